What follows belongs to an exercise in optimizing a design on an open flow for small area; a production flow would make more cautious choices. The RTL was checked by simulation tests, not by an equivalence proof against the original design. Runs are listed by start time; runs that overlapped did not see each other's results, and the first one shown may already differ from the original design. Not every run is shown, and edits may drop behaviour that the tests do not exercise. Power and IR drop assume default switching activity.

## design/flow/design.v

```verilog
module blend_sum (
	input  wire [7:0] d00, d01, d10, d11,
	input  wire [7:0] c00, c01, c10, c11,
	output wire [7:0] s
);
	wire p_d00_0_0 = d00[0] & c00[0];
	wire p_d00_0_1 = d00[0] & c00[1];
	wire p_d00_0_2 = d00[0] & c00[2];
	wire p_d00_0_3 = d00[0] & c00[3];
	wire p_d00_0_4 = d00[0] & c00[4];
	wire p_d00_0_5 = d00[0] & c00[5];
	wire p_d00_0_6 = d00[0] & c00[6];
	wire p_d00_0_7 = d00[0] & c00[7];
	wire p_d00_1_0 = d00[1] & c00[0];
	wire p_d00_1_1 = d00[1] & c00[1];
	wire p_d00_1_2 = d00[1] & c00[2];
	wire p_d00_1_3 = d00[1] & c00[3];
	wire p_d00_1_4 = d00[1] & c00[4];
	wire p_d00_1_5 = d00[1] & c00[5];
	wire p_d00_1_6 = d00[1] & c00[6];
	wire p_d00_1_7 = d00[1] & c00[7];
	wire p_d00_2_0 = d00[2] & c00[0];
	wire p_d00_2_1 = d00[2] & c00[1];
	wire p_d00_2_2 = d00[2] & c00[2];
	wire p_d00_2_3 = d00[2] & c00[3];
	wire p_d00_2_4 = d00[2] & c00[4];
	wire p_d00_2_5 = d00[2] & c00[5];
	wire p_d00_2_6 = d00[2] & c00[6];
	wire p_d00_2_7 = d00[2] & c00[7];
	wire p_d00_3_0 = d00[3] & c00[0];
	wire p_d00_3_1 = d00[3] & c00[1];
	wire p_d00_3_2 = d00[3] & c00[2];
	wire p_d00_3_3 = d00[3] & c00[3];
	wire p_d00_3_4 = d00[3] & c00[4];
	wire p_d00_3_5 = d00[3] & c00[5];
	wire p_d00_3_6 = d00[3] & c00[6];
	wire p_d00_3_7 = d00[3] & c00[7];
	wire p_d00_4_0 = d00[4] & c00[0];
	wire p_d00_4_1 = d00[4] & c00[1];
	wire p_d00_4_2 = d00[4] & c00[2];
	wire p_d00_4_3 = d00[4] & c00[3];
	wire p_d00_4_4 = d00[4] & c00[4];
	wire p_d00_4_5 = d00[4] & c00[5];
	wire p_d00_4_6 = d00[4] & c00[6];
	wire p_d00_4_7 = d00[4] & c00[7];
	wire p_d00_5_0 = d00[5] & c00[0];
	wire p_d00_5_1 = d00[5] & c00[1];
	wire p_d00_5_2 = d00[5] & c00[2];
	wire p_d00_5_3 = d00[5] & c00[3];
	wire p_d00_5_4 = d00[5] & c00[4];
	wire p_d00_5_5 = d00[5] & c00[5];
	wire p_d00_5_6 = d00[5] & c00[6];
	wire p_d00_5_7 = d00[5] & c00[7];
	wire p_d00_6_0 = d00[6] & c00[0];
	wire p_d00_6_1 = d00[6] & c00[1];
	wire p_d00_6_2 = d00[6] & c00[2];
	wire p_d00_6_3 = d00[6] & c00[3];
	wire p_d00_6_4 = d00[6] & c00[4];
	wire p_d00_6_5 = d00[6] & c00[5];
	wire p_d00_6_6 = d00[6] & c00[6];
	wire p_d00_6_7 = d00[6] & c00[7];
	wire p_d00_7_0 = d00[7] & c00[0];
	wire p_d00_7_1 = d00[7] & c00[1];
	wire p_d00_7_2 = d00[7] & c00[2];
	wire p_d00_7_3 = d00[7] & c00[3];
	wire p_d00_7_4 = d00[7] & c00[4];
	wire p_d00_7_5 = d00[7] & c00[5];
	wire p_d00_7_6 = d00[7] & c00[6];
	wire p_d00_7_7 = d00[7] & c00[7];
	wire p_d01_0_0 = d01[0] & c01[0];
	wire p_d01_0_1 = d01[0] & c01[1];
	wire p_d01_0_2 = d01[0] & c01[2];
	wire p_d01_0_3 = d01[0] & c01[3];
	wire p_d01_0_4 = d01[0] & c01[4];
	wire p_d01_0_5 = d01[0] & c01[5];
	wire p_d01_0_6 = d01[0] & c01[6];
	wire p_d01_0_7 = d01[0] & c01[7];
	wire p_d01_1_0 = d01[1] & c01[0];
	wire p_d01_1_1 = d01[1] & c01[1];
	wire p_d01_1_2 = d01[1] & c01[2];
	wire p_d01_1_3 = d01[1] & c01[3];
	wire p_d01_1_4 = d01[1] & c01[4];
	wire p_d01_1_5 = d01[1] & c01[5];
	wire p_d01_1_6 = d01[1] & c01[6];
	wire p_d01_1_7 = d01[1] & c01[7];
	wire p_d01_2_0 = d01[2] & c01[0];
	wire p_d01_2_1 = d01[2] & c01[1];
	wire p_d01_2_2 = d01[2] & c01[2];
	wire p_d01_2_3 = d01[2] & c01[3];
	wire p_d01_2_4 = d01[2] & c01[4];
	wire p_d01_2_5 = d01[2] & c01[5];
	wire p_d01_2_6 = d01[2] & c01[6];
	wire p_d01_2_7 = d01[2] & c01[7];
	wire p_d01_3_0 = d01[3] & c01[0];
	wire p_d01_3_1 = d01[3] & c01[1];
	wire p_d01_3_2 = d01[3] & c01[2];
	wire p_d01_3_3 = d01[3] & c01[3];
	wire p_d01_3_4 = d01[3] & c01[4];
	wire p_d01_3_5 = d01[3] & c01[5];
	wire p_d01_3_6 = d01[3] & c01[6];
	wire p_d01_3_7 = d01[3] & c01[7];
	wire p_d01_4_0 = d01[4] & c01[0];
	wire p_d01_4_1 = d01[4] & c01[1];
	wire p_d01_4_2 = d01[4] & c01[2];
	wire p_d01_4_3 = d01[4] & c01[3];
	wire p_d01_4_4 = d01[4] & c01[4];
	wire p_d01_4_5 = d01[4] & c01[5];
	wire p_d01_4_6 = d01[4] & c01[6];
	wire p_d01_4_7 = d01[4] & c01[7];
	wire p_d01_5_0 = d01[5] & c01[0];
	wire p_d01_5_1 = d01[5] & c01[1];
	wire p_d01_5_2 = d01[5] & c01[2];
	wire p_d01_5_3 = d01[5] & c01[3];
	wire p_d01_5_4 = d01[5] & c01[4];
	wire p_d01_5_5 = d01[5] & c01[5];
	wire p_d01_5_6 = d01[5] & c01[6];
	wire p_d01_5_7 = d01[5] & c01[7];
	wire p_d01_6_0 = d01[6] & c01[0];
	wire p_d01_6_1 = d01[6] & c01[1];
	wire p_d01_6_2 = d01[6] & c01[2];
	wire p_d01_6_3 = d01[6] & c01[3];
	wire p_d01_6_4 = d01[6] & c01[4];
	wire p_d01_6_5 = d01[6] & c01[5];
	wire p_d01_6_6 = d01[6] & c01[6];
	wire p_d01_6_7 = d01[6] & c01[7];
	wire p_d01_7_0 = d01[7] & c01[0];
	wire p_d01_7_1 = d01[7] & c01[1];
	wire p_d01_7_2 = d01[7] & c01[2];
	wire p_d01_7_3 = d01[7] & c01[3];
	wire p_d01_7_4 = d01[7] & c01[4];
	wire p_d01_7_5 = d01[7] & c01[5];
	wire p_d01_7_6 = d01[7] & c01[6];
	wire p_d01_7_7 = d01[7] & c01[7];
	wire p_d10_0_0 = d10[0] & c10[0];
	wire p_d10_0_1 = d10[0] & c10[1];
	wire p_d10_0_2 = d10[0] & c10[2];
	wire p_d10_0_3 = d10[0] & c10[3];
	wire p_d10_0_4 = d10[0] & c10[4];
	wire p_d10_0_5 = d10[0] & c10[5];
	wire p_d10_0_6 = d10[0] & c10[6];
	wire p_d10_0_7 = d10[0] & c10[7];
	wire p_d10_1_0 = d10[1] & c10[0];
	wire p_d10_1_1 = d10[1] & c10[1];
	wire p_d10_1_2 = d10[1] & c10[2];
	wire p_d10_1_3 = d10[1] & c10[3];
	wire p_d10_1_4 = d10[1] & c10[4];
	wire p_d10_1_5 = d10[1] & c10[5];
	wire p_d10_1_6 = d10[1] & c10[6];
	wire p_d10_1_7 = d10[1] & c10[7];
	wire p_d10_2_0 = d10[2] & c10[0];
	wire p_d10_2_1 = d10[2] & c10[1];
	wire p_d10_2_2 = d10[2] & c10[2];
	wire p_d10_2_3 = d10[2] & c10[3];
	wire p_d10_2_4 = d10[2] & c10[4];
	wire p_d10_2_5 = d10[2] & c10[5];
	wire p_d10_2_6 = d10[2] & c10[6];
	wire p_d10_2_7 = d10[2] & c10[7];
	wire p_d10_3_0 = d10[3] & c10[0];
	wire p_d10_3_1 = d10[3] & c10[1];
	wire p_d10_3_2 = d10[3] & c10[2];
	wire p_d10_3_3 = d10[3] & c10[3];
	wire p_d10_3_4 = d10[3] & c10[4];
	wire p_d10_3_5 = d10[3] & c10[5];
	wire p_d10_3_6 = d10[3] & c10[6];
	wire p_d10_3_7 = d10[3] & c10[7];
	wire p_d10_4_0 = d10[4] & c10[0];
	wire p_d10_4_1 = d10[4] & c10[1];
	wire p_d10_4_2 = d10[4] & c10[2];
	wire p_d10_4_3 = d10[4] & c10[3];
	wire p_d10_4_4 = d10[4] & c10[4];
	wire p_d10_4_5 = d10[4] & c10[5];
	wire p_d10_4_6 = d10[4] & c10[6];
	wire p_d10_4_7 = d10[4] & c10[7];
	wire p_d10_5_0 = d10[5] & c10[0];
	wire p_d10_5_1 = d10[5] & c10[1];
	wire p_d10_5_2 = d10[5] & c10[2];
	wire p_d10_5_3 = d10[5] & c10[3];
	wire p_d10_5_4 = d10[5] & c10[4];
	wire p_d10_5_5 = d10[5] & c10[5];
	wire p_d10_5_6 = d10[5] & c10[6];
	wire p_d10_5_7 = d10[5] & c10[7];
	wire p_d10_6_0 = d10[6] & c10[0];
	wire p_d10_6_1 = d10[6] & c10[1];
	wire p_d10_6_2 = d10[6] & c10[2];
	wire p_d10_6_3 = d10[6] & c10[3];
	wire p_d10_6_4 = d10[6] & c10[4];
	wire p_d10_6_5 = d10[6] & c10[5];
	wire p_d10_6_6 = d10[6] & c10[6];
	wire p_d10_6_7 = d10[6] & c10[7];
	wire p_d10_7_0 = d10[7] & c10[0];
	wire p_d10_7_1 = d10[7] & c10[1];
	wire p_d10_7_2 = d10[7] & c10[2];
	wire p_d10_7_3 = d10[7] & c10[3];
	wire p_d10_7_4 = d10[7] & c10[4];
	wire p_d10_7_5 = d10[7] & c10[5];
	wire p_d10_7_6 = d10[7] & c10[6];
	wire p_d10_7_7 = d10[7] & c10[7];
	wire p_d11_0_0 = d11[0] & c11[0];
	wire p_d11_0_1 = d11[0] & c11[1];
	wire p_d11_0_2 = d11[0] & c11[2];
	wire p_d11_0_3 = d11[0] & c11[3];
	wire p_d11_0_4 = d11[0] & c11[4];
	wire p_d11_0_5 = d11[0] & c11[5];
	wire p_d11_0_6 = d11[0] & c11[6];
	wire p_d11_0_7 = d11[0] & c11[7];
	wire p_d11_1_0 = d11[1] & c11[0];
	wire p_d11_1_1 = d11[1] & c11[1];
	wire p_d11_1_2 = d11[1] & c11[2];
	wire p_d11_1_3 = d11[1] & c11[3];
	wire p_d11_1_4 = d11[1] & c11[4];
	wire p_d11_1_5 = d11[1] & c11[5];
	wire p_d11_1_6 = d11[1] & c11[6];
	wire p_d11_1_7 = d11[1] & c11[7];
	wire p_d11_2_0 = d11[2] & c11[0];
	wire p_d11_2_1 = d11[2] & c11[1];
	wire p_d11_2_2 = d11[2] & c11[2];
	wire p_d11_2_3 = d11[2] & c11[3];
	wire p_d11_2_4 = d11[2] & c11[4];
	wire p_d11_2_5 = d11[2] & c11[5];
	wire p_d11_2_6 = d11[2] & c11[6];
	wire p_d11_2_7 = d11[2] & c11[7];
	wire p_d11_3_0 = d11[3] & c11[0];
	wire p_d11_3_1 = d11[3] & c11[1];
	wire p_d11_3_2 = d11[3] & c11[2];
	wire p_d11_3_3 = d11[3] & c11[3];
	wire p_d11_3_4 = d11[3] & c11[4];
	wire p_d11_3_5 = d11[3] & c11[5];
	wire p_d11_3_6 = d11[3] & c11[6];
	wire p_d11_3_7 = d11[3] & c11[7];
	wire p_d11_4_0 = d11[4] & c11[0];
	wire p_d11_4_1 = d11[4] & c11[1];
	wire p_d11_4_2 = d11[4] & c11[2];
	wire p_d11_4_3 = d11[4] & c11[3];
	wire p_d11_4_4 = d11[4] & c11[4];
	wire p_d11_4_5 = d11[4] & c11[5];
	wire p_d11_4_6 = d11[4] & c11[6];
	wire p_d11_4_7 = d11[4] & c11[7];
	wire p_d11_5_0 = d11[5] & c11[0];
	wire p_d11_5_1 = d11[5] & c11[1];
	wire p_d11_5_2 = d11[5] & c11[2];
	wire p_d11_5_3 = d11[5] & c11[3];
	wire p_d11_5_4 = d11[5] & c11[4];
	wire p_d11_5_5 = d11[5] & c11[5];
	wire p_d11_5_6 = d11[5] & c11[6];
	wire p_d11_5_7 = d11[5] & c11[7];
	wire p_d11_6_0 = d11[6] & c11[0];
	wire p_d11_6_1 = d11[6] & c11[1];
	wire p_d11_6_2 = d11[6] & c11[2];
	wire p_d11_6_3 = d11[6] & c11[3];
	wire p_d11_6_4 = d11[6] & c11[4];
	wire p_d11_6_5 = d11[6] & c11[5];
	wire p_d11_6_6 = d11[6] & c11[6];
	wire p_d11_6_7 = d11[6] & c11[7];
	wire p_d11_7_0 = d11[7] & c11[0];
	wire p_d11_7_1 = d11[7] & c11[1];
	wire p_d11_7_2 = d11[7] & c11[2];
	wire p_d11_7_3 = d11[7] & c11[3];
	wire p_d11_7_4 = d11[7] & c11[4];
	wire p_d11_7_5 = d11[7] & c11[5];
	wire p_d11_7_6 = d11[7] & c11[6];
	wire p_d11_7_7 = d11[7] & c11[7];
	wire t1 = p_d00_0_7 ^ p_d00_1_6 ^ p_d00_2_5;
	wire t2 = (p_d00_0_7 & p_d00_1_6) | (p_d00_2_5 & (p_d00_0_7 ^ p_d00_1_6));
	wire t3 = p_d00_3_4 ^ p_d00_4_3 ^ p_d00_5_2;
	wire t4 = (p_d00_3_4 & p_d00_4_3) | (p_d00_5_2 & (p_d00_3_4 ^ p_d00_4_3));
	wire t5 = p_d00_1_7 ^ p_d00_2_6 ^ p_d00_3_5;
	wire t6 = (p_d00_1_7 & p_d00_2_6) | (p_d00_3_5 & (p_d00_1_7 ^ p_d00_2_6));
	wire t7 = p_d00_0_4 ^ p_d00_1_3;
	wire t8 = p_d00_0_4 & p_d00_1_3;
	wire t9 = p_d00_0_5 ^ p_d00_1_4 ^ p_d00_2_3;
	wire t10 = (p_d00_0_5 & p_d00_1_4) | (p_d00_2_3 & (p_d00_0_5 ^ p_d00_1_4));
	wire t11 = p_d00_3_2 ^ p_d00_4_1 ^ p_d00_5_0;
	wire t12 = (p_d00_3_2 & p_d00_4_1) | (p_d00_5_0 & (p_d00_3_2 ^ p_d00_4_1));
	wire t13 = p_d01_0_5 ^ p_d01_1_4 ^ p_d01_2_3;
	wire t14 = (p_d01_0_5 & p_d01_1_4) | (p_d01_2_3 & (p_d01_0_5 ^ p_d01_1_4));
	wire t15 = p_d00_0_6 ^ p_d00_1_5 ^ p_d00_2_4;
	wire t16 = (p_d00_0_6 & p_d00_1_5) | (p_d00_2_4 & (p_d00_0_6 ^ p_d00_1_5));
	wire t17 = p_d00_3_3 ^ p_d00_4_2 ^ p_d00_5_1;
	wire t18 = (p_d00_3_3 & p_d00_4_2) | (p_d00_5_1 & (p_d00_3_3 ^ p_d00_4_2));
	wire t19 = p_d00_6_0 ^ p_d01_0_6 ^ p_d01_1_5;
	wire t20 = (p_d00_6_0 & p_d01_0_6) | (p_d01_1_5 & (p_d00_6_0 ^ p_d01_0_6));
	wire t21 = p_d01_2_4 ^ p_d01_3_3 ^ p_d01_4_2;
	wire t22 = (p_d01_2_4 & p_d01_3_3) | (p_d01_4_2 & (p_d01_2_4 ^ p_d01_3_3));
	wire t23 = p_d01_5_1 ^ p_d01_6_0 ^ p_d10_0_6;
	wire t24 = (p_d01_5_1 & p_d01_6_0) | (p_d10_0_6 & (p_d01_5_1 ^ p_d01_6_0));
	wire t25 = p_d10_1_5 ^ p_d10_2_4 ^ p_d10_3_3;
	wire t26 = (p_d10_1_5 & p_d10_2_4) | (p_d10_3_3 & (p_d10_1_5 ^ p_d10_2_4));
	wire t27 = t1 ^ t3 ^ p_d00_6_1;
	wire t28 = (t1 & t3) | (p_d00_6_1 & (t1 ^ t3));
	wire t29 = p_d00_7_0 ^ p_d01_0_7 ^ p_d01_1_6;
	wire t30 = (p_d00_7_0 & p_d01_0_7) | (p_d01_1_6 & (p_d00_7_0 ^ p_d01_0_7));
	wire t31 = p_d01_2_5 ^ p_d01_3_4 ^ p_d01_4_3;
	wire t32 = (p_d01_2_5 & p_d01_3_4) | (p_d01_4_3 & (p_d01_2_5 ^ p_d01_3_4));
	wire t33 = p_d01_5_2 ^ p_d01_6_1 ^ p_d01_7_0;
	wire t34 = (p_d01_5_2 & p_d01_6_1) | (p_d01_7_0 & (p_d01_5_2 ^ p_d01_6_1));
	wire t35 = p_d10_0_7 ^ p_d10_1_6 ^ p_d10_2_5;
	wire t36 = (p_d10_0_7 & p_d10_1_6) | (p_d10_2_5 & (p_d10_0_7 ^ p_d10_1_6));
	wire t37 = p_d10_3_4 ^ p_d10_4_3 ^ p_d10_5_2;
	wire t38 = (p_d10_3_4 & p_d10_4_3) | (p_d10_5_2 & (p_d10_3_4 ^ p_d10_4_3));
	wire t39 = p_d10_6_1 ^ p_d10_7_0 ^ p_d11_0_7;
	wire t40 = (p_d10_6_1 & p_d10_7_0) | (p_d11_0_7 & (p_d10_6_1 ^ p_d10_7_0));
	wire t41 = p_d11_1_6 ^ p_d11_2_5;
	wire t42 = p_d11_1_6 & p_d11_2_5;
	wire t43 = t2 ^ t4 ^ t5;
	wire t44 = (t2 & t4) | (t5 & (t2 ^ t4));
	wire t45 = p_d00_4_4 ^ p_d00_5_3 ^ p_d00_6_2;
	wire t46 = (p_d00_4_4 & p_d00_5_3) | (p_d00_6_2 & (p_d00_4_4 ^ p_d00_5_3));
	wire t47 = p_d00_7_1 ^ p_d01_1_7 ^ p_d01_2_6;
	wire t48 = (p_d00_7_1 & p_d01_1_7) | (p_d01_2_6 & (p_d00_7_1 ^ p_d01_1_7));
	wire t49 = p_d01_3_5 ^ p_d01_4_4 ^ p_d01_5_3;
	wire t50 = (p_d01_3_5 & p_d01_4_4) | (p_d01_5_3 & (p_d01_3_5 ^ p_d01_4_4));
	wire t51 = p_d01_6_2 ^ p_d01_7_1 ^ p_d10_1_7;
	wire t52 = (p_d01_6_2 & p_d01_7_1) | (p_d10_1_7 & (p_d01_6_2 ^ p_d01_7_1));
	wire t53 = p_d10_2_6 ^ p_d10_3_5 ^ p_d10_4_4;
	wire t54 = (p_d10_2_6 & p_d10_3_5) | (p_d10_4_4 & (p_d10_2_6 ^ p_d10_3_5));
	wire t55 = p_d10_5_3 ^ p_d10_6_2 ^ p_d10_7_1;
	wire t56 = (p_d10_5_3 & p_d10_6_2) | (p_d10_7_1 & (p_d10_5_3 ^ p_d10_6_2));
	wire t57 = p_d11_1_7 ^ p_d11_2_6 ^ p_d11_3_5;
	wire t58 = (p_d11_1_7 & p_d11_2_6) | (p_d11_3_5 & (p_d11_1_7 ^ p_d11_2_6));
	wire t59 = p_d11_4_4 ^ p_d11_5_3;
	wire t60 = p_d11_4_4 & p_d11_5_3;
	wire t61 = t6 ^ p_d00_2_7 ^ p_d00_3_6;
	wire t62 = (t6 & p_d00_2_7) | (p_d00_3_6 & (t6 ^ p_d00_2_7));
	wire t63 = p_d00_4_5 ^ p_d00_5_4 ^ p_d00_6_3;
	wire t64 = (p_d00_4_5 & p_d00_5_4) | (p_d00_6_3 & (p_d00_4_5 ^ p_d00_5_4));
	wire t65 = p_d00_7_2 ^ p_d01_2_7 ^ p_d01_3_6;
	wire t66 = (p_d00_7_2 & p_d01_2_7) | (p_d01_3_6 & (p_d00_7_2 ^ p_d01_2_7));
	wire t67 = p_d01_4_5 ^ p_d01_5_4 ^ p_d01_6_3;
	wire t68 = (p_d01_4_5 & p_d01_5_4) | (p_d01_6_3 & (p_d01_4_5 ^ p_d01_5_4));
	wire t69 = p_d01_7_2 ^ p_d10_2_7 ^ p_d10_3_6;
	wire t70 = (p_d01_7_2 & p_d10_2_7) | (p_d10_3_6 & (p_d01_7_2 ^ p_d10_2_7));
	wire t71 = p_d10_4_5 ^ p_d10_5_4 ^ p_d10_6_3;
	wire t72 = (p_d10_4_5 & p_d10_5_4) | (p_d10_6_3 & (p_d10_4_5 ^ p_d10_5_4));
	wire t73 = p_d10_7_2 ^ p_d11_2_7 ^ p_d11_3_6;
	wire t74 = (p_d10_7_2 & p_d11_2_7) | (p_d11_3_6 & (p_d10_7_2 ^ p_d11_2_7));
	wire t75 = p_d11_4_5 ^ p_d11_5_4;
	wire t76 = p_d11_4_5 & p_d11_5_4;
	wire t77 = p_d00_3_7 ^ p_d00_4_6 ^ p_d00_5_5;
	wire t78 = (p_d00_3_7 & p_d00_4_6) | (p_d00_5_5 & (p_d00_3_7 ^ p_d00_4_6));
	wire t79 = p_d00_6_4 ^ p_d00_7_3 ^ p_d01_3_7;
	wire t80 = (p_d00_6_4 & p_d00_7_3) | (p_d01_3_7 & (p_d00_6_4 ^ p_d00_7_3));
	wire t81 = p_d01_4_6 ^ p_d01_5_5 ^ p_d01_6_4;
	wire t82 = (p_d01_4_6 & p_d01_5_5) | (p_d01_6_4 & (p_d01_4_6 ^ p_d01_5_5));
	wire t83 = p_d01_7_3 ^ p_d10_3_7 ^ p_d10_4_6;
	wire t84 = (p_d01_7_3 & p_d10_3_7) | (p_d10_4_6 & (p_d01_7_3 ^ p_d10_3_7));
	wire t85 = p_d10_5_5 ^ p_d10_6_4;
	wire t86 = p_d10_5_5 & p_d10_6_4;
	wire t87 = p_d00_4_7 ^ p_d00_5_6 ^ p_d00_6_5;
	wire t88 = (p_d00_4_7 & p_d00_5_6) | (p_d00_6_5 & (p_d00_4_7 ^ p_d00_5_6));
	wire t89 = p_d00_0_3 ^ p_d00_1_2 ^ p_d00_2_1;
	wire t90 = (p_d00_0_3 & p_d00_1_2) | (p_d00_2_1 & (p_d00_0_3 ^ p_d00_1_2));
	wire t91 = p_d00_3_0 ^ p_d01_0_3;
	wire t92 = p_d00_3_0 & p_d01_0_3;
	wire t93 = t7 ^ p_d00_2_2 ^ p_d00_3_1;
	wire t94 = (t7 & p_d00_2_2) | (p_d00_3_1 & (t7 ^ p_d00_2_2));
	wire t95 = p_d00_4_0 ^ p_d01_0_4 ^ p_d01_1_3;
	wire t96 = (p_d00_4_0 & p_d01_0_4) | (p_d01_1_3 & (p_d00_4_0 ^ p_d01_0_4));
	wire t97 = p_d01_2_2 ^ p_d01_3_1 ^ p_d01_4_0;
	wire t98 = (p_d01_2_2 & p_d01_3_1) | (p_d01_4_0 & (p_d01_2_2 ^ p_d01_3_1));
	wire t99 = p_d10_0_4 ^ p_d10_1_3 ^ p_d10_2_2;
	wire t100 = (p_d10_0_4 & p_d10_1_3) | (p_d10_2_2 & (p_d10_0_4 ^ p_d10_1_3));
	wire t101 = t8 ^ t9 ^ t11;
	wire t102 = (t8 & t9) | (t11 & (t8 ^ t9));
	wire t103 = t13 ^ p_d01_3_2 ^ p_d01_4_1;
	wire t104 = (t13 & p_d01_3_2) | (p_d01_4_1 & (t13 ^ p_d01_3_2));
	wire t105 = p_d01_5_0 ^ p_d10_0_5 ^ p_d10_1_4;
	wire t106 = (p_d01_5_0 & p_d10_0_5) | (p_d10_1_4 & (p_d01_5_0 ^ p_d10_0_5));
	wire t107 = p_d10_2_3 ^ p_d10_3_2 ^ p_d10_4_1;
	wire t108 = (p_d10_2_3 & p_d10_3_2) | (p_d10_4_1 & (p_d10_2_3 ^ p_d10_3_2));
	wire t109 = p_d10_5_0 ^ p_d11_0_5 ^ p_d11_1_4;
	wire t110 = (p_d10_5_0 & p_d11_0_5) | (p_d11_1_4 & (p_d10_5_0 ^ p_d11_0_5));
	wire t111 = t10 ^ t12 ^ t14;
	wire t112 = (t10 & t12) | (t14 & (t10 ^ t12));
	wire t113 = t15 ^ t17 ^ t19;
	wire t114 = (t15 & t17) | (t19 & (t15 ^ t17));
	wire t115 = t21 ^ t23 ^ t25;
	wire t116 = (t21 & t23) | (t25 & (t21 ^ t23));
	wire t117 = p_d10_4_2 ^ p_d10_5_1 ^ p_d10_6_0;
	wire t118 = (p_d10_4_2 & p_d10_5_1) | (p_d10_6_0 & (p_d10_4_2 ^ p_d10_5_1));
	wire t119 = p_d11_0_6 ^ p_d11_1_5 ^ p_d11_2_4;
	wire t120 = (p_d11_0_6 & p_d11_1_5) | (p_d11_2_4 & (p_d11_0_6 ^ p_d11_1_5));
	wire t121 = p_d11_3_3 ^ p_d11_4_2;
	wire t122 = p_d11_3_3 & p_d11_4_2;
	wire t123 = t16 ^ t18 ^ t20;
	wire t124 = (t16 & t18) | (t20 & (t16 ^ t18));
	wire t125 = t22 ^ t24 ^ t26;
	wire t126 = (t22 & t24) | (t26 & (t22 ^ t24));
	wire t127 = t27 ^ t29 ^ t31;
	wire t128 = (t27 & t29) | (t31 & (t27 ^ t29));
	wire t129 = t33 ^ t35 ^ t37;
	wire t130 = (t33 & t35) | (t37 & (t33 ^ t35));
	wire t131 = t39 ^ t41 ^ p_d11_3_4;
	wire t132 = (t39 & t41) | (p_d11_3_4 & (t39 ^ t41));
	wire t133 = p_d11_4_3 ^ p_d11_5_2 ^ p_d11_6_1;
	wire t134 = (p_d11_4_3 & p_d11_5_2) | (p_d11_6_1 & (p_d11_4_3 ^ p_d11_5_2));
	wire t135 = t28 ^ t30 ^ t32;
	wire t136 = (t28 & t30) | (t32 & (t28 ^ t30));
	wire t137 = t34 ^ t36 ^ t38;
	wire t138 = (t34 & t36) | (t38 & (t34 ^ t36));
	wire t139 = t40 ^ t42 ^ t43;
	wire t140 = (t40 & t42) | (t43 & (t40 ^ t42));
	wire t141 = t45 ^ t47 ^ t49;
	wire t142 = (t45 & t47) | (t49 & (t45 ^ t47));
	wire t143 = t51 ^ t53 ^ t55;
	wire t144 = (t51 & t53) | (t55 & (t51 ^ t53));
	wire t145 = t57 ^ t59 ^ p_d11_6_2;
	wire t146 = (t57 & t59) | (p_d11_6_2 & (t57 ^ t59));
	wire t147 = t44 ^ t46 ^ t48;
	wire t148 = (t44 & t46) | (t48 & (t44 ^ t46));
	wire t149 = t50 ^ t52 ^ t54;
	wire t150 = (t50 & t52) | (t54 & (t50 ^ t52));
	wire t151 = t56 ^ t58 ^ t60;
	wire t152 = (t56 & t58) | (t60 & (t56 ^ t58));
	wire t153 = t61 ^ t63 ^ t65;
	wire t154 = (t61 & t63) | (t65 & (t61 ^ t63));
	wire t155 = t67 ^ t69 ^ t71;
	wire t156 = (t67 & t69) | (t71 & (t67 ^ t69));
	wire t157 = t73 ^ t75 ^ p_d11_6_3;
	wire t158 = (t73 & t75) | (p_d11_6_3 & (t73 ^ t75));
	wire t159 = t62 ^ t64 ^ t66;
	wire t160 = (t62 & t64) | (t66 & (t62 ^ t64));
	wire t161 = t68 ^ t70 ^ t72;
	wire t162 = (t68 & t70) | (t72 & (t68 ^ t70));
	wire t163 = t74 ^ t76 ^ t77;
	wire t164 = (t74 & t76) | (t77 & (t74 ^ t76));
	wire t165 = t79 ^ t81 ^ t83;
	wire t166 = (t79 & t81) | (t83 & (t79 ^ t81));
	wire t167 = t85 ^ p_d10_7_3 ^ p_d11_3_7;
	wire t168 = (t85 & p_d10_7_3) | (p_d11_3_7 & (t85 ^ p_d10_7_3));
	wire t169 = p_d11_4_6 ^ p_d11_5_5 ^ p_d11_6_4;
	wire t170 = (p_d11_4_6 & p_d11_5_5) | (p_d11_6_4 & (p_d11_4_6 ^ p_d11_5_5));
	wire t171 = t78 ^ t80 ^ t82;
	wire t172 = (t78 & t80) | (t82 & (t78 ^ t80));
	wire t173 = t84 ^ t86 ^ t87;
	wire t174 = (t84 & t86) | (t87 & (t84 ^ t86));
	wire t175 = p_d00_7_4 ^ p_d01_4_7 ^ p_d01_5_6;
	wire t176 = (p_d00_7_4 & p_d01_4_7) | (p_d01_5_6 & (p_d00_7_4 ^ p_d01_4_7));
	wire t177 = p_d01_6_5 ^ p_d01_7_4 ^ p_d10_4_7;
	wire t178 = (p_d01_6_5 & p_d01_7_4) | (p_d10_4_7 & (p_d01_6_5 ^ p_d01_7_4));
	wire t179 = p_d10_5_6 ^ p_d10_6_5 ^ p_d10_7_4;
	wire t180 = (p_d10_5_6 & p_d10_6_5) | (p_d10_7_4 & (p_d10_5_6 ^ p_d10_6_5));
	wire t181 = p_d11_4_7 ^ p_d11_5_6 ^ p_d11_6_5;
	wire t182 = (p_d11_4_7 & p_d11_5_6) | (p_d11_6_5 & (p_d11_4_7 ^ p_d11_5_6));
	wire t183 = t88 ^ p_d00_5_7 ^ p_d00_6_6;
	wire t184 = (t88 & p_d00_5_7) | (p_d00_6_6 & (t88 ^ p_d00_5_7));
	wire t185 = p_d00_7_5 ^ p_d01_5_7 ^ p_d01_6_6;
	wire t186 = (p_d00_7_5 & p_d01_5_7) | (p_d01_6_6 & (p_d00_7_5 ^ p_d01_5_7));
	wire t187 = p_d01_7_5 ^ p_d10_5_7 ^ p_d10_6_6;
	wire t188 = (p_d01_7_5 & p_d10_5_7) | (p_d10_6_6 & (p_d01_7_5 ^ p_d10_5_7));
	wire t189 = p_d00_0_2 ^ p_d00_1_1 ^ p_d00_2_0;
	wire t190 = (p_d00_0_2 & p_d00_1_1) | (p_d00_2_0 & (p_d00_0_2 ^ p_d00_1_1));
	wire t191 = p_d01_0_2 ^ p_d01_1_1;
	wire t192 = p_d01_0_2 & p_d01_1_1;
	wire t193 = t89 ^ t91 ^ p_d01_1_2;
	wire t194 = (t89 & t91) | (p_d01_1_2 & (t89 ^ t91));
	wire t195 = p_d01_2_1 ^ p_d01_3_0 ^ p_d10_0_3;
	wire t196 = (p_d01_2_1 & p_d01_3_0) | (p_d10_0_3 & (p_d01_2_1 ^ p_d01_3_0));
	wire t197 = p_d10_1_2 ^ p_d10_2_1 ^ p_d10_3_0;
	wire t198 = (p_d10_1_2 & p_d10_2_1) | (p_d10_3_0 & (p_d10_1_2 ^ p_d10_2_1));
	wire t199 = t90 ^ t92 ^ t93;
	wire t200 = (t90 & t92) | (t93 & (t90 ^ t92));
	wire t201 = t95 ^ t97 ^ t99;
	wire t202 = (t95 & t97) | (t99 & (t95 ^ t97));
	wire t203 = p_d10_3_1 ^ p_d10_4_0 ^ p_d11_0_4;
	wire t204 = (p_d10_3_1 & p_d10_4_0) | (p_d11_0_4 & (p_d10_3_1 ^ p_d10_4_0));
	wire t205 = p_d11_1_3 ^ p_d11_2_2;
	wire t206 = p_d11_1_3 & p_d11_2_2;
	wire t207 = t94 ^ t96 ^ t98;
	wire t208 = (t94 & t96) | (t98 & (t94 ^ t96));
	wire t209 = t100 ^ t101 ^ t103;
	wire t210 = (t100 & t101) | (t103 & (t100 ^ t101));
	wire t211 = t105 ^ t107 ^ t109;
	wire t212 = (t105 & t107) | (t109 & (t105 ^ t107));
	wire t213 = p_d11_2_3 ^ p_d11_3_2 ^ p_d11_4_1;
	wire t214 = (p_d11_2_3 & p_d11_3_2) | (p_d11_4_1 & (p_d11_2_3 ^ p_d11_3_2));
	wire t215 = t102 ^ t104 ^ t106;
	wire t216 = (t102 & t104) | (t106 & (t102 ^ t104));
	wire t217 = t108 ^ t110 ^ t111;
	wire t218 = (t108 & t110) | (t111 & (t108 ^ t110));
	wire t219 = t113 ^ t115 ^ t117;
	wire t220 = (t113 & t115) | (t117 & (t113 ^ t115));
	wire t221 = t119 ^ t121 ^ p_d11_5_1;
	wire t222 = (t119 & t121) | (p_d11_5_1 & (t119 ^ t121));
	wire t223 = t112 ^ t114 ^ t116;
	wire t224 = (t112 & t114) | (t116 & (t112 ^ t114));
	wire t225 = t118 ^ t120 ^ t122;
	wire t226 = (t118 & t120) | (t122 & (t118 ^ t120));
	wire t227 = t123 ^ t125 ^ t127;
	wire t228 = (t123 & t125) | (t127 & (t123 ^ t125));
	wire t229 = t129 ^ t131 ^ t133;
	wire t230 = (t129 & t131) | (t133 & (t129 ^ t131));
	wire t231 = t124 ^ t126 ^ t128;
	wire t232 = (t124 & t126) | (t128 & (t124 ^ t126));
	wire t233 = t130 ^ t132 ^ t134;
	wire t234 = (t130 & t132) | (t134 & (t130 ^ t132));
	wire t235 = t135 ^ t137 ^ t139;
	wire t236 = (t135 & t137) | (t139 & (t135 ^ t137));
	wire t237 = t141 ^ t143 ^ t145;
	wire t238 = (t141 & t143) | (t145 & (t141 ^ t143));
	wire t239 = t136 ^ t138 ^ t140;
	wire t240 = (t136 & t138) | (t140 & (t136 ^ t138));
	wire t241 = t142 ^ t144 ^ t146;
	wire t242 = (t142 & t144) | (t146 & (t142 ^ t144));
	wire t243 = t147 ^ t149 ^ t151;
	wire t244 = (t147 & t149) | (t151 & (t147 ^ t149));
	wire t245 = t153 ^ t155 ^ t157;
	wire t246 = (t153 & t155) | (t157 & (t153 ^ t155));
	wire t247 = t148 ^ t150 ^ t152;
	wire t248 = (t148 & t150) | (t152 & (t148 ^ t150));
	wire t249 = t154 ^ t156 ^ t158;
	wire t250 = (t154 & t156) | (t158 & (t154 ^ t156));
	wire t251 = t159 ^ t161 ^ t163;
	wire t252 = (t159 & t161) | (t163 & (t159 ^ t161));
	wire t253 = t165 ^ t167 ^ t169;
	wire t254 = (t165 & t167) | (t169 & (t165 ^ t167));
	wire t255 = t160 ^ t162 ^ t164;
	wire t256 = (t160 & t162) | (t164 & (t160 ^ t162));
	wire t257 = t166 ^ t168 ^ t170;
	wire t258 = (t166 & t168) | (t170 & (t166 ^ t168));
	wire t259 = t171 ^ t173 ^ t175;
	wire t260 = (t171 & t173) | (t175 & (t171 ^ t173));
	wire t261 = t177 ^ t179 ^ t181;
	wire t262 = (t177 & t179) | (t181 & (t177 ^ t179));
	wire t263 = t172 ^ t174 ^ t176;
	wire t264 = (t172 & t174) | (t176 & (t172 ^ t174));
	wire t265 = t178 ^ t180 ^ t182;
	wire t266 = (t178 & t180) | (t182 & (t178 ^ t180));
	wire t267 = t183 ^ t185 ^ t187;
	wire t268 = (t183 & t185) | (t187 & (t183 ^ t185));
	wire t269 = p_d10_7_5 ^ p_d11_5_7 ^ p_d11_6_6;
	wire t270 = (p_d10_7_5 & p_d11_5_7) | (p_d11_6_6 & (p_d10_7_5 ^ p_d11_5_7));
	wire t271 = t184 ^ t186 ^ t188;
	wire t272 = (t184 & t186) | (t188 & (t184 ^ t186));
	wire t273 = p_d00_6_7 ^ p_d00_7_6 ^ p_d01_6_7;
	wire t274 = (p_d00_6_7 & p_d00_7_6) | (p_d01_6_7 & (p_d00_6_7 ^ p_d00_7_6));
	wire t275 = p_d01_7_6 ^ p_d10_6_7 ^ p_d10_7_6;
	wire t276 = (p_d01_7_6 & p_d10_6_7) | (p_d10_7_6 & (p_d01_7_6 ^ p_d10_6_7));
	wire t277 = p_d00_0_1 ^ p_d00_1_0 ^ p_d01_0_1;
	wire t278 = (p_d00_0_1 & p_d00_1_0) | (p_d01_0_1 & (p_d00_0_1 ^ p_d00_1_0));
	wire t279 = t189 ^ t191 ^ p_d01_2_0;
	wire t280 = (t189 & t191) | (p_d01_2_0 & (t189 ^ t191));
	wire t281 = p_d10_0_2 ^ p_d10_1_1 ^ p_d10_2_0;
	wire t282 = (p_d10_0_2 & p_d10_1_1) | (p_d10_2_0 & (p_d10_0_2 ^ p_d10_1_1));
	wire t283 = t190 ^ t192 ^ t193;
	wire t284 = (t190 & t192) | (t193 & (t190 ^ t192));
	wire t285 = t195 ^ t197 ^ p_d11_0_3;
	wire t286 = (t195 & t197) | (p_d11_0_3 & (t195 ^ t197));
	wire t287 = p_d11_1_2 ^ p_d11_2_1;
	wire t288 = p_d11_1_2 & p_d11_2_1;
	wire t289 = t194 ^ t196 ^ t198;
	wire t290 = (t194 & t196) | (t198 & (t194 ^ t196));
	wire t291 = t199 ^ t201 ^ t203;
	wire t292 = (t199 & t201) | (t203 & (t199 ^ t201));
	wire t293 = t205 ^ p_d11_3_1 ^ p_d11_4_0;
	wire t294 = (t205 & p_d11_3_1) | (p_d11_4_0 & (t205 ^ p_d11_3_1));
	wire t295 = t200 ^ t202 ^ t204;
	wire t296 = (t200 & t202) | (t204 & (t200 ^ t202));
	wire t297 = t206 ^ t207 ^ t209;
	wire t298 = (t206 & t207) | (t209 & (t206 ^ t207));
	wire t299 = t211 ^ t213 ^ p_d11_5_0;
	wire t300 = (t211 & t213) | (p_d11_5_0 & (t211 ^ t213));
	wire t301 = t208 ^ t210 ^ t212;
	wire t302 = (t208 & t210) | (t212 & (t208 ^ t210));
	wire t303 = t214 ^ t215 ^ t217;
	wire t304 = (t214 & t215) | (t217 & (t214 ^ t215));
	wire t305 = t219 ^ t221 ^ p_d11_6_0;
	wire t306 = (t219 & t221) | (p_d11_6_0 & (t219 ^ t221));
	wire t307 = t216 ^ t218 ^ t220;
	wire t308 = (t216 & t218) | (t220 & (t216 ^ t218));
	wire t309 = t222 ^ t223 ^ t225;
	wire t310 = (t222 & t223) | (t225 & (t222 ^ t223));
	wire t311 = t227 ^ t229 ^ p_d11_7_0;
	wire t312 = (t227 & t229) | (p_d11_7_0 & (t227 ^ t229));
	wire t313 = t224 ^ t226 ^ t228;
	wire t314 = (t224 & t226) | (t228 & (t224 ^ t226));
	wire t315 = t230 ^ t231 ^ t233;
	wire t316 = (t230 & t231) | (t233 & (t230 ^ t231));
	wire t317 = t235 ^ t237 ^ p_d11_7_1;
	wire t318 = (t235 & t237) | (p_d11_7_1 & (t235 ^ t237));
	wire t319 = t232 ^ t234 ^ t236;
	wire t320 = (t232 & t234) | (t236 & (t232 ^ t234));
	wire t321 = t238 ^ t239 ^ t241;
	wire t322 = (t238 & t239) | (t241 & (t238 ^ t239));
	wire t323 = t243 ^ t245 ^ p_d11_7_2;
	wire t324 = (t243 & t245) | (p_d11_7_2 & (t243 ^ t245));
	wire t325 = t240 ^ t242 ^ t244;
	wire t326 = (t240 & t242) | (t244 & (t240 ^ t242));
	wire t327 = t246 ^ t247 ^ t249;
	wire t328 = (t246 & t247) | (t249 & (t246 ^ t247));
	wire t329 = t251 ^ t253 ^ p_d11_7_3;
	wire t330 = (t251 & t253) | (p_d11_7_3 & (t251 ^ t253));
	wire t331 = t248 ^ t250 ^ t252;
	wire t332 = (t248 & t250) | (t252 & (t248 ^ t250));
	wire t333 = t254 ^ t255 ^ t257;
	wire t334 = (t254 & t255) | (t257 & (t254 ^ t255));
	wire t335 = t259 ^ t261 ^ p_d11_7_4;
	wire t336 = (t259 & t261) | (p_d11_7_4 & (t259 ^ t261));
	wire t337 = t256 ^ t258 ^ t260;
	wire t338 = (t256 & t258) | (t260 & (t256 ^ t258));
	wire t339 = t262 ^ t263 ^ t265;
	wire t340 = (t262 & t263) | (t265 & (t262 ^ t263));
	wire t341 = t267 ^ t269 ^ p_d11_7_5;
	wire t342 = (t267 & t269) | (p_d11_7_5 & (t267 ^ t269));
	wire t343 = t264 ^ t266 ^ t268;
	wire t344 = (t264 & t266) | (t268 & (t264 ^ t266));
	wire t345 = t270 ^ t271 ^ t273;
	wire t346 = (t270 & t271) | (t273 & (t270 ^ t271));
	wire t347 = t275 ^ p_d11_6_7 ^ p_d11_7_6;
	wire t348 = (t275 & p_d11_6_7) | (p_d11_7_6 & (t275 ^ p_d11_6_7));
	wire t349 = t272 ^ t274 ^ t276;
	wire t350 = (t272 & t274) | (t276 & (t272 ^ t274));
	wire t351 = p_d00_7_7 ^ p_d01_7_7 ^ p_d10_7_7;
	wire t352 = (p_d00_7_7 & p_d01_7_7) | (p_d10_7_7 & (p_d00_7_7 ^ p_d01_7_7));
	wire t353 = t277 ^ p_d01_1_0 ^ p_d10_0_1;
	wire t354 = (t277 & p_d01_1_0) | (p_d10_0_1 & (t277 ^ p_d01_1_0));
	wire t355 = t278 ^ t279 ^ t281;
	wire t356 = (t278 & t279) | (t281 & (t278 ^ t279));
	wire t357 = p_d11_0_2 ^ p_d11_1_1;
	wire t358 = p_d11_0_2 & p_d11_1_1;
	wire t359 = t280 ^ t282 ^ t283;
	wire t360 = (t280 & t282) | (t283 & (t280 ^ t282));
	wire t361 = t285 ^ t287 ^ p_d11_3_0;
	wire t362 = (t285 & t287) | (p_d11_3_0 & (t285 ^ t287));
	wire t363 = t284 ^ t286 ^ t288;
	wire t364 = (t284 & t286) | (t288 & (t284 ^ t286));
	wire t365 = t289 ^ t291 ^ t293;
	wire t366 = (t289 & t291) | (t293 & (t289 ^ t291));
	wire t367 = t290 ^ t292 ^ t294;
	wire t368 = (t290 & t292) | (t294 & (t290 ^ t292));
	wire t369 = t295 ^ t297 ^ t299;
	wire t370 = (t295 & t297) | (t299 & (t295 ^ t297));
	wire t371 = t296 ^ t298 ^ t300;
	wire t372 = (t296 & t298) | (t300 & (t296 ^ t298));
	wire t373 = t301 ^ t303 ^ t305;
	wire t374 = (t301 & t303) | (t305 & (t301 ^ t303));
	wire t375 = t302 ^ t304 ^ t306;
	wire t376 = (t302 & t304) | (t306 & (t302 ^ t304));
	wire t377 = t307 ^ t309 ^ t311;
	wire t378 = (t307 & t309) | (t311 & (t307 ^ t309));
	wire t379 = t308 ^ t310 ^ t312;
	wire t380 = (t308 & t310) | (t312 & (t308 ^ t310));
	wire t381 = t313 ^ t315 ^ t317;
	wire t382 = (t313 & t315) | (t317 & (t313 ^ t315));
	wire t383 = t314 ^ t316 ^ t318;
	wire t384 = (t314 & t316) | (t318 & (t314 ^ t316));
	wire t385 = t319 ^ t321 ^ t323;
	wire t386 = (t319 & t321) | (t323 & (t319 ^ t321));
	wire t387 = t320 ^ t322 ^ t324;
	wire t388 = (t320 & t322) | (t324 & (t320 ^ t322));
	wire t389 = t325 ^ t327 ^ t329;
	wire t390 = (t325 & t327) | (t329 & (t325 ^ t327));
	wire t391 = t326 ^ t328 ^ t330;
	wire t392 = (t326 & t328) | (t330 & (t326 ^ t328));
	wire t393 = t331 ^ t333 ^ t335;
	wire t394 = (t331 & t333) | (t335 & (t331 ^ t333));
	wire t395 = t332 ^ t334 ^ t336;
	wire t396 = (t332 & t334) | (t336 & (t332 ^ t334));
	wire t397 = t337 ^ t339 ^ t341;
	wire t398 = (t337 & t339) | (t341 & (t337 ^ t339));
	wire t399 = t338 ^ t340 ^ t342;
	wire t400 = (t338 & t340) | (t342 & (t338 ^ t340));
	wire t401 = t343 ^ t345 ^ t347;
	wire t402 = (t343 & t345) | (t347 & (t343 ^ t345));
	wire t403 = t344 ^ t346 ^ t348;
	wire t404 = (t344 & t346) | (t348 & (t344 ^ t346));
	wire t405 = t349 ^ t351 ^ p_d11_7_7;
	wire t406 = (t349 & t351) | (p_d11_7_7 & (t349 ^ t351));
	wire t407 = p_d00_0_0 ^ p_d01_0_0;
	wire t408 = p_d00_0_0 & p_d01_0_0;
	wire t409 = t353 ^ p_d10_1_0 ^ p_d11_0_1;
	wire t410 = (t353 & p_d10_1_0) | (p_d11_0_1 & (t353 ^ p_d10_1_0));
	wire t411 = t354 ^ t355 ^ t357;
	wire t412 = (t354 & t355) | (t357 & (t354 ^ t355));
	wire t413 = t356 ^ t358 ^ t359;
	wire t414 = (t356 & t358) | (t359 & (t356 ^ t358));
	wire t415 = t360 ^ t362 ^ t363;
	wire t416 = (t360 & t362) | (t363 & (t360 ^ t362));
	wire t417 = t364 ^ t366 ^ t367;
	wire t418 = (t364 & t366) | (t367 & (t364 ^ t366));
	wire t419 = t368 ^ t370 ^ t371;
	wire t420 = (t368 & t370) | (t371 & (t368 ^ t370));
	wire t421 = t372 ^ t374 ^ t375;
	wire t422 = (t372 & t374) | (t375 & (t372 ^ t374));
	wire t423 = t376 ^ t378 ^ t379;
	wire t424 = (t376 & t378) | (t379 & (t376 ^ t378));
	wire t425 = t380 ^ t382 ^ t383;
	wire t426 = (t380 & t382) | (t383 & (t380 ^ t382));
	wire t427 = t384 ^ t386 ^ t387;
	wire t428 = (t384 & t386) | (t387 & (t384 ^ t386));
	wire t429 = t388 ^ t390 ^ t391;
	wire t430 = (t388 & t390) | (t391 & (t388 ^ t390));
	wire t431 = t392 ^ t394 ^ t395;
	wire t432 = (t392 & t394) | (t395 & (t392 ^ t394));
	wire t433 = t396 ^ t398 ^ t399;
	wire t434 = (t396 & t398) | (t399 & (t396 ^ t398));
	wire t435 = t400 ^ t402 ^ t403;
	wire t436 = (t400 & t402) | (t403 & (t400 ^ t402));
	wire t437 = t404 ^ t406 ^ t350;
	wire t438 = (t404 & t406) | (t350 & (t404 ^ t406));
	wire t439 = t407 ^ p_d10_0_0;
	wire t440 = t407 & p_d10_0_0;
	wire t441 = t408 ^ t409 ^ p_d11_1_0;
	wire t442 = (t408 & t409) | (p_d11_1_0 & (t408 ^ t409));
	wire t443 = t410 ^ t411 ^ p_d11_2_0;
	wire t444 = (t410 & t411) | (p_d11_2_0 & (t410 ^ t411));
	wire t445 = t412 ^ t413 ^ t361;
	wire t446 = (t412 & t413) | (t361 & (t412 ^ t413));
	wire t447 = t414 ^ t415 ^ t365;
	wire t448 = (t414 & t415) | (t365 & (t414 ^ t415));
	wire t449 = t416 ^ t417 ^ t369;
	wire t450 = (t416 & t417) | (t369 & (t416 ^ t417));
	wire t451 = t418 ^ t419 ^ t373;
	wire t452 = (t418 & t419) | (t373 & (t418 ^ t419));
	wire t453 = t420 ^ t421 ^ t377;
	wire t454 = (t420 & t421) | (t377 & (t420 ^ t421));
	wire t455 = t422 ^ t423 ^ t381;
	wire t456 = (t422 & t423) | (t381 & (t422 ^ t423));
	wire t457 = t424 ^ t425 ^ t385;
	wire t458 = (t424 & t425) | (t385 & (t424 ^ t425));
	wire t459 = t426 ^ t427 ^ t389;
	wire t460 = (t426 & t427) | (t389 & (t426 ^ t427));
	wire t461 = t428 ^ t429 ^ t393;
	wire t462 = (t428 & t429) | (t393 & (t428 ^ t429));
	wire t463 = t430 ^ t431 ^ t397;
	wire t464 = (t430 & t431) | (t397 & (t430 ^ t431));
	wire t465 = t432 ^ t433 ^ t401;
	wire t466 = (t432 & t433) | (t401 & (t432 ^ t433));
	wire t467 = t434 ^ t435 ^ t405;
	wire t468 = (t434 & t435) | (t405 & (t434 ^ t435));
	wire t469 = t436 ^ t437 ^ t352;
	wire t470 = (t436 & t437) | (t352 & (t436 ^ t437));
	wire [15:0] row0 = {t468, t466, t464, t462, t460, t458, t456, t454, t452, t450, t448, t446, t444, t442, t440, t439};
	wire [15:0] row1 = {t469, t467, t465, t463, t461, t459, t457, t455, t453, t451, t449, t447, t445, t443, t441, p_d11_0_0};
	wire [15:0] sum = row0 + row1;
	assign s = sum[15:8];
endmodule
module ramFifo (
	input  wire        clk   ,
	input  wire        we    ,
	input  wire [1:0]  wline ,
	input  wire [4:0]  waddr ,
	input  wire [23:0] wdata ,
	input  wire [4:0]  raddr ,
	input  wire [1:0]  rline ,		 
	output reg  [23:0] readData00,	 
	output reg  [23:0] readData01,	 
	output reg  [23:0] readData10,	 
	output reg  [23:0] readData11	 
);
reg [3071:0] mem;
genvar l, b, k;
generate
	for (l = 0; l < 4; l = l + 1) begin : g_wl
		for (b = 0; b < 2; b = b + 1) begin : g_wb
			for (k = 0; k < 16; k = k + 1) begin : g_wk
				always @(posedge clk)
					if (we && wline == l && waddr == (2*k + b)) mem[(l*32 + b*16 + k)*24 +: 24] <= wdata;
			end
		end
	end
endgenerate
wire [3:0] eIdx = raddr[4:1] + raddr[0];
wire [3:0] oIdx = raddr[4:1];
reg [23:0] evenQ [0:3];
reg [23:0] oddQ  [0:3];
integer li;
always @(*) begin
	for (li = 0; li < 4; li = li + 1) begin
		evenQ[li] = mem[(li*32 + eIdx)*24 +: 24];
		oddQ[li]  = mem[(li*32 + 16 + oIdx)*24 +: 24];
	end
end
wire [1:0]  rline1 = rline + 2'd1;
wire [23:0] e0 = evenQ[rline],  o0 = oddQ[rline];
wire [23:0] e1 = evenQ[rline1], o1 = oddQ[rline1];
always @(posedge clk) begin
	readData00 <= raddr[0] ? o0 : e0;
	readData01 <= raddr[0] ? e0 : o0;
	readData10 <= raddr[0] ? o1 : e1;
	readData11 <= raddr[0] ? e1 : o1;
end
endmodule  
module helai_video_scale #(
parameter	DATA_WIDTH         =	8 ,
parameter	CHANNELS           =	3 ,
parameter 	DISCARD_CNT_WIDTH  =	8 ,
parameter	INPUT_X_RES_WIDTH  =	5 ,
parameter	INPUT_Y_RES_WIDTH  =	11,
parameter	OUTPUT_X_RES_WIDTH =	11,
parameter	OUTPUT_Y_RES_WIDTH =	11,
parameter	FRACTION_BITS      =	8 ,
parameter	SCALE_INT_BITS     =	8 ,
parameter	SCALE_FRAC_BITS    =	14,
parameter	BUFFER_SIZE        =	4 ,
parameter	SCALE_BITS         =	SCALE_INT_BITS + SCALE_FRAC_BITS
)(
input  wire							                 clk             ,
input  wire							                 rst             ,
input  wire [23:0]                                   i_vid_data      ,
input  wire							                 i_vid_de        ,
output wire							                 o_vid_fifo_read ,
input  wire							                 i_vid_vs        ,
output reg  [23:0]                                   o_vout_data     ,
output reg							                 o_vout_de       ,
output wire                                          o_vout_vs       ,
input  wire							                 i_vout_read     ,
input  wire [DISCARD_CNT_WIDTH-1:0]	                 i_discard_cnt   ,	 
input  wire [4:0]	                                 i_src_image_x   ,
input  wire [10:0]	                                 i_src_image_y   ,
input  wire [10:0]	                                 i_des_image_x   ,
input  wire [10:0]	                                 i_des_image_y   ,	 
input  wire [21:0]			                         i_scaler_x_ratio,
input  wire [21:0]			                         i_scaler_y_ratio,
input  wire [OUTPUT_X_RES_WIDTH-1+SCALE_FRAC_BITS:0] i_left_offset   ,	 
input  wire [SCALE_FRAC_BITS-1:0]	                 i_top_offset    ,	 
input  wire							                 i_scaler_type
);
assign o_vout_vs = i_vid_vs;
wire clr = rst | i_vid_vs;
reg        advanceRead1;
reg        advanceRead2;
reg [2:0]  fillCount;
reg [1:0]  readSel;			 
reg [1:0]  writeSel;		 
reg        readyForRead;
reg [10:0] outputColumn;
reg [18:0] xScaleAmount;	 
reg [13:0] yScaleFrac;		 
wire [14:0] yFracNext = {1'b0, yScaleFrac} + {1'b0, i_scaler_y_ratio[13:0]};
wire [8:0]  yStep = i_scaler_y_ratio[21:14] + yFracNext[14];
reg        lineSwitchOutputDisable;
reg        dOutValidInt;
reg        readState;
wire [4:0]  xPixLow     = xScaleAmount[18:14];
wire allDataWritten;
always @(posedge clk) begin
	if (clr) begin
		outputColumn <= 0;
		xScaleAmount <= 0;
		yScaleFrac <= 0;
		readState <= 0;
		dOutValidInt <= 0;
		lineSwitchOutputDisable <= 0;
		advanceRead1 <= 0;
		advanceRead2 <= 0;
	end
	else begin
		if (!readState) begin
			xScaleAmount <= 0;
			yScaleFrac <= 0;
			if (readyForRead) begin
				readState <= 1;
				dOutValidInt <= 1;
			end
		end
		else begin
			if (i_vout_read && dOutValidInt) begin
				if (outputColumn == i_des_image_x) begin
					if (yStep == 9'd1) begin
						advanceRead1 <= 1;
						if (fillCount < 3) dOutValidInt <= 0;
					end
					else if (yStep > 9'd1) begin
						advanceRead2 <= 1;
						if (fillCount < 4) dOutValidInt <= 0;
					end
					outputColumn <= 0;
					xScaleAmount <= 0;
					yScaleFrac <= yFracNext[13:0];
					lineSwitchOutputDisable <= 1;
				end
				else begin
					if (lineSwitchOutputDisable == 0) begin
						outputColumn <= outputColumn + 1;
						xScaleAmount <= xScaleAmount + i_scaler_x_ratio[18:0];
					end
					advanceRead1 <= 0;
					advanceRead2 <= 0;
					lineSwitchOutputDisable <= 0;
				end
			end
			else begin
				advanceRead1 <= 0;
				advanceRead2 <= 0;
				lineSwitchOutputDisable <= 0;
			end
			if (fillCount >= 2 && dOutValidInt == 0 || allDataWritten) begin
				if (!advanceRead1 && !advanceRead2) begin
					dOutValidInt <= 1;
					lineSwitchOutputDisable <= 0;
				end
			end
		end
	end
end
reg dOutValid_1, dOutValid_2, dOutValid_3;
always @(posedge clk) begin
	if (rst) begin
		dOutValid_1 <= 0;
		dOutValid_2 <= 0;
		dOutValid_3 <= 0;
		o_vout_de <= 0;
	end
	else begin
		dOutValid_1 <= i_vout_read && dOutValidInt && !lineSwitchOutputDisable;
		dOutValid_2 <= dOutValid_1;
		dOutValid_3 <= dOutValid_2;
		o_vout_de <= dOutValid_3;
	end
end
reg [4:0] raddr1, raddr2;
reg [1:0] rsel1;
reg [7:0] xBlend, xBlend2, yBlend1;
always @(posedge clk) begin
	raddr1 <= xPixLow; raddr2 <= raddr1;
	rsel1 <= readSel;
	xBlend  <= xScaleAmount[13:6];
	xBlend2 <= xBlend;
	yBlend1 <= yScaleFrac[13:6];
end
wire [15:0] P    = xBlend2 * yBlend1;
wire        rUp  = P[7:0] >= 8'd129;
wire        rDn  = P[7:0] >= 8'd128;
wire [8:0]  bc11 = P[15:8] + rUp;
wire [8:0]  bc01 = xBlend2 - P[15:8] - rDn;
wire [8:0]  bc10 = yBlend1 - P[15:8] - rDn;
wire [8:0]  bc00 = 9'd256 - xBlend2 - yBlend1 + P[15:8] + rUp;
reg [8:0] coeff00, coeff01, coeff10, coeff11;
always @(posedge clk) begin
	if (i_scaler_type == 1'b0) begin
		coeff00 <= bc00;
		coeff01 <= bc01;
		coeff10 <= bc10;
		coeff11 <= bc11;
	end
	else begin
		coeff00 <= {~xBlend2[7] & ~yBlend1[7], 8'd0};
		coeff01 <= { xBlend2[7] & ~yBlend1[7], 8'd0};
		coeff10 <= {~xBlend2[7] &  yBlend1[7], 8'd0};
		coeff11 <= { xBlend2[7] &  yBlend1[7], 8'd0};
	end
end
wire [23:0] readData00, readData01, readData10, readData11;
genvar ch;
generate
	for (ch = 0; ch < 3; ch = ch + 1) begin : g_blend
		wire [7:0] d00 = readData00[8*ch +: 8];
		wire [7:0] d01 = readData01[8*ch +: 8];
		wire [7:0] d10 = readData10[8*ch +: 8];
		wire [7:0] d11 = readData11[8*ch +: 8];
		wire [7:0] sum;
		blend_sum u_sum (
			.d00(d00), .d01(d01), .d10(d10), .d11(d11),
			.c00(coeff00[7:0]), .c01(coeff01[7:0]), .c10(coeff10[7:0]), .c11(coeff11[7:0]),
			.s(sum)
		);
		wire [7:0] pass = (d00 & {8{coeff00[8]}}) | (d01 & {8{coeff01[8]}}) |
		                  (d10 & {8{coeff10[8]}}) | (d11 & {8{coeff11[8]}});
		always @(posedge clk) o_vout_data[8*ch +: 8] <= sum | pass;
	end
endgenerate
reg [8:0]  writeNextValidLine;
reg [9:0]  writeNextPlusOne;
reg [8:0]  writeRowCount;
reg [22:0] writeLineAcc;	 
reg        getNextPlusOne;
always @(posedge clk) begin
	if (clr) begin
		writeLineAcc <= 0;
		writeNextValidLine <= 0;
		writeNextPlusOne <= 1;
		getNextPlusOne <= 1;
	end
	else begin
		if (writeRowCount >= writeNextValidLine) begin
			if (getNextPlusOne) writeNextPlusOne <= writeNextValidLine + 1;
			getNextPlusOne <= 0;
			writeLineAcc <= writeLineAcc + {1'b0, i_scaler_y_ratio};
			writeNextValidLine <= writeLineAcc[22:14];
		end
		else getNextPlusOne <= 1;
	end
end
reg       discardInput;
reg [1:0] writeState;		 
reg [4:0] writeColCount;
reg       enableNextDin;
reg       forceRead;
wire xfer = i_vid_de & o_vid_fifo_read;
always @(posedge clk) begin
	if (clr) begin
		writeState <= 0;
		enableNextDin <= 0;
		discardInput <= 0;
		readyForRead <= 0;
		writeRowCount <= 0;
		writeColCount <= 0;
		forceRead <= 0;
	end
	else begin
		case (writeState)
			2'd0: begin
				discardInput <= 0;
				enableNextDin <= 1;
				writeState <= 1;
			end
			2'd1: begin
				if (xfer) begin
					if (writeColCount == i_src_image_x) begin
						if ((writeNextValidLine == writeRowCount + 1) || (writeNextPlusOne == writeRowCount + 1)) discardInput <= 0;
						else discardInput <= 1;
						if (writeRowCount[1]) readyForRead <= 1;
						if (writeRowCount == i_src_image_y[8:0]) begin
							writeState <= 2;
							enableNextDin <= 0;
							forceRead <= 1;
						end
						writeColCount <= 0;
						writeRowCount <= writeRowCount + 1;
					end
					else writeColCount <= writeColCount + 1;
				end
			end
			default: ;
		endcase
	end
end
wire advanceWrite = (writeColCount == i_src_image_x) & (discardInput == 0) & xfer;
assign allDataWritten = writeState == 2;
assign o_vid_fifo_read = (fillCount < BUFFER_SIZE) & enableNextDin;
wire writeEnable = xfer & ~discardInput & ~forceRead;
always @(posedge clk) begin
	if (clr) begin
		readSel <= 0;
		writeSel <= 0;
		fillCount <= 0;
	end
	else begin
		if (advanceRead1) readSel <= readSel + 2'd1;
		else if (advanceRead2) readSel <= readSel + 2'd2;
		if (advanceWrite) writeSel <= writeSel + 2'd1;
		if (advanceWrite) begin
			if (advanceRead1) fillCount <= fillCount;
			else if (advanceRead2) fillCount <= fillCount - 1;
			else fillCount <= fillCount + 1;
		end
		else begin
			if (advanceRead1) fillCount <= fillCount - 1;
			else if (advanceRead2) fillCount <= fillCount - 2;
		end
	end
end
ramFifo ramRB (
	.clk       (clk          ),
	.we        (writeEnable  ),
	.wline     (writeSel     ),
	.waddr     (writeColCount),
	.wdata     (i_vid_data   ),
	.raddr     (raddr2       ),
	.rline     (rsel1        ),
	.readData00(readData00   ),
	.readData01(readData01   ),
	.readData10(readData10   ),
	.readData11(readData11   )
);
endmodule	 
module scaler_top (
	input  wire        clk             ,
	input  wire        rst             ,
	input  wire [23:0] i_vid_data      ,
	input  wire        i_vid_de        ,
	output wire        o_vid_fifo_read ,
	input  wire        i_vid_vs        ,
	output wire [23:0] o_vout_data     ,
	output wire        o_vout_de       ,
	output wire        o_vout_vs       ,
	input  wire        i_vout_read     ,
	input  wire [4:0]  i_src_image_x   ,
	input  wire [10:0] i_src_image_y   ,
	input  wire [10:0] i_des_image_x   ,
	input  wire [10:0] i_des_image_y   ,
	input  wire [21:0] i_scaler_x_ratio,
	input  wire [21:0] i_scaler_y_ratio,
	input  wire        i_scaler_type
);
helai_video_scale #(
	.DATA_WIDTH         (8 ),
	.CHANNELS           (3 ),
	.DISCARD_CNT_WIDTH  (8 ),
	.INPUT_X_RES_WIDTH  (5 ),
	.INPUT_Y_RES_WIDTH  (11),
	.OUTPUT_X_RES_WIDTH (11),
	.OUTPUT_Y_RES_WIDTH (11),
	.FRACTION_BITS      (8 ),
	.SCALE_INT_BITS     (8 ),
	.SCALE_FRAC_BITS    (14),
	.BUFFER_SIZE        (4 )
) u_scale (
	.clk             (clk             ),
	.rst             (rst             ),
	.i_vid_data      (i_vid_data      ),
	.i_vid_de        (i_vid_de        ),
	.o_vid_fifo_read (o_vid_fifo_read ),
	.i_vid_vs        (i_vid_vs        ),
	.o_vout_data     (o_vout_data     ),
	.o_vout_de       (o_vout_de       ),
	.o_vout_vs       (o_vout_vs       ),
	.i_vout_read     (i_vout_read     ),
	.i_discard_cnt   (8'd0            ),
	.i_src_image_x   (i_src_image_x   ),
	.i_src_image_y   (i_src_image_y   ),
	.i_des_image_x   (i_des_image_x   ),
	.i_des_image_y   (i_des_image_y   ),
	.i_scaler_x_ratio(i_scaler_x_ratio),
	.i_scaler_y_ratio(i_scaler_y_ratio),
	.i_left_offset   (25'd0           ),
	.i_top_offset    (14'd0           ),
	.i_scaler_type   (i_scaler_type   )
);
endmodule
```

## design/flow/run.sh

```bash
#!/bin/bash
# synth_recipe.tcl (not shown) runs the flow's synth.tcl, then flattens the netlist and writes it again
# the make line also repeats each setting of config.mk as NAME=value (left out here)
make -C /OpenROAD-flow-scripts/flow DESIGN_CONFIG=/design/flow/config.mk WORK_HOME=/design/flow/orfs CLKGATE_MAP_FILE= SYNTH_SCRIPT=/design/flow/synth_recipe.tcl finish
```

## design/flow/config.mk

```make
export PLATFORM = sky130hd
export DESIGN_NAME = scaler_top
export DESIGN_NICKNAME = scaler_top
export VERILOG_FILES = /design/flow/design.v
export SDC_FILE = /design/flow/constraint.sdc
export NUM_CORES = 4
export LEC_CHECK = 0
export CAP_MARGIN = 20
export CORE_MARGIN = 2
export CORE_UTILIZATION = 40
export SLEW_MARGIN = 20
```

## design/flow/constraint.sdc

```tcl
create_clock -name core_clock -period 10.0 [get_ports {clk}]
set_input_delay 2.0000 -clock core_clock [delete_from_list [all_inputs] [get_ports {clk}]]
set_output_delay 2.0000 -clock core_clock [all_outputs]
set_load 0.01 [all_outputs]
```

==> results.txt, run 1 <==
- Worst-case headroom to the max-slew limit: 0.211
- Category of the most critical setup path: reg2reg
- Routability-driven placement finished with a final weighted congestion of 0.848.
- The final hold violation count was 0.
- Logic depth of the worst register-to-register path: 27
- Overall fraction of global-route tracks in use: 0.208
- Area Overhead vs Synth: 12.2%
* CP arrival: 8.23 ns
- The pre-antenna-repair detailed-routing pass consisted of 6 iterations.
- Between clock sinks in the finished design, the worst skew comes to 0.0932 ns.
- Post-cts hold buffer count: 0
* Commonest non-fill, non-tap cell in the layout: sky130_fd_sc_hd__edfxtp_1
- Critical register-to-register path endpoint: u_scale.coeff00[8]
- Broken down by cell family, the worst path's largest delay share belongs to adder cells.
* Vias in the first global route: 86400
- At the worst endpoint, the required time is 10.82 ns.
- Number of synthesized register bits: 3386
- After routing the design area is 177000 um2.
- Of the synthesized area, sequential elements account for 0.624.
- In this run the mean area of a mapped cell was 17.3 um2.
- Layout cells sized above 1: 0.195
- Final ANT Viol Nets: 0
- Count of boundary I/O pins: 139
- In this run the core area contains 230 standard-cell rows.
- The slowest stage of the critical path belongs to the cell sky130_fd_sc_hd__xor2_1.
- Setup violations remaining at the end of the flow were counted as 0.
- Hold is met by 0.326 ns.
- Counting along the longest clock path gives a buffer depth of 4.
- Setup repair after global routing left no endpoint under its margin.
- Post-CTS repair changed the size of 0 cells.
- Pin slew with the least headroom to its limit: 1.18 ns
* Overall die width: 632 um
- The share of synthesized area in the top cell type comes to 0.585.
- Setup TNS Final: 0 ns
- The number of setup buffers added after CTS is 0.
* Worst vdd rail ir drop: 0.000133 V
- Yosys attributes the largest share of cell area to sky130_fd_sc_hd__edfxtp_1, sky130_fd_sc_hd__mux4_2, sky130_fd_sc_hd__fa_1.
- The flow ran to the end and the layout has no timing, DRC or antenna violations.
- Largest incremental delay on the critical path: 0.64 ns
- Height of the chip: 632 um
- The H-tree was split into 5 levels.
- The final route contains 82600 vias.
- Buf+Inv Stages, Crit Path: 5
* Most area-hungry cell type in the Yosys netlist: sky130_fd_sc_hd__edfxtp_1
* Minimum clock period after layout: 7.40 ns
* Critical register-to-register path startpoint: u_scale.xBlend2[2]
- Average detailed-routed wire length per instance: 28.0 um
- The finished layout holds 14900 standard cells, fillers aside.
* Final period util: 0.740
* Number of distinct library cells after synthesis: 67
- The analysis attributes to cell leakage a power of 59.4 nW.
* TritonCTS clock tree: done
* Cell area after synthesis: 158000 um2
- Maximum fanout encountered on the critical timing path: 9
- Final setup slack of the worst path: 2.60 ns
- Syn. warnings: 4
- The tightest min-delay check is of the reg2reg type.
- Nature of the critical path startpoint: flip-flop
* Post-placement setup slack: 2.66 ns
* Max Cap Violations: 0
- The path with the worst hold slack has its endpoint at u_scale.xBlend2[5].
- Count of flip-flops with a built-in enable after synthesis: 3072
* Clock transition time at the flip-flop clock pins of the worst setup and hold paths: 0.06 ns
- Based on the critical path, the design can be clocked at up to 135 MHz.
- Maximum number of pins on one net before global-route repair: 193
- The worst register-to-register path has a setup slack of 2.60 ns.
* Hold path startpoint: u_scale.xBlend[5]
* Final HPWL from detailed placement: 256000 um
* Total length of routed wires: 418000 um
- Cells on Worst Hold Path: 0
- Net count after synthesis: 10200
- CORE AREA: 393000 um2
- Fraction of registers with async set or reset after synthesis: 0
* Critical path endpoint category: flip-flop
- Synthesis handed over a netlist of 9143 instances.
- The top cell types in the final layout, fill and taps aside, are sky130_fd_sc_hd__edfxtp_1, sky130_fd_sc_hd__mux4_2, sky130_fd_sc_hd__inv_1.
* Total placed cells including tap cells: 14300
- The number of max-slew violations in the final report is 0.
* Power per standard cell area: 162 nW/um2
- Number of DRC markers after the initial detailed-route iteration: 9185
* Via/cell ratio: 5.54
- Number of sinks driven by the clock tree: 3386
- The clock reaches the later pin of the worst-skew pair after 0.99 ns.
- In the synthesized netlist the dominant register cell turns out to be sky130_fd_sc_hd__edfxtp_1.
* Placed cell areas: 166000 um2
- In the routed design, unresolved DRC markers number 0.
- The first global-routing pass estimated 605000 um of wire.
- For this configuration, the core starts out at a cell density of 0.402.
- CTS Root Cell: sky130_fd_sc_hd__clkbuf_16
- CTS Buf Count: 351
* # port buffers: 122
- Final layout net count: 10500
* Die ar.: 400000 um2
- GRT Residual Overflow: 0
- The initial antenna violation count was 19.
[metrics by stage]
step	util	power, W
floorplan	-	0.0160
global placement	0.423	0.0163
detailed placement	0.423	0.0163
CTS	0.451	0.0289
global route	0.451	0.0295
finish	0.451	0.0287
[cell usage after synthesis (all sizes together), types with 5 or more instances]
cell,count
mux2,55
o21ai,107
o41ai,5
nand2,504
or3,14
fa,712
edfxtp,3072
or2,10
or4,6
a211oi,29
a22oi,58
clkbuf,282
nor2,325
mux2i,173
nand4,25
a21oi,177
and3,28
a21o,38
nor2b,28
a211o,5
buf,146
nor3b,5
o21a,19
o31a,6
nor3,32
ha,255
xor2,67
o31ai,9
mux4,960
inv,837
o21bai,16
dfxtp,314
nand3,105
a31oi,16
xnor2,99
nand2b,40
nand3b,7
and2,510
[power breakdown]
part,leakage (nW),switching (W),internal [W]
Sequential,30.2,0.0000353,0.0154
Clock,5.35,0.00543,0.00721
Combinational,23.8,0.000398,0.000141
Total,59.4,0.00587,0.0228
[worst reg2reg max path, delay by kind of cell (launching register included)]
| family | cells | cell delay [ns] |
|---|---|---|
| buf+inv | 5 | 0.53 |
| fa+ha+maj | 8 | 3.22 |
| flops | 1 | 0.41 |
| mux | 1 | 0.26 |
| xor+xnor | 2 | 0.74 |
| compound gates | 9 | 1.87 |
| simple gates | 2 | 0.24 |
[logic make-up (layout without fill, tap and decap cells)]
family / after synthesis / count (layout) / share of synthesized area
and+or+nand+nor: 1651 / 1651 / 0.0515
adders and majority gates: 967 / 967 / 0.111
buffers and inverters: 1265 / 1794 / 0.0318
xor gates and xnor gates: 166 / 166 / 0.00921
AOI/OAI and AO/OA: 520 / 520 / 0.0207
DFF: 3386 / 3386 / 0.624
muxes: 1188 / 1188 / 0.152
other: 0 / 14 / 0
[worst max-delay path by stage]
stage | startpoint | end | cells after the start
after floorplan | u_scale.coeff00[3] | u_scale.o_vout_data[22] | 21
after global placement | u_scale.coeff00[6] | u_scale.o_vout_data[23] | 23
after detailed placement | u_scale.coeff00[6] | u_scale.o_vout_data[23] | 23
after CTS | u_scale.coeff00[6] | u_scale.o_vout_data[23] | 23
after global routing | u_scale.yBlend1[2] | u_scale.coeff00[8] | 27
final | u_scale.xBlend2[2] | u_scale.coeff00[8] | 27
[state kept, by name (all words and copies together) (netlist names), 9 cells and up]
name and count:
u_scale.writeRowCount 9, u_scale.writeNextValidLine 9, u_scale.coeff10 9, u_scale.yScaleFrac 14
u_scale.ramRB.readData00 24, u_scale.coeff01 9, u_scale.ramRB.readData10 24, u_scale.outputColumn 11
u_scale.o_vout_data 24, u_scale.ramRB.mem 3072, u_scale.ramRB.readData01 24, u_scale.xScaleAmount 19
u_scale.ramRB.readData11 24, u_scale.writeLineAcc 23, u_scale.coeff11 9, u_scale.writeNextPlusOne 10
u_scale.coeff00 9
[final cells by class]
cell class | count | area [um2]
flip-flops and latches | 3386 | 98600
diodes | 14 | 35.0
multi-input cells | 4492 | 54800
well taps | 5220 | 6530
clock buffers | 439 | 9420
repair buffers | 338 | 3060
clock inverters | 180 | 1530
inverters | 837 | 3140
fillers | 33600 | 215000
[per-layer routing]
metal / up-vias / global-route usage / wire [um]
met5: - / 0 / 20
met4: 4 / 0.0557 / 11300
met3: 539 / 0.0301 / 29400
met2: 3170 / 0.336 / 199000
met1: 44200 / 0.298 / 178000
li1: 34600 / - / -
==> run 2: changes to the inputs <==
--- a/design/flow/design.v
+++ b/design/flow/design.v
@@ -759,17 +759,18 @@
 		end
 	end
 endgenerate
-wire [3:0] eIdx = raddr[4:1] + raddr[0];
-wire [3:0] oIdx = raddr[4:1];
-reg [23:0] evenQ [0:3];
-reg [23:0] oddQ  [0:3];
-integer li;
-always @(*) begin
-	for (li = 0; li < 4; li = li + 1) begin
-		evenQ[li] = mem[(li*32 + eIdx)*24 +: 24];
-		oddQ[li]  = mem[(li*32 + 16 + oIdx)*24 +: 24];
+wire [3:0]  eIdx = raddr[4:1] + raddr[0];
+wire [3:0]  oIdx = raddr[4:1];
+wire [15:0] eSel = 16'd1 << eIdx;
+wire [15:0] oSel = 16'd1 << oIdx;
+wire [23:0] evenQ [0:3];
+wire [23:0] oddQ  [0:3];
+generate
+	for (l = 0; l < 4; l = l + 1) begin : g_rd
+		sel16 u_even (.sel(eSel), .d(mem[l*768       +: 384]), .q(evenQ[l]));
+		sel16 u_odd  (.sel(oSel), .d(mem[l*768 + 384 +: 384]), .q(oddQ[l]));
 	end
-end
+endgenerate
 wire [1:0]  rline1 = rline + 2'd1;
 wire [23:0] e0 = evenQ[rline],  o0 = oddQ[rline];
 wire [23:0] e1 = evenQ[rline1], o1 = oddQ[rline1];
@@ -780,6 +781,17 @@
 	readData11 <= raddr[0] ? e1 : o1;
 end
 endmodule  
+module sel16 (
+	input  wire [15:0]  sel,
+	input  wire [383:0] d,
+	output reg  [23:0]  q
+);
+integer k;
+always @(*) begin
+	q = 24'd0;
+	for (k = 0; k < 16; k = k + 1) q = q | (d[k*24 +: 24] & {24{sel[k]}});
+end
+endmodule
 module helai_video_scale #(
 parameter	DATA_WIDTH         =	8 ,
 parameter	CHANNELS           =	3 ,
==> design/flow/config.mk (replaced) <==
export PLATFORM = sky130hd
export DESIGN_NAME = scaler_top
export DESIGN_NICKNAME = scaler_top
export VERILOG_FILES = /design/flow/design.v
export SDC_FILE = /design/flow/constraint.sdc
export NUM_CORES = 4
export LEC_CHECK = 0
export CAP_MARGIN = 0
export CORE_MARGIN = 2
export CORE_UTILIZATION = 60
export CTS_BUF_LIST = sky130_fd_sc_hd__clkbuf_8
export CTS_CLUSTER_SIZE = 30
export GPL_TIMING_DRIVEN = 0
export SLEW_MARGIN = 0
export SYNTH_HIERARCHICAL = 1
==> results.txt, run 2 <==
* Final hold viol count: 0
- Run status: complete, but fails checks
- Critical path endpoint category: flip-flop
- Mean instance size in the synthesized netlist: 15.4 um2
- Final Slew Violations: 50
- Logic depth of the worst register-to-register path: 24
- After detailed placement, the total cell area comes to 162000 um2.
- Buffers inserted by post-CTS timing repair: 0
* Unrepaired setup endpoints after global routing: no
* Net count after synthesis: 11000
* Number of sinks driven by the clock tree: 3386
- The routed layout has 95200 vias.
- STA puts the critical path data required time at 10.98 ns.
- Count of boundary I/O pins: 139
* Worst-case headroom to the max-slew limit: -0.0110
- In the final layout, the share of cells above drive strength 1 is 0.132.
- Post-placement setup slack: 2.27 ns
- Insertion delay of the later-clocked pin in the worst-skew pair: 1.19 ns
* Layer with the highest usage after global routing: met2
* Number of DRC markers after the initial detailed-route iteration: 10800
- Detailed placement finished with a half-perimeter wire length of 319000 um.
- In the routed layout, each cell is associated on average with a via count of 6.55.
- Hold path startpoint: u_scale.xBlend[4]
- Synthesis produced 9953 cells.
- Max-cap violations in this run came to 2.
* Average detailed-routed wire length per instance: 31.3 um
- In this run, CTS created clock tree buffers numbering 547.
- At the worst endpoint, the arrival time is 8.61 ns.
* Height of the chip: 509 um
- Total placed cells including tap cells: 13600
- The die covers 260000 um2.
* Maximum fanout encountered on the critical timing path: 24
- Summed over all cells, the static leakage comes to 59.9 nW.
* CORE AREA: 254000 um2
- Clock transition time at the flip-flop clock pins of the worst setup and hold paths: 0.06 ns
- # port buffers: 121
* Worst vdd rail ir drop: 0.000177 V
- The initial antenna violation count came to 36.
* Met1 capacity usage during global routing: 0.497
- GRT Residual Overflow: 0
- Number of standard-cell rows in the floorplan: 185
- For the pin with the worst max-slew slack, the measured transition is 1.52 ns.
* Maximum number of pins on one net before global-route repair: 109
* Final Instance Area: 172000 um2
* Smallest hold slack: 0.325 ns
- Register with the most flip-flops: u_scale.ramRB.mem
- In the post-route analysis, the smallest setup slack over all paths is 2.38 ns.
* Category of the most critical setup path: reg2reg
* Max reg flops: 3072
* Syn. warnings: 9
- Commonest non-fill, non-tap cell in the layout: sky130_fd_sc_hd__edfxtp_1
- The worst path in the final design needs a cycle of 7.62 ns, including I/O delays and setup.
* Post-CTS sizing: 0
- In the global route stage, met3 resource usage came out at 0.0716.
- Across the routed clock network, the largest skew measured is 0.0776 ns.
- Cell area after synthesis: 153000 um2
- The worst hold path was traced through 0 stages.
- The tree is rooted in a sky130_fd_sc_hd__clkbuf_8.
* Max H-tree Level: 6
- After detailed routing, the number of remaining DRC violations is 0.
- Initial standard-cell utilization of the core: 0.603
* Commonest cells after routing, fill and taps aside: sky130_fd_sc_hd__edfxtp_1, sky130_fd_sc_hd__inv_1, sky130_fd_sc_hd__a221oi_1
* Highest clock rate: 131 MHz
- Overall die width: 509 um
* Final Wtd Congestion: 0.967
- Layout check failures: capacitance limit, slew limit
* Final layout net count: 11800
- TritonCTS clock tree: done
* First-pass GRT wire length: 652000 um
- Critical register-to-register path endpoint: u_scale.o_vout_data[23]
- Min-Delay Endpoint: u_scale.xBlend2[4]
- Met2 global-route usage: 0.541
- The area growth from synthesis to layout is 12.3%.
* Reg-to-reg setup timing slack: 2.38 ns
- Power per standard cell area: 156 nW/um2
- Post-cts hold buffer count: 0
- Critical register-to-register path startpoint: u_scale.coeff00[4]
- Final ANT Viol Nets: 0
- Non-filler instance count after layout: 14500
* Vias in the first global route: 94500
- Overall fraction of global-route tracks in use: 0.350
- Router iterations before antenna repair: 10
- The path class of the tightest hold or removal check is reg2reg.
* Clock buffer depth: 4
- The worst setup path is launched from a flip-flop.
- Summed over all layers, the routed wires come to 455000 um.
- Final period util: 0.762
- Final-report setup violation count: 0
## run 2: changes by cell type in the layout (fill, tap and decap cells not counted), sizes merged, moves of 97 or more
cell,change
o221ai,+97
a22o,+769
clkbuf,+311
a221oi,+768
inv,+221
mux4,-960
buf,+146
nand4,+190
## run 2: critical path, cell delays in order (launching register included)
cell and delay (ns):
sky130_fd_sc_hd__dfxtp_1 1.32, sky130_fd_sc_hd__nand2_1 0.16, sky130_fd_sc_hd__fa_1 0.52, sky130_fd_sc_hd__fa_1 0.52, sky130_fd_sc_hd__inv_1 0.06, sky130_fd_sc_hd__fa_1 0.53, sky130_fd_sc_hd__inv_1 0.05, sky130_fd_sc_hd__fa_1 0.48
sky130_fd_sc_hd__inv_1 0.07, sky130_fd_sc_hd__fa_1 0.53, sky130_fd_sc_hd__inv_1 0.05, sky130_fd_sc_hd__fa_1 0.35, sky130_fd_sc_hd__inv_1 0.09, sky130_fd_sc_hd__fa_1 0.41, sky130_fd_sc_hd__inv_1 0.09, sky130_fd_sc_hd__fa_1 0.41
sky130_fd_sc_hd__inv_1 0.06, sky130_fd_sc_hd__ha_1 0.30, sky130_fd_sc_hd__a21oi_1 0.25, sky130_fd_sc_hd__o211ai_1 0.14, sky130_fd_sc_hd__a221o_1 0.33, sky130_fd_sc_hd__a31oi_1 0.38, sky130_fd_sc_hd__xnor2_1 0.12, sky130_fd_sc_hd__a21oi_1 0.13
sky130_fd_sc_hd__nand2_1 0.12
## run 2: power breakdown
part           switching, W  internal (W)
registers         0.0000322        0.0154
clock network       0.00543       0.00542
logic              0.000413      0.000167
## run 2: area by class of cell
class / count / area (um2)
inverters: 848 / 3180
plain buffers: 392 / 2520
flip-flops and latches: 3386 / 98600
fillers: 17500 / 81900
well taps: 3366 / 4210
clock buffers: 566 / 7790
multi-input cells: 5327 / 50100
diodes: 17 / 42.5
clock inverters: 367 / 1880
repair buffers: 275 / 3950
## run 2: per-layer routing
metal  wire [um]  vias to the layer above
met5         237                        -
li1            -                    40100
met4       18200                       30
met1      182000                    49200
met2      210000                     4929
met3       44400                      942
## run 2: worst max-delay path by stage
stage | end | slack [ns] | depth (start not counted) | from
after floorplan | u_scale.coeff00[8] | 3.66 | 25 | u_scale.yBlend1[7]
after global placement | u_scale.ramRB.readData00[1] | -0.77 | 9 | u_scale.raddr2[0]
after detailed placement | u_scale.o_vout_data[23] | 2.27 | 24 | u_scale.coeff00[2]
after CTS | u_scale.o_vout_data[23] | 2.24 | 24 | u_scale.coeff00[2]
after global routing | u_scale.o_vout_data[23] | 2.02 | 24 | u_scale.coeff00[4]
final | u_scale.o_vout_data[23] | 2.38 | 24 | u_scale.coeff00[4]
## run 2: per-stage QoR
step	utilization	power [W]	setup TNS [ns]
6_report	0.678	0.0269	0
5_1_grt	0.678	0.0277	0
4_1_cts	0.677	0.0270	0
3_5_place_dp	0.639	0.0163	0
3_3_place_gp	0.624	0.0164	-9.45
2_1_floorplan	-	0.0160	0
==> run 3: changes to the inputs <==
==> design/flow/flow/run.sh (new file) <==
#!/bin/bash
# Standard layout (standard.sh: synthesis, floorplan, placement,
# routing) with one change at clock tree synthesis: clusters of up to 24
# flip-flops per clkbuf_16 leaf buffer and no dummy loads, instead of the
# default clusters of about 11 and balancing dummy loads. The make output
# goes to flow_make.log; each ORFS step keeps its own log under orfs/logs.
set -euo pipefail
cd "$(dirname "$0")/.."
B=sky130_fd_sc_hd__clkbuf_16
bash standard.sh \
  CTS_ARGS="-sink_clustering_enable -repair_clock_nets -dont_use_dummy_load -buf_list $B -sink_clustering_size 24 -sink_clustering_max_diameter 60 -sink_buffer_max_cap_derate 1.0" \
  finish > flow_make.log 2>&1
==> design/flow/standard.sh (new file) <==
#!/bin/bash
# synth_recipe.tcl (not shown) runs the flow's synth.tcl, then flattens the netlist and writes it again
# the make line also repeats each setting of config.mk as NAME=value (left out here)
make -C /OpenROAD-flow-scripts/flow DESIGN_CONFIG=/design/flow/config.mk WORK_HOME=/design/flow/orfs CLKGATE_MAP_FILE= SYNTH_SCRIPT=/design/flow/synth_recipe.tcl "${@:-finish}"
==> design/flow/config.mk (replaced) <==
export PLATFORM = sky130hd
export DESIGN_NAME = scaler_top
export DESIGN_NICKNAME = scaler_top
export VERILOG_FILES = /design/flow/design.v
export SDC_FILE = /design/flow/constraint.sdc
export NUM_CORES = 4
export LEC_CHECK = 0
export CAP_MARGIN = 20
export CORE_MARGIN = 2
export CORE_UTILIZATION = 60
export SLEW_MARGIN = 20
export SYNTH_HIERARCHICAL = 1
removed: design/flow/run.sh
==> results.txt, run 3 <==
* CORE AREA: 254000 um2
- Via/cell ratio: 6.85
- The die covers 260000 um2.
- Maximum number of pins on one net before global-route repair: 100
* Setup TNS Final: 0 ns
- Measured against its own limit, the worst slew margin works out to 0.201.
- Routability-driven placement finished with a final weighted congestion of 0.924.
* TritonCTS clock tree: done
- Final Slew Violations: 0
- Together, buffers and inverters on the worst path number 5.
* CTS Buf Count: 199
- Max reg flops: 3072
- Across every metal layer, demand over resource in global routing totals 0.355.
* Number of standard-cell rows in the floorplan: 185
- Clock transition time at the flip-flop clock pins of the worst setup and hold paths: 0.09 ns
- Net switching power figure: 0.00468 W
* Hold path startpoint: u_scale.xBlend[6]
- Total area of multi-input combinational cells: 49900 um2
* Worst vdd rail ir drop: 0.000180 V
- GRT Residual Overflow: 0
* Final hold viol count: 0
- Register with the most flip-flops: u_scale.ramRB.mem
- After clock tree synthesis, the repair step resized 0 gates.
- Layout cells sized above 1: 0.0905
* Hold crit path type: reg2reg
- Of the total power, the clock network draws 0.327.
- The detail route stage leaves a number of antenna-violating nets equal to 0.
- The sequential cells in the finished layout cover a total of 98500 um2.
- CTS Root Cell: sky130_fd_sc_hd__clkbuf_16
- Filler Cells Inserted: 18300
- Counting along the longest clock path gives a buffer depth of 3.
- The share of total power dissipated in combinational logic is 0.022.
* Final Instance Area: 164000 um2
- Setup violations remaining at the end of the flow were counted as 0.
* Nature of the critical path startpoint: flip-flop
* Net count after synthesis: 11000
- Once placement finished, the instance area stood at 159000 um2.
- Post-cts hold buffer count: 0
- Initial standard-cell utilization of the core: 0.603
- For the worst-skew pair, the clock arrives at the later sink with an insertion delay of 0.92 ns.
- Final HPWL from detailed placement: 280000 um
* Pin slew with the least headroom to its limit: 1.20 ns
* Average detailed-routed wire length per instance: 34.2 um
- The cell area that synthesis handed to floorplanning was 153000 um2.
* Overall die width: 509 um
- First-pass GRT wire length: 654000 um
* Commonest non-fill, non-tap cell in the layout: sky130_fd_sc_hd__edfxtp_1
- STA classifies the critical path endpoint as a flip-flop.
* Category of the most critical setup path: reg2reg
- Summed over all cells, the static leakage comes to 55.5 nW.
- Of all nets on the critical path, the largest fanout is 8.
- # port buffers: 122
- The worst register-to-register path ends at u_scale.coeff00[8].
- Across the routed clock network, the largest skew measured is 0.156 ns.
- Dividing total power by cell area gives a power density of 145 nW/um2.
- Number of sinks driven by the clock tree: 3386
* Vias in the first global route: 91800
- Dividing the final minimum period by the clock period gives 0.746.
- The slowest stage of the critical path is the sky130_fd_sc_hd__dfxtp_1 cell.
- Max-cap violations in this run came to 0.
- The worst register-to-register path has a depth of 25.
* Seq pwr share: 0.651
- Area Overhead vs Synth: 7.14%
* Required time of the worst setup path: 10.70 ns
* Count of vias placed by the detailed router: 92700
- Number of DRC violations after detailed routing: 0
- Yosys printed 9 warnings.
- Buffers inserted by post-CTS timing repair: 0
- Cell-internal power: 0.0191 W
- Critical register-to-register path startpoint: u_scale.yBlend1[7]
- At the end of the flow, the number of nets in the layout was 11200.
* Reg-to-reg setup timing slack: 2.54 ns
* Commonest cells after routing, fill and taps aside: sky130_fd_sc_hd__edfxtp_1, sky130_fd_sc_hd__inv_1, sky130_fd_sc_hd__a221oi_1
* Run status: timing/DRC/antenna clean
- Initial antenna violation count: 16
- Router iterations before antenna repair: 7
- After the first detailed-routing iteration, the DRC count stood at 11700.
* Mean instance size in the synthesized netlist: 15.4 um2
- In this design, the largest share of critical-path delay is due to adder cells.
- The path with the worst hold slack has its endpoint at u_scale.xBlend2[6].
- For this run, the slowest stage of the critical path takes 0.63 ns.
- CP arrival: 8.16 ns
* Unrepaired setup endpoints after global routing: no
- 139 I/O pins were placed.
- The worst hold path was traced through 0 stages.
* Total length of routed wires: 462000 um
* Height of the chip: 509 um
* Highest clock rate: 134 MHz
- The cell count after synthesis came out at 9953.
- In this run the number of H-tree levels came out at 4.
* Minimum clock period after layout: 7.46 ns
- Of the total power, the share spent switching nets is 0.197.
==> run 3: routing by layer <==
layer	wire length (um)	vias up	share of wire	global-route usage
li1	-	38400	-	-
met2	210000	4891	0.45	0.547
met5	71	-	0.00015	0
met3	48400	750	0.10	0.0751
met4	18200	10	0.039	0.122
met1	185000	48600	0.40	0.509
==> run 3: area by class of cell <==
type,count,area share
inverter,848,0.0194
timing repair buffer,387,0.0204
antenna,16,0.000244
clock buffer,199,0.0303
tap,3366,0.0256
sequential,3386,0.600
multi-input combinational,5327,0.304
==> run 3: metrics by stage <==
step            util  instances  hold slack (ns)  power, W  setup WS [ns]
5_1_grt        0.646      13500            0.336    0.0243           2.11
6_report       0.646      13500            0.328    0.0237           2.54
3_5_place_dp   0.626      13300            0.312    0.0163           2.54
3_3_place_gp   0.626      13300            0.313    0.0163           2.73
2_1_floorplan      -       9953            0.310    0.0160           3.66
4_1_cts        0.645      13500            0.330    0.0238           2.47
==> run 3: worst max path at each step <==
stage	cells after the start	endpoint	startpoint	slack, ns
floorplan	25	u_scale.coeff00[8]	u_scale.yBlend1[7]	3.66
CTS	25	u_scale.coeff00[8]	u_scale.yBlend1[7]	2.47
finish	25	u_scale.coeff00[8]	u_scale.yBlend1[7]	2.54
detailed placement	25	u_scale.coeff00[8]	u_scale.yBlend1[7]	2.54
global placement	25	u_scale.coeff00[8]	u_scale.yBlend1[7]	2.73
global route	25	u_scale.coeff00[8]	u_scale.yBlend1[7]	2.11
==> run 3: power by group through the flow <==
stage          registers, W  logic, W  clock network, W
6_report             0.0155  0.000532           0.00776
3_5_place_dp         0.0158  0.000525                 0
3_3_place_gp         0.0158  0.000502                 0
2_1_floorplan        0.0158  0.000197                 0
5_1_grt              0.0155  0.000572           0.00828
4_1_cts              0.0155  0.000525           0.00782
==> run 4: changes to the inputs <==
==> design/flow/design.v (replaced) <==
module blend_sum (
	input  wire [7:0] d00, d01, d10, d11,
	input  wire [7:0] c00, c01, c10, c11,
	output wire [7:0] s
);
	wire p_d00_c00_0_0 = d00[0] & c00[0];
	wire p_d00_c00_0_1 = d00[0] & c00[1];
	wire p_d00_c00_0_2 = d00[0] & c00[2];
	wire p_d00_c00_0_3 = d00[0] & c00[3];
	wire p_d00_c00_0_4 = d00[0] & c00[4];
	wire p_d00_c00_0_5 = d00[0] & c00[5];
	wire p_d00_c00_0_6 = d00[0] & c00[6];
	wire p_d00_c00_0_7 = d00[0] & c00[7];
	wire p_d00_c00_1_0 = d00[1] & c00[0];
	wire p_d00_c00_1_1 = d00[1] & c00[1];
	wire p_d00_c00_1_2 = d00[1] & c00[2];
	wire p_d00_c00_1_3 = d00[1] & c00[3];
	wire p_d00_c00_1_4 = d00[1] & c00[4];
	wire p_d00_c00_1_5 = d00[1] & c00[5];
	wire p_d00_c00_1_6 = d00[1] & c00[6];
	wire p_d00_c00_1_7 = d00[1] & c00[7];
	wire p_d00_c00_2_0 = d00[2] & c00[0];
	wire p_d00_c00_2_1 = d00[2] & c00[1];
	wire p_d00_c00_2_2 = d00[2] & c00[2];
	wire p_d00_c00_2_3 = d00[2] & c00[3];
	wire p_d00_c00_2_4 = d00[2] & c00[4];
	wire p_d00_c00_2_5 = d00[2] & c00[5];
	wire p_d00_c00_2_6 = d00[2] & c00[6];
	wire p_d00_c00_2_7 = d00[2] & c00[7];
	wire p_d00_c00_3_0 = d00[3] & c00[0];
	wire p_d00_c00_3_1 = d00[3] & c00[1];
	wire p_d00_c00_3_2 = d00[3] & c00[2];
	wire p_d00_c00_3_3 = d00[3] & c00[3];
	wire p_d00_c00_3_4 = d00[3] & c00[4];
	wire p_d00_c00_3_5 = d00[3] & c00[5];
	wire p_d00_c00_3_6 = d00[3] & c00[6];
	wire p_d00_c00_3_7 = d00[3] & c00[7];
	wire p_d00_c00_4_0 = d00[4] & c00[0];
	wire p_d00_c00_4_1 = d00[4] & c00[1];
	wire p_d00_c00_4_2 = d00[4] & c00[2];
	wire p_d00_c00_4_3 = d00[4] & c00[3];
	wire p_d00_c00_4_4 = d00[4] & c00[4];
	wire p_d00_c00_4_5 = d00[4] & c00[5];
	wire p_d00_c00_4_6 = d00[4] & c00[6];
	wire p_d00_c00_4_7 = d00[4] & c00[7];
	wire p_d00_c00_5_0 = d00[5] & c00[0];
	wire p_d00_c00_5_1 = d00[5] & c00[1];
	wire p_d00_c00_5_2 = d00[5] & c00[2];
	wire p_d00_c00_5_3 = d00[5] & c00[3];
	wire p_d00_c00_5_4 = d00[5] & c00[4];
	wire p_d00_c00_5_5 = d00[5] & c00[5];
	wire p_d00_c00_5_6 = d00[5] & c00[6];
	wire p_d00_c00_5_7 = d00[5] & c00[7];
	wire p_d00_c00_6_0 = d00[6] & c00[0];
	wire p_d00_c00_6_1 = d00[6] & c00[1];
	wire p_d00_c00_6_2 = d00[6] & c00[2];
	wire p_d00_c00_6_3 = d00[6] & c00[3];
	wire p_d00_c00_6_4 = d00[6] & c00[4];
	wire p_d00_c00_6_5 = d00[6] & c00[5];
	wire p_d00_c00_6_6 = d00[6] & c00[6];
	wire p_d00_c00_6_7 = d00[6] & c00[7];
	wire p_d00_c00_7_0 = d00[7] & c00[0];
	wire p_d00_c00_7_1 = d00[7] & c00[1];
	wire p_d00_c00_7_2 = d00[7] & c00[2];
	wire p_d00_c00_7_3 = d00[7] & c00[3];
	wire p_d00_c00_7_4 = d00[7] & c00[4];
	wire p_d00_c00_7_5 = d00[7] & c00[5];
	wire p_d00_c00_7_6 = d00[7] & c00[6];
	wire p_d00_c00_7_7 = d00[7] & c00[7];
	wire p_d01_c01_0_0 = d01[0] & c01[0];
	wire p_d01_c01_0_1 = d01[0] & c01[1];
	wire p_d01_c01_0_2 = d01[0] & c01[2];
	wire p_d01_c01_0_3 = d01[0] & c01[3];
	wire p_d01_c01_0_4 = d01[0] & c01[4];
	wire p_d01_c01_0_5 = d01[0] & c01[5];
	wire p_d01_c01_0_6 = d01[0] & c01[6];
	wire p_d01_c01_0_7 = d01[0] & c01[7];
	wire p_d01_c01_1_0 = d01[1] & c01[0];
	wire p_d01_c01_1_1 = d01[1] & c01[1];
	wire p_d01_c01_1_2 = d01[1] & c01[2];
	wire p_d01_c01_1_3 = d01[1] & c01[3];
	wire p_d01_c01_1_4 = d01[1] & c01[4];
	wire p_d01_c01_1_5 = d01[1] & c01[5];
	wire p_d01_c01_1_6 = d01[1] & c01[6];
	wire p_d01_c01_1_7 = d01[1] & c01[7];
	wire p_d01_c01_2_0 = d01[2] & c01[0];
	wire p_d01_c01_2_1 = d01[2] & c01[1];
	wire p_d01_c01_2_2 = d01[2] & c01[2];
	wire p_d01_c01_2_3 = d01[2] & c01[3];
	wire p_d01_c01_2_4 = d01[2] & c01[4];
	wire p_d01_c01_2_5 = d01[2] & c01[5];
	wire p_d01_c01_2_6 = d01[2] & c01[6];
	wire p_d01_c01_2_7 = d01[2] & c01[7];
	wire p_d01_c01_3_0 = d01[3] & c01[0];
	wire p_d01_c01_3_1 = d01[3] & c01[1];
	wire p_d01_c01_3_2 = d01[3] & c01[2];
	wire p_d01_c01_3_3 = d01[3] & c01[3];
	wire p_d01_c01_3_4 = d01[3] & c01[4];
	wire p_d01_c01_3_5 = d01[3] & c01[5];
	wire p_d01_c01_3_6 = d01[3] & c01[6];
	wire p_d01_c01_3_7 = d01[3] & c01[7];
	wire p_d01_c01_4_0 = d01[4] & c01[0];
	wire p_d01_c01_4_1 = d01[4] & c01[1];
	wire p_d01_c01_4_2 = d01[4] & c01[2];
	wire p_d01_c01_4_3 = d01[4] & c01[3];
	wire p_d01_c01_4_4 = d01[4] & c01[4];
	wire p_d01_c01_4_5 = d01[4] & c01[5];
	wire p_d01_c01_4_6 = d01[4] & c01[6];
	wire p_d01_c01_4_7 = d01[4] & c01[7];
	wire p_d01_c01_5_0 = d01[5] & c01[0];
	wire p_d01_c01_5_1 = d01[5] & c01[1];
	wire p_d01_c01_5_2 = d01[5] & c01[2];
	wire p_d01_c01_5_3 = d01[5] & c01[3];
	wire p_d01_c01_5_4 = d01[5] & c01[4];
	wire p_d01_c01_5_5 = d01[5] & c01[5];
	wire p_d01_c01_5_6 = d01[5] & c01[6];
	wire p_d01_c01_5_7 = d01[5] & c01[7];
	wire p_d01_c01_6_0 = d01[6] & c01[0];
	wire p_d01_c01_6_1 = d01[6] & c01[1];
	wire p_d01_c01_6_2 = d01[6] & c01[2];
	wire p_d01_c01_6_3 = d01[6] & c01[3];
	wire p_d01_c01_6_4 = d01[6] & c01[4];
	wire p_d01_c01_6_5 = d01[6] & c01[5];
	wire p_d01_c01_6_6 = d01[6] & c01[6];
	wire p_d01_c01_6_7 = d01[6] & c01[7];
	wire p_d01_c01_7_0 = d01[7] & c01[0];
	wire p_d01_c01_7_1 = d01[7] & c01[1];
	wire p_d01_c01_7_2 = d01[7] & c01[2];
	wire p_d01_c01_7_3 = d01[7] & c01[3];
	wire p_d01_c01_7_4 = d01[7] & c01[4];
	wire p_d01_c01_7_5 = d01[7] & c01[5];
	wire p_d01_c01_7_6 = d01[7] & c01[6];
	wire p_d01_c01_7_7 = d01[7] & c01[7];
	wire p_d10_c10_0_0 = d10[0] & c10[0];
	wire p_d10_c10_0_1 = d10[0] & c10[1];
	wire p_d10_c10_0_2 = d10[0] & c10[2];
	wire p_d10_c10_0_3 = d10[0] & c10[3];
	wire p_d10_c10_0_4 = d10[0] & c10[4];
	wire p_d10_c10_0_5 = d10[0] & c10[5];
	wire p_d10_c10_0_6 = d10[0] & c10[6];
	wire p_d10_c10_0_7 = d10[0] & c10[7];
	wire p_d10_c10_1_0 = d10[1] & c10[0];
	wire p_d10_c10_1_1 = d10[1] & c10[1];
	wire p_d10_c10_1_2 = d10[1] & c10[2];
	wire p_d10_c10_1_3 = d10[1] & c10[3];
	wire p_d10_c10_1_4 = d10[1] & c10[4];
	wire p_d10_c10_1_5 = d10[1] & c10[5];
	wire p_d10_c10_1_6 = d10[1] & c10[6];
	wire p_d10_c10_1_7 = d10[1] & c10[7];
	wire p_d10_c10_2_0 = d10[2] & c10[0];
	wire p_d10_c10_2_1 = d10[2] & c10[1];
	wire p_d10_c10_2_2 = d10[2] & c10[2];
	wire p_d10_c10_2_3 = d10[2] & c10[3];
	wire p_d10_c10_2_4 = d10[2] & c10[4];
	wire p_d10_c10_2_5 = d10[2] & c10[5];
	wire p_d10_c10_2_6 = d10[2] & c10[6];
	wire p_d10_c10_2_7 = d10[2] & c10[7];
	wire p_d10_c10_3_0 = d10[3] & c10[0];
	wire p_d10_c10_3_1 = d10[3] & c10[1];
	wire p_d10_c10_3_2 = d10[3] & c10[2];
	wire p_d10_c10_3_3 = d10[3] & c10[3];
	wire p_d10_c10_3_4 = d10[3] & c10[4];
	wire p_d10_c10_3_5 = d10[3] & c10[5];
	wire p_d10_c10_3_6 = d10[3] & c10[6];
	wire p_d10_c10_3_7 = d10[3] & c10[7];
	wire p_d10_c10_4_0 = d10[4] & c10[0];
	wire p_d10_c10_4_1 = d10[4] & c10[1];
	wire p_d10_c10_4_2 = d10[4] & c10[2];
	wire p_d10_c10_4_3 = d10[4] & c10[3];
	wire p_d10_c10_4_4 = d10[4] & c10[4];
	wire p_d10_c10_4_5 = d10[4] & c10[5];
	wire p_d10_c10_4_6 = d10[4] & c10[6];
	wire p_d10_c10_4_7 = d10[4] & c10[7];
	wire p_d10_c10_5_0 = d10[5] & c10[0];
	wire p_d10_c10_5_1 = d10[5] & c10[1];
	wire p_d10_c10_5_2 = d10[5] & c10[2];
	wire p_d10_c10_5_3 = d10[5] & c10[3];
	wire p_d10_c10_5_4 = d10[5] & c10[4];
	wire p_d10_c10_5_5 = d10[5] & c10[5];
	wire p_d10_c10_5_6 = d10[5] & c10[6];
	wire p_d10_c10_5_7 = d10[5] & c10[7];
	wire p_d10_c10_6_0 = d10[6] & c10[0];
	wire p_d10_c10_6_1 = d10[6] & c10[1];
	wire p_d10_c10_6_2 = d10[6] & c10[2];
	wire p_d10_c10_6_3 = d10[6] & c10[3];
	wire p_d10_c10_6_4 = d10[6] & c10[4];
	wire p_d10_c10_6_5 = d10[6] & c10[5];
	wire p_d10_c10_6_6 = d10[6] & c10[6];
	wire p_d10_c10_6_7 = d10[6] & c10[7];
	wire p_d10_c10_7_0 = d10[7] & c10[0];
	wire p_d10_c10_7_1 = d10[7] & c10[1];
	wire p_d10_c10_7_2 = d10[7] & c10[2];
	wire p_d10_c10_7_3 = d10[7] & c10[3];
	wire p_d10_c10_7_4 = d10[7] & c10[4];
	wire p_d10_c10_7_5 = d10[7] & c10[5];
	wire p_d10_c10_7_6 = d10[7] & c10[6];
	wire p_d10_c10_7_7 = d10[7] & c10[7];
	wire p_d11_c11_0_0 = d11[0] & c11[0];
	wire p_d11_c11_0_1 = d11[0] & c11[1];
	wire p_d11_c11_0_2 = d11[0] & c11[2];
	wire p_d11_c11_0_3 = d11[0] & c11[3];
	wire p_d11_c11_0_4 = d11[0] & c11[4];
	wire p_d11_c11_0_5 = d11[0] & c11[5];
	wire p_d11_c11_0_6 = d11[0] & c11[6];
	wire p_d11_c11_0_7 = d11[0] & c11[7];
	wire p_d11_c11_1_0 = d11[1] & c11[0];
	wire p_d11_c11_1_1 = d11[1] & c11[1];
	wire p_d11_c11_1_2 = d11[1] & c11[2];
	wire p_d11_c11_1_3 = d11[1] & c11[3];
	wire p_d11_c11_1_4 = d11[1] & c11[4];
	wire p_d11_c11_1_5 = d11[1] & c11[5];
	wire p_d11_c11_1_6 = d11[1] & c11[6];
	wire p_d11_c11_1_7 = d11[1] & c11[7];
	wire p_d11_c11_2_0 = d11[2] & c11[0];
	wire p_d11_c11_2_1 = d11[2] & c11[1];
	wire p_d11_c11_2_2 = d11[2] & c11[2];
	wire p_d11_c11_2_3 = d11[2] & c11[3];
	wire p_d11_c11_2_4 = d11[2] & c11[4];
	wire p_d11_c11_2_5 = d11[2] & c11[5];
	wire p_d11_c11_2_6 = d11[2] & c11[6];
	wire p_d11_c11_2_7 = d11[2] & c11[7];
	wire p_d11_c11_3_0 = d11[3] & c11[0];
	wire p_d11_c11_3_1 = d11[3] & c11[1];
	wire p_d11_c11_3_2 = d11[3] & c11[2];
	wire p_d11_c11_3_3 = d11[3] & c11[3];
	wire p_d11_c11_3_4 = d11[3] & c11[4];
	wire p_d11_c11_3_5 = d11[3] & c11[5];
	wire p_d11_c11_3_6 = d11[3] & c11[6];
	wire p_d11_c11_3_7 = d11[3] & c11[7];
	wire p_d11_c11_4_0 = d11[4] & c11[0];
	wire p_d11_c11_4_1 = d11[4] & c11[1];
	wire p_d11_c11_4_2 = d11[4] & c11[2];
	wire p_d11_c11_4_3 = d11[4] & c11[3];
	wire p_d11_c11_4_4 = d11[4] & c11[4];
	wire p_d11_c11_4_5 = d11[4] & c11[5];
	wire p_d11_c11_4_6 = d11[4] & c11[6];
	wire p_d11_c11_4_7 = d11[4] & c11[7];
	wire p_d11_c11_5_0 = d11[5] & c11[0];
	wire p_d11_c11_5_1 = d11[5] & c11[1];
	wire p_d11_c11_5_2 = d11[5] & c11[2];
	wire p_d11_c11_5_3 = d11[5] & c11[3];
	wire p_d11_c11_5_4 = d11[5] & c11[4];
	wire p_d11_c11_5_5 = d11[5] & c11[5];
	wire p_d11_c11_5_6 = d11[5] & c11[6];
	wire p_d11_c11_5_7 = d11[5] & c11[7];
	wire p_d11_c11_6_0 = d11[6] & c11[0];
	wire p_d11_c11_6_1 = d11[6] & c11[1];
	wire p_d11_c11_6_2 = d11[6] & c11[2];
	wire p_d11_c11_6_3 = d11[6] & c11[3];
	wire p_d11_c11_6_4 = d11[6] & c11[4];
	wire p_d11_c11_6_5 = d11[6] & c11[5];
	wire p_d11_c11_6_6 = d11[6] & c11[6];
	wire p_d11_c11_6_7 = d11[6] & c11[7];
	wire p_d11_c11_7_0 = d11[7] & c11[0];
	wire p_d11_c11_7_1 = d11[7] & c11[1];
	wire p_d11_c11_7_2 = d11[7] & c11[2];
	wire p_d11_c11_7_3 = d11[7] & c11[3];
	wire p_d11_c11_7_4 = d11[7] & c11[4];
	wire p_d11_c11_7_5 = d11[7] & c11[5];
	wire p_d11_c11_7_6 = d11[7] & c11[6];
	wire p_d11_c11_7_7 = d11[7] & c11[7];
	wire t1 = p_d00_c00_0_7 ^ p_d00_c00_1_6 ^ p_d00_c00_2_5;
	wire t2 = (p_d00_c00_0_7 & p_d00_c00_1_6) | (p_d00_c00_2_5 & (p_d00_c00_0_7 ^ p_d00_c00_1_6));
	wire t3 = p_d00_c00_3_4 ^ p_d00_c00_4_3 ^ p_d00_c00_5_2;
	wire t4 = (p_d00_c00_3_4 & p_d00_c00_4_3) | (p_d00_c00_5_2 & (p_d00_c00_3_4 ^ p_d00_c00_4_3));
	wire t5 = p_d00_c00_1_7 ^ p_d00_c00_2_6 ^ p_d00_c00_3_5;
	wire t6 = (p_d00_c00_1_7 & p_d00_c00_2_6) | (p_d00_c00_3_5 & (p_d00_c00_1_7 ^ p_d00_c00_2_6));
	wire t7 = p_d00_c00_0_4 ^ p_d00_c00_1_3;
	wire t8 = p_d00_c00_0_4 & p_d00_c00_1_3;
	wire t9 = p_d00_c00_0_5 ^ p_d00_c00_1_4 ^ p_d00_c00_2_3;
	wire t10 = (p_d00_c00_0_5 & p_d00_c00_1_4) | (p_d00_c00_2_3 & (p_d00_c00_0_5 ^ p_d00_c00_1_4));
	wire t11 = p_d00_c00_3_2 ^ p_d00_c00_4_1 ^ p_d00_c00_5_0;
	wire t12 = (p_d00_c00_3_2 & p_d00_c00_4_1) | (p_d00_c00_5_0 & (p_d00_c00_3_2 ^ p_d00_c00_4_1));
	wire t13 = p_d01_c01_0_5 ^ p_d01_c01_1_4 ^ p_d01_c01_2_3;
	wire t14 = (p_d01_c01_0_5 & p_d01_c01_1_4) | (p_d01_c01_2_3 & (p_d01_c01_0_5 ^ p_d01_c01_1_4));
	wire t15 = p_d00_c00_0_6 ^ p_d00_c00_1_5 ^ p_d00_c00_2_4;
	wire t16 = (p_d00_c00_0_6 & p_d00_c00_1_5) | (p_d00_c00_2_4 & (p_d00_c00_0_6 ^ p_d00_c00_1_5));
	wire t17 = p_d00_c00_3_3 ^ p_d00_c00_4_2 ^ p_d00_c00_5_1;
	wire t18 = (p_d00_c00_3_3 & p_d00_c00_4_2) | (p_d00_c00_5_1 & (p_d00_c00_3_3 ^ p_d00_c00_4_2));
	wire t19 = p_d00_c00_6_0 ^ p_d01_c01_0_6 ^ p_d01_c01_1_5;
	wire t20 = (p_d00_c00_6_0 & p_d01_c01_0_6) | (p_d01_c01_1_5 & (p_d00_c00_6_0 ^ p_d01_c01_0_6));
	wire t21 = p_d01_c01_2_4 ^ p_d01_c01_3_3 ^ p_d01_c01_4_2;
	wire t22 = (p_d01_c01_2_4 & p_d01_c01_3_3) | (p_d01_c01_4_2 & (p_d01_c01_2_4 ^ p_d01_c01_3_3));
	wire t23 = p_d01_c01_5_1 ^ p_d01_c01_6_0 ^ p_d10_c10_0_6;
	wire t24 = (p_d01_c01_5_1 & p_d01_c01_6_0) | (p_d10_c10_0_6 & (p_d01_c01_5_1 ^ p_d01_c01_6_0));
	wire t25 = p_d10_c10_1_5 ^ p_d10_c10_2_4 ^ p_d10_c10_3_3;
	wire t26 = (p_d10_c10_1_5 & p_d10_c10_2_4) | (p_d10_c10_3_3 & (p_d10_c10_1_5 ^ p_d10_c10_2_4));
	wire t27 = t1 ^ t3 ^ p_d00_c00_6_1;
	wire t28 = (t1 & t3) | (p_d00_c00_6_1 & (t1 ^ t3));
	wire t29 = p_d00_c00_7_0 ^ p_d01_c01_0_7 ^ p_d01_c01_1_6;
	wire t30 = (p_d00_c00_7_0 & p_d01_c01_0_7) | (p_d01_c01_1_6 & (p_d00_c00_7_0 ^ p_d01_c01_0_7));
	wire t31 = p_d01_c01_2_5 ^ p_d01_c01_3_4 ^ p_d01_c01_4_3;
	wire t32 = (p_d01_c01_2_5 & p_d01_c01_3_4) | (p_d01_c01_4_3 & (p_d01_c01_2_5 ^ p_d01_c01_3_4));
	wire t33 = p_d01_c01_5_2 ^ p_d01_c01_6_1 ^ p_d01_c01_7_0;
	wire t34 = (p_d01_c01_5_2 & p_d01_c01_6_1) | (p_d01_c01_7_0 & (p_d01_c01_5_2 ^ p_d01_c01_6_1));
	wire t35 = p_d10_c10_0_7 ^ p_d10_c10_1_6 ^ p_d10_c10_2_5;
	wire t36 = (p_d10_c10_0_7 & p_d10_c10_1_6) | (p_d10_c10_2_5 & (p_d10_c10_0_7 ^ p_d10_c10_1_6));
	wire t37 = p_d10_c10_3_4 ^ p_d10_c10_4_3 ^ p_d10_c10_5_2;
	wire t38 = (p_d10_c10_3_4 & p_d10_c10_4_3) | (p_d10_c10_5_2 & (p_d10_c10_3_4 ^ p_d10_c10_4_3));
	wire t39 = p_d10_c10_6_1 ^ p_d10_c10_7_0 ^ p_d11_c11_0_7;
	wire t40 = (p_d10_c10_6_1 & p_d10_c10_7_0) | (p_d11_c11_0_7 & (p_d10_c10_6_1 ^ p_d10_c10_7_0));
	wire t41 = p_d11_c11_1_6 ^ p_d11_c11_2_5;
	wire t42 = p_d11_c11_1_6 & p_d11_c11_2_5;
	wire t43 = t2 ^ t4 ^ t5;
	wire t44 = (t2 & t4) | (t5 & (t2 ^ t4));
	wire t45 = p_d00_c00_4_4 ^ p_d00_c00_5_3 ^ p_d00_c00_6_2;
	wire t46 = (p_d00_c00_4_4 & p_d00_c00_5_3) | (p_d00_c00_6_2 & (p_d00_c00_4_4 ^ p_d00_c00_5_3));
	wire t47 = p_d00_c00_7_1 ^ p_d01_c01_1_7 ^ p_d01_c01_2_6;
	wire t48 = (p_d00_c00_7_1 & p_d01_c01_1_7) | (p_d01_c01_2_6 & (p_d00_c00_7_1 ^ p_d01_c01_1_7));
	wire t49 = p_d01_c01_3_5 ^ p_d01_c01_4_4 ^ p_d01_c01_5_3;
	wire t50 = (p_d01_c01_3_5 & p_d01_c01_4_4) | (p_d01_c01_5_3 & (p_d01_c01_3_5 ^ p_d01_c01_4_4));
	wire t51 = p_d01_c01_6_2 ^ p_d01_c01_7_1 ^ p_d10_c10_1_7;
	wire t52 = (p_d01_c01_6_2 & p_d01_c01_7_1) | (p_d10_c10_1_7 & (p_d01_c01_6_2 ^ p_d01_c01_7_1));
	wire t53 = p_d10_c10_2_6 ^ p_d10_c10_3_5 ^ p_d10_c10_4_4;
	wire t54 = (p_d10_c10_2_6 & p_d10_c10_3_5) | (p_d10_c10_4_4 & (p_d10_c10_2_6 ^ p_d10_c10_3_5));
	wire t55 = p_d10_c10_5_3 ^ p_d10_c10_6_2 ^ p_d10_c10_7_1;
	wire t56 = (p_d10_c10_5_3 & p_d10_c10_6_2) | (p_d10_c10_7_1 & (p_d10_c10_5_3 ^ p_d10_c10_6_2));
	wire t57 = p_d11_c11_1_7 ^ p_d11_c11_2_6 ^ p_d11_c11_3_5;
	wire t58 = (p_d11_c11_1_7 & p_d11_c11_2_6) | (p_d11_c11_3_5 & (p_d11_c11_1_7 ^ p_d11_c11_2_6));
	wire t59 = p_d11_c11_4_4 ^ p_d11_c11_5_3;
	wire t60 = p_d11_c11_4_4 & p_d11_c11_5_3;
	wire t61 = t6 ^ p_d00_c00_2_7 ^ p_d00_c00_3_6;
	wire t62 = (t6 & p_d00_c00_2_7) | (p_d00_c00_3_6 & (t6 ^ p_d00_c00_2_7));
	wire t63 = p_d00_c00_4_5 ^ p_d00_c00_5_4 ^ p_d00_c00_6_3;
	wire t64 = (p_d00_c00_4_5 & p_d00_c00_5_4) | (p_d00_c00_6_3 & (p_d00_c00_4_5 ^ p_d00_c00_5_4));
	wire t65 = p_d00_c00_7_2 ^ p_d01_c01_2_7 ^ p_d01_c01_3_6;
	wire t66 = (p_d00_c00_7_2 & p_d01_c01_2_7) | (p_d01_c01_3_6 & (p_d00_c00_7_2 ^ p_d01_c01_2_7));
	wire t67 = p_d01_c01_4_5 ^ p_d01_c01_5_4 ^ p_d01_c01_6_3;
	wire t68 = (p_d01_c01_4_5 & p_d01_c01_5_4) | (p_d01_c01_6_3 & (p_d01_c01_4_5 ^ p_d01_c01_5_4));
	wire t69 = p_d01_c01_7_2 ^ p_d10_c10_2_7 ^ p_d10_c10_3_6;
	wire t70 = (p_d01_c01_7_2 & p_d10_c10_2_7) | (p_d10_c10_3_6 & (p_d01_c01_7_2 ^ p_d10_c10_2_7));
	wire t71 = p_d10_c10_4_5 ^ p_d10_c10_5_4 ^ p_d10_c10_6_3;
	wire t72 = (p_d10_c10_4_5 & p_d10_c10_5_4) | (p_d10_c10_6_3 & (p_d10_c10_4_5 ^ p_d10_c10_5_4));
	wire t73 = p_d10_c10_7_2 ^ p_d11_c11_2_7 ^ p_d11_c11_3_6;
	wire t74 = (p_d10_c10_7_2 & p_d11_c11_2_7) | (p_d11_c11_3_6 & (p_d10_c10_7_2 ^ p_d11_c11_2_7));
	wire t75 = p_d11_c11_4_5 ^ p_d11_c11_5_4;
	wire t76 = p_d11_c11_4_5 & p_d11_c11_5_4;
	wire t77 = p_d00_c00_3_7 ^ p_d00_c00_4_6 ^ p_d00_c00_5_5;
	wire t78 = (p_d00_c00_3_7 & p_d00_c00_4_6) | (p_d00_c00_5_5 & (p_d00_c00_3_7 ^ p_d00_c00_4_6));
	wire t79 = p_d00_c00_6_4 ^ p_d00_c00_7_3 ^ p_d01_c01_3_7;
	wire t80 = (p_d00_c00_6_4 & p_d00_c00_7_3) | (p_d01_c01_3_7 & (p_d00_c00_6_4 ^ p_d00_c00_7_3));
	wire t81 = p_d01_c01_4_6 ^ p_d01_c01_5_5 ^ p_d01_c01_6_4;
	wire t82 = (p_d01_c01_4_6 & p_d01_c01_5_5) | (p_d01_c01_6_4 & (p_d01_c01_4_6 ^ p_d01_c01_5_5));
	wire t83 = p_d01_c01_7_3 ^ p_d10_c10_3_7 ^ p_d10_c10_4_6;
	wire t84 = (p_d01_c01_7_3 & p_d10_c10_3_7) | (p_d10_c10_4_6 & (p_d01_c01_7_3 ^ p_d10_c10_3_7));
	wire t85 = p_d10_c10_5_5 ^ p_d10_c10_6_4;
	wire t86 = p_d10_c10_5_5 & p_d10_c10_6_4;
	wire t87 = p_d00_c00_4_7 ^ p_d00_c00_5_6 ^ p_d00_c00_6_5;
	wire t88 = (p_d00_c00_4_7 & p_d00_c00_5_6) | (p_d00_c00_6_5 & (p_d00_c00_4_7 ^ p_d00_c00_5_6));
	wire t89 = p_d00_c00_0_3 ^ p_d00_c00_1_2 ^ p_d00_c00_2_1;
	wire t90 = (p_d00_c00_0_3 & p_d00_c00_1_2) | (p_d00_c00_2_1 & (p_d00_c00_0_3 ^ p_d00_c00_1_2));
	wire t91 = p_d00_c00_3_0 ^ p_d01_c01_0_3;
	wire t92 = p_d00_c00_3_0 & p_d01_c01_0_3;
	wire t93 = t7 ^ p_d00_c00_2_2 ^ p_d00_c00_3_1;
	wire t94 = (t7 & p_d00_c00_2_2) | (p_d00_c00_3_1 & (t7 ^ p_d00_c00_2_2));
	wire t95 = p_d00_c00_4_0 ^ p_d01_c01_0_4 ^ p_d01_c01_1_3;
	wire t96 = (p_d00_c00_4_0 & p_d01_c01_0_4) | (p_d01_c01_1_3 & (p_d00_c00_4_0 ^ p_d01_c01_0_4));
	wire t97 = p_d01_c01_2_2 ^ p_d01_c01_3_1 ^ p_d01_c01_4_0;
	wire t98 = (p_d01_c01_2_2 & p_d01_c01_3_1) | (p_d01_c01_4_0 & (p_d01_c01_2_2 ^ p_d01_c01_3_1));
	wire t99 = p_d10_c10_0_4 ^ p_d10_c10_1_3 ^ p_d10_c10_2_2;
	wire t100 = (p_d10_c10_0_4 & p_d10_c10_1_3) | (p_d10_c10_2_2 & (p_d10_c10_0_4 ^ p_d10_c10_1_3));
	wire t101 = t8 ^ t9 ^ t11;
	wire t102 = (t8 & t9) | (t11 & (t8 ^ t9));
	wire t103 = t13 ^ p_d01_c01_3_2 ^ p_d01_c01_4_1;
	wire t104 = (t13 & p_d01_c01_3_2) | (p_d01_c01_4_1 & (t13 ^ p_d01_c01_3_2));
	wire t105 = p_d01_c01_5_0 ^ p_d10_c10_0_5 ^ p_d10_c10_1_4;
	wire t106 = (p_d01_c01_5_0 & p_d10_c10_0_5) | (p_d10_c10_1_4 & (p_d01_c01_5_0 ^ p_d10_c10_0_5));
	wire t107 = p_d10_c10_2_3 ^ p_d10_c10_3_2 ^ p_d10_c10_4_1;
	wire t108 = (p_d10_c10_2_3 & p_d10_c10_3_2) | (p_d10_c10_4_1 & (p_d10_c10_2_3 ^ p_d10_c10_3_2));
	wire t109 = p_d10_c10_5_0 ^ p_d11_c11_0_5 ^ p_d11_c11_1_4;
	wire t110 = (p_d10_c10_5_0 & p_d11_c11_0_5) | (p_d11_c11_1_4 & (p_d10_c10_5_0 ^ p_d11_c11_0_5));
	wire t111 = t10 ^ t12 ^ t14;
	wire t112 = (t10 & t12) | (t14 & (t10 ^ t12));
	wire t113 = t15 ^ t17 ^ t19;
	wire t114 = (t15 & t17) | (t19 & (t15 ^ t17));
	wire t115 = t21 ^ t23 ^ t25;
	wire t116 = (t21 & t23) | (t25 & (t21 ^ t23));
	wire t117 = p_d10_c10_4_2 ^ p_d10_c10_5_1 ^ p_d10_c10_6_0;
	wire t118 = (p_d10_c10_4_2 & p_d10_c10_5_1) | (p_d10_c10_6_0 & (p_d10_c10_4_2 ^ p_d10_c10_5_1));
	wire t119 = p_d11_c11_0_6 ^ p_d11_c11_1_5 ^ p_d11_c11_2_4;
	wire t120 = (p_d11_c11_0_6 & p_d11_c11_1_5) | (p_d11_c11_2_4 & (p_d11_c11_0_6 ^ p_d11_c11_1_5));
	wire t121 = p_d11_c11_3_3 ^ p_d11_c11_4_2;
	wire t122 = p_d11_c11_3_3 & p_d11_c11_4_2;
	wire t123 = t16 ^ t18 ^ t20;
	wire t124 = (t16 & t18) | (t20 & (t16 ^ t18));
	wire t125 = t22 ^ t24 ^ t26;
	wire t126 = (t22 & t24) | (t26 & (t22 ^ t24));
	wire t127 = t27 ^ t29 ^ t31;
	wire t128 = (t27 & t29) | (t31 & (t27 ^ t29));
	wire t129 = t33 ^ t35 ^ t37;
	wire t130 = (t33 & t35) | (t37 & (t33 ^ t35));
	wire t131 = t39 ^ t41 ^ p_d11_c11_3_4;
	wire t132 = (t39 & t41) | (p_d11_c11_3_4 & (t39 ^ t41));
	wire t133 = p_d11_c11_4_3 ^ p_d11_c11_5_2 ^ p_d11_c11_6_1;
	wire t134 = (p_d11_c11_4_3 & p_d11_c11_5_2) | (p_d11_c11_6_1 & (p_d11_c11_4_3 ^ p_d11_c11_5_2));
	wire t135 = t28 ^ t30 ^ t32;
	wire t136 = (t28 & t30) | (t32 & (t28 ^ t30));
	wire t137 = t34 ^ t36 ^ t38;
	wire t138 = (t34 & t36) | (t38 & (t34 ^ t36));
	wire t139 = t40 ^ t42 ^ t43;
	wire t140 = (t40 & t42) | (t43 & (t40 ^ t42));
	wire t141 = t45 ^ t47 ^ t49;
	wire t142 = (t45 & t47) | (t49 & (t45 ^ t47));
	wire t143 = t51 ^ t53 ^ t55;
	wire t144 = (t51 & t53) | (t55 & (t51 ^ t53));
	wire t145 = t57 ^ t59 ^ p_d11_c11_6_2;
	wire t146 = (t57 & t59) | (p_d11_c11_6_2 & (t57 ^ t59));
	wire t147 = t44 ^ t46 ^ t48;
	wire t148 = (t44 & t46) | (t48 & (t44 ^ t46));
	wire t149 = t50 ^ t52 ^ t54;
	wire t150 = (t50 & t52) | (t54 & (t50 ^ t52));
	wire t151 = t56 ^ t58 ^ t60;
	wire t152 = (t56 & t58) | (t60 & (t56 ^ t58));
	wire t153 = t61 ^ t63 ^ t65;
	wire t154 = (t61 & t63) | (t65 & (t61 ^ t63));
	wire t155 = t67 ^ t69 ^ t71;
	wire t156 = (t67 & t69) | (t71 & (t67 ^ t69));
	wire t157 = t73 ^ t75 ^ p_d11_c11_6_3;
	wire t158 = (t73 & t75) | (p_d11_c11_6_3 & (t73 ^ t75));
	wire t159 = t62 ^ t64 ^ t66;
	wire t160 = (t62 & t64) | (t66 & (t62 ^ t64));
	wire t161 = t68 ^ t70 ^ t72;
	wire t162 = (t68 & t70) | (t72 & (t68 ^ t70));
	wire t163 = t74 ^ t76 ^ t77;
	wire t164 = (t74 & t76) | (t77 & (t74 ^ t76));
	wire t165 = t79 ^ t81 ^ t83;
	wire t166 = (t79 & t81) | (t83 & (t79 ^ t81));
	wire t167 = t85 ^ p_d10_c10_7_3 ^ p_d11_c11_3_7;
	wire t168 = (t85 & p_d10_c10_7_3) | (p_d11_c11_3_7 & (t85 ^ p_d10_c10_7_3));
	wire t169 = p_d11_c11_4_6 ^ p_d11_c11_5_5 ^ p_d11_c11_6_4;
	wire t170 = (p_d11_c11_4_6 & p_d11_c11_5_5) | (p_d11_c11_6_4 & (p_d11_c11_4_6 ^ p_d11_c11_5_5));
	wire t171 = t78 ^ t80 ^ t82;
	wire t172 = (t78 & t80) | (t82 & (t78 ^ t80));
	wire t173 = t84 ^ t86 ^ t87;
	wire t174 = (t84 & t86) | (t87 & (t84 ^ t86));
	wire t175 = p_d00_c00_7_4 ^ p_d01_c01_4_7 ^ p_d01_c01_5_6;
	wire t176 = (p_d00_c00_7_4 & p_d01_c01_4_7) | (p_d01_c01_5_6 & (p_d00_c00_7_4 ^ p_d01_c01_4_7));
	wire t177 = p_d01_c01_6_5 ^ p_d01_c01_7_4 ^ p_d10_c10_4_7;
	wire t178 = (p_d01_c01_6_5 & p_d01_c01_7_4) | (p_d10_c10_4_7 & (p_d01_c01_6_5 ^ p_d01_c01_7_4));
	wire t179 = p_d10_c10_5_6 ^ p_d10_c10_6_5 ^ p_d10_c10_7_4;
	wire t180 = (p_d10_c10_5_6 & p_d10_c10_6_5) | (p_d10_c10_7_4 & (p_d10_c10_5_6 ^ p_d10_c10_6_5));
	wire t181 = p_d11_c11_4_7 ^ p_d11_c11_5_6 ^ p_d11_c11_6_5;
	wire t182 = (p_d11_c11_4_7 & p_d11_c11_5_6) | (p_d11_c11_6_5 & (p_d11_c11_4_7 ^ p_d11_c11_5_6));
	wire t183 = t88 ^ p_d00_c00_5_7 ^ p_d00_c00_6_6;
	wire t184 = (t88 & p_d00_c00_5_7) | (p_d00_c00_6_6 & (t88 ^ p_d00_c00_5_7));
	wire t185 = p_d00_c00_7_5 ^ p_d01_c01_5_7 ^ p_d01_c01_6_6;
	wire t186 = (p_d00_c00_7_5 & p_d01_c01_5_7) | (p_d01_c01_6_6 & (p_d00_c00_7_5 ^ p_d01_c01_5_7));
	wire t187 = p_d01_c01_7_5 ^ p_d10_c10_5_7 ^ p_d10_c10_6_6;
	wire t188 = (p_d01_c01_7_5 & p_d10_c10_5_7) | (p_d10_c10_6_6 & (p_d01_c01_7_5 ^ p_d10_c10_5_7));
	wire t189 = p_d00_c00_0_2 ^ p_d00_c00_1_1 ^ p_d00_c00_2_0;
	wire t190 = (p_d00_c00_0_2 & p_d00_c00_1_1) | (p_d00_c00_2_0 & (p_d00_c00_0_2 ^ p_d00_c00_1_1));
	wire t191 = p_d01_c01_0_2 ^ p_d01_c01_1_1;
	wire t192 = p_d01_c01_0_2 & p_d01_c01_1_1;
	wire t193 = t89 ^ t91 ^ p_d01_c01_1_2;
	wire t194 = (t89 & t91) | (p_d01_c01_1_2 & (t89 ^ t91));
	wire t195 = p_d01_c01_2_1 ^ p_d01_c01_3_0 ^ p_d10_c10_0_3;
	wire t196 = (p_d01_c01_2_1 & p_d01_c01_3_0) | (p_d10_c10_0_3 & (p_d01_c01_2_1 ^ p_d01_c01_3_0));
	wire t197 = p_d10_c10_1_2 ^ p_d10_c10_2_1 ^ p_d10_c10_3_0;
	wire t198 = (p_d10_c10_1_2 & p_d10_c10_2_1) | (p_d10_c10_3_0 & (p_d10_c10_1_2 ^ p_d10_c10_2_1));
	wire t199 = t90 ^ t92 ^ t93;
	wire t200 = (t90 & t92) | (t93 & (t90 ^ t92));
	wire t201 = t95 ^ t97 ^ t99;
	wire t202 = (t95 & t97) | (t99 & (t95 ^ t97));
	wire t203 = p_d10_c10_3_1 ^ p_d10_c10_4_0 ^ p_d11_c11_0_4;
	wire t204 = (p_d10_c10_3_1 & p_d10_c10_4_0) | (p_d11_c11_0_4 & (p_d10_c10_3_1 ^ p_d10_c10_4_0));
	wire t205 = p_d11_c11_1_3 ^ p_d11_c11_2_2;
	wire t206 = p_d11_c11_1_3 & p_d11_c11_2_2;
	wire t207 = t94 ^ t96 ^ t98;
	wire t208 = (t94 & t96) | (t98 & (t94 ^ t96));
	wire t209 = t100 ^ t101 ^ t103;
	wire t210 = (t100 & t101) | (t103 & (t100 ^ t101));
	wire t211 = t105 ^ t107 ^ t109;
	wire t212 = (t105 & t107) | (t109 & (t105 ^ t107));
	wire t213 = p_d11_c11_2_3 ^ p_d11_c11_3_2 ^ p_d11_c11_4_1;
	wire t214 = (p_d11_c11_2_3 & p_d11_c11_3_2) | (p_d11_c11_4_1 & (p_d11_c11_2_3 ^ p_d11_c11_3_2));
	wire t215 = t102 ^ t104 ^ t106;
	wire t216 = (t102 & t104) | (t106 & (t102 ^ t104));
	wire t217 = t108 ^ t110 ^ t111;
	wire t218 = (t108 & t110) | (t111 & (t108 ^ t110));
	wire t219 = t113 ^ t115 ^ t117;
	wire t220 = (t113 & t115) | (t117 & (t113 ^ t115));
	wire t221 = t119 ^ t121 ^ p_d11_c11_5_1;
	wire t222 = (t119 & t121) | (p_d11_c11_5_1 & (t119 ^ t121));
	wire t223 = t112 ^ t114 ^ t116;
	wire t224 = (t112 & t114) | (t116 & (t112 ^ t114));
	wire t225 = t118 ^ t120 ^ t122;
	wire t226 = (t118 & t120) | (t122 & (t118 ^ t120));
	wire t227 = t123 ^ t125 ^ t127;
	wire t228 = (t123 & t125) | (t127 & (t123 ^ t125));
	wire t229 = t129 ^ t131 ^ t133;
	wire t230 = (t129 & t131) | (t133 & (t129 ^ t131));
	wire t231 = t124 ^ t126 ^ t128;
	wire t232 = (t124 & t126) | (t128 & (t124 ^ t126));
	wire t233 = t130 ^ t132 ^ t134;
	wire t234 = (t130 & t132) | (t134 & (t130 ^ t132));
	wire t235 = t135 ^ t137 ^ t139;
	wire t236 = (t135 & t137) | (t139 & (t135 ^ t137));
	wire t237 = t141 ^ t143 ^ t145;
	wire t238 = (t141 & t143) | (t145 & (t141 ^ t143));
	wire t239 = t136 ^ t138 ^ t140;
	wire t240 = (t136 & t138) | (t140 & (t136 ^ t138));
	wire t241 = t142 ^ t144 ^ t146;
	wire t242 = (t142 & t144) | (t146 & (t142 ^ t144));
	wire t243 = t147 ^ t149 ^ t151;
	wire t244 = (t147 & t149) | (t151 & (t147 ^ t149));
	wire t245 = t153 ^ t155 ^ t157;
	wire t246 = (t153 & t155) | (t157 & (t153 ^ t155));
	wire t247 = t148 ^ t150 ^ t152;
	wire t248 = (t148 & t150) | (t152 & (t148 ^ t150));
	wire t249 = t154 ^ t156 ^ t158;
	wire t250 = (t154 & t156) | (t158 & (t154 ^ t156));
	wire t251 = t159 ^ t161 ^ t163;
	wire t252 = (t159 & t161) | (t163 & (t159 ^ t161));
	wire t253 = t165 ^ t167 ^ t169;
	wire t254 = (t165 & t167) | (t169 & (t165 ^ t167));
	wire t255 = t160 ^ t162 ^ t164;
	wire t256 = (t160 & t162) | (t164 & (t160 ^ t162));
	wire t257 = t166 ^ t168 ^ t170;
	wire t258 = (t166 & t168) | (t170 & (t166 ^ t168));
	wire t259 = t171 ^ t173 ^ t175;
	wire t260 = (t171 & t173) | (t175 & (t171 ^ t173));
	wire t261 = t177 ^ t179 ^ t181;
	wire t262 = (t177 & t179) | (t181 & (t177 ^ t179));
	wire t263 = t172 ^ t174 ^ t176;
	wire t264 = (t172 & t174) | (t176 & (t172 ^ t174));
	wire t265 = t178 ^ t180 ^ t182;
	wire t266 = (t178 & t180) | (t182 & (t178 ^ t180));
	wire t267 = t183 ^ t185 ^ t187;
	wire t268 = (t183 & t185) | (t187 & (t183 ^ t185));
	wire t269 = p_d10_c10_7_5 ^ p_d11_c11_5_7 ^ p_d11_c11_6_6;
	wire t270 = (p_d10_c10_7_5 & p_d11_c11_5_7) | (p_d11_c11_6_6 & (p_d10_c10_7_5 ^ p_d11_c11_5_7));
	wire t271 = t184 ^ t186 ^ t188;
	wire t272 = (t184 & t186) | (t188 & (t184 ^ t186));
	wire t273 = p_d00_c00_6_7 ^ p_d00_c00_7_6 ^ p_d01_c01_6_7;
	wire t274 = (p_d00_c00_6_7 & p_d00_c00_7_6) | (p_d01_c01_6_7 & (p_d00_c00_6_7 ^ p_d00_c00_7_6));
	wire t275 = p_d01_c01_7_6 ^ p_d10_c10_6_7 ^ p_d10_c10_7_6;
	wire t276 = (p_d01_c01_7_6 & p_d10_c10_6_7) | (p_d10_c10_7_6 & (p_d01_c01_7_6 ^ p_d10_c10_6_7));
	wire t277 = p_d00_c00_0_1 ^ p_d00_c00_1_0 ^ p_d01_c01_0_1;
	wire t278 = (p_d00_c00_0_1 & p_d00_c00_1_0) | (p_d01_c01_0_1 & (p_d00_c00_0_1 ^ p_d00_c00_1_0));
	wire t279 = t189 ^ t191 ^ p_d01_c01_2_0;
	wire t280 = (t189 & t191) | (p_d01_c01_2_0 & (t189 ^ t191));
	wire t281 = p_d10_c10_0_2 ^ p_d10_c10_1_1 ^ p_d10_c10_2_0;
	wire t282 = (p_d10_c10_0_2 & p_d10_c10_1_1) | (p_d10_c10_2_0 & (p_d10_c10_0_2 ^ p_d10_c10_1_1));
	wire t283 = t190 ^ t192 ^ t193;
	wire t284 = (t190 & t192) | (t193 & (t190 ^ t192));
	wire t285 = t195 ^ t197 ^ p_d11_c11_0_3;
	wire t286 = (t195 & t197) | (p_d11_c11_0_3 & (t195 ^ t197));
	wire t287 = p_d11_c11_1_2 ^ p_d11_c11_2_1;
	wire t288 = p_d11_c11_1_2 & p_d11_c11_2_1;
	wire t289 = t194 ^ t196 ^ t198;
	wire t290 = (t194 & t196) | (t198 & (t194 ^ t196));
	wire t291 = t199 ^ t201 ^ t203;
	wire t292 = (t199 & t201) | (t203 & (t199 ^ t201));
	wire t293 = t205 ^ p_d11_c11_3_1 ^ p_d11_c11_4_0;
	wire t294 = (t205 & p_d11_c11_3_1) | (p_d11_c11_4_0 & (t205 ^ p_d11_c11_3_1));
	wire t295 = t200 ^ t202 ^ t204;
	wire t296 = (t200 & t202) | (t204 & (t200 ^ t202));
	wire t297 = t206 ^ t207 ^ t209;
	wire t298 = (t206 & t207) | (t209 & (t206 ^ t207));
	wire t299 = t211 ^ t213 ^ p_d11_c11_5_0;
	wire t300 = (t211 & t213) | (p_d11_c11_5_0 & (t211 ^ t213));
	wire t301 = t208 ^ t210 ^ t212;
	wire t302 = (t208 & t210) | (t212 & (t208 ^ t210));
	wire t303 = t214 ^ t215 ^ t217;
	wire t304 = (t214 & t215) | (t217 & (t214 ^ t215));
	wire t305 = t219 ^ t221 ^ p_d11_c11_6_0;
	wire t306 = (t219 & t221) | (p_d11_c11_6_0 & (t219 ^ t221));
	wire t307 = t216 ^ t218 ^ t220;
	wire t308 = (t216 & t218) | (t220 & (t216 ^ t218));
	wire t309 = t222 ^ t223 ^ t225;
	wire t310 = (t222 & t223) | (t225 & (t222 ^ t223));
	wire t311 = t227 ^ t229 ^ p_d11_c11_7_0;
	wire t312 = (t227 & t229) | (p_d11_c11_7_0 & (t227 ^ t229));
	wire t313 = t224 ^ t226 ^ t228;
	wire t314 = (t224 & t226) | (t228 & (t224 ^ t226));
	wire t315 = t230 ^ t231 ^ t233;
	wire t316 = (t230 & t231) | (t233 & (t230 ^ t231));
	wire t317 = t235 ^ t237 ^ p_d11_c11_7_1;
	wire t318 = (t235 & t237) | (p_d11_c11_7_1 & (t235 ^ t237));
	wire t319 = t232 ^ t234 ^ t236;
	wire t320 = (t232 & t234) | (t236 & (t232 ^ t234));
	wire t321 = t238 ^ t239 ^ t241;
	wire t322 = (t238 & t239) | (t241 & (t238 ^ t239));
	wire t323 = t243 ^ t245 ^ p_d11_c11_7_2;
	wire t324 = (t243 & t245) | (p_d11_c11_7_2 & (t243 ^ t245));
	wire t325 = t240 ^ t242 ^ t244;
	wire t326 = (t240 & t242) | (t244 & (t240 ^ t242));
	wire t327 = t246 ^ t247 ^ t249;
	wire t328 = (t246 & t247) | (t249 & (t246 ^ t247));
	wire t329 = t251 ^ t253 ^ p_d11_c11_7_3;
	wire t330 = (t251 & t253) | (p_d11_c11_7_3 & (t251 ^ t253));
	wire t331 = t248 ^ t250 ^ t252;
	wire t332 = (t248 & t250) | (t252 & (t248 ^ t250));
	wire t333 = t254 ^ t255 ^ t257;
	wire t334 = (t254 & t255) | (t257 & (t254 ^ t255));
	wire t335 = t259 ^ t261 ^ p_d11_c11_7_4;
	wire t336 = (t259 & t261) | (p_d11_c11_7_4 & (t259 ^ t261));
	wire t337 = t256 ^ t258 ^ t260;
	wire t338 = (t256 & t258) | (t260 & (t256 ^ t258));
	wire t339 = t262 ^ t263 ^ t265;
	wire t340 = (t262 & t263) | (t265 & (t262 ^ t263));
	wire t341 = t267 ^ t269 ^ p_d11_c11_7_5;
	wire t342 = (t267 & t269) | (p_d11_c11_7_5 & (t267 ^ t269));
	wire t343 = t264 ^ t266 ^ t268;
	wire t344 = (t264 & t266) | (t268 & (t264 ^ t266));
	wire t345 = t270 ^ t271 ^ t273;
	wire t346 = (t270 & t271) | (t273 & (t270 ^ t271));
	wire t347 = t275 ^ p_d11_c11_6_7 ^ p_d11_c11_7_6;
	wire t348 = (t275 & p_d11_c11_6_7) | (p_d11_c11_7_6 & (t275 ^ p_d11_c11_6_7));
	wire t349 = t272 ^ t274 ^ t276;
	wire t350 = (t272 & t274) | (t276 & (t272 ^ t274));
	wire t351 = p_d00_c00_7_7 ^ p_d01_c01_7_7 ^ p_d10_c10_7_7;
	wire t352 = (p_d00_c00_7_7 & p_d01_c01_7_7) | (p_d10_c10_7_7 & (p_d00_c00_7_7 ^ p_d01_c01_7_7));
	wire t353 = t277 ^ p_d01_c01_1_0 ^ p_d10_c10_0_1;
	wire t354 = (t277 & p_d01_c01_1_0) | (p_d10_c10_0_1 & (t277 ^ p_d01_c01_1_0));
	wire t355 = t278 ^ t279 ^ t281;
	wire t356 = (t278 & t279) | (t281 & (t278 ^ t279));
	wire t357 = p_d11_c11_0_2 ^ p_d11_c11_1_1;
	wire t358 = p_d11_c11_0_2 & p_d11_c11_1_1;
	wire t359 = t280 ^ t282 ^ t283;
	wire t360 = (t280 & t282) | (t283 & (t280 ^ t282));
	wire t361 = t285 ^ t287 ^ p_d11_c11_3_0;
	wire t362 = (t285 & t287) | (p_d11_c11_3_0 & (t285 ^ t287));
	wire t363 = t284 ^ t286 ^ t288;
	wire t364 = (t284 & t286) | (t288 & (t284 ^ t286));
	wire t365 = t289 ^ t291 ^ t293;
	wire t366 = (t289 & t291) | (t293 & (t289 ^ t291));
	wire t367 = t290 ^ t292 ^ t294;
	wire t368 = (t290 & t292) | (t294 & (t290 ^ t292));
	wire t369 = t295 ^ t297 ^ t299;
	wire t370 = (t295 & t297) | (t299 & (t295 ^ t297));
	wire t371 = t296 ^ t298 ^ t300;
	wire t372 = (t296 & t298) | (t300 & (t296 ^ t298));
	wire t373 = t301 ^ t303 ^ t305;
	wire t374 = (t301 & t303) | (t305 & (t301 ^ t303));
	wire t375 = t302 ^ t304 ^ t306;
	wire t376 = (t302 & t304) | (t306 & (t302 ^ t304));
	wire t377 = t307 ^ t309 ^ t311;
	wire t378 = (t307 & t309) | (t311 & (t307 ^ t309));
	wire t379 = t308 ^ t310 ^ t312;
	wire t380 = (t308 & t310) | (t312 & (t308 ^ t310));
	wire t381 = t313 ^ t315 ^ t317;
	wire t382 = (t313 & t315) | (t317 & (t313 ^ t315));
	wire t383 = t314 ^ t316 ^ t318;
	wire t384 = (t314 & t316) | (t318 & (t314 ^ t316));
	wire t385 = t319 ^ t321 ^ t323;
	wire t386 = (t319 & t321) | (t323 & (t319 ^ t321));
	wire t387 = t320 ^ t322 ^ t324;
	wire t388 = (t320 & t322) | (t324 & (t320 ^ t322));
	wire t389 = t325 ^ t327 ^ t329;
	wire t390 = (t325 & t327) | (t329 & (t325 ^ t327));
	wire t391 = t326 ^ t328 ^ t330;
	wire t392 = (t326 & t328) | (t330 & (t326 ^ t328));
	wire t393 = t331 ^ t333 ^ t335;
	wire t394 = (t331 & t333) | (t335 & (t331 ^ t333));
	wire t395 = t332 ^ t334 ^ t336;
	wire t396 = (t332 & t334) | (t336 & (t332 ^ t334));
	wire t397 = t337 ^ t339 ^ t341;
	wire t398 = (t337 & t339) | (t341 & (t337 ^ t339));
	wire t399 = t338 ^ t340 ^ t342;
	wire t400 = (t338 & t340) | (t342 & (t338 ^ t340));
	wire t401 = t343 ^ t345 ^ t347;
	wire t402 = (t343 & t345) | (t347 & (t343 ^ t345));
	wire t403 = t344 ^ t346 ^ t348;
	wire t404 = (t344 & t346) | (t348 & (t344 ^ t346));
	wire t405 = t349 ^ t351 ^ p_d11_c11_7_7;
	wire t406 = (t349 & t351) | (p_d11_c11_7_7 & (t349 ^ t351));
	wire t407 = p_d00_c00_0_0 ^ p_d01_c01_0_0;
	wire t408 = p_d00_c00_0_0 & p_d01_c01_0_0;
	wire t409 = t353 ^ p_d10_c10_1_0 ^ p_d11_c11_0_1;
	wire t410 = (t353 & p_d10_c10_1_0) | (p_d11_c11_0_1 & (t353 ^ p_d10_c10_1_0));
	wire t411 = t354 ^ t355 ^ t357;
	wire t412 = (t354 & t355) | (t357 & (t354 ^ t355));
	wire t413 = t356 ^ t358 ^ t359;
	wire t414 = (t356 & t358) | (t359 & (t356 ^ t358));
	wire t415 = t360 ^ t362 ^ t363;
	wire t416 = (t360 & t362) | (t363 & (t360 ^ t362));
	wire t417 = t364 ^ t366 ^ t367;
	wire t418 = (t364 & t366) | (t367 & (t364 ^ t366));
	wire t419 = t368 ^ t370 ^ t371;
	wire t420 = (t368 & t370) | (t371 & (t368 ^ t370));
	wire t421 = t372 ^ t374 ^ t375;
	wire t422 = (t372 & t374) | (t375 & (t372 ^ t374));
	wire t423 = t376 ^ t378 ^ t379;
	wire t424 = (t376 & t378) | (t379 & (t376 ^ t378));
	wire t425 = t380 ^ t382 ^ t383;
	wire t426 = (t380 & t382) | (t383 & (t380 ^ t382));
	wire t427 = t384 ^ t386 ^ t387;
	wire t428 = (t384 & t386) | (t387 & (t384 ^ t386));
	wire t429 = t388 ^ t390 ^ t391;
	wire t430 = (t388 & t390) | (t391 & (t388 ^ t390));
	wire t431 = t392 ^ t394 ^ t395;
	wire t432 = (t392 & t394) | (t395 & (t392 ^ t394));
	wire t433 = t396 ^ t398 ^ t399;
	wire t434 = (t396 & t398) | (t399 & (t396 ^ t398));
	wire t435 = t400 ^ t402 ^ t403;
	wire t436 = (t400 & t402) | (t403 & (t400 ^ t402));
	wire t437 = t404 ^ t406 ^ t350;
	wire t438 = (t404 & t406) | (t350 & (t404 ^ t406));
	wire t439 = t407 ^ p_d10_c10_0_0;
	wire t440 = t407 & p_d10_c10_0_0;
	wire t441 = t408 ^ t409 ^ p_d11_c11_1_0;
	wire t442 = (t408 & t409) | (p_d11_c11_1_0 & (t408 ^ t409));
	wire t443 = t410 ^ t411 ^ p_d11_c11_2_0;
	wire t444 = (t410 & t411) | (p_d11_c11_2_0 & (t410 ^ t411));
	wire t445 = t412 ^ t413 ^ t361;
	wire t446 = (t412 & t413) | (t361 & (t412 ^ t413));
	wire t447 = t414 ^ t415 ^ t365;
	wire t448 = (t414 & t415) | (t365 & (t414 ^ t415));
	wire t449 = t416 ^ t417 ^ t369;
	wire t450 = (t416 & t417) | (t369 & (t416 ^ t417));
	wire t451 = t418 ^ t419 ^ t373;
	wire t452 = (t418 & t419) | (t373 & (t418 ^ t419));
	wire t453 = t420 ^ t421 ^ t377;
	wire t454 = (t420 & t421) | (t377 & (t420 ^ t421));
	wire t455 = t422 ^ t423 ^ t381;
	wire t456 = (t422 & t423) | (t381 & (t422 ^ t423));
	wire t457 = t424 ^ t425 ^ t385;
	wire t458 = (t424 & t425) | (t385 & (t424 ^ t425));
	wire t459 = t426 ^ t427 ^ t389;
	wire t460 = (t426 & t427) | (t389 & (t426 ^ t427));
	wire t461 = t428 ^ t429 ^ t393;
	wire t462 = (t428 & t429) | (t393 & (t428 ^ t429));
	wire t463 = t430 ^ t431 ^ t397;
	wire t464 = (t430 & t431) | (t397 & (t430 ^ t431));
	wire t465 = t432 ^ t433 ^ t401;
	wire t466 = (t432 & t433) | (t401 & (t432 ^ t433));
	wire t467 = t434 ^ t435 ^ t405;
	wire t468 = (t434 & t435) | (t405 & (t434 ^ t435));
	wire t469 = t436 ^ t437 ^ t352;
	wire t470 = (t436 & t437) | (t352 & (t436 ^ t437));
	wire [15:0] row0 = {t468, t466, t464, t462, t460, t458, t456, t454, t452, t450, t448, t446, t444, t442, t440, t439};
	wire [15:0] row1 = {t469, t467, t465, t463, t461, t459, t457, t455, t453, t451, t449, t447, t445, t443, t441, p_d11_c11_0_0};
	wire [15:0] sum = row0 + row1;
	assign s = sum[15:8];
endmodule
module coeff_calc (
	input  wire [7:0] x, y,
	output wire [8:0] c00, c01, c10, c11
);
	wire p_x_y_0_0 = x[0] & y[0];
	wire p_x_y_0_1 = x[0] & y[1];
	wire p_x_y_0_2 = x[0] & y[2];
	wire p_x_y_0_3 = x[0] & y[3];
	wire p_x_y_0_4 = x[0] & y[4];
	wire p_x_y_0_5 = x[0] & y[5];
	wire p_x_y_0_6 = x[0] & y[6];
	wire p_x_y_0_7 = x[0] & y[7];
	wire p_x_y_1_0 = x[1] & y[0];
	wire p_x_y_1_1 = x[1] & y[1];
	wire p_x_y_1_2 = x[1] & y[2];
	wire p_x_y_1_3 = x[1] & y[3];
	wire p_x_y_1_4 = x[1] & y[4];
	wire p_x_y_1_5 = x[1] & y[5];
	wire p_x_y_1_6 = x[1] & y[6];
	wire p_x_y_1_7 = x[1] & y[7];
	wire p_x_y_2_0 = x[2] & y[0];
	wire p_x_y_2_1 = x[2] & y[1];
	wire p_x_y_2_2 = x[2] & y[2];
	wire p_x_y_2_3 = x[2] & y[3];
	wire p_x_y_2_4 = x[2] & y[4];
	wire p_x_y_2_5 = x[2] & y[5];
	wire p_x_y_2_6 = x[2] & y[6];
	wire p_x_y_2_7 = x[2] & y[7];
	wire p_x_y_3_0 = x[3] & y[0];
	wire p_x_y_3_1 = x[3] & y[1];
	wire p_x_y_3_2 = x[3] & y[2];
	wire p_x_y_3_3 = x[3] & y[3];
	wire p_x_y_3_4 = x[3] & y[4];
	wire p_x_y_3_5 = x[3] & y[5];
	wire p_x_y_3_6 = x[3] & y[6];
	wire p_x_y_3_7 = x[3] & y[7];
	wire p_x_y_4_0 = x[4] & y[0];
	wire p_x_y_4_1 = x[4] & y[1];
	wire p_x_y_4_2 = x[4] & y[2];
	wire p_x_y_4_3 = x[4] & y[3];
	wire p_x_y_4_4 = x[4] & y[4];
	wire p_x_y_4_5 = x[4] & y[5];
	wire p_x_y_4_6 = x[4] & y[6];
	wire p_x_y_4_7 = x[4] & y[7];
	wire p_x_y_5_0 = x[5] & y[0];
	wire p_x_y_5_1 = x[5] & y[1];
	wire p_x_y_5_2 = x[5] & y[2];
	wire p_x_y_5_3 = x[5] & y[3];
	wire p_x_y_5_4 = x[5] & y[4];
	wire p_x_y_5_5 = x[5] & y[5];
	wire p_x_y_5_6 = x[5] & y[6];
	wire p_x_y_5_7 = x[5] & y[7];
	wire p_x_y_6_0 = x[6] & y[0];
	wire p_x_y_6_1 = x[6] & y[1];
	wire p_x_y_6_2 = x[6] & y[2];
	wire p_x_y_6_3 = x[6] & y[3];
	wire p_x_y_6_4 = x[6] & y[4];
	wire p_x_y_6_5 = x[6] & y[5];
	wire p_x_y_6_6 = x[6] & y[6];
	wire p_x_y_6_7 = x[6] & y[7];
	wire p_x_y_7_0 = x[7] & y[0];
	wire p_x_y_7_1 = x[7] & y[1];
	wire p_x_y_7_2 = x[7] & y[2];
	wire p_x_y_7_3 = x[7] & y[3];
	wire p_x_y_7_4 = x[7] & y[4];
	wire p_x_y_7_5 = x[7] & y[5];
	wire p_x_y_7_6 = x[7] & y[6];
	wire p_x_y_7_7 = x[7] & y[7];
	wire u1 = p_x_y_0_6 ^ p_x_y_1_5;
	wire u2 = p_x_y_0_6 & p_x_y_1_5;
	wire u3 = p_x_y_0_7 ^ p_x_y_1_6 ^ p_x_y_2_5;
	wire u4 = (p_x_y_0_7 & p_x_y_1_6) | (p_x_y_2_5 & (p_x_y_0_7 ^ p_x_y_1_6));
	wire u5 = p_x_y_3_4 ^ p_x_y_4_3;
	wire u6 = p_x_y_3_4 & p_x_y_4_3;
	wire u7 = p_x_y_1_7 ^ p_x_y_2_6 ^ p_x_y_3_5;
	wire u8 = (p_x_y_1_7 & p_x_y_2_6) | (p_x_y_3_5 & (p_x_y_1_7 ^ p_x_y_2_6));
	wire u9 = p_x_y_4_4 ^ p_x_y_5_3;
	wire u10 = p_x_y_4_4 & p_x_y_5_3;
	wire u11 = p_x_y_2_7 ^ p_x_y_3_6 ^ p_x_y_4_5;
	wire u12 = (p_x_y_2_7 & p_x_y_3_6) | (p_x_y_4_5 & (p_x_y_2_7 ^ p_x_y_3_6));
	wire u13 = p_x_y_0_4 ^ p_x_y_1_3;
	wire u14 = p_x_y_0_4 & p_x_y_1_3;
	wire u15 = p_x_y_0_5 ^ p_x_y_1_4 ^ p_x_y_2_3;
	wire u16 = (p_x_y_0_5 & p_x_y_1_4) | (p_x_y_2_3 & (p_x_y_0_5 ^ p_x_y_1_4));
	wire u17 = p_x_y_3_2 ^ p_x_y_4_1;
	wire u18 = p_x_y_3_2 & p_x_y_4_1;
	wire u19 = u1 ^ p_x_y_2_4 ^ p_x_y_3_3;
	wire u20 = (u1 & p_x_y_2_4) | (p_x_y_3_3 & (u1 ^ p_x_y_2_4));
	wire u21 = p_x_y_4_2 ^ p_x_y_5_1 ^ p_x_y_6_0;
	wire u22 = (p_x_y_4_2 & p_x_y_5_1) | (p_x_y_6_0 & (p_x_y_4_2 ^ p_x_y_5_1));
	wire u23 = u2 ^ u3 ^ u5;
	wire u24 = (u2 & u3) | (u5 & (u2 ^ u3));
	wire u25 = p_x_y_5_2 ^ p_x_y_6_1 ^ p_x_y_7_0;
	wire u26 = (p_x_y_5_2 & p_x_y_6_1) | (p_x_y_7_0 & (p_x_y_5_2 ^ p_x_y_6_1));
	wire u27 = u4 ^ u6 ^ u7;
	wire u28 = (u4 & u6) | (u7 & (u4 ^ u6));
	wire u29 = u9 ^ p_x_y_6_2 ^ p_x_y_7_1;
	wire u30 = (u9 & p_x_y_6_2) | (p_x_y_7_1 & (u9 ^ p_x_y_6_2));
	wire u31 = u8 ^ u10 ^ u11;
	wire u32 = (u8 & u10) | (u11 & (u8 ^ u10));
	wire u33 = p_x_y_5_4 ^ p_x_y_6_3 ^ p_x_y_7_2;
	wire u34 = (p_x_y_5_4 & p_x_y_6_3) | (p_x_y_7_2 & (p_x_y_5_4 ^ p_x_y_6_3));
	wire u35 = u12 ^ p_x_y_3_7 ^ p_x_y_4_6;
	wire u36 = (u12 & p_x_y_3_7) | (p_x_y_4_6 & (u12 ^ p_x_y_3_7));
	wire u37 = p_x_y_5_5 ^ p_x_y_6_4 ^ p_x_y_7_3;
	wire u38 = (p_x_y_5_5 & p_x_y_6_4) | (p_x_y_7_3 & (p_x_y_5_5 ^ p_x_y_6_4));
	wire u39 = p_x_y_4_7 ^ p_x_y_5_6 ^ p_x_y_6_5;
	wire u40 = (p_x_y_4_7 & p_x_y_5_6) | (p_x_y_6_5 & (p_x_y_4_7 ^ p_x_y_5_6));
	wire u41 = p_x_y_0_3 ^ p_x_y_1_2;
	wire u42 = p_x_y_0_3 & p_x_y_1_2;
	wire u43 = u13 ^ p_x_y_2_2 ^ p_x_y_3_1;
	wire u44 = (u13 & p_x_y_2_2) | (p_x_y_3_1 & (u13 ^ p_x_y_2_2));
	wire u45 = u14 ^ u15 ^ u17;
	wire u46 = (u14 & u15) | (u17 & (u14 ^ u15));
	wire u47 = u16 ^ u18 ^ u19;
	wire u48 = (u16 & u18) | (u19 & (u16 ^ u18));
	wire u49 = u20 ^ u22 ^ u23;
	wire u50 = (u20 & u22) | (u23 & (u20 ^ u22));
	wire u51 = u24 ^ u26 ^ u27;
	wire u52 = (u24 & u26) | (u27 & (u24 ^ u26));
	wire u53 = u28 ^ u30 ^ u31;
	wire u54 = (u28 & u30) | (u31 & (u28 ^ u30));
	wire u55 = u32 ^ u34 ^ u35;
	wire u56 = (u32 & u34) | (u35 & (u32 ^ u34));
	wire u57 = u36 ^ u38 ^ u39;
	wire u58 = (u36 & u38) | (u39 & (u36 ^ u38));
	wire u59 = u40 ^ p_x_y_5_7 ^ p_x_y_6_6;
	wire u60 = (u40 & p_x_y_5_7) | (p_x_y_6_6 & (u40 ^ p_x_y_5_7));
	wire u61 = p_x_y_0_2 ^ p_x_y_1_1;
	wire u62 = p_x_y_0_2 & p_x_y_1_1;
	wire u63 = u41 ^ p_x_y_2_1 ^ p_x_y_3_0;
	wire u64 = (u41 & p_x_y_2_1) | (p_x_y_3_0 & (u41 ^ p_x_y_2_1));
	wire u65 = u42 ^ u43 ^ p_x_y_4_0;
	wire u66 = (u42 & u43) | (p_x_y_4_0 & (u42 ^ u43));
	wire u67 = u44 ^ u45 ^ p_x_y_5_0;
	wire u68 = (u44 & u45) | (p_x_y_5_0 & (u44 ^ u45));
	wire u69 = u46 ^ u47 ^ u21;
	wire u70 = (u46 & u47) | (u21 & (u46 ^ u47));
	wire u71 = u48 ^ u49 ^ u25;
	wire u72 = (u48 & u49) | (u25 & (u48 ^ u49));
	wire u73 = u50 ^ u51 ^ u29;
	wire u74 = (u50 & u51) | (u29 & (u50 ^ u51));
	wire u75 = u52 ^ u53 ^ u33;
	wire u76 = (u52 & u53) | (u33 & (u52 ^ u53));
	wire u77 = u54 ^ u55 ^ u37;
	wire u78 = (u54 & u55) | (u37 & (u54 ^ u55));
	wire u79 = u56 ^ u57 ^ p_x_y_7_4;
	wire u80 = (u56 & u57) | (p_x_y_7_4 & (u56 ^ u57));
	wire u81 = u58 ^ u59 ^ p_x_y_7_5;
	wire u82 = (u58 & u59) | (p_x_y_7_5 & (u58 ^ u59));
	wire u83 = u60 ^ p_x_y_6_7 ^ p_x_y_7_6;
	wire u84 = (u60 & p_x_y_6_7) | (p_x_y_7_6 & (u60 ^ p_x_y_6_7));
	wire [15:0] row0 = {1'b0, u84, u82, u80, u78, u76, u74, u72, u70, u68, u66, u64, u62, u61, p_x_y_0_1, p_x_y_0_0};
	wire [15:0] row1 = {1'b0, p_x_y_7_7, u83, u81, u79, u77, u75, u73, u71, u69, u67, u65, u63, p_x_y_2_0, p_x_y_1_0, 1'b0};
	wire [15:0] P = row0 + row1;
	wire       rUp = P[7] & (|P[6:0]);	 
	wire [8:0] q   = P[15:8] + P[7];	 
	assign c11 = P[15:8] + rUp;
	assign c01 = {1'b0, x} - q;
	assign c10 = {1'b0, y} - q;
	assign c00 = 9'd256 + c11 - x - y;
endmodule
module ramFifo (
	input  wire        clk   ,
	input  wire        we    ,
	input  wire [1:0]  wline ,
	input  wire [4:0]  waddr ,
	input  wire [23:0] wdata ,
	input  wire [4:0]  raddr ,
	input  wire [1:0]  rline ,		 
	output reg  [23:0] readData00,	 
	output reg  [23:0] readData01,	 
	output reg  [23:0] readData10,	 
	output reg  [23:0] readData11	 
);
reg [3071:0] mem;
genvar l, b, k;
generate
	for (l = 0; l < 4; l = l + 1) begin : g_wl
		for (b = 0; b < 2; b = b + 1) begin : g_wb
			for (k = 0; k < 16; k = k + 1) begin : g_wk
				always @(posedge clk)
					if (we && wline == l && waddr == (2*k + b)) mem[(l*32 + b*16 + k)*24 +: 24] <= wdata;
			end
		end
	end
endgenerate
wire [3:0]  eIdx = raddr[4:1] + raddr[0];
wire [3:0]  oIdx = raddr[4:1];
wire [15:0] eSel = 16'd1 << eIdx;
wire [15:0] oSel = 16'd1 << oIdx;
wire [23:0] evenQ [0:3];
wire [23:0] oddQ  [0:3];
generate
	for (l = 0; l < 4; l = l + 1) begin : g_rd
		sel16 u_even (.sel(eSel), .d(mem[l*768       +: 384]), .q(evenQ[l]));
		sel16 u_odd  (.sel(oSel), .d(mem[l*768 + 384 +: 384]), .q(oddQ[l]));
	end
endgenerate
wire [1:0]  rline1 = rline + 2'd1;
wire [23:0] e0 = evenQ[rline],  o0 = oddQ[rline];
wire [23:0] e1 = evenQ[rline1], o1 = oddQ[rline1];
always @(posedge clk) begin
	readData00 <= raddr[0] ? o0 : e0;
	readData01 <= raddr[0] ? e0 : o0;
	readData10 <= raddr[0] ? o1 : e1;
	readData11 <= raddr[0] ? e1 : o1;
end
endmodule  
module sel16 (
	input  wire [15:0]  sel,
	input  wire [383:0] d,
	output reg  [23:0]  q
);
integer k;
always @(*) begin
	q = 24'd0;
	for (k = 0; k < 16; k = k + 1) q = q | (d[k*24 +: 24] & {24{sel[k]}});
end
endmodule
module helai_video_scale #(
parameter	DATA_WIDTH         =	8 ,
parameter	CHANNELS           =	3 ,
parameter 	DISCARD_CNT_WIDTH  =	8 ,
parameter	INPUT_X_RES_WIDTH  =	5 ,
parameter	INPUT_Y_RES_WIDTH  =	11,
parameter	OUTPUT_X_RES_WIDTH =	11,
parameter	OUTPUT_Y_RES_WIDTH =	11,
parameter	FRACTION_BITS      =	8 ,
parameter	SCALE_INT_BITS     =	8 ,
parameter	SCALE_FRAC_BITS    =	14,
parameter	BUFFER_SIZE        =	4 ,
parameter	SCALE_BITS         =	SCALE_INT_BITS + SCALE_FRAC_BITS
)(
input  wire							                 clk             ,
input  wire							                 rst             ,
input  wire [23:0]                                   i_vid_data      ,
input  wire							                 i_vid_de        ,
output wire							                 o_vid_fifo_read ,
input  wire							                 i_vid_vs        ,
output reg  [23:0]                                   o_vout_data     ,
output reg							                 o_vout_de       ,
output wire                                          o_vout_vs       ,
input  wire							                 i_vout_read     ,
input  wire [DISCARD_CNT_WIDTH-1:0]	                 i_discard_cnt   ,	 
input  wire [4:0]	                                 i_src_image_x   ,
input  wire [10:0]	                                 i_src_image_y   ,
input  wire [10:0]	                                 i_des_image_x   ,
input  wire [10:0]	                                 i_des_image_y   ,	 
input  wire [21:0]			                         i_scaler_x_ratio,
input  wire [21:0]			                         i_scaler_y_ratio,
input  wire [OUTPUT_X_RES_WIDTH-1+SCALE_FRAC_BITS:0] i_left_offset   ,	 
input  wire [SCALE_FRAC_BITS-1:0]	                 i_top_offset    ,	 
input  wire							                 i_scaler_type
);
assign o_vout_vs = i_vid_vs;
wire clr = rst | i_vid_vs;
reg        advanceRead1;
reg        advanceRead2;
reg [2:0]  fillCount;
reg [1:0]  readSel;			 
reg [1:0]  writeSel;		 
reg        readyForRead;
reg [10:0] outputColumn;
reg [18:0] xScaleAmount;	 
reg [13:0] yScaleFrac;		 
wire [14:0] yFracNext = {1'b0, yScaleFrac} + {1'b0, i_scaler_y_ratio[13:0]};
wire [8:0]  yStep = i_scaler_y_ratio[21:14] + yFracNext[14];
reg        lineSwitchOutputDisable;
reg        dOutValidInt;
reg        readState;
wire [4:0]  xPixLow     = xScaleAmount[18:14];
wire allDataWritten;
always @(posedge clk) begin
	if (clr) begin
		outputColumn <= 0;
		xScaleAmount <= 0;
		yScaleFrac <= 0;
		readState <= 0;
		dOutValidInt <= 0;
		lineSwitchOutputDisable <= 0;
		advanceRead1 <= 0;
		advanceRead2 <= 0;
	end
	else begin
		if (!readState) begin
			xScaleAmount <= 0;
			yScaleFrac <= 0;
			if (readyForRead) begin
				readState <= 1;
				dOutValidInt <= 1;
			end
		end
		else begin
			if (i_vout_read && dOutValidInt) begin
				if (outputColumn == i_des_image_x) begin
					if (yStep == 9'd1) begin
						advanceRead1 <= 1;
						if (fillCount < 3) dOutValidInt <= 0;
					end
					else if (yStep > 9'd1) begin
						advanceRead2 <= 1;
						if (fillCount < 4) dOutValidInt <= 0;
					end
					outputColumn <= 0;
					xScaleAmount <= 0;
					yScaleFrac <= yFracNext[13:0];
					lineSwitchOutputDisable <= 1;
				end
				else begin
					if (lineSwitchOutputDisable == 0) begin
						outputColumn <= outputColumn + 1;
						xScaleAmount <= xScaleAmount + i_scaler_x_ratio[18:0];
					end
					advanceRead1 <= 0;
					advanceRead2 <= 0;
					lineSwitchOutputDisable <= 0;
				end
			end
			else begin
				advanceRead1 <= 0;
				advanceRead2 <= 0;
				lineSwitchOutputDisable <= 0;
			end
			if (fillCount >= 2 && dOutValidInt == 0 || allDataWritten) begin
				if (!advanceRead1 && !advanceRead2) begin
					dOutValidInt <= 1;
					lineSwitchOutputDisable <= 0;
				end
			end
		end
	end
end
reg dOutValid_1, dOutValid_2, dOutValid_3;
always @(posedge clk) begin
	if (rst) begin
		dOutValid_1 <= 0;
		dOutValid_2 <= 0;
		dOutValid_3 <= 0;
		o_vout_de <= 0;
	end
	else begin
		dOutValid_1 <= i_vout_read && dOutValidInt && !lineSwitchOutputDisable;
		dOutValid_2 <= dOutValid_1;
		dOutValid_3 <= dOutValid_2;
		o_vout_de <= dOutValid_3;
	end
end
reg [4:0] raddr1, raddr2;
reg [1:0] rsel1;
reg [7:0] xBlend, xBlend2, yBlend1;
always @(posedge clk) begin
	raddr1 <= xPixLow; raddr2 <= raddr1;
	rsel1 <= readSel;
	xBlend  <= xScaleAmount[13:6];
	xBlend2 <= xBlend;
	yBlend1 <= yScaleFrac[13:6];
end
wire [8:0] bc00, bc01, bc10, bc11;
coeff_calc u_coeff (
	.x(xBlend2), .y(yBlend1),
	.c00(bc00), .c01(bc01), .c10(bc10), .c11(bc11)
);
reg [8:0] coeff00, coeff01, coeff10, coeff11;
always @(posedge clk) begin
	if (i_scaler_type == 1'b0) begin
		coeff00 <= bc00;
		coeff01 <= bc01;
		coeff10 <= bc10;
		coeff11 <= bc11;
	end
	else begin
		coeff00 <= {~xBlend2[7] & ~yBlend1[7], 8'd0};
		coeff01 <= { xBlend2[7] & ~yBlend1[7], 8'd0};
		coeff10 <= {~xBlend2[7] &  yBlend1[7], 8'd0};
		coeff11 <= { xBlend2[7] &  yBlend1[7], 8'd0};
	end
end
wire [23:0] readData00, readData01, readData10, readData11;
genvar ch;
generate
	for (ch = 0; ch < 3; ch = ch + 1) begin : g_blend
		wire [7:0] d00 = readData00[8*ch +: 8];
		wire [7:0] d01 = readData01[8*ch +: 8];
		wire [7:0] d10 = readData10[8*ch +: 8];
		wire [7:0] d11 = readData11[8*ch +: 8];
		wire [7:0] sum;
		blend_sum u_sum (
			.d00(d00), .d01(d01), .d10(d10), .d11(d11),
			.c00(coeff00[7:0]), .c01(coeff01[7:0]), .c10(coeff10[7:0]), .c11(coeff11[7:0]),
			.s(sum)
		);
		wire [7:0] pass = (d00 & {8{coeff00[8]}}) | (d01 & {8{coeff01[8]}}) |
		                  (d10 & {8{coeff10[8]}}) | (d11 & {8{coeff11[8]}});
		always @(posedge clk) o_vout_data[8*ch +: 8] <= sum | pass;
	end
endgenerate
reg [8:0]  writeNextValidLine;
reg [9:0]  writeNextPlusOne;
reg [8:0]  writeRowCount;
reg [22:0] writeLineAcc;	 
reg        getNextPlusOne;
always @(posedge clk) begin
	if (clr) begin
		writeLineAcc <= 0;
		writeNextValidLine <= 0;
		writeNextPlusOne <= 1;
		getNextPlusOne <= 1;
	end
	else begin
		if (writeRowCount >= writeNextValidLine) begin
			if (getNextPlusOne) writeNextPlusOne <= writeNextValidLine + 1;
			getNextPlusOne <= 0;
			writeLineAcc <= writeLineAcc + {1'b0, i_scaler_y_ratio};
			writeNextValidLine <= writeLineAcc[22:14];
		end
		else getNextPlusOne <= 1;
	end
end
reg       discardInput;
reg [1:0] writeState;		 
reg [4:0] writeColCount;
reg       enableNextDin;
reg       forceRead;
wire xfer = i_vid_de & o_vid_fifo_read;
always @(posedge clk) begin
	if (clr) begin
		writeState <= 0;
		enableNextDin <= 0;
		discardInput <= 0;
		readyForRead <= 0;
		writeRowCount <= 0;
		writeColCount <= 0;
		forceRead <= 0;
	end
	else begin
		case (writeState)
			2'd0: begin
				discardInput <= 0;
				enableNextDin <= 1;
				writeState <= 1;
			end
			2'd1: begin
				if (xfer) begin
					if (writeColCount == i_src_image_x) begin
						if ((writeNextValidLine == writeRowCount + 1) || (writeNextPlusOne == writeRowCount + 1)) discardInput <= 0;
						else discardInput <= 1;
						if (writeRowCount[1]) readyForRead <= 1;
						if (writeRowCount == i_src_image_y[8:0]) begin
							writeState <= 2;
							enableNextDin <= 0;
							forceRead <= 1;
						end
						writeColCount <= 0;
						writeRowCount <= writeRowCount + 1;
					end
					else writeColCount <= writeColCount + 1;
				end
			end
			default: ;
		endcase
	end
end
wire advanceWrite = (writeColCount == i_src_image_x) & (discardInput == 0) & xfer;
assign allDataWritten = writeState == 2;
assign o_vid_fifo_read = (fillCount < BUFFER_SIZE) & enableNextDin;
wire writeEnable = xfer & ~discardInput & ~forceRead;
always @(posedge clk) begin
	if (clr) begin
		readSel <= 0;
		writeSel <= 0;
		fillCount <= 0;
	end
	else begin
		if (advanceRead1) readSel <= readSel + 2'd1;
		else if (advanceRead2) readSel <= readSel + 2'd2;
		if (advanceWrite) writeSel <= writeSel + 2'd1;
		if (advanceWrite) begin
			if (advanceRead1) fillCount <= fillCount;
			else if (advanceRead2) fillCount <= fillCount - 1;
			else fillCount <= fillCount + 1;
		end
		else begin
			if (advanceRead1) fillCount <= fillCount - 1;
			else if (advanceRead2) fillCount <= fillCount - 2;
		end
	end
end
ramFifo ramRB (
	.clk       (clk          ),
	.we        (writeEnable  ),
	.wline     (writeSel     ),
	.waddr     (writeColCount),
	.wdata     (i_vid_data   ),
	.raddr     (raddr2       ),
	.rline     (rsel1        ),
	.readData00(readData00   ),
	.readData01(readData01   ),
	.readData10(readData10   ),
	.readData11(readData11   )
);
endmodule	 
module scaler_top (
	input  wire        clk             ,
	input  wire        rst             ,
	input  wire [23:0] i_vid_data      ,
	input  wire        i_vid_de        ,
	output wire        o_vid_fifo_read ,
	input  wire        i_vid_vs        ,
	output wire [23:0] o_vout_data     ,
	output wire        o_vout_de       ,
	output wire        o_vout_vs       ,
	input  wire        i_vout_read     ,
	input  wire [4:0]  i_src_image_x   ,
	input  wire [10:0] i_src_image_y   ,
	input  wire [10:0] i_des_image_x   ,
	input  wire [10:0] i_des_image_y   ,
	input  wire [21:0] i_scaler_x_ratio,
	input  wire [21:0] i_scaler_y_ratio,
	input  wire        i_scaler_type
);
helai_video_scale #(
	.DATA_WIDTH         (8 ),
	.CHANNELS           (3 ),
	.DISCARD_CNT_WIDTH  (8 ),
	.INPUT_X_RES_WIDTH  (5 ),
	.INPUT_Y_RES_WIDTH  (11),
	.OUTPUT_X_RES_WIDTH (11),
	.OUTPUT_Y_RES_WIDTH (11),
	.FRACTION_BITS      (8 ),
	.SCALE_INT_BITS     (8 ),
	.SCALE_FRAC_BITS    (14),
	.BUFFER_SIZE        (4 )
) u_scale (
	.clk             (clk             ),
	.rst             (rst             ),
	.i_vid_data      (i_vid_data      ),
	.i_vid_de        (i_vid_de        ),
	.o_vid_fifo_read (o_vid_fifo_read ),
	.i_vid_vs        (i_vid_vs        ),
	.o_vout_data     (o_vout_data     ),
	.o_vout_de       (o_vout_de       ),
	.o_vout_vs       (o_vout_vs       ),
	.i_vout_read     (i_vout_read     ),
	.i_discard_cnt   (8'd0            ),
	.i_src_image_x   (i_src_image_x   ),
	.i_src_image_y   (i_src_image_y   ),
	.i_des_image_x   (i_des_image_x   ),
	.i_des_image_y   (i_des_image_y   ),
	.i_scaler_x_ratio(i_scaler_x_ratio),
	.i_scaler_y_ratio(i_scaler_y_ratio),
	.i_left_offset   (25'd0           ),
	.i_top_offset    (14'd0           ),
	.i_scaler_type   (i_scaler_type   )
);
endmodule
==> design/flow/flow/run.sh (replaced) <==
#!/bin/bash
# The standard layout (standard.sh) with two changes:
#  * synthesis: the standard flow's script with the synth wrapper of synth_proc.tcl
#    (module blend_sum skips the quick ABC pass before extract_fa);
#  * clock tree synthesis: clusters of up to 24 flip-flops per clkbuf_16
#    leaf buffer and no dummy loads.
# The make output goes to flow_make.log; each ORFS step keeps its own log
# under orfs/logs.
set -euo pipefail
cd "$(dirname "$0")/.."
head -1 synth_recipe.tcl | grep -q '^proc synth ' || { echo "unexpected synth_recipe.tcl" >&2; exit 1; }
{ cat flow/synth_proc.tcl; tail -n +2 synth_recipe.tcl; } > flow_synth.tcl
B=sky130_fd_sc_hd__clkbuf_16
bash standard.sh \
  SYNTH_SCRIPT="$PWD/flow_synth.tcl" \
  CTS_ARGS="-sink_clustering_enable -repair_clock_nets -dont_use_dummy_load -buf_list $B -sink_clustering_size 24 -sink_clustering_max_diameter 60 -sink_buffer_max_cap_derate 1.0" \
  finish > flow_make.log 2>&1
==> design/flow/flow/synth_proc.tcl (new file) <==
# Replaces the first line of the standard flow's synth_recipe.tcl (its synth wrapper).
# Same passes as the standard flow's wrapper (synth -nofsm -noshare), except that the
# register-free arithmetic module blend_sum skips the quick ABC pass of
# synth's fine step, so extract_fa maps its Dadda tree to full adders as
# written (ABC's restructuring leaves ~240 inverters between the adders).
# Every other module gets the same ABC and opt passes as before.
set noabc_modules {blend_sum}
proc synth {args} {
  if {[lsearch -exact $args "fine:"] >= 0} {
    yosys synth -nofsm -noshare {*}$args -noabc
    set sel [list =*]
    foreach m $::noabc_modules { lappend sel =$m %d }
    yosys abc -fast {*}$sel
    yosys opt -fast {*}$sel
  } else {
    yosys synth -nofsm -noshare {*}$args
  }
}
==> results.txt, run 4 <==
- Commonest non-fill, non-tap cell in the layout: sky130_fd_sc_hd__edfxtp_1
* Final HPWL from detailed placement: 277000 um
- By startpoint and endpoint, the worst setup path is classified as reg2reg.
- Initial standard-cell utilization of the core: 0.602
* # port buffers: 122
* Final ANT Viol Nets: 0
- Counting cells, the worst reg-to-reg path comes to 29.
- Post-layout utilization of the core: 0.647
- Total length of routed wires: 460000 um
- In this run, post-CTS repair resized a total of 0 instances.
- Smallest hold slack: 0.310 ns
- Final Slew Violations: 0
- Fraction of power spent switching nets: 0.198
* Number of standard-cell rows in the floorplan: 184
- After synthesis the cells add up to 151000 um2.
- Family of cells with the greatest summed delay on the critical path: adder cells
- Setup repair after global routing left no endpoint under its margin.
- Critical path's most frequent cell: sky130_fd_sc_hd__ha_1
- For the worst-skew pair, the clock arrives at the later sink with an insertion delay of 0.92 ns.
* Commonest cells after routing, fill and taps aside: sky130_fd_sc_hd__edfxtp_1, sky130_fd_sc_hd__and2_1, sky130_fd_sc_hd__a221oi_1
- The worst-case IR drop observed on VDD is 0.000202 V.
- Clock skew: 0.156 ns
* Minimum clock period after layout: 7.66 ns
- Pin slew with the least headroom to its limit: 1.17 ns
- For this run, design rule violations remaining after detail routing come to 0.
- Post-cts hold buffer count: 0
- Count of vias placed by the detailed router: 90100
* Max Cap Violations: 0
- Critical register-to-register path startpoint: u_scale.xBlend2[0]
- Final period util: 0.766
- The die covers 256000 um2.
- Total area of multi-input combinational cells: 50400 um2
- The tree is rooted in a sky130_fd_sc_hd__clkbuf_16.
- The sequential cells in the finished layout cover a total of 98500 um2.
- The flow ran to the end and the layout has no timing, DRC or antenna violations.
* Metal3 WL: 53000 um
- Source of the critical timing path: u_scale.xBlend2[0]
* Vias in the first global route: 89000
- Count of boundary I/O pins: 139
- In this run the power density over the cells is 147 nW/um2.
- The startpoint identified for the worst hold timing path is u_scale.raddr1[1].
* Final-report setup violation count: 0
- Clk network pwr share: 0.327
- CORE AREA: 251000 um2
- First-pass GRT wire length: 647000 um
- Counting the fill cells in the layout gives 17800.
- Setup TNS Final: 0 ns
- Synthesized instance count: 9244
- The worst pin sits at a relative slew slack of 0.216.
* Highest clock rate: 130 MHz
* Met1 Routed Length: 178000 um
* Critical path endpoint category: flip-flop
- The worst hold path belongs to the class reg2reg.
- Counting both buffers and inverters, the worst setup path holds a total of 5.
- Syn. warnings: 2149
* Register with the most flip-flops: u_scale.ramRB.mem
- Comb pwr share: 0.023
- Overall fraction of global-route tracks in use: 0.356
* CTS Buf Count: 199
- Clock buffer depth: 3
* Maximum number of pins on one net before global-route repair: 98
- Area Overhead vs Synth: 7.32%
* TritonCTS clock tree: done
- The total overflow left after global routing is 0.
- The H-tree was split into 4 levels.
- Via/cell ratio: 7.04
- Final hold viol count: 0
- Number of DRC markers after the initial detailed-route iteration: 12300
* Clock transition time at the flip-flop clock pins of the worst setup and hold paths: 0.07 ns
- The pre-antenna-repair detailed-routing pass consisted of 6 iterations.
- Net count after synthesis: 10300
* Largest incremental delay on the critical path: 0.58 ns
- The die is 506 um wide.
- The analysis attributes to cell leakage a power of 56.2 nW.
* Maximum fanout encountered on the critical timing path: 8
* Nature of the critical path startpoint: flip-flop
* Seq pwr share: 0.650
- The slowest stage of the critical path is the sky130_fd_sc_hd__a221oi_1 cell.
- Summed over all nets, wire length on met2 after detailed routing comes to 207000 um.
- Average detailed-routed wire length per instance: 36.0 um
- Mean instance size in the synthesized netlist: 16.4 um2
* Max reg flops: 3072
* Final Wtd Congestion: 0.939
* Net switching power figure: 0.00470 W
- In this run the post-CTS setup repair buffer count came out at 0.
- The die is 506 um tall.
- Highest layer used for signal routing: met5
* Final layout net count: 10500
* Required time of the worst setup path: 10.71 ns
- CP arrival: 8.38 ns
- The initial antenna violation count was 43.
- Number of sinks driven by the clock tree: 3386
- Layout cells sized above 1: 0.0964
- Cells on Worst Hold Path: 0
* Cell-internal power: 0.0191 W
- Instance count on the critical path: 29
## run 4: cell types whose count changed in the layout (fill, tap and decap cells not counted), moves of 17 or more
| cell | change |
|---|---|
| sky130_fd_sc_hd__inv_1 | -715 |
| sky130_fd_sc_hd__ha_1 | -27 |
| sky130_fd_sc_hd__and2_1 | +306 |
| sky130_fd_sc_hd__nor2_4 | -22 |
| sky130_fd_sc_hd__o21ai_1 | +17 |
| sky130_fd_sc_hd__nand2_1 | -263 |
| sky130_fd_sc_hd__nor2_1 | -53 |
| sky130_fd_sc_hd__buf_12 | +21 |
| sky130_fd_sc_hd__nor2b_1 | +26 |
| sky130_fd_sc_hd__nor2_2 | +28 |
## run 4: through the flow
stage | setup slack (ns) | cell area (um2) | total power [W] | std cells
after floorplan | 3.06 | 151000 | 0.0160 | 9244
after global placement | 2.31 | 157000 | 0.0163 | 12600
after detailed placement | 2.31 | 157000 | 0.0163 | 12600
after CTS | 2.25 | 162000 | 0.0238 | 12800
after global routing | 1.76 | 162000 | 0.0243 | 12800
final | 2.34 | 162000 | 0.0238 | 12800
## run 4: area by class of cell
class,count,area share
antenna,9,0.000139
clock buffer,199,0.0307
inverter,132,0.00305
multi-input combinational,5327,0.311
sequential,3386,0.607
tap,3348,0.0258
timing repair buffer,396,0.0224
## run 4: routing by layer
| metal | up-vias | track usage |
|---|---|---|
| li1 | 37000 | - |
| met4 | 20 | 0.145 |
| met3 | 834 | 0.0864 |
| met1 | 47000 | 0.501 |
| met5 | - | 0 |
| met2 | 5203 | 0.538 |
## run 4: power groups by stage
stage,clock [W],combinational (W),sequential [W]
finish,0.00778,0.000547,0.0155
global route,0.00830,0.000587,0.0155
CTS,0.00785,0.000539,0.0155
detailed placement,0,0.000538,0.0158
global placement,0,0.000515,0.0158
floorplan,0,0.000208,0.0158
## run 4: final timing paths
kind	to	slack, ns
max reg2reg	u_scale.coeff00[8]	2.34
min	u_scale.raddr2[1]	0.31
max	u_scale.coeff00[8]	2.34
min reg2reg	u_scale.raddr2[1]	0.31
==> run 5: changes to the inputs <==
==> design/flow/flow/run.sh (replaced) <==
#!/bin/bash
# The standard layout (standard.sh) with three changes:
#  * synthesis: the standard flow's script with the synth wrapper of synth_proc.tcl
#    (module blend_sum skips the quick ABC pass before extract_fa);
#  * port buffers: buf_1 (instead of clkdlybuf4s50_1) on every input and
#    output port;
#  * clock tree synthesis: clusters of up to 30 flip-flops per clkbuf_16
#    leaf buffer and no dummy loads.
# The make output goes to flow_make.log; each ORFS step keeps its own log
# under orfs/logs.
set -euo pipefail
cd "$(dirname "$0")/.."
head -1 synth_recipe.tcl | grep -q '^proc synth ' || { echo "unexpected synth_recipe.tcl" >&2; exit 1; }
{ cat flow/synth_proc.tcl; tail -n +2 synth_recipe.tcl; } > flow_synth.tcl
B=sky130_fd_sc_hd__clkbuf_16
bash standard.sh \
  SYNTH_SCRIPT="$PWD/flow_synth.tcl" \
  BUFFER_PORTS_ARGS="-buffer_cell sky130_fd_sc_hd__buf_1" \
  CTS_ARGS="-sink_clustering_enable -repair_clock_nets -dont_use_dummy_load -buf_list $B -sink_clustering_size 30 -sink_clustering_max_diameter 80 -sink_buffer_max_cap_derate 1.0" \
  finish > flow_make.log 2>&1
==> results.txt, run 5 <==
- Initial standard-cell utilization of the core: 0.602
- The most numerous cell type found on the critical path is sky130_fd_sc_hd__ha_1.
- TritonCTS built the clock tree.
- CTS Buf Count: 148
* Max Cap Violations: 0
* Unrepaired setup endpoints after global routing: no
- Post-cts hold buffer count: 0
- Pin slew with the least headroom to its limit: 1.23 ns
- Ranked by flip-flop count, first place goes to u_scale.ramRB.mem.
- On the worst path, the slowest cell contributes a delay of 0.61 ns.
- Entering global routing, the biggest net connects 97 pins.
- Layout cells sized above 1: 0.0910
- Final Wtd Congestion: 0.902
- Layer with the highest usage after global routing: met2
* Number of sinks driven by the clock tree: 3386
- Met2 global-route usage: 0.535
- Initial antenna violation count: 19
* Cell area after synthesis: 151000 um2
- Clock skew: 0.128 ns
* CTS Root Cell: sky130_fd_sc_hd__clkbuf_16
- Relative to the synthesized area, the layout overhead comes to 5.96%.
- In the global route stage, met1 resource usage came out at 0.512.
* Nature of the critical path startpoint: flip-flop
- The H-tree was split into 4 levels.
- Power, Total: 0.0227 W
* Smallest hold slack: 0.279 ns
* Count of boundary I/O pins: 139
- Die ar.: 256000 um2
- Cell with the largest stage delay on the worst path: sky130_fd_sc_hd__a221oi_1
- Syn. warnings: 2149
- First-pass GRT wire length: 646000 um
- Based on the critical path, the design can be clocked at up to 130 MHz.
- The flow ran to the end and the layout has no timing, DRC or antenna violations.
- Final ANT Viol Nets: 0
- Net count after synthesis: 10300
- Summed over all layers, the routed wires come to 460000 um.
- Leaving out fill and tap cells, the most frequent cells in the layout are sky130_fd_sc_hd__edfxtp_1, sky130_fd_sc_hd__and2_1, sky130_fd_sc_hd__a221oi_1.
* Met3 track demand over resource in global routing: 0.0839
- Setup TNS Final: 0 ns
- Number of standard-cell rows in the floorplan: 184
* Critical path endpoint category: flip-flop
* Vias in the first global route: 88200
- Synthesis produced a netlist whose cell count is 9244.
- The number of max-slew violations in the final report was 0.
- STA puts the critical path data required time at 10.62 ns.
- CP arrival: 8.31 ns
- Via/cell ratio: 7.05
- Gates resized during post-CTS repair numbered 0.
- Power per standard cell area: 142 nW/um2
* Worst vdd rail ir drop: 0.000190 V
- Input and output buffers added on the ports amount to 122.
* Placed cell areas: 156000 um2
- Final period util: 0.770
* Number of DRC violations after detailed routing: 0
* Average detailed-routed wire length per instance: 36.1 um
- Final Instance Area: 160000 um2
- The die is 506 um wide.
- In this run the deepest clock path goes through 3 buffers.
* Router iterations before antenna repair: 7
- In this run, the number of DRC markers left after iteration 0 of detailed routing was 13500.
* Count of vias placed by the detailed router: 89900
- Height of the chip: 506 um
- The worst setup path is of the reg2reg kind.
* Leakage power summed over all cells: 55.2 nW
- Buffers added to address setup during post-CTS repair amount to 0.
- Post-layout utilization of the core: 0.638
- Detailed placement finished with a half-perimeter wire length of 277000 um.
* Max reg flops: 3072
- Final hold viol count: 0
* Clock transition time at the flip-flop clock pins of the worst setup and hold paths: 0.10 ns
- In this run the worst hold path is classified as reg2reg.
- At the later pin of the worst-skew pair, clock insertion delay measures 0.89 ns.
- For the finished layout, the period the worst path requires is 7.70 ns.
- In the global route stage, overall resource usage came out at 0.356.
* Worst-case headroom to the max-slew limit: 0.178
- The core region is 251000 um2.
* Final layout net count: 10400
* GRT Residual Overflow: 0
* Commonest non-fill, non-tap cell in the layout: sky130_fd_sc_hd__edfxtp_1
- Final-report setup violation count: 0
- Each instance of the synthesized netlist takes up on average 16.4 um2.
- In this run the worst path has a maximum fanout of 8.
-- run 5: worst max-delay path: cells and delay by family (launching register included) --
kind / cells / cell delay, ns
buffers and inverters: 5 / 0.36
adders and majority gates: 11 / 3.88
xor gates and xnor gates: 4 / 0.63
AOI/OAI and AO/OA: 5 / 1.33
DFF: 1 / 0.56
and+or+nand+nor: 3 / 0.54
muxes: 1 / 0.25
-- run 5: path summary, 6_finish.rpt --
path                           start                  to  slack, ns  depth (start not counted)
setup reg to reg  u_scale.xBlend2[0]  u_scale.coeff00[8]       2.30                         29
hold / removal     u_scale.raddr1[1]   u_scale.raddr2[1]       0.28                          0
setup / recovery  u_scale.xBlend2[0]  u_scale.coeff00[8]       2.30                         29
hold reg to reg    u_scale.raddr1[1]   u_scale.raddr2[1]       0.28                          0
-- run 5: cell type report --
class                      count  area (um2)
antenna                        7        17.5
clock buffer                 148        3700
fill                       18100       90800
inverter                     132         495
multi-input combinational   5327       50400
sequential                  3386       98500
tap                         3348        4190
timing repair buffer         391        2860
-- run 5: per-layer routing --
layer  wire length (um)  part of all wire
met1             182000              0.40
met2             206000              0.45
met3              51500              0.11
met4              19800             0.043
met5                 34          0.000074
-- run 5: power by group --
| group | internal, W | switching (W) | total (W) |
|---|---|---|---|
| logic | 0.000123 | 0.000402 | 0.000526 |
| registers | 0.0154 | 0.0000308 | 0.0155 |
| clock network | 0.00266 | 0.00409 | 0.00674 |
| total | 0.0182 | 0.00452 | 0.0227 |
-- run 5: stage by stage --
| stage | worst slack [ns] | instances |
|---|---|---|
| floorplan | 3.06 | 9244 |
| CTS | 2.25 | 12700 |
| detailed placement | 2.31 | 12600 |
| global placement | 2.29 | 12600 |
| global route | 1.78 | 12700 |
| finish | 2.30 | 12700 |
==> run 6: changes to the inputs <==
--- a/design/flow/design.v
+++ b/design/flow/design.v
@@ -899,7 +899,8 @@
 module ramFifo (
 	input  wire        clk   ,
 	input  wire        we    ,
-	input  wire [1:0]  wline ,
+	input  wire        wclr  ,		 
+	input  wire        wadv  ,		 
 	input  wire [4:0]  waddr ,
 	input  wire [23:0] wdata ,
 	input  wire [4:0]  raddr ,
@@ -910,13 +911,27 @@
 	output reg  [23:0] readData11	 
 );
 reg [3071:0] mem;
+reg [3:0] wlineHot, wlineCold;
+always @(posedge clk) begin
+	if (wclr) begin
+		wlineHot  <= 4'b0001;
+		wlineCold <= 4'b1110;
+	end
+	else if (wadv) begin
+		wlineHot  <= {wlineHot[2:0], wlineHot[3]};
+		wlineCold <= {wlineCold[2:0], wlineCold[3]};
+	end
+end
 genvar l, b, k;
 generate
 	for (l = 0; l < 4; l = l + 1) begin : g_wl
 		for (b = 0; b < 2; b = b + 1) begin : g_wb
 			for (k = 0; k < 16; k = k + 1) begin : g_wk
+				wire colSel = waddr == (2*k + b);
+				wire en   = we & wlineHot[l] & colSel;
+				wire hold = ~we | wlineCold[l] | ~colSel;
 				always @(posedge clk)
-					if (we && wline == l && waddr == (2*k + b)) mem[(l*32 + b*16 + k)*24 +: 24] <= wdata;
+					mem[(l*32 + b*16 + k)*24 +: 24] <= (wdata & {24{en}}) | (mem[(l*32 + b*16 + k)*24 +: 24] & {24{hold}});
 			end
 		end
 	end
@@ -995,7 +1010,6 @@
 reg        advanceRead2;
 reg [2:0]  fillCount;
 reg [1:0]  readSel;			 
-reg [1:0]  writeSel;		 
 reg        readyForRead;
 reg [10:0] outputColumn;
 reg [18:0] xScaleAmount;	 
@@ -1204,13 +1218,11 @@
 always @(posedge clk) begin
 	if (clr) begin
 		readSel <= 0;
-		writeSel <= 0;
 		fillCount <= 0;
 	end
 	else begin
 		if (advanceRead1) readSel <= readSel + 2'd1;
 		else if (advanceRead2) readSel <= readSel + 2'd2;
-		if (advanceWrite) writeSel <= writeSel + 2'd1;
 		if (advanceWrite) begin
 			if (advanceRead1) fillCount <= fillCount;
 			else if (advanceRead2) fillCount <= fillCount - 1;
@@ -1225,7 +1237,8 @@
 ramFifo ramRB (
 	.clk       (clk          ),
 	.we        (writeEnable  ),
-	.wline     (writeSel     ),
+	.wclr      (clr          ),
+	.wadv      (advanceWrite ),
 	.waddr     (writeColCount),
 	.wdata     (i_vid_data   ),
 	.raddr     (raddr2       ),
--- a/design/flow/flow/run.sh
+++ b/design/flow/flow/run.sh
@@ -1,7 +1,7 @@
 #!/bin/bash
 # The standard layout (standard.sh) with three changes:
 #  * synthesis: the standard flow's script with the synth wrapper of synth_proc.tcl
-#    (module blend_sum skips the quick ABC pass before extract_fa);
+#    (modules blend_sum and sel16 skip the quick ABC pass of synth);
 #  * port buffers: buf_1 (instead of clkdlybuf4s50_1) on every input and
 #    output port;
 #  * clock tree synthesis: clusters of up to 30 flip-flops per clkbuf_16
==> design/flow/flow/synth_proc.tcl (replaced) <==
# Replaces the first line of the standard flow's synth_recipe.tcl (its synth wrapper).
# Same passes as the standard flow's wrapper (synth -nofsm -noshare), except that the
# register-free modules blend_sum and sel16 skip the quick ABC pass of
# synth's fine step, so extract_fa maps its Dadda tree to full adders as
# written (ABC's restructuring leaves ~240 inverters between the adders).
# Every other module gets the same ABC and opt passes as before.
set noabc_modules {blend_sum sel16}
proc synth {args} {
  if {[lsearch -exact $args "fine:"] >= 0} {
    yosys synth -nofsm -noshare {*}$args -noabc
    set sel [list =*]
    foreach m $::noabc_modules { lappend sel =$m %d }
    yosys abc -fast {*}$sel
    yosys opt -fast {*}$sel
  } else {
    yosys synth -nofsm -noshare {*}$args
  }
}
==> results.txt, run 6 <==
- After clock tree synthesis, the clock-pin slew on the worst setup and hold paths is 0.10 ns.
- Average detailed-routed wire length per instance: 37.3 um
- Area Overhead vs Synth: 4.01%
- Syn. warnings: 2149
* Post-placement setup slack: 1.88 ns
- Leaving out fill and tap cells, the most frequent cell in the layout is sky130_fd_sc_hd__dfxtp_1.
* Final period util: 0.823
- Final HPWL from detailed placement: 356000 um
- In the global route stage, overall resource usage came out at 0.452.
* Max H-tree Level: 4
- Total length of routed wires: 599000 um
- Via/cell ratio: 7.76
* Final Slew Violations: 0
* Setup TNS Final: 0 ns
- For this run, the share of the core covered by cells in the final layout is 0.628.
- The floorplan has 184 rows.
- Die ar.: 257000 um2
* Pin slew with the least headroom to its limit: 1.42 ns
* Final hold viol count: 0
- Initial standard-cell utilization of the core: 0.603
- The number of cells on the worst reg-to-reg path is 30.
- Final setup slack of the worst path: 1.77 ns
* Post-cts hold buffer count: 0
- Max Cap Violations: 0
- After clock tree synthesis, the repair step resized 0 gates.
- Maximum number of pins on one net before global-route repair: 97
* Number of DRC markers after the initial detailed-route iteration: 16100
* Number of DRC violations after detailed routing: 0
- The register with the most flip-flops in the layout has 3072 of them.
- In the layout the commonest cells are sky130_fd_sc_hd__dfxtp_1, sky130_fd_sc_hd__o2bb2ai_1, sky130_fd_sc_hd__and2_1.
- Hold crit path type: reg2reg
* Maximum fanout encountered on the critical timing path: 14
- Run status: timing/DRC/antenna clean
- Layout cells sized above 1: 0.0701
- Buffers inserted by post-CTS timing repair: 0
- Insertion delay of the later-clocked pin in the worst-skew pair: 0.93 ns
- During I/O placement, the number of pins put on the boundary was 139.
- The number of global-route vias before repair is 123000.
* Worst vdd rail ir drop: 0.000202 V
- First-pass GRT wire length: 857000 um
- Final Wtd Congestion: 0.980
- Cell with the largest stage delay on the worst path: sky130_fd_sc_hd__dfxtp_1
- Clock skew: 0.139 ns
* Final ANT Viol Nets: 0
- The initial antenna violation count is 51.
- Counting every sink on the clock net gives 3392.
- Cell area after synthesis: 152000 um2
- Unrepaired setup endpoints after global routing: no
- Largest incremental delay on the critical path: 0.72 ns
- Clock buffer depth: 3
- CTS Buf Count: 153
* Cells on Worst Hold Path: 0
* Power per standard cell area: 136 nW/um2
* Highest clock rate: 121 MHz
- Critical path's most frequent cell: sky130_fd_sc_hd__fa_1
- Leakage power summed over all cells: 55.9 nW
- At the worst endpoint, the arrival time is 8.93 ns.
* CORE AREA: 251000 um2
- Synthesis produced a netlist with a net count of 14400.
- Mean instance size in the synthesized netlist: 11.3 um2
- TritonCTS clock tree: done
* Required time of the worst setup path: 10.69 ns
* GRT Residual Overflow: 0
* Final layout net count: 13700
- Final-report setup violation count: 0
- Detailed routing inserted a total of 125000 vias.
- Overall die width: 507 um
* Height of the chip: 507 um
- Router iterations before antenna repair: 10
- Critical path endpoint category: flip-flop
* Register with the most flip-flops: u_scale.ramRB.mem
* CTS Root Cell: sky130_fd_sc_hd__clkbuf_16
- In this run the tool buffered the top-level ports with 122 buffer cells.
- Nature of the critical path startpoint: flip-flop
- Worst-case headroom to the max-slew limit: 0.0557
* Synthesized instance count: 13400
* Minimum clock period after layout: 8.23 ns
- Category of the most critical setup path: reg2reg
==> run 6: cell count changes in the layout (fill, tap and decap cells not counted), sizes merged, moves of 27 or more <==
| cell | delta |
|---|---|
| nand2 | +241 |
| dfxtp | +3078 |
| diode | +27 |
| o2bb2ai | +3071 |
| nand3 | +28 |
| buf | +62 |
| nor2 | -136 |
| edfxtp | -3072 |
==> run 6: where the power goes <==
group | internal (W) | switching, W
combinational | 0.000208 | 0.000486
clock | 0.00275 | 0.00430
sequential | 0.0136 | 0.000154
==> run 6: path summary, 6_finish.rpt <==
kind                      start                  to  slack, ns
max          u_scale.yBlend1[7]  u_scale.coeff00[8]       1.77
min reg2reg   u_scale.raddr1[1]   u_scale.raddr2[1]       0.32
min           u_scale.raddr1[1]   u_scale.raddr2[1]       0.32
max reg2reg  u_scale.yBlend1[7]  u_scale.coeff00[8]       1.77
==> run 6: critical path: cells and delay by family, from the launching register on <==
family,cells,cell delay [ns]
flip-flops,1,0.72
buffers and inverters,3,0.14
XOR/XNOR,3,0.53
AO/OA/AOI/OAI,8,1.28
adder cells (fa/ha/maj),9,3.95
AND/OR/NAND/NOR,6,1.13
multiplexers,1,0.26
==> run 6: layout make-up <==
cell class              count  area, um2
diodes                     34       85.1
clock buffers             153       3830
fillers                 19900      93500
inverters                 124        465
multi-input cells        8574      78100
flip-flops and latches   3392      67900
well taps                3348       4190
repair buffers            434       3030
==> run 6: through the flow <==
step                      cells  hold WS, ns  power [W]  instance area, um2
after global routing      16000        0.334     0.0220              158000
after CTS                 16000        0.328     0.0214              157000
after global placement    15900        0.311     0.0147              153000
after detailed placement  15900        0.312     0.0147              153000
after floorplan           13400        0.310     0.0143              152000
final                     16100        0.321     0.0215              158000
==> run 6: per-layer routing <==
metal | vias up | global-route usage | share of wire
li1 | 50400 | - | -
met1 | 62600 | 0.569 | 0.37
met2 | 9283 | 0.641 | 0.41
met3 | 2320 | 0.175 | 0.14
met4 | 34 | 0.301 | 0.079
met5 | - | 0.00870 | 0.0010
==> run 7: changes to the inputs <==
==> design/flow/flow/run.sh (replaced) <==
#!/bin/bash
# The standard layout (standard.sh) with four changes:
#  * synthesis: the standard flow's script with the synth wrapper of synth_proc.tcl
#    (modules blend_sum and sel16 skip the quick ABC pass of synth);
#  * after floorplan (downsize.tcl): combinational cells back to their
#    smallest drive strength before placement's repair sizes them;
#  * port buffers: buf_1 (instead of clkdlybuf4s50_1) on every input and
#    output port;
#  * clock tree synthesis: clusters of up to 27 flip-flops per clkbuf_16
#    leaf buffer and no dummy loads.
# The make output goes to flow_make.log; each ORFS step keeps its own log
# under orfs/logs.
set -euo pipefail
cd "$(dirname "$0")/.."
head -1 synth_recipe.tcl | grep -q '^proc synth ' || { echo "unexpected synth_recipe.tcl" >&2; exit 1; }
{ cat flow/synth_proc.tcl; tail -n +2 synth_recipe.tcl; } > flow_synth.tcl
B=sky130_fd_sc_hd__clkbuf_16
bash standard.sh \
  SYNTH_SCRIPT="$PWD/flow_synth.tcl" \
  POST_FLOORPLAN_TCL="$PWD/flow/downsize.tcl" \
  BUFFER_PORTS_ARGS="-buffer_cell sky130_fd_sc_hd__buf_1" \
  CTS_ARGS="-sink_clustering_enable -repair_clock_nets -dont_use_dummy_load -buf_list $B -sink_clustering_size 27 -sink_clustering_max_diameter 70 -sink_buffer_max_cap_derate 1.0" \
  finish > flow_make.log 2>&1
==> design/flow/flow/downsize.tcl (new file) <==
# POST_FLOORPLAN hook: set every combinational cell that synthesis mapped at
# a drive strength above the smallest available one back to that smallest
# one (same function and pins); placement's repair_design then sizes up
# only what its loads need. Flip-flops, buffers and inverters are left.
set block [ord::get_db_block]
set db [ord::get_db]
set n 0
set saved 0.0
foreach inst [$block getInsts] {
  set m [$inst getMaster]
  set name [$m getName]
  if {![regexp {^(sky130_fd_sc_hd__)([a-z0-9]+)_([0-9]+)$} $name -> pfx base drv]} { continue }
  if {[regexp {^(df|edf|sdf|dl|buf|clkbuf|inv|clkinv|tap|fill|decap|conb|diode|dly|clkdly)} $base]} { continue }
  foreach d {0 1 2} {
    if {$d >= $drv} { break }
    set cand [$db findMaster "${pfx}${base}_$d"]
    if {$cand != "NULL"} {
      set saved [expr {$saved + ([$m getWidth] - [$cand getWidth]) * [$m getHeight] / 1e6}]
      $inst swapMaster $cand
      incr n
      break
    }
  }
}
puts "downsize: $n cells set to their smallest drive strength, [format %.1f $saved] um^2"
==> results.txt, run 7 <==
- The run finished with no timing, DRC or antenna violations.
* Worst vdd rail ir drop: 0.000189 V
- Overall fraction of global-route tracks in use: 0.451
- Post-CTS timing repair inserted 0 buffers for setup.
- Hold crit path type: reg2reg
- Counting cells, the worst reg-to-reg path comes to 30.
- Final Wtd Congestion: 1.01
* Leakage power summed over all cells: 55.4 nW
- Via/cell ratio: 7.74
- In this design, the stage delay of the slowest critical-path cell is 0.71 ns.
* Clock skew: 0.118 ns
- Syn. warnings: 2149
* Final HPWL from detailed placement: 360000 um
* Register with the most flip-flops: u_scale.ramRB.mem
- The die is 507 um tall.
* Pin slew with the least headroom to its limit: 1.40 ns
* Mean instance size in the synthesized netlist: 11.3 um2
- The critical path is of the reg2reg type.
- Data on the critical path arrives at its endpoint at 8.85 ns.
* Commonest cells after routing, fill and taps aside: sky130_fd_sc_hd__dfxtp_1, sky130_fd_sc_hd__o2bb2ai_1, sky130_fd_sc_hd__and2_0
- Number of sinks driven by the clock tree: 3392
- Net count after synthesis: 14400
- Cells on Worst Hold Path: 0
- TritonCTS clock tree: done
- Worst-case headroom to the max-slew limit: 0.0673
* Vias in the first global route: 123000
- CTS Buf Count: 173
* CORE AREA: 251000 um2
* Cell area after synthesis: 152000 um2
* Final period util: 0.815
* Cell with the largest stage delay on the worst path: sky130_fd_sc_hd__dfxtp_1
- After clock tree synthesis, the flow added hold-fix buffers numbering 0.
* Clock buffer depth: 3
* Average detailed-routed wire length per instance: 37.1 um
- Leaving out fill and tap cells, the most frequent cell in the layout is sky130_fd_sc_hd__dfxtp_1.
- Filler Cells Inserted: 20000
- Of all nets on the critical path, the largest fanout is 14.
* Insertion delay of the later-clocked pin in the worst-skew pair: 0.93 ns
- Count of boundary I/O pins: 139
- The final hold violation count is 0.
* Layout cells sized above 1: 0.0548
- After routing, the total negative slack on setup checks comes to 0 ns.
- Data on the critical path is required at its endpoint by 10.70 ns.
- Minimum clock period after layout: 8.15 ns
* Total length of routed wires: 598000 um
- Overall die width: 507 um
- Max reg flops: 3072
- CTS Root Cell: sky130_fd_sc_hd__clkbuf_16
- In this run the number of H-tree levels came out at 4.
- The worst setup path is captured at a flip-flop.
* Maximum number of pins on one net before global-route repair: 82
- After detailed routing, the number of remaining DRC violations is 0.
- The net count of the finished layout is 13800.
* Number of DRC markers after the initial detailed-route iteration: 17100
- Post-CTS sizing: 0
- In this run the remaining antenna-violating nets after routing total 0.
- Highest clock rate: 123 MHz
- The total overflow left after global routing is 0.
- The initial antenna violation count came to 53.
- First-pass GRT wire length: 857000 um
- Max-cap violations in this run came to 0.
- Nature of the critical path startpoint: flip-flop
- Final-report setup violation count: 0
- # port buffers: 122
- Area Overhead vs Synth: 4.12%
- After clock tree synthesis, the clock-pin slew on the worst setup and hold paths is 0.09 ns.
- After the flow finishes, the layout carries non-filler instances totaling 16100.
- Count of vias placed by the detailed router: 125000
- The pre-antenna-repair detailed-routing pass consisted of 9 iterations.
* Die ar.: 257000 um2
- Including well taps, the total number of placed cells is 15900.
* Power per standard cell area: 139 nW/um2
* Unrepaired setup endpoints after global routing: no
* Number of standard-cell rows in the floorplan: 184
- The cell count after synthesis came out at 13400.
- Critical path's most frequent cell: sky130_fd_sc_hd__fa_1
- The initial utilization of the core area, before any placement, comes to 0.603.
* Final Slew Violations: 0
==> run 7: path summary, 6_finish.rpt <==
path | startpoint | endpoint | slack, ns
worst max-delay path | u_scale.yBlend1[7] | u_scale.coeff00[8] | 1.85
worst min-delay path | u_scale.xBlend[2] | u_scale.xBlend2[2] | 0.33
worst max register to register | u_scale.yBlend1[7] | u_scale.coeff00[8] | 1.85
worst min register to register | u_scale.xBlend[2] | u_scale.xBlend2[2] | 0.33
==> run 7: power breakdown <==
group	total, W	internal, W	switching (W)
Combinational	0.000692	0.000207	0.000485
Clock	0.00743	0.00308	0.00435
Sequential	0.0138	0.0136	0.000158
==> run 7: per-layer routing <==
metal | track usage | vias up | share of wire
met5 | 0 | - | 0.00088
met4 | 0.293 | 34 | 0.077
met3 | 0.180 | 2284 | 0.14
met2 | 0.641 | 9383 | 0.41
met1 | 0.566 | 62500 | 0.37
li1 | - | 50500 | -
==> run 7: critical path, delay by kind of cell, from the launching register on <==
family / cells / cell delay [ns]
buffers and inverters: 3 / 0.14
adders and majority gates: 9 / 3.90
DFF: 1 / 0.71
AOI/OAI and AO/OA: 8 / 1.25
and+or+nand+nor: 6 / 1.14
xor gates and xnor gates: 3 / 0.48
muxes: 1 / 0.29
==> run 7: area by class of cell <==
cell class / count / area (um2) / share of cell area
timing repair buffer: 478 / 3350 / 0.0212
inverter: 124 / 465 / 0.00295
clock buffer: 173 / 4330 / 0.0274
sequential: 3392 / 67900 / 0.430
antenna: 34 / 85.1 / 0.000539
tap: 3348 / 4190 / 0.0265
multi-input combinational: 8574 / 77500 / 0.491
==> run 7: stage by stage <==
step | utilization | cell area, um2 | hold slack (ns) | total power [W] | setup WS (ns)
2_1_floorplan | - | 152000 | 0.310 | 0.0143 | 2.90
3_3_place_gp | 0.610 | 153000 | 0.311 | 0.0147 | 1.87
3_5_place_dp | 0.610 | 153000 | 0.312 | 0.0147 | 1.98
4_1_cts | 0.627 | 158000 | 0.329 | 0.0218 | 1.84
5_1_grt | 0.628 | 158000 | 0.340 | 0.0223 | 1.33
6_report | 0.628 | 158000 | 0.327 | 0.0219 | 1.85

-- what the ideal ports hide --
In the flow no input, the clock included, has a driving cell. The finished layouts below were timed again as built, in two steps. Step 1 sets driving cells, clkbuf_16 on the clock port and buf_2 on the other inputs (assumed; they add their load-dependent delay and slew). Step 2, shift: input delay + t, output delay - t, t = (earliest + latest rising clock arrival at the registers) / 2. This alone moves slack from input paths to output paths. Slacks: ideal / step 1 / step 2; pairs: ideal / step 1.
run	t (ns)	setup slack, ns	hold WS [ns]	worst setup path after step 2
run 1	1.063	2.597 / 2.597 / 2.597	0.326 / 0.326 / 0.326	register to register
run 2	1.243	2.378 / 2.378 / 2.378	0.325 / 0.325 / 0.325	register to register
run 3	0.938	2.542 / 2.542 / 2.542	0.328 / 0.328 / 0.328	register to register
run 4	0.950	2.337 / 2.337 / 2.337	0.310 / 0.310 / 0.310	register to register
run 5	0.916	2.303 / 2.303 / 2.303	0.279 / 0.279 / 0.279	register to register
run 6	0.959	1.769 / 1.769 / 1.769	0.321 / 0.321 / 0.321	register to register
run 7	0.954	1.848 / 1.848 / 1.848	0.327 / 0.327 / 0.327	register to register
